What follows belongs to an exercise in optimizing a design on an open flow for small area; a production flow would make more cautious choices.
Function was checked by simulation only, so behaviour that the tests miss may differ from the original.
Order is by start time. A run may have started before the one above it ended, and the first run may already hold edits.
The series may have gaps, and a smaller design here may also do less where the tests do not look.
The flow treats the clock pin as an ideal source, which a real chip does not have.
Power and IR drop assume default switching activity.

==> flow/design.v <==
module	LevelToPulse(
			 Clock,
			 Reset,
			 Level,
			 Pulse 
	);
	input					Clock;	 
	input					Reset;	 
	input					Level;
	output	 reg			Pulse;
	parameter INICIAL = 2'd00, INTERMEDIARIO = 2'd01, FINAL = 2'd11;
	reg [1:0] state , proxState;
	always @(posedge Clock or negedge  Reset) begin
		if(!Reset) begin
			state <= INICIAL;
		end
		else state <= proxState;
	end
	always @(*) begin
		case(state)
		INICIAL:begin
			Pulse <= 0;
			if(Level == 0)begin
				proxState <= INTERMEDIARIO ;
			end
			else proxState <= INICIAL;
		end
		INTERMEDIARIO:begin
				Pulse <= 1;
				proxState <= FINAL;
		end
		FINAL:begin
			Pulse <= 1;
			if(Level == 1)begin
				proxState <= INICIAL ;
			end
			else proxState <= FINAL ;
		end
		default:begin
			Pulse <= 0;
			proxState <= INICIAL;
		end
		endcase
	end
endmodule  
module fsm_genius(		 
  input reset,				 
  input clock, 				 
  input btn0,
  input btn1,
  input btn2,
  input btn3,
  input timerPronto,
  input colorPronto,
  input [3:0] colorSeq,
  input [3:0]key,  
  output [3:0] disp7,
  output [6:0] disp7Scr,
  output [5:0] disp7Aux,
  output [3:0]color_out,
  output exibeCor,
  output pulseSeq,
  output setTimerOn,
  output [1:0] velocity
);
  reg [3:0]color;
  reg [3:0]code;
  reg [6:0]codeScr;
  reg [5:0]codeAux;
  reg [5:0] state;							 
  reg [5:0] next_state;			 
  reg [1:0] dificuldade;
  reg [1:0] velocidade;
  reg [1:0] modo;
  reg [5:0] qtd_cores;			 
  reg [5:0] indSeq ;
  reg [1:0] cor;				     
  reg [5:0] max_cor;				 
  reg [4:0] cor_atual;			 
  reg [3:0] seq[31:0];	     
  reg pulse;					       
  reg next_player;
  reg p1;	 
  reg stateTimer;
  reg stateColor;
  reg geraSeq;
  reg setColor;
  reg startTimer;
  reg btn0on;
  reg btn1on;
  reg btn2on;
  reg btn3on;
	parameter off=                  1,
				 menu=                 2,
	 			 dif1=                 3,
				 dif2=                 4,
				 dif3=                 5,
				 vel1=                 6,
				 vel2=                 7,
				 mode1=                8,
				 mode2=                9,
 				 gen_sequence=         10,
				 exibe_sequencia=      11,
				 errou=             	  12,
 				 acertou=              13,
 				 player_gera=          14,
 				 continuar=				  15,
				 player_responde=      16,
				 ganhou=					  17;	
  always @(posedge clock) begin
		if(!reset) begin
			state <= off;
		end
		else state <= next_state;
	end
  always @(posedge clock) begin
  if(!reset) begin
	color = 4'b0000;
	code <= 4'b0000;
	codeScr = 7'b0000000;
	codeAux <= 6'b000000;
	p1 = 1;
	stateTimer = 0;
	stateColor = 0;
	geraSeq <= 0;
	setColor = 0;
	startTimer <= 0;
	btn0on = 0;
	btn1on = 0;
	btn2on = 0;
	btn3on = 0;
	velocidade <= 0;
	qtd_cores = 0;
	indSeq = 0;
	next_state <= off;
  end else begin
	  case(state)
    	off:	begin 
			setColor = 1;
			color = 4'b0101;
			dificuldade=0;
			velocidade <= 0;
			modo =0;
			qtd_cores = 0;
			code <= 0;
			codeAux <= 0;
			codeScr = 0;
			indSeq = 0;
			next_state <= off;
			if(btn0) begin  
				next_state <= menu;
			end
		end
		menu:	begin
				next_state <= dif1;
				btn0on = 1;
		end
      dif1: begin 
			max_cor = 8;
			dificuldade = 1;
			code <= 1;	
			if(btn0 && !btn0on) begin 	
				btn0on = 1; next_state <= dif2;
			end
			if(!btn0) begin btn0on = 0; end
			if(btn1 && !btn1on) begin 
				btn1on = 1; next_state <= vel1;
			end
			if(!btn1) begin btn1on = 0; end
      end
		dif2:begin
			max_cor = 16;
			dificuldade = 2;
			code <= 2;
			if(btn0 && !btn0on) begin 	
				btn0on = 1; next_state <= dif3;
			end
			if(!btn0) begin btn0on = 0; end
			if(btn1 && !btn1on) begin 
				btn1on = 1; next_state <= vel1;
			end
			if(!btn1) begin btn1on = 0; end
		end
      dif3:begin
			max_cor = 32;
			dificuldade = 3;
			code <= 3;
			if(btn0 && !btn0on) begin  
				btn0on = 1; next_state <= dif1;
			end
			if(!btn0) begin btn0on = 0; end
			if(btn1 && !btn1on) begin 
				btn1on = 1; next_state <= vel1;
			end
			if(!btn1) begin btn1on = 0; end
		end
		vel1:begin
			velocidade <= 1;
			code <= 4;
			if(btn0 && !btn0on) begin  
				btn0on = 1; next_state <= vel2;
			end
			if(!btn0) begin btn0on = 0; end
			if(btn1 && !btn1on) begin 
				btn1on = 1; next_state <= mode1;
			end
			if(!btn1) begin btn1on = 0; end
		end
		vel2:begin
			velocidade <= 2;
			code <= 5;
			if(btn0 && !btn0on) begin  
				btn0on = 1; next_state <= vel1;
			end
			if(!btn0) begin btn0on = 0; end
			if(btn1 && !btn1on) begin 
				btn1on = 1; next_state <= mode1;
			end
			if(!btn1) begin btn1on = 0; end
		end
		mode1: begin
			modo = 1;
			code <= 6;
			if(btn0 && !btn0on) begin  
				btn0on = 1; next_state <= mode2;
			end
			if(!btn0) begin btn0on = 0; end
			if(btn1 && !btn1on) begin 
				btn1on = 1; next_state <= gen_sequence;
			end
			if(!btn1) begin btn1on = 0; end
		end
		mode2: begin 
			modo = 2;
			code <= 7;
			if(btn0 && !btn0on) begin  
				btn0on = 1; next_state <= mode1;
			end
			if(!btn0) begin btn0on = 0; end
			if(btn1 && !btn1on) begin 
				btn1on = 1; next_state <= player_gera;
			end
			if(!btn1) begin btn1on = 0; end
		end
		gen_sequence: begin
			if(colorPronto) begin 
				stateColor = 1;
				seq[qtd_cores] = colorSeq;
				geraSeq <= 0;
				next_state <= gen_sequence;
			end  
			else begin 
				if(!colorPronto && stateColor)begin 
					geraSeq <= 0; 
					stateColor = 0; 
					if(max_cor > qtd_cores)begin 
						qtd_cores = qtd_cores + 1;
						next_state <= exibe_sequencia;
					end else begin 
						if(qtd_cores == max_cor) begin 
							qtd_cores = 0;
							next_state <= ganhou;
						end
					end 
				end
				else begin geraSeq <= 1; end
			end
				codeScr = (qtd_cores * 2)-2;
				if(velocidade == 2) begin 
					codeScr = qtd_cores;	
				end
			end
	  exibe_sequencia: begin
		code <= 12;
	  if(timerPronto)begin 
		color = seq[indSeq];
		stateTimer = 1;
		code <= 13;
	  end else begin 
		  if(!timerPronto && stateTimer)begin 
				stateTimer = 0;
				indSeq = indSeq + 1;
				startTimer <= 0;
				if(qtd_cores > indSeq) begin 
					next_state <= exibe_sequencia; 	
				end else begin 
					if(indSeq == qtd_cores) begin 
					indSeq = 0;
					color = 4'b0110;  
					next_state <= player_responde;
					end
				end 
		  end else 	begin 
				startTimer <= 1;
				color = 4'b1111; 
			end
	  end
		end
		 continuar: begin 
			 if(btn0 && !btn0on) begin  
					btn0on = 1; 
					next_state <= gen_sequence; 
			 end
			 if(!btn0) begin btn0on = 0; end
      end
		player_responde: begin 
			code <= 11;
			if(btn0 && !btn0on) begin color = 4'b0011; end  
			if(btn1 && !btn1on) begin color = 4'b0100; end  
			if(btn2 && !btn2on) begin color = 4'b0010; end  
			if(btn3 && !btn3on) begin color = 4'b0001; end  
			if(!btn0) begin btn0on = 0; end
			if(!btn1) begin btn1on = 0; end
			if(!btn2) begin btn2on = 0; end
			if(!btn3) begin btn3on = 0; end
			if( (btn0 && !btn0on)||(btn1 && !btn1on)||(btn2 && !btn2on)||(btn3 && !btn3on) ) begin 
				btn0on = 1 ;
				btn1on = 1 ;
				btn2on = 1 ;
				btn3on = 1 ;
				if(seq [indSeq] == color)begin 
					indSeq = indSeq +1;
					if(indSeq < qtd_cores)begin
						next_state <= player_responde;
					end else begin  
						if(indSeq == qtd_cores)begin
							indSeq = 0;
							color = 4'b1111;
							next_state <= acertou;
						end
					end	
				end else if(seq [indSeq] != color)begin 
					next_state <= errou;
				end
			end
				codeAux <= indSeq;
		end
		acertou: begin 
			startTimer <= 1;
			if(timerPronto) begin
				startTimer <= 0;
				code <= 9;  
				if(modo == 1) begin next_state <= gen_sequence;end
				if(modo == 2) begin next_state <= player_gera; end	
			end 
		end
		errou: begin 
			codeAux <= 33;
			code <= 14;
			if(btn0 && !btn0on) begin  
				qtd_cores = 0;
				indSeq = 0;
				btn0on = 1; 
				next_state <= gen_sequence;
			end
			if(!btn0) begin btn0on = 0; end
			if(btn1 && !btn1on) begin 
				qtd_cores = 0;
				btn1on = 1; next_state <= off;
			end
			if(!btn1) begin btn1on = 0; end
		end
		ganhou:begin 
			codeAux <= 34;
			code <= 14;  
			if(btn0 && !btn0on) begin  
				qtd_cores = 0;
				btn0on = 1; 
				if(modo == 1) begin 
					next_state <= gen_sequence;
				end
				if(modo == 2) begin 
					next_state <= player_gera;
				end
			end
			if(!btn0) begin btn0on = 0; end
			if(btn1 && !btn1on) begin 
				qtd_cores = 0;
				btn1on = 1; next_state <= off;
			end
			if(!btn1) begin btn1on = 0; end
		end
		player_gera: begin 
			p1 = ~p1;
			code <= 10;
			if(btn0 && !btn0on) begin color = 4'b0011; end  
			if(btn1 && !btn1on) begin color = 4'b0100; end  
			if(btn2 && !btn2on) begin color = 4'b0010; end  
			if(btn3 && !btn3on) begin color = 4'b0001; end  
			if(!btn0) begin btn0on = 0; end
			if(!btn1) begin btn1on = 0; end
			if(!btn2) begin btn2on = 0; end
			if(!btn3) begin btn3on = 0; end
			if( (btn0 && !btn0on)||(btn1 && !btn1on)||(btn2 && !btn2on)||(btn3 && !btn3on) ) begin 
				btn0on = 1 ;
				btn1on = 1 ;
				btn2on = 1 ;
				btn3on = 1 ;
				seq[qtd_cores] = color;
				if(max_cor > qtd_cores)begin 
					qtd_cores = qtd_cores + 1;
					next_state <= exibe_sequencia;
				end else begin 
					if(qtd_cores == max_cor) begin 
						qtd_cores = 0;
						next_state <= ganhou;
					end
				end 
			end
				codeScr = (qtd_cores * 2)-2;
				if(velocidade == 2) begin 
					codeScr = qtd_cores;	
				end
		end
		default: next_state <= off;
	  endcase
	  end
	  end
	  assign color_out[3:0]   = color;
	  assign disp7[3:0]   = code;
	  assign disp7Scr[6:0]   = codeScr;
	  assign disp7Aux[5:0]   = codeAux;
	  assign pulseSeq = geraSeq;
	  assign setTimerOn = startTimer;
	  assign velocity = velocidade;
	  assign exibeCor = setColor;
	  endmodule
module RandColor(
  input  clk,
  input  reset,
  input  enable,
  output reg [5:0] data,
  output reg [3:0] signal,
  output reg colorPronto
);
reg [5:0] data_next;
reg [1:0] rnd;
always @(*) begin
  data_next[4] = data[4]^data[1];
  data_next[3] = data[3]^data[0];
  data_next[2] = data[2]^data_next[4];
  data_next[1] = data[1]^data_next[3];
  data_next[0] = data[0]^data_next[2];
  data_next[5] = data[5];
  rnd[0] = data_next[1];
  rnd[1] = data_next[3];
end
always @(posedge clk) begin
  if (~reset) begin
    data <= 6'd0;
    signal <= 4'b0000;
    colorPronto <= 0;
  end
  else if (~enable) begin
    data <= data + signal + 4'hc;
	 colorPronto <= 0;
	 end
  else begin
		  case(rnd) 
			 2'b00: begin
				signal <= 4'b0001; 
			 end
			 2'b01: begin
				signal <= 4'b0010; 
			 end
			 2'b10: begin
				signal <= 4'b0100;
			 end
			 2'b11: begin
				signal <= 4'b0011;
			 end
		  endcase
		  colorPronto <= 1;
		  data <= data_next;
	end
end
endmodule
`timescale 1ns / 1ps
module counter1second #(
	parameter BIT_VEL1 = 4,
	parameter BIT_VEL2 = 5
) (
	input clock,     
	input reset,
	input [1:0] velocidade,
	input enable,
	output [3:0] y
);
	reg [31:0] value;
	reg saida;
always @(posedge clock) begin
	if (!reset) begin
		value <= 32'd0;
		saida <= 1'b0;
	end else begin
	value <= enable ? (value + 1'b1) : 4'b0000 ;
	if(velocidade == 1) begin 	saida <= value [BIT_VEL1];  end 
	if(velocidade == 2) begin 	saida <= value [BIT_VEL2];  end 
	end
end
	assign y = saida;
endmodule
`timescale 1ns / 1ps
module dec7seg(
   input  [3:0] X,
   output [6:0] segment0,
   output [6:0] segment1,
   output [6:0] segment2,
   output [6:0] segment3
);
	reg [6:0] seg0,seg1,seg2,seg3;
	always@ (*) begin
		case(X)
		0:begin  
		seg0 = ~(7'b0000000);
		seg1 = ~(7'b1110001);
		seg2 = ~(7'b1110001);
		seg3 = ~(7'b0111111);
		end
		1:begin  
		seg0 = ~(7'b0000110);
		seg1 = ~(7'b1110001);
		seg2 = ~(7'b0000110);
		seg3 = ~(7'b1011110);
		end
		2:begin  
		seg0 = ~(7'b1011011);
		seg1 = ~(7'b1110001);
		seg2 = ~(7'b0000110);
		seg3 = ~(7'b1011110);
		end
		3:begin  
		seg0 = ~(7'b1001111);
		seg1 = ~(7'b1110001);
		seg2 = ~(7'b0000110);
		seg3 = ~(7'b1011110);
		end
		4:begin  
		seg0 = ~(7'b0000110);
		seg1 = ~(7'b0111000);
		seg2 = ~(7'b1111001);
		seg3 = ~(7'b0111110);
		end
		5:begin  
		seg0 = ~(7'b1011011);
		seg1 = ~(7'b0111000);
		seg2 = ~(7'b1111001);
		seg3 = ~(7'b0111110);
		end
		6:begin  
		seg0 = ~(7'b0000000);
		seg1 = ~(7'b0000000);
		seg2 = ~(7'b0111001);
		seg3 = ~(7'b1110011);
		end
		7:begin	 
		seg0 = ~(7'b0000000);
		seg1 = ~(7'b1110011);
		seg2 = ~(7'b0111110);
		seg3 = ~(7'b1110011);
		end
		8:begin	 
		seg0 = ~(7'b1011100);
		seg1 = ~(7'b1010000);
		seg2 = ~(7'b1010000);
		seg3 = ~(7'b1111001);
		end
		9:begin	 
		seg0 = ~(7'b1101101);
		seg1 = ~(7'b1101101);
		seg2 = ~(7'b0111110);
		seg3 = ~(7'b1101101);
		end
		10:begin  
		seg0 = ~(7'b0000110);
		seg1 = ~(7'b1111101);
		seg2 = ~(7'b0000110);
		seg3 = ~(7'b1011110);
		end
		11:begin	 
		seg0 = ~(7'b1110011);
		seg1 = ~(7'b1101101);
		seg2 = ~(7'b1111001);
		seg3 = ~(7'b1010000);
		end
		12:begin  
		seg0 = ~(7'b1111111);
		seg1 = ~(7'b1111111);
		seg2 = ~(7'b1111111);
		seg3 = ~(7'b1111111);
		end
		13:begin  
		seg0 = ~(7'b0000000);
		seg1 = ~(7'b0000000);
		seg2 = ~(7'b0000000);
		seg3 = ~(7'b0000000);
		end
		14:begin  
		seg0 = ~(7'b0110001);
		seg1 = ~(7'b1010100);
		seg2 = ~(7'b1011100);
		seg3 = ~(7'b0111001);
		end
				default:begin
			seg0 = 7'b1111111;
			seg1 = 7'b1111111;
			seg2 = 7'b1111111;
			seg3 = 7'b1111111;
		end
		endcase
	end
	assign segment0 = seg0;
	assign segment1 = seg1;
	assign segment2 = seg2;
	assign segment3 = seg3;
endmodule
`timescale 1ns / 1ps
module dec7segScr(
   input  [6:0] X,
   output [6:0] segment5,
   output [6:0] segment4
);
	reg [6:0] seg5,seg4;
	always@ (*) begin
		case(X)
			6'd0:begin 
				seg5 = ~(7'b0111111);
				seg4 = ~(7'b0111111);
			end
			6'd1:begin 
				seg5 = ~(7'b0111111);
				seg4 = ~(7'b0000110);
			end
			6'd2:begin 
				seg5 = ~(7'b0111111);
				seg4 = ~(7'b1011011);
			end
			6'd3:begin 
				seg5 = ~(7'b0111111);
				seg4 = ~(7'b1001111);
			end
			6'd4:begin 
				seg5 = ~(7'b0111111);
				seg4 = ~(7'b1100110);
			end
			6'd5:begin 
				seg5 = ~(7'b0111111);
				seg4 = ~(7'b1101101);
			end
			6'd6:begin 
				seg5 = ~(7'b0111111);
				seg4 = ~(7'b1111101);
			end
			6'd7:begin 
				seg5 = ~(7'b0111111);
				seg4 = ~(7'b0000111);
			end
			6'd8:begin 
				seg5 = ~(7'b0111111);
				seg4 = ~(7'b1111111);
			end
			6'd9:begin 
				seg5 = ~(7'b0111111);
				seg4 = ~(7'b1101111);
			end
			6'd10:begin 
				seg5 = ~(7'b0111111);
				seg4 = ~(7'b0111111);
			end
			6'd11:begin 
				seg5 = ~(7'b0000110);
				seg4 = ~(7'b0000110);
			end
			6'd12:begin 
				seg5 = ~(7'b0000110);
				seg4 = ~(7'b1011011);
			end
			6'd13:begin 
				seg5 = ~(7'b0000110);
				seg4 = ~(7'b1001111);
			end
			6'd14:begin 
				seg5 = ~(7'b0000110);
				seg4 = ~(7'b1100110);
			end
			6'd15:begin 
				seg5 = ~(7'b0000110);
				seg4 = ~(7'b1101101);
			end
			6'd16:begin 
				seg5 = ~(7'b0000110);
				seg4 = ~(7'b1111101);
			end
			6'd17:begin 
				seg5 = ~(7'b0000110);
				seg4 = ~(7'b0000111);
			end
			6'd18:begin 
				seg5 = ~(7'b0000110);
				seg4 = ~(7'b1111111);
			end
			6'd19:begin 
				seg5 = ~(7'b0000110);
				seg4 = ~(7'b1101111);
			end
			6'd20:begin 
				seg5 = ~(7'b1011011);
				seg4 = ~(7'b0111111);
			end
			6'd21:begin 
				seg5 = ~(7'b1011011);
				seg4 = ~(7'b0000110);
			end
			6'd22:begin 
				seg5 = ~(7'b1011011);
				seg4 = ~(7'b1011011);
			end
			6'd23:begin 
				seg5 = ~(7'b1011011);
				seg4 = ~(7'b1001111);
			end
			6'd24:begin 
				seg5 = ~(7'b1011011);
				seg4 = ~(7'b1100110);
			end
			6'd25:begin 
				seg5 = ~(7'b1011011);
				seg4 = ~(7'b1101101);
			end
			6'd26:begin 
				seg5 = ~(7'b1011011);
				seg4 = ~(7'b1111101);
			end
			6'd27:begin 
				seg5 = ~(7'b1011011);
				seg4 = ~(7'b0000111);
			end
			6'd28:begin 
				seg5 = ~(7'b1011011);
				seg4 = ~(7'b1111111);
			end
			6'd29:begin 
				seg5 = ~(7'b1011011);
				seg4 = ~(7'b1101111);
			end
			6'd30:begin 
				seg5 = ~(7'b1001111);
				seg4 = ~(7'b0111111);
			end
			6'd31:begin 
				seg5 = ~(7'b1001111);
				seg4 = ~(7'b0000110);
			end
			6'd32:begin 
				seg5 = ~(7'b1001111);
				seg4 = ~(7'b1011011);
			end
			6'd33:begin 
				seg5 = ~(7'b1001111);
				seg4 = ~(7'b1001111);
			end
			6'd34:begin 
				seg5 = ~(7'b1001111);
				seg4 = ~(7'b1100110);
			end
			6'd35:begin 
				seg5 = ~(7'b1001111);
				seg4 = ~(7'b1101101);
			end
			6'd36:begin 
				seg5 = ~(7'b1001111);
				seg4 = ~(7'b1111101);
			end
			6'd37:begin 
				seg5 = ~(7'b1001111);
				seg4 = ~(7'b0000111);
			end
			6'd38:begin 
				seg5 = ~(7'b1001111);
				seg4 = ~(7'b1111111);
			end
			6'd39:begin 
				seg5 = ~(7'b1001111);
				seg4 = ~(7'b1101111);
			end
			6'd40:begin 
				seg5 = ~(7'b1100110);
				seg4 = ~(7'b0111111);
			end
			6'd41:begin 
				seg5 = ~(7'b1100110);
				seg4 = ~(7'b0000110);
			end
			6'd42:begin 
				seg5 = ~(7'b1100110);
				seg4 = ~(7'b1011011);
			end
			6'd43:begin 
				seg5 = ~(7'b1100110);
				seg4 = ~(7'b0000110);
			end
			6'd44:begin 
				seg5 = ~(7'b1100110);
				seg4 = ~(7'b1100110);
			end
			6'd45:begin 
				seg5 = ~(7'b1100110);
				seg4 = ~(7'b1101101);
			end
			6'd46:begin 
				seg5 = ~(7'b1100110);
				seg4 = ~(7'b1111101);
			end
			6'd47:begin 
				seg5 = ~(7'b1100110);
				seg4 = ~(7'b0000111);
			end
			6'd48:begin 
				seg5 = ~(7'b1100110);
				seg4 = ~(7'b1111111);
			end
			6'd49:begin 
				seg5 = ~(7'b1100110);
				seg4 = ~(7'b1101111);
			end
			6'd50:begin 
				seg5 = ~(7'b1101101);
				seg4 = ~(7'b0111111);
			end
			6'd51:begin 
				seg5 = ~(7'b1101101);
				seg4 = ~(7'b0000110);
			end
			6'd52:begin 
				seg5 = ~(7'b1101101);
				seg4 = ~(7'b1011011);
			end
			6'd53:begin 
				seg5 = ~(7'b1101101);
				seg4 = ~(7'b0000110);
			end
			6'd54:begin 
				seg5 = ~(7'b1101101);
				seg4 = ~(7'b1100110);
			end
			6'd55:begin 
				seg5 = ~(7'b1101101);
				seg4 = ~(7'b0000110);
			end
			6'd56:begin 
				seg5 = ~(7'b1101101);
				seg4 = ~(7'b1111101);
			end
			6'd57:begin 
				seg5 = ~(7'b1101101);
				seg4 = ~(7'b0000111);
			end
			6'd58:begin 
				seg5 = ~(7'b1101101);
				seg4 = ~(7'b1111111);
			end
			6'd59:begin 
				seg5 = ~(7'b1101101);
				seg4 = ~(7'b1101111);
			end
			6'd60:begin 
				seg5 = ~(7'b1111101);
				seg4 = ~(7'b0111111);
			end
			6'd61:begin 
				seg5 = ~(7'b1111101);
				seg4 = ~(7'b0000110);
			end
			6'd62:begin 
				seg5 = ~(7'b1111101);
				seg4 = ~(7'b1011011);
			end
			6'd63:begin 
				seg5 = ~(7'b1111101);
				seg4 = ~(7'b0000110);
			end
			6'd64:begin 
				seg5 = ~(7'b1111101);
				seg4 = ~(7'b1100110);
			end
				default:begin
			seg5 = 7'b1111111;
			seg4 = 7'b1111111;
		end
		endcase
	end
	assign segment5 = seg5;
	assign segment4 = seg4;
endmodule
`timescale 1ns / 1ps
module dec7segAux(
   input  [5:0] X,
   output [6:0] segment7,
   output [6:0] segment6
   );
	reg [6:0] seg7,seg6;
	always@ (*) begin
		case(X)
			0:begin 
				seg7 = ~(7'b0111111);
				seg6 = ~(7'b0111111);
			end
			1:begin 
				seg7 = ~(7'b0111111);
				seg6 = ~(7'b0000110);
			end
			2:begin 
				seg7 = ~(7'b0111111);
				seg6 = ~(7'b1011011);
			end
			3:begin 
				seg7 = ~(7'b0111111);
				seg6 = ~(7'b1001111);
			end
			4:begin 
				seg7 = ~(7'b0111111);
				seg6 = ~(7'b1100110);
			end
			5:begin 
				seg7 = ~(7'b0111111);
				seg6 = ~(7'b1101101);
			end
			6:begin 
				seg7 = ~(7'b0111111);
				seg6 = ~(7'b1111101);
			end
			7:begin 
				seg7 = ~(7'b0111111);
				seg6 = ~(7'b0000111);
			end
			8:begin 
				seg7 = ~(7'b0111111);
				seg6 = ~(7'b1111111);
			end
			9:begin 
				seg7 = ~(7'b0111111);
				seg6 = ~(7'b1101111);
			end
			10:begin 
				seg7 = ~(7'b0111111);
				seg6 = ~(7'b0111111);
			end
			11:begin 
				seg7 = ~(7'b0000110);
				seg6 = ~(7'b0000110);
			end
			12:begin 
				seg7 = ~(7'b0000110);
				seg6 = ~(7'b1011011);
			end
			13:begin 
				seg7 = ~(7'b0000110);
				seg6 = ~(7'b1001111);
			end
			14:begin 
				seg7 = ~(7'b0000110);
				seg6 = ~(7'b1100110);
			end
			15:begin 
				seg7 = ~(7'b0000110);
				seg6 = ~(7'b1101101);
			end
			16:begin 
				seg7 = ~(7'b0000110);
				seg6 = ~(7'b1111101);
			end
			17:begin 
				seg7 = ~(7'b0000110);
				seg6 = ~(7'b0000111);
			end
			18:begin 
				seg7 = ~(7'b0000110);
				seg6 = ~(7'b1111111);
			end
			19:begin 
				seg7 = ~(7'b0000110);
				seg6 = ~(7'b1101111);
			end
			20:begin 
				seg7 = ~(7'b1011011);
				seg6 = ~(7'b0111111);
			end
			21:begin 
				seg7 = ~(7'b1011011);
				seg6 = ~(7'b0000110);
			end
			22:begin 
				seg7 = ~(7'b1011011);
				seg6 = ~(7'b1011011);
			end
			23:begin 
				seg7 = ~(7'b1011011);
				seg6 = ~(7'b1001111);
			end
			24:begin 
				seg7 = ~(7'b1011011);
				seg6 = ~(7'b1100110);
			end
			25:begin 
				seg7 = ~(7'b1011011);
				seg6 = ~(7'b1101101);
			end
			26:begin 
				seg7 = ~(7'b1011011);
				seg6 = ~(7'b1111101);
			end
			27:begin 
				seg7 = ~(7'b1011011);
				seg6 = ~(7'b0000111);
			end
			28:begin 
				seg7 = ~(7'b1011011);
				seg6 = ~(7'b1111111);
			end
			29:begin 
				seg7 = ~(7'b1011011);
				seg6 = ~(7'b1101111);
			end
			30:begin 
				seg7 = ~(7'b1001111);
				seg6 = ~(7'b0111111);
			end
			31:begin 
				seg7 = ~(7'b1001111);
				seg6 = ~(7'b0000110);
			end
			32:begin
				seg7 = ~(7'b1001111);
				seg6 = ~(7'b1011011);
			end
			33:begin 
				seg7 = ~(7'b1111001);
				seg6 = ~(7'b1010000);
			end
			34:begin 
				seg7 = ~(7'b1101101);
				seg6 = ~(7'b1101101);
			end
				default:begin
			seg7 = 7'b1111111;
			seg6 = 7'b1111111;
		end
		endcase
	end
	assign segment7 = seg7;
	assign segment6 = seg6;
endmodule
module genius_top
	(
		input CLOCK_50,
		input RESET_N,
		input [3:0] KEY,
		output [7:0] LEDG,
		output [3:0] COLOR,
		output [6:0] HEX0,
		output [6:0] HEX1,
		output [6:0] HEX2,
		output [6:0] HEX3,
		output [6:0] HEX4,
		output [6:0] HEX5,
		output [6:0] HEX6,
		output [6:0] HEX7
	);
	wire LockReset = RESET_N;
	wire timerPronto;
	wire colorPronto;
	wire setTimerOn;
	wire pulseSeq;
	wire setColor;
	wire btn0;
	wire btn1;
	wire btn2;
	wire btn3;
	wire [1:0] velSelecionada;
	wire [3:0] signalRand;
	wire [3:0] color_fsm;
	wire [3:0] code;
	wire [6:0] codeScr;
	wire [5:0] codeAux;
	wire [5:0] auxData;
	wire [3:0] timerOut;
	LevelToPulse	LockEnterPulse0	(
						.Clock(				CLOCK_50),
						.Reset(				LockReset),
						.Level(				KEY[0]),
						.Pulse(				btn0));
	LevelToPulse	LockEnterPulse1	(
						.Clock(				CLOCK_50),
						.Reset(				LockReset),
						.Level(				KEY[1]),
						.Pulse(				btn1));
	LevelToPulse	LockEnterPulse2	(
						.Clock(				CLOCK_50),
						.Reset(				LockReset),
						.Level(				KEY[2]),
						.Pulse(				btn2));
	LevelToPulse	LockEnterPulse3	(
						.Clock(				CLOCK_50),
						.Reset(				LockReset),
						.Level(				KEY[3]),
						.Pulse(				btn3));
	fsm_genius FSM(.clock(CLOCK_50),
		.reset(LockReset),
		.key(KEY),
		.btn0(btn0),
		.btn1(btn1),
		.btn2(btn2),
		.btn3(btn3),
		.timerPronto(timerPronto),
		.colorPronto(colorPronto),
		.colorSeq(signalRand),
		.color_out(color_fsm),
		.disp7(code),
		.disp7Scr(codeScr),
		.disp7Aux(codeAux),
		.pulseSeq(pulseSeq),
		.exibeCor(setColor),
		.setTimerOn(setTimerOn),
		.velocity(velSelecionada)
		);
	assign LEDG[1:0] = {btn0,btn0};
	assign LEDG[3:2] = {btn1,btn1};
	assign LEDG[5:4] = {btn2,btn2};
	assign LEDG[7:6] = {btn3,btn3};
	assign COLOR = color_fsm;
	RandColor rand_gen(.clk(CLOCK_50), .reset(LockReset), .enable(pulseSeq), .data(auxData), .signal(signalRand), .colorPronto(colorPronto));
	counter1second contador (.clock(CLOCK_50), .reset(LockReset), .velocidade(velSelecionada), .enable(setTimerOn), .y(timerOut));
	assign timerPronto = timerOut[0];
	dec7seg dec7segDisplay (.X(code), .segment0(HEX0), .segment1(HEX1), .segment2(HEX2), .segment3(HEX3));
	dec7segScr dec7segScrDisplay (.X(codeScr), .segment5(HEX5), .segment4(HEX4));
	dec7segAux dec7segScrDisplayAux (.X(codeAux), .segment7(HEX7), .segment6(HEX6));
endmodule
==> flow/run.sh <==
#!/bin/bash
# synth_recipe.tcl (not shown) runs the flow's synth.tcl, then flattens the netlist and writes it again
# the make line also repeats each setting of config.mk as NAME=value (left out here)
make -C /OpenROAD-flow-scripts/flow DESIGN_CONFIG=/design/flow/config.mk WORK_HOME=/design/flow/orfs CLKGATE_MAP_FILE= SYNTH_SCRIPT=/design/flow/synth_recipe.tcl finish
==> flow/config.mk <==
export PLATFORM = sky130hd
export DESIGN_NAME = genius_top
export DESIGN_NICKNAME = genius_top
export VERILOG_FILES = /design/flow/design.v
export SDC_FILE = /design/flow/constraint.sdc
export NUM_CORES = 4
export LEC_CHECK = 0
export CAP_MARGIN = 20
export CORE_MARGIN = 2
export CORE_UTILIZATION = 40
export SLEW_MARGIN = 20
==> flow/constraint.sdc <==
create_clock -name core_clock -period 10.0 [get_ports {CLOCK_50}]
set_input_delay 2.0000 -clock core_clock [delete_from_list [all_inputs] [get_ports {CLOCK_50}]]
set_output_delay 2.0000 -clock core_clock [all_outputs]
set_load 0.01 [all_outputs]
==> results.json, run 1 <==
{
  "status": "timing/DRC/antenna clean",
  "slew_headroom": 0.2246,
  "grt_use_met1": 0.3540,
  "slew_viol_final": 0,
  "cpPeakStageDelay_ns": 0.64,
  "fin_setup_tns_ns": 0,
  "row_count": 70,
  "final_cell_mix": "157 x nor2_1, 149 x nand2_1, 133 x edfxtp_1",
  "crit_type": "reg2reg",
  "globalplace.congestion": 0.9595,
  "antenna_cells": 0,
  "dr.pass1.iters": 6,
  "postCtsHoldBufs": 0,
  "drt_iter0_markers": 1647,
  "crit_arrival_ns": 6.29,
  "finClkSkew_ns": 0.01447,
  "timing.final.ws_setup_ns": 4.213,
  "crit_path_frequent_cell": "ha_1",
  "start_util": 0.4057,
  "cp_max_fo": 20,
  "cts_made_buffers": 30,
  "leakage_nw": 6.266,
  "ir_drop_mv": 0.1308,
  "netlist.area_leader.share": 0.2689,
  "grt_use_met3": 0.03901,
  "dieWidth_um": 196.7,
  "critPathBufInv": 2,
  "postCtsSetupRepairBufs": 0,
  "fp.dieArea_sq_um": 38690,
  "antenna_found_initial": 0,
  "clk_pin_slew_ns": 0.06,
  "seqCellArea_sq_um": 6698,
  "synth_edf_count": 133,
  "wl_per_cell_um": 21.41,
  "post-route-period-util": 0.5787,
  "grt_overflow": 0,
  "post_cts_resized": 0,
  "drc": 0,
  "grt_pass1_vias": 11770,
  "syn_avg_cell_area_sq_um": 9.225,
  "async_reset_ff_frac": 0.03008,
  "grt_pass1_wl_um": 70220,
  "hpwl_um": 31710,
  "fillCellCount": 3446,
  "fin_crit_ns": 5.787,
  "powerDensity_nw_per_um2": 174.1,
  "synth.ff_latch_count": 266,
  "grt_use_met2": 0.3370,
  "fmax_mhz": 172.8,
  "start_kind": "flip-flop",
  "setup_viol": 0,
  "final_common_cell": "nor2_1",
  "grt_max_degree": 54,
  "cts-htree-levels": 1,
  "grtUsageTotal": 0.2311,
  "numClockSinks": 266,
  "ys_seq_area_frac": 0.4509,
  "synth_top_flop_cell": "edfxtp_1",
  "drive_gt1_frac": 0.07365,
  "endpoint_kind": "flip-flop",
  "num-nets-final": 1685,
  "die_h_um": 196.7,
  "cts_tree": "built",
  "syn_to_final_growth_pct": 13.34,
  "pre_cts_slack_ns": 4.309,
  "ys_top_cells_by_area": "edfxtp_1 27%, dfxtp_1 17%, ha_1 4.7%",
  "synthDistinctLibCells": 95,
  "synthCells": 1610,
  "rsz0062_at_grt": "false",
  "io-pin-count": 74,
  "syn-cell-area_sq_um": 14850,
  "crit_chain": "ha_1, and3_1, ha_1, a22oi_1, o21ai_1, a2111oi_0, nand4b_1, mux2i_2, and3_1, nand2_1, mux2i_1, o22ai_1, nand2_1, inv_1, ha_1, inv_1, or4b_4, a31oi_2, a211oi_1, o211ai_2",
  "critPathTopFamily": "simple AND/OR/NAND/NOR gates",
  "synth_warnings": 10,
  "worstHoldPathType": "reg2reg",
  "hold_viol": 0,
  "synthesis.nets": 1673,
  "clockBufferDepth": 3,
  "drt-total-wl_um": 45200,
  "worst_pin_slew_ns": 1.163,
  "routed_via_density": 6.101,
  "drv_cap": 0,
  "drtAntennaViolNets": 0,
  "portBuffers": 73,
  "yosys.area.top_type": "edfxtp_1",
  "vias": 12880,
  "worst_skew_pair.late_latency_ns": 0.58,
  "cts-root-buf": "clkbuf_16",
  "grt.busiest_layer": "met1",
  "multiInputGateArea_sq_um": 7431,
  "core_sq_um": 36610,
  "crit_required_ns": 10.50,
  "slowest_stage": "a2111oi_0"
}
-- where the power goes --
group | switching, W | internal [W] | leakage [nW]
clock network | 0.000455 | 0.000689 | 0.499
registers | 0.0000472 | 0.00119 | 2.41
logic | 0.000338 | 0.000211 | 3.36
-- area by class of cell --
type,count,share of cell area
sequential,266,0.3979
tap,468,0.03479
inverter,63,0.01405
multi-input combinational,1170,0.4414
clock buffer,34,0.04668
timing repair buffer,91,0.05114
clock inverter,19,0.01405
-- registers in the layout, summed over array words and instances (netlist names), 3 cells and up, named ones only --
name             cells
FSM.seq            128
FSM.codeScr          7
HEX0                 7
HEX1                 7
HEX2                 7
HEX3                 7
HEX6                 7
FSM.codeAux          6
FSM.indSeq           6
FSM.next_state       6
FSM.qtd_cores        6
FSM.state            6
HEX7                 6
contador.value       6
rand_gen.data        5
FSM.code             4
FSM.color            4
FSM.max_cor          3
rand_gen.signal      3
-- layer usage --
metal / vias up / share of wire
met2: 638 / 0.42
met5: - / 0
met4: 0 / 0.024
met3: 75 / 0.093
met1: 6188 / 0.46
li1: 5979 / -
-- logic make-up (layout without fill, tap and decap cells) --
family,Yosys count,count (layout),synth area share
AND/OR/NAND/NOR,566,566,0.1883
AO/OA/AOI/OAI,485,485,0.2186
flip-flops,266,266,0.4509
buffers and inverters,174,207,0.05097
adder cells (fa/ha/maj),58,58,0.04920
multiplexers,33,33,0.02367
XOR/XNOR,28,28,0.01837
-- through the flow --
stage | total power (W) | hold WS [ns] | utilization | area [sq um] | cells
finish | 0.002931 | 0.4476 | 0.4598 | 16830 | 2111
global route | 0.003049 | 0.4662 | 0.4598 | 16830 | 2111
CTS | 0.002942 | 0.4499 | 0.4598 | 16830 | 2111
detailed placement | 0.001794 | 0.4387 | 0.4319 | 15810 | 2058
global placement | 0.001797 | 0.4253 | 0.4319 | 15810 | 2058
floorplan | 0.001617 | 0.4132 | - | 14850 | 1610
-- Yosys cell counts, types with 7 or more instances --
| cell type | number |
|---|---|
| nor3_1 | 27 |
| nand3b_1 | 16 |
| and2_1 | 23 |
| dfxtp_1 | 125 |
| mux2i_1 | 24 |
| edfxtp_1 | 133 |
| nand4_1 | 8 |
| o21a_1 | 10 |
| a211oi_1 | 18 |
| a22oi_1 | 26 |
| buf_2 | 14 |
| a221o_1 | 8 |
| or3_1 | 15 |
| o211ai_1 | 11 |
| o21ai_0 | 94 |
| nor2_1 | 157 |
| a31oi_1 | 35 |
| buf_1 | 10 |
| o22ai_1 | 23 |
| a21oi_1 | 125 |
| buf_4 | 13 |
| clkbuf_1 | 69 |
| ha_1 | 56 |
| a21o_1 | 15 |
| xor2_1 | 7 |
| nor2b_1 | 18 |
| a32oi_1 | 11 |
| nand2_1 | 149 |
| a22o_1 | 15 |
| nor4_1 | 16 |
| or2_2 | 20 |
| a221oi_1 | 10 |
| nand2b_1 | 27 |
| xnor2_1 | 19 |
| and3_1 | 15 |
| nand3_1 | 45 |
| inv_1 | 56 |
| dfrtp_1 | 8 |
-- worst reg2reg max path: cells and delay by family, from the launching register on --
kind,cells,cell delay (ns)
adders and majority gates,3,1.11
AOI/OAI and AO/OA,7,1.59
buffers and inverters,2,0.36
DFF,1,0.38
muxes,2,0.49
and+or+nand+nor,6,1.78
-- final timing paths --
kind / startpoint / end / slack (ns) / cells past startpoint
max in group asynchronous: RESET_N / LockEnterPulse1.state[0] / 7.95 / 2
hold / removal: contador.value[0] / contador.value[0] / 0.45 / 1
min in group asynchronous: RESET_N / LockEnterPulse3.state[1] / 1.67 / 2
setup reg to reg: FSM.indSeq[0] / HEX6[6] / 4.21 / 20
hold reg to reg: contador.value[0] / contador.value[0] / 0.45 / 1
setup / recovery: FSM.indSeq[0] / HEX6[6] / 4.21 / 20
==> inputs of run 2 (changes only) <==
==> flow/design.v (replaced) <==
module	LevelToPulse(
			 Clock,
			 Reset,
			 Level,
			 Pulse 
	);
	input					Clock;	 
	input					Reset;	 
	input					Level;
	output	 reg			Pulse;
	parameter INICIAL = 2'd00, INTERMEDIARIO = 2'd01, FINAL = 2'd11;
	reg [1:0] state , proxState;
	always @(posedge Clock or negedge  Reset) begin
		if(!Reset) begin
			state <= INICIAL;
		end
		else state <= proxState;
	end
	always @(*) begin
		case(state)
		INICIAL:begin
			Pulse <= 0;
			if(Level == 0)begin
				proxState <= INTERMEDIARIO ;
			end
			else proxState <= INICIAL;
		end
		INTERMEDIARIO:begin
				Pulse <= 1;
				proxState <= FINAL;
		end
		FINAL:begin
			Pulse <= 1;
			if(Level == 1)begin
				proxState <= INICIAL ;
			end
			else proxState <= FINAL ;
		end
		default:begin
			Pulse <= 0;
			proxState <= INICIAL;
		end
		endcase
	end
endmodule  
module fsm_genius(
  input reset,
  input clock,
  input btn0,
  input btn1,
  input btn2,
  input btn3,
  input timerPronto,
  input colorPronto,
  input [3:0] colorSeq,
  input [3:0] key,
  output [3:0] disp7,
  output [6:0] disp7Scr,
  output [5:0] disp7Aux,
  output [3:0] color_out,
  output pulseSeq,
  output setTimerOn,
  output [1:0] velocity
);
  reg [3:0] color;
  reg [3:0] code;
  reg [6:0] codeScr;
  reg [5:0] codeAux;
  reg [4:0] state;
  reg [4:0] next_state;
  reg [1:0] velocidade;
  reg [1:0] modo;
  reg [5:0] qtd_cores;
  reg [5:0] indSeq;
  reg [1:0] mcs;
  reg [1:0] seq [31:0];
  reg stateTimer;
  reg stateColor;
  reg geraSeq;
  reg startTimer;
  reg btn0on, btn1on, btn2on, btn3on;
  reg [1:0] k;
  reg [5:0] max_cor;
  reg newp;
  parameter off=1, menu=2, dif1=3, dif2=4, dif3=5, vel1=6, vel2=7, mode1=8, mode2=9,
            gen_sequence=10, exibe_sequencia=11, errou=12, acertou=13, player_gera=14,
            continuar=15, player_responde=16, ganhou=17;
  function [3:0] col;
    input [1:0] c;
    case (c)
      2'd0: col = 4'b0001;
      2'd1: col = 4'b0010;
      2'd2: col = 4'b0100;
      default: col = 4'b0011;
    endcase
  endfunction
  always @(posedge clock) begin
    if (!reset) state <= off;
    else state <= next_state;
  end
  always @(*) begin
    case (mcs)
      2'd0: max_cor = 6'd8;
      2'd1: max_cor = 6'd16;
      default: max_cor = 6'd32;
    endcase
  end
  always @(posedge clock) begin
  if (!reset) begin
    color = 4'b0000;
    code <= 4'b0000;
    codeScr = 7'b0000000;
    codeAux <= 6'b000000;
    stateTimer = 0;
    stateColor = 0;
    geraSeq <= 0;
    startTimer <= 0;
    btn0on = 0;
    btn1on = 0;
    btn2on = 0;
    btn3on = 0;
    velocidade <= 0;
    qtd_cores = 0;
    indSeq = 0;
    next_state <= off;
  end else begin
    case (state)
    off: begin
      color = 4'b0101;
      velocidade <= 0;
      modo = 0;
      qtd_cores = 0;
      code <= 0;
      codeAux <= 0;
      codeScr = 0;
      indSeq = 0;
      next_state <= off;
      if (btn0) next_state <= menu;
    end
    menu: begin
      next_state <= dif1;
      btn0on = 1;
    end
    dif1: begin
      mcs = 0;
      code <= 1;
      if (btn0 && !btn0on) begin btn0on = 1; next_state <= dif2; end
      if (!btn0) btn0on = 0;
      if (btn1 && !btn1on) begin btn1on = 1; next_state <= vel1; end
      if (!btn1) btn1on = 0;
    end
    dif2: begin
      mcs = 1;
      code <= 2;
      if (btn0 && !btn0on) begin btn0on = 1; next_state <= dif3; end
      if (!btn0) btn0on = 0;
      if (btn1 && !btn1on) begin btn1on = 1; next_state <= vel1; end
      if (!btn1) btn1on = 0;
    end
    dif3: begin
      mcs = 2;
      code <= 3;
      if (btn0 && !btn0on) begin btn0on = 1; next_state <= dif1; end
      if (!btn0) btn0on = 0;
      if (btn1 && !btn1on) begin btn1on = 1; next_state <= vel1; end
      if (!btn1) btn1on = 0;
    end
    vel1: begin
      velocidade <= 1;
      code <= 4;
      if (btn0 && !btn0on) begin btn0on = 1; next_state <= vel2; end
      if (!btn0) btn0on = 0;
      if (btn1 && !btn1on) begin btn1on = 1; next_state <= mode1; end
      if (!btn1) btn1on = 0;
    end
    vel2: begin
      velocidade <= 2;
      code <= 5;
      if (btn0 && !btn0on) begin btn0on = 1; next_state <= vel1; end
      if (!btn0) btn0on = 0;
      if (btn1 && !btn1on) begin btn1on = 1; next_state <= mode1; end
      if (!btn1) btn1on = 0;
    end
    mode1: begin
      modo = 1;
      code <= 6;
      if (btn0 && !btn0on) begin btn0on = 1; next_state <= mode2; end
      if (!btn0) btn0on = 0;
      if (btn1 && !btn1on) begin btn1on = 1; next_state <= gen_sequence; end
      if (!btn1) btn1on = 0;
    end
    mode2: begin
      modo = 2;
      code <= 7;
      if (btn0 && !btn0on) begin btn0on = 1; next_state <= mode1; end
      if (!btn0) btn0on = 0;
      if (btn1 && !btn1on) begin btn1on = 1; next_state <= player_gera; end
      if (!btn1) btn1on = 0;
    end
    gen_sequence: begin
      if (colorPronto) begin
        stateColor = 1;
        if (!qtd_cores[5])
          seq[qtd_cores[4:0]] = {colorSeq[2] | (colorSeq[1] & colorSeq[0]), colorSeq[1]};
        geraSeq <= 0;
        next_state <= gen_sequence;
      end else begin
        if (stateColor) begin
          geraSeq <= 0;
          stateColor = 0;
          if (max_cor > qtd_cores) begin
            qtd_cores = qtd_cores + 1;
            next_state <= exibe_sequencia;
          end else if (qtd_cores == max_cor) begin
            qtd_cores = 0;
            next_state <= ganhou;
          end
        end else geraSeq <= 1;
      end
      codeScr = (qtd_cores * 2) - 2;
      if (velocidade == 2) codeScr = qtd_cores;
    end
    exibe_sequencia: begin
      code <= 12;
      if (timerPronto) begin
        color = col(seq[indSeq[4:0]]);
        stateTimer = 1;
        code <= 13;
      end else begin
        if (stateTimer) begin
          stateTimer = 0;
          indSeq = indSeq + 1;
          startTimer <= 0;
          if (qtd_cores > indSeq) begin
            next_state <= exibe_sequencia;
          end else if (indSeq == qtd_cores) begin
            indSeq = 0;
            color = 4'b0110;
            next_state <= player_responde;
          end
        end else begin
          startTimer <= 1;
          color = 4'b1111;
        end
      end
    end
    continuar: begin
      if (btn0 && !btn0on) begin btn0on = 1; next_state <= gen_sequence; end
      if (!btn0) btn0on = 0;
    end
    player_responde: begin
      code <= 11;
      newp = (btn0 && !btn0on) || (btn1 && !btn1on) || (btn2 && !btn2on) || (btn3 && !btn3on);
      k = 2'd0;
      if (btn0 && !btn0on) begin color = 4'b0011; k = 2'd3; end
      if (btn1 && !btn1on) begin color = 4'b0100; k = 2'd2; end
      if (btn2 && !btn2on) begin color = 4'b0010; k = 2'd1; end
      if (btn3 && !btn3on) begin color = 4'b0001; k = 2'd0; end
      if (!btn0) btn0on = 0;
      if (!btn1) btn1on = 0;
      if (!btn2) btn2on = 0;
      if (!btn3) btn3on = 0;
      if (newp) begin
        btn0on = 1;
        btn1on = 1;
        btn2on = 1;
        btn3on = 1;
        if (seq[indSeq[4:0]] == k) begin
          indSeq = indSeq + 1;
          if (indSeq < qtd_cores) begin
            next_state <= player_responde;
          end else if (indSeq == qtd_cores) begin
            indSeq = 0;
            color = 4'b1111;
            next_state <= acertou;
          end
        end else begin
          next_state <= errou;
        end
      end
      codeAux <= indSeq;
    end
    acertou: begin
      startTimer <= 1;
      if (timerPronto) begin
        startTimer <= 0;
        code <= 9;
        if (modo == 1) next_state <= gen_sequence;
        if (modo == 2) next_state <= player_gera;
      end
    end
    errou: begin
      codeAux <= 33;
      code <= 14;
      if (btn0 && !btn0on) begin
        qtd_cores = 0;
        indSeq = 0;
        btn0on = 1;
        next_state <= gen_sequence;
      end
      if (!btn0) btn0on = 0;
      if (btn1 && !btn1on) begin
        qtd_cores = 0;
        btn1on = 1;
        next_state <= off;
      end
      if (!btn1) btn1on = 0;
    end
    ganhou: begin
      codeAux <= 34;
      code <= 14;
      if (btn0 && !btn0on) begin
        qtd_cores = 0;
        btn0on = 1;
        if (modo == 1) next_state <= gen_sequence;
        if (modo == 2) next_state <= player_gera;
      end
      if (!btn0) btn0on = 0;
      if (btn1 && !btn1on) begin
        qtd_cores = 0;
        btn1on = 1;
        next_state <= off;
      end
      if (!btn1) btn1on = 0;
    end
    player_gera: begin
      code <= 10;
      newp = (btn0 && !btn0on) || (btn1 && !btn1on) || (btn2 && !btn2on) || (btn3 && !btn3on);
      k = 2'd0;
      if (btn0 && !btn0on) begin color = 4'b0011; k = 2'd3; end
      if (btn1 && !btn1on) begin color = 4'b0100; k = 2'd2; end
      if (btn2 && !btn2on) begin color = 4'b0010; k = 2'd1; end
      if (btn3 && !btn3on) begin color = 4'b0001; k = 2'd0; end
      if (!btn0) btn0on = 0;
      if (!btn1) btn1on = 0;
      if (!btn2) btn2on = 0;
      if (!btn3) btn3on = 0;
      if (newp) begin
        btn0on = 1;
        btn1on = 1;
        btn2on = 1;
        btn3on = 1;
        if (!qtd_cores[5]) seq[qtd_cores[4:0]] = k;
        if (max_cor > qtd_cores) begin
          qtd_cores = qtd_cores + 1;
          next_state <= exibe_sequencia;
        end else if (qtd_cores == max_cor) begin
          qtd_cores = 0;
          next_state <= ganhou;
        end
      end
      codeScr = (qtd_cores * 2) - 2;
      if (velocidade == 2) codeScr = qtd_cores;
    end
    default: next_state <= off;
    endcase
  end
  end
  assign color_out = color;
  assign disp7 = code;
  assign disp7Scr = codeScr;
  assign disp7Aux = codeAux;
  assign pulseSeq = geraSeq;
  assign setTimerOn = startTimer;
  assign velocity = velocidade;
endmodule
module RandColor(
  input  clk,
  input  reset,
  input  enable,
  output [5:0] data,
  output [3:0] signal,
  output reg colorPronto
);
reg [4:0] d;
reg [2:0] s;
wire [4:0] dn;
assign dn[4] = d[4]^d[1];
assign dn[3] = d[3]^d[0];
assign dn[2] = d[2]^dn[4];
assign dn[1] = d[1]^dn[3];
assign dn[0] = d[0]^dn[2];
always @(posedge clk) begin
  if (~reset) begin
    d <= 5'd0;
    s <= 3'b000;
    colorPronto <= 0;
  end else if (~enable) begin
    d <= d + {2'b00, s} + 5'd12;
    colorPronto <= 0;
  end else begin
    case ({dn[3], dn[1]})
      2'b00: s <= 3'b001;
      2'b01: s <= 3'b010;
      2'b10: s <= 3'b100;
      2'b11: s <= 3'b011;
    endcase
    colorPronto <= 1;
    d <= dn;
  end
end
assign data = {1'b0, d};
assign signal = {1'b0, s};
endmodule
module counter1second (
	input clock,
	input reset,
	input [1:0] velocidade,
	input enable,
	output [3:0] y
);
	reg [5:0] value;
	reg saida;
	always @(posedge clock) begin
		if (!reset) begin
			value <= 6'd0;
			saida <= 1'b0;
		end else begin
			value <= enable ? (value + 1'b1) : 6'd0;
			if (velocidade == 1) saida <= value[4];
			if (velocidade == 2) saida <= value[5];
		end
	end
	assign y = {3'b000, saida};
endmodule
module dec7seg(input [3:0] X, output [6:0] segment0, output [6:0] segment1, output [6:0] segment2, output [6:0] segment3);
  assign segment0[0] = (~X[1] & ~X[2] & ~X[3]) | (~X[0] & ~X[2] & X[3]) | (X[0] & X[2] & X[3]) | (X[1] & X[2] & ~X[3]) | (~X[0] & ~X[1] & ~X[3]);
  assign segment0[1] = (~X[0] & ~X[1] & ~X[2]) | (X[1] & X[2]) | (X[0] & ~X[1] & X[3]);
  assign segment0[2] = (X[0] & X[2]) | (X[0] & X[1] & X[3]) | (X[1] & X[2]) | (~X[0] & ~X[2] & ~X[3]);
  assign segment0[3] = (~X[1] & ~X[2] & ~X[3]) | (X[1] & X[2]) | (X[1] & X[3]) | (X[0] & X[2] & X[3]) | (~X[0] & ~X[1] & ~X[3]);
  assign segment0[4] = (~X[0] & ~X[2] & X[3]) | (~X[1] & ~X[2]) | (X[0] & X[1] & ~X[3]) | (~X[0] & X[2] & ~X[3]) | (X[0] & X[2] & X[3]);
  assign segment0[5] = (~X[3]) | (~X[0] & ~X[2]) | (X[0] & X[2]);
  assign segment0[6] = (~X[1] & ~X[2] & ~X[3]) | (X[1] & X[2]) | (X[0] & X[2] & X[3]) | (~X[0] & ~X[1] & ~X[3]) | (~X[0] & X[1] & X[3]);
  assign segment1[0] = (~X[0] & X[2] & ~X[3]) | (X[0] & ~X[1] & X[2]) | (~X[0] & X[1] & X[2]);
  assign segment1[1] = (~X[2]) | (X[0] & ~X[1]) | (~X[0] & X[1]) | (~X[1] & ~X[3]);
  assign segment1[2] = (~X[3]) | (X[0] & X[2]);
  assign segment1[3] = (~X[2] & ~X[3]) | (X[1] & X[2]) | (X[0] & X[2] & X[3]);
  assign segment1[4] = (X[0] & X[3]) | (~X[0] & X[1] & X[2] & ~X[3]);
  assign segment1[5] = (X[0] & X[2] & X[3]) | (~X[0] & X[1] & X[2]);
  assign segment1[6] = (~X[0] & X[2] & ~X[3]) | (X[0] & ~X[1] & X[2]);
  assign segment2[0] = (X[0] & ~X[2] & ~X[3]) | (X[0] & ~X[1] & X[3]) | (~X[0] & X[1] & X[3]) | (X[1] & ~X[2] & ~X[3]) | (X[0] & X[1] & ~X[3]);
  assign segment2[1] = (X[0] & X[1] & X[3]) | (~X[0] & ~X[1] & ~X[3]) | (X[0] & ~X[1] & X[2]) | (~X[0] & X[1] & X[2]);
  assign segment2[2] = (~X[0] & X[2] & ~X[3]) | (X[0] & X[1] & X[3]) | (X[0] & ~X[1] & X[2]) | (~X[0] & ~X[1] & ~X[3]);
  assign segment2[3] = (~X[2] & ~X[3]) | (~X[0] & ~X[2]) | (X[0] & X[2] & X[3]);
  assign segment2[4] = (X[0] & ~X[2] & ~X[3]) | (X[0] & X[2] & X[3]) | (~X[0] & X[1] & ~X[2]);
  assign segment2[5] = (X[0] & ~X[2] & ~X[3]) | (X[0] & X[2] & X[3]) | (~X[0] & X[1] & ~X[2]) | (X[1] & X[2] & X[3]);
  assign segment2[6] = (X[1] & ~X[3]) | (X[0] & ~X[1] & ~X[2]) | (~X[0] & X[1] & ~X[2]) | (X[0] & X[2] & X[3]);
  assign segment3[0] = (X[1] & ~X[2]) | (~X[1] & X[2] & ~X[3]) | (X[0] & ~X[2] & ~X[3]) | (X[0] & ~X[1] & X[2]);
  assign segment3[1] = (X[0] & X[3]) | (X[1] & X[2] & X[3]);
  assign segment3[2] = (X[1] & X[2]) | (X[0] & X[1] & X[3]) | (X[0] & X[2] & X[3]);
  assign segment3[3] = (X[0] & X[1] & X[3]) | (X[0] & X[2] & X[3]) | (X[1] & X[2] & ~X[3]);
  assign segment3[4] = (X[0] & ~X[1] & X[3]);
  assign segment3[5] = (X[0] & ~X[2] & ~X[3]) | (X[1] & ~X[2]) | (X[0] & X[2] & X[3]);
  assign segment3[6] = (X[1] & X[2] & X[3]) | (~X[0] & ~X[1] & ~X[3]) | (X[0] & ~X[1] & X[2]);
endmodule
module dec7segScr(input [6:0] X, output [6:0] segment5, output [6:0] segment4);
  assign segment5[0] = (X[3] & ~X[4] & X[5]) | (X[0] & X[1] & X[3] & ~X[4]) | (X[2] & X[3] & ~X[4]) | (~X[2] & ~X[3] & X[4] & ~X[5]) | (~X[1] & ~X[2] & ~X[3] & X[4]) | (X[6]);
  assign segment5[1] = (X[1] & X[4] & X[5]) | (X[3] & X[4] & X[5]) | (X[2] & X[4] & X[5]);
  assign segment5[2] = (X[2] & ~X[3] & X[4] & ~X[5]) | (~X[2] & X[3] & X[4] & ~X[5]) | (X[6]) | (~X[1] & X[2] & X[4] & ~X[5]);
  assign segment5[3] = (X[3] & ~X[4] & X[5]) | (X[0] & X[1] & X[3] & ~X[4]) | (X[2] & X[3] & ~X[4]) | (~X[2] & ~X[3] & X[4] & ~X[5]) | (~X[1] & ~X[2] & ~X[3] & X[4]) | (X[6]);
  assign segment5[4] = (X[0] & X[1] & X[3] & ~X[4]) | (X[2] & X[3] & ~X[4]) | (~X[2] & ~X[3] & X[4]) | (X[6]) | (~X[3] & X[5]) | (~X[2] & X[5]) | (X[1] & X[2] & X[3] & ~X[5]);
  assign segment5[5] = (X[0] & X[1] & X[3]) | (X[2] & X[3] & ~X[5]) | (~X[3] & ~X[4] & X[5]) | (X[4] & ~X[5]) | (X[6]);
  assign segment5[6] = (~X[4] & ~X[5]) | (~X[2] & ~X[3] & ~X[5]) | (X[6]);
  assign segment4[0] = (X[0] & ~X[1] & ~X[2] & ~X[3] & ~X[4]) | (X[1] & ~X[2] & ~X[3] & ~X[4] & X[5]) | (~X[0] & ~X[1] & X[2] & ~X[3] & ~X[4] & ~X[5]) | (X[0] & X[1] & ~X[2] & X[3] & ~X[4]) | (~X[1] & X[2] & X[3] & ~X[4] & X[5]) | (~X[0] & X[1] & X[2] & X[3] & ~X[4] & ~X[5]) | (X[0] & ~X[1] & X[2] & ~X[3] & X[4]) | (~X[0] & ~X[1] & ~X[2] & X[3] & X[4] & ~X[5]) | (X[1] & X[2] & ~X[3] & X[4] & X[5]) | (X[6]) | (X[0] & X[1] & X[2] & X[3] & X[4]);
  assign segment4[1] = (~X[1] & X[2] & ~X[3] & ~X[4] & X[5]) | (X[0] & ~X[1] & X[2] & ~X[3] & ~X[4]) | (~X[0] & X[1] & X[2] & ~X[3] & ~X[4] & ~X[5]) | (X[1] & X[2] & X[3] & ~X[4] & X[5]) | (X[0] & X[1] & X[2] & X[3] & ~X[4]) | (~X[0] & ~X[1] & ~X[2] & ~X[3] & X[4] & ~X[5]) | (~X[1] & ~X[2] & X[3] & X[4] & X[5]) | (X[0] & ~X[1] & ~X[2] & X[3] & X[4]) | (~X[0] & X[1] & ~X[2] & X[3] & X[4] & ~X[5]) | (X[6]);
  assign segment4[2] = (~X[1] & ~X[2] & ~X[3] & ~X[4] & X[5]) | (~X[0] & X[1] & ~X[2] & ~X[3] & ~X[4] & ~X[5]) | (X[1] & ~X[2] & X[3] & ~X[4] & X[5]) | (~X[0] & ~X[1] & X[2] & X[3] & ~X[4] & ~X[5]) | (X[1] & X[2] & X[3] & X[4] & X[5]) | (~X[1] & X[2] & ~X[3] & X[4] & X[5]) | (~X[0] & X[1] & X[2] & ~X[3] & X[4] & ~X[5]);
  assign segment4[3] = (X[0] & ~X[1] & ~X[2] & ~X[3]) | (X[1] & ~X[2] & ~X[3] & ~X[4] & X[5]) | (~X[0] & ~X[1] & X[2] & ~X[3] & ~X[4] & ~X[5]) | (X[0] & X[1] & X[2] & ~X[3] & ~X[4]) | (X[0] & X[1] & ~X[2] & X[3]) | (~X[1] & X[2] & X[3] & ~X[4] & X[5]) | (~X[0] & X[1] & X[2] & X[3] & ~X[4] & ~X[5]) | (X[0] & ~X[1] & ~X[3] & X[4]) | (~X[0] & ~X[1] & ~X[2] & X[3] & X[4] & ~X[5]) | (X[1] & X[2] & ~X[3] & X[4] & X[5]) | (X[6]) | (X[0] & X[1] & X[3] & X[4]);
  assign segment4[4] = (X[0]) | (X[1] & ~X[2] & ~X[3] & ~X[4] & X[5]) | (~X[1] & X[2] & ~X[3] & ~X[4] & ~X[5]) | (~X[1] & X[2] & X[3] & ~X[4] & X[5]) | (X[1] & X[2] & ~X[3] & X[4] & X[5]) | (~X[1] & ~X[2] & X[3] & X[4] & ~X[5]) | (X[6]) | (X[1] & X[2] & X[3] & ~X[4] & ~X[5]);
  assign segment4[5] = (X[1] & ~X[2] & ~X[3] & ~X[4] & ~X[5]) | (~X[1] & ~X[2] & ~X[3] & ~X[4] & X[5]) | (X[1] & ~X[2] & X[3] & ~X[4] & X[5]) | (~X[1] & X[2] & X[3] & ~X[4] & ~X[5]) | (~X[1] & X[2] & ~X[3] & X[4] & X[5]) | (X[1] & X[2] & ~X[3] & X[4] & ~X[5]) | (X[1] & X[2] & X[3] & X[4] & X[5]) | (X[0] & X[1] & ~X[2] & X[3]) | (X[0] & ~X[1] & ~X[3] & X[4]) | (X[0] & ~X[2] & ~X[3] & ~X[4]) | (X[0] & X[1] & ~X[3] & ~X[4]) | (X[0] & X[1] & X[3] & X[4]);
  assign segment4[6] = (~X[1] & ~X[2] & ~X[3] & ~X[4] & ~X[5]) | (X[0] & X[1] & X[2] & ~X[3] & ~X[4]) | (~X[1] & ~X[2] & X[3] & ~X[4] & X[5]) | (X[1] & ~X[2] & X[3] & ~X[4] & ~X[5]) | (X[1] & ~X[2] & ~X[3] & X[4] & X[5]) | (~X[1] & X[2] & ~X[3] & X[4] & ~X[5]) | (X[1] & X[2] & X[3] & X[4] & ~X[5]) | (~X[1] & X[2] & X[3] & X[4] & X[5]) | (X[6]) | (X[0] & ~X[1] & ~X[3] & X[4]) | (X[0] & X[1] & ~X[2] & X[3]);
endmodule
module dec7segAux(input [5:0] X, output [6:0] segment7, output [6:0] segment6);
  assign segment7[0] = (X[0] & X[1] & X[3] & ~X[4]) | (X[2] & X[3] & ~X[4]) | (~X[2] & ~X[3] & X[4]);
  assign segment7[1] = (X[5]);
  assign segment7[2] = (X[2] & ~X[3] & X[4]) | (~X[2] & X[3] & X[4]) | (~X[1] & X[3] & X[4]) | (X[0] & X[5]);
  assign segment7[3] = (X[0] & X[1] & X[3] & ~X[4]) | (X[2] & X[3] & ~X[4]) | (~X[2] & ~X[3] & X[4]);
  assign segment7[4] = (X[0] & X[1] & X[3] & ~X[4]) | (X[2] & X[3] & ~X[4]) | (~X[2] & ~X[3] & X[4]) | (X[1] & X[2] & X[3]) | (~X[0] & X[5]);
  assign segment7[5] = (X[0] & X[1] & X[3]) | (X[2] & X[3]) | (X[4]);
  assign segment7[6] = (~X[4] & ~X[5]) | (~X[2] & ~X[3] & X[4]);
  assign segment6[0] = (X[0] & ~X[1] & ~X[2] & ~X[3] & ~X[4]) | (~X[0] & ~X[1] & X[2] & ~X[3] & ~X[4]) | (X[0] & X[1] & ~X[2] & X[3] & ~X[4]) | (~X[0] & ~X[1] & ~X[2] & X[3] & X[4]) | (X[0] & ~X[1] & X[2] & ~X[3] & X[4]) | (~X[0] & X[1] & X[2] & X[3] & ~X[4]) | (X[0] & X[1] & X[2] & X[3] & X[4]);
  assign segment6[1] = (X[5]) | (X[0] & ~X[1] & X[2] & ~X[3] & ~X[4]) | (~X[0] & X[1] & X[2] & ~X[3] & ~X[4]) | (~X[0] & ~X[1] & ~X[2] & ~X[3] & X[4]) | (X[0] & ~X[1] & ~X[2] & X[3] & X[4]) | (~X[0] & X[1] & ~X[2] & X[3] & X[4]) | (X[0] & X[1] & X[2] & X[3] & ~X[4]);
  assign segment6[2] = (~X[0] & X[1] & ~X[2] & ~X[3] & ~X[4] & ~X[5]) | (~X[0] & ~X[1] & X[2] & X[3] & ~X[4]) | (~X[0] & X[1] & X[2] & ~X[3] & X[4]) | (~X[1] & X[5]);
  assign segment6[3] = (X[0] & ~X[1] & ~X[2] & ~X[3]) | (~X[0] & ~X[1] & X[2] & ~X[3] & ~X[4]) | (X[0] & X[1] & X[2] & ~X[3] & ~X[4]) | (X[0] & X[1] & ~X[2] & X[3]) | (~X[0] & ~X[1] & ~X[2] & X[3] & X[4]) | (X[0] & ~X[1] & ~X[3] & X[4]) | (~X[0] & X[1] & X[2] & X[3] & ~X[4]) | (X[0] & X[1] & X[3] & X[4]);
  assign segment6[4] = (X[0] & ~X[5]) | (~X[1] & ~X[2] & X[3] & X[4]) | (~X[1] & X[2] & ~X[3] & ~X[4]) | (X[1] & X[2] & X[3] & ~X[4]) | (~X[0] & X[5]);
  assign segment6[5] = (X[1] & ~X[2] & ~X[3] & ~X[4] & ~X[5]) | (~X[1] & X[2] & X[3] & ~X[4]) | (X[1] & X[2] & ~X[3] & X[4]) | (X[0] & ~X[1] & ~X[2] & ~X[3]) | (X[0] & X[1] & ~X[2] & X[3]) | (X[0] & ~X[1] & ~X[3] & X[4]) | (X[0] & X[1] & ~X[3] & ~X[4]) | (X[0] & X[1] & X[3] & X[4]);
  assign segment6[6] = (X[0] & X[1] & X[2] & ~X[3] & ~X[4]) | (X[1] & ~X[2] & X[3] & ~X[4]) | (~X[1] & X[2] & ~X[3] & X[4]) | (X[1] & X[2] & X[3] & X[4]) | (~X[1] & ~X[2] & ~X[3] & ~X[4] & ~X[5]) | (X[0] & ~X[1] & ~X[3] & X[4]) | (X[0] & X[1] & ~X[2] & X[3]);
endmodule
module genius_top
	(
		input CLOCK_50,
		input RESET_N,
		input [3:0] KEY,
		output [7:0] LEDG,
		output [3:0] COLOR,
		output [6:0] HEX0,
		output [6:0] HEX1,
		output [6:0] HEX2,
		output [6:0] HEX3,
		output [6:0] HEX4,
		output [6:0] HEX5,
		output [6:0] HEX6,
		output [6:0] HEX7
	);
	wire LockReset = RESET_N;
	wire timerPronto;
	wire colorPronto;
	wire setTimerOn;
	wire pulseSeq;
	wire setColor;
	wire btn0;
	wire btn1;
	wire btn2;
	wire btn3;
	wire [1:0] velSelecionada;
	wire [3:0] signalRand;
	wire [3:0] color_fsm;
	wire [3:0] code;
	wire [6:0] codeScr;
	wire [5:0] codeAux;
	wire [5:0] auxData;
	wire [3:0] timerOut;
	LevelToPulse	LockEnterPulse0	(
						.Clock(				CLOCK_50),
						.Reset(				LockReset),
						.Level(				KEY[0]),
						.Pulse(				btn0));
	LevelToPulse	LockEnterPulse1	(
						.Clock(				CLOCK_50),
						.Reset(				LockReset),
						.Level(				KEY[1]),
						.Pulse(				btn1));
	LevelToPulse	LockEnterPulse2	(
						.Clock(				CLOCK_50),
						.Reset(				LockReset),
						.Level(				KEY[2]),
						.Pulse(				btn2));
	LevelToPulse	LockEnterPulse3	(
						.Clock(				CLOCK_50),
						.Reset(				LockReset),
						.Level(				KEY[3]),
						.Pulse(				btn3));
	fsm_genius FSM(.clock(CLOCK_50),
		.reset(LockReset),
		.key(KEY),
		.btn0(btn0),
		.btn1(btn1),
		.btn2(btn2),
		.btn3(btn3),
		.timerPronto(timerPronto),
		.colorPronto(colorPronto),
		.colorSeq(signalRand),
		.color_out(color_fsm),
		.disp7(code),
		.disp7Scr(codeScr),
		.disp7Aux(codeAux),
		.pulseSeq(pulseSeq),
		.setTimerOn(setTimerOn),
		.velocity(velSelecionada)
		);
	assign LEDG[1:0] = {btn0,btn0};
	assign LEDG[3:2] = {btn1,btn1};
	assign LEDG[5:4] = {btn2,btn2};
	assign LEDG[7:6] = {btn3,btn3};
	assign COLOR = color_fsm;
	RandColor rand_gen(.clk(CLOCK_50), .reset(LockReset), .enable(pulseSeq), .data(auxData), .signal(signalRand), .colorPronto(colorPronto));
	counter1second contador (.clock(CLOCK_50), .reset(LockReset), .velocidade(velSelecionada), .enable(setTimerOn), .y(timerOut));
	assign timerPronto = timerOut[0];
	dec7seg dec7segDisplay (.X(code), .segment0(HEX0), .segment1(HEX1), .segment2(HEX2), .segment3(HEX3));
	dec7segScr dec7segScrDisplay (.X(codeScr), .segment5(HEX5), .segment4(HEX4));
	dec7segAux dec7segScrDisplayAux (.X(codeAux), .segment7(HEX7), .segment6(HEX6));
endmodule
==> run 2 against run 1 <==
  * Register-to-register slack better by 1.7 ns
  * Sequential share of layout area down 8.8 points
  * Area after synthesis down 31%
  * Clock skew down 0.0034 ns
  * Clock power down 41%
  * Highest routed layer unchanged
  * Largest cell class unchanged
  * Power down 27%
  * Critical path type is now reg2out
  * Largest power group unchanged
  * Synthesized cell count down 21%
  * Design area down 31%
  * Sequential power down 41%
  * Via count down 24%
==> results.json, run 2 <==
{
  "grt_pass1_wl_um": 49060,
  "synth_top_flop_cell": "dfxtp_1",
  "io-pin-count": 74,
  "post-route-period-util": 0.4745,
  "comb_power_share": 0.342,
  "drv_cap": 0,
  "powerDensity_nw_per_um2": 182.6,
  "post_cts_resized": 0,
  "drtAntennaViolNets": 0,
  "synth_most_common_cell": "nor2_1",
  "synth_edf_count": 68,
  "cts_made_buffers": 17,
  "fp.dieArea_sq_um": 27000,
  "grt_use_met3": 0.03864,
  "num-nets-final": 1320,
  "multiInputGateArea_sq_um": 5991,
  "net-switching-power_w": 0.0007674,
  "die_h_um": 164.3,
  "synthesis.nets": 1316,
  "fin_crit_ns": 4.745,
  "crit_required_ns": 8.00,
  "syn_avg_cell_area_sq_um": 8.056,
  "syn-cell-area_sq_um": 10280,
  "seqCellArea_sq_um": 3623,
  "dieWidth_um": 164.3,
  "clk_pin_slew_ns": 0.06,
  "drt_iter0_markers": 1314,
  "cts-root-buf": "clkbuf_16",
  "cp_max_fo": 16,
  "hold_viol": 0,
  "routed_via_density": 6.046,
  "fin_area_sq_um": 11690,
  "portBuffers": 73,
  "endpoint_kind": "output port",
  "drive_gt1_frac": 0.05800,
  "setup_viol": 0,
  "slew_headroom": 0.3188,
  "crit_arrival_ns": 2.75,
  "grt_pass1_vias": 8867,
  "synthCells": 1276,
  "row_count": 58,
  "clockBufferDepth": 2,
  "status": "timing/DRC/antenna clean",
  "final_common_cell": "nor2_1",
  "clkPwrFrac": 0.316,
  "grt_overflow": 0,
  "largest_reg_flops": 64,
  "dr.pass1.iters": 6,
  "drt-total-wl_um": 30990,
  "postCtsSetupRepairBufs": 0,
  "p_int_w": 0.001367,
  "core_sq_um": 25180,
  "finClkSkew_ns": 0.01106,
  "vias": 9819,
  "start_util": 0.4082,
  "syn_to_final_growth_pct": 13.69,
  "worstHoldStart": "LockEnterPulse1.state[1]",
  "start_kind": "flip-flop",
  "worstHoldPathType": "reg2reg",
  "fmax_mhz": 210.7,
  "grt.busiest_layer": "met2",
  "fillCellCount": 2489,
  "rsz0062_at_grt": "false",
  "fin_setup_tns_ns": 0,
  "grt_use_met1": 0.3243,
  "ir_drop_mv": 0.1144,
  "synth.ff_latch_count": 145,
  "wl_per_cell_um": 19.08,
  "drc": 0,
  "grt_max_degree": 40,
  "numClockSinks": 145,
  "slew_viol_final": 0,
  "globalplace.congestion": 0.9542,
  "ys_seq_area_frac": 0.3525,
  "postCtsHoldBufs": 0,
  "grt_use_met2": 0.3606,
  "cts_tree": "built",
  "yosys.area.top_type": "edfxtp_1",
  "leakage_nw": 4.300,
  "crit_type": "reg2out",
  "worst_skew_pair.late_latency_ns": 0.44,
  "worst_pin_slew_ns": 1.019,
  "async_reset_ff_frac": 0.05517,
  "final_cell_mix": "140 x nor2_1, 128 x nand2_1, 125 x a21oi_1",
  "swShare": 0.3595,
  "antenna_found_initial": 1,
  "cts-htree-levels": 4,
  "seqPwrFrac": 0.343,
  "hpwl_um": 22340,
  "placed_area_sq_um": 11080,
  "netlist.area_leader.share": 0.1986,
  "grtUsageTotal": 0.2317,
  "ys_top_cells_by_area": "edfxtp_1 20%, dfxtp_1 13%, a21oi_1 6.1%",
  "r2r_start": "FSM.qtd_cores[0]",
  "synthDistinctLibCells": 94,
  "synth_warnings": 6,
  "cp-startpoint": "FSM.code[2]",
  "yosys-top-cells-count": "140 x nor2_1, 128 x nand2_1, 126 x a21oi_1, 76 x o21ai_0, 75 x clkbuf_1"
}
run 2: cell type report:
cell class | count | share of cell area
repair buffers | 91 | 0.07408
clock inverters | 15 | 0.01563
well taps | 330 | 0.03533
diodes | 1 | 0.0002141
multi-input cells | 976 | 0.5126
inverters | 49 | 0.01574
clock buffers | 17 | 0.03640
flip-flops and latches | 145 | 0.3100
run 2: metal layers:
| layer | vias to the layer above | share of wire |
|---|---|---|
| li1 | 4675 | - |
| met1 | 4641 | 0.45 |
| met2 | 434 | 0.45 |
| met3 | 69 | 0.075 |
| met4 | 0 | 0.031 |
| met5 | - | 0 |
run 2: worst max-delay path: stages (launching register included):
cell             delay [ns]
dfxtp_1                0.66
clkinv_1               0.39
nand2_1                0.28
inv_1                  0.11
a21oi_1                0.15
nor2_1                 0.06
a21oi_1                0.13
clkdlybuf4s50_1        0.54
run 2: cell families after synthesis:
| logic type | Yosys count | synth area share |
|---|---|---|
| AND/OR/NAND/NOR | 451 | 0.2078 |
| AO/OA/AOI/OAI | 429 | 0.2757 |
| buffers and inverters | 155 | 0.06548 |
| flip-flops | 145 | 0.3525 |
| XOR/XNOR | 38 | 0.03238 |
| adder cells (fa/ha/maj) | 35 | 0.04309 |
| multiplexers | 23 | 0.02312 |
run 2: path summary, 6_finish.rpt:
path | to | slack, ns | cells after the start
hold / removal | LockEnterPulse1.state[1] | 0.44 | 1
min in group asynchronous | LockEnterPulse3.state[0] | 1.99 | 2
max in group asynchronous | LockEnterPulse1.state[0] | 7.70 | 2
setup reg to reg | FSM.seq[3][1] | 5.87 | 11
setup / recovery | HEX0[4] | 5.25 | 7
hold reg to reg | LockEnterPulse1.state[1] | 0.44 | 1
run 2: power by group through the flow:
stage | Clock [W] | Sequential (W) | Combinational (W)
detailed placement | 0 | 0.000744 | 0.000721
global route | 0.000709 | 0.000744 | 0.000799
CTS | 0.000681 | 0.000732 | 0.000723
floorplan | 0 | 0.000701 | 0.000508
finish | 0.000674 | 0.000732 | 0.000729
global placement | 0 | 0.000743 | 0.000719
run 2: per-stage QoR:
stage	setup slack, ns	power (W)	utilization	hold slack (ns)	std cells
finish	5.255	0.002135	0.4641	0.4431	1624
global route	4.980	0.002252	0.4640	0.4710	1623
detailed placement	5.214	0.001466	0.4399	0.4398	1591
global placement	5.260	0.001462	0.4399	0.4310	1591
floorplan	6.433	0.001208	-	0.4176	1276
CTS	5.246	0.002136	0.4640	0.4480	1623
==> inputs of run 3 (changes only) <==
==> flow/design.v (replaced) <==
module	LevelToPulse(
			 Clock,
			 Reset,
			 Level,
			 Pulse 
	);
	input					Clock;	 
	input					Reset;	 
	input					Level;
	output	 reg			Pulse;
	parameter INICIAL = 2'd00, INTERMEDIARIO = 2'd01, FINAL = 2'd11;
	reg [1:0] state , proxState;
	always @(posedge Clock or negedge  Reset) begin
		if(!Reset) begin
			state <= INICIAL;
		end
		else state <= proxState;
	end
	always @(*) begin
		case(state)
		INICIAL:begin
			Pulse <= 0;
			if(Level == 0)begin
				proxState <= INTERMEDIARIO ;
			end
			else proxState <= INICIAL;
		end
		INTERMEDIARIO:begin
				Pulse <= 1;
				proxState <= FINAL;
		end
		FINAL:begin
			Pulse <= 1;
			if(Level == 1)begin
				proxState <= INICIAL ;
			end
			else proxState <= FINAL ;
		end
		default:begin
			Pulse <= 0;
			proxState <= INICIAL;
		end
		endcase
	end
endmodule  
module fsm_genius(
  input reset,
  input clock,
  input btn0,
  input btn1,
  input btn2,
  input btn3,
  input timerPronto,
  input colorPronto,
  input [1:0] colorSeq,
  output reg [3:0] code,
  output reg [6:0] codeScr,
  output reg [6:0] codeAux,
  output reg [3:0] color,
  output reg geraSeq,
  output reg startTimer,
  output reg velA,
  output reg velB
);
  localparam OFF=4'd0, MENU=4'd1, DIF1=4'd2, DIF2=4'd3, DIF3=4'd4, VEL1=4'd5,
             VEL2=4'd6, MODE1=4'd7, MODE2=4'd8, GEN=4'd9, EXIBE=4'd10,
             ERROU=4'd11, ACERTOU=4'd12, GERA=4'd13, RESP=4'd14, GANHOU=4'd15;
  reg [3:0] state, next_state;
  reg [5:0] qtd_cores;    
  reg [6:0] indSeq;       
  reg stateTimer, stateColor;
  reg btn0on, btn1on, btn2on, btn3on;
  reg modo1, modo2;
  reg m16, m32;
  wire n0 = btn0 & ~btn0on;
  wire n1 = btn1 & ~btn1on;
  wire n2 = btn2 & ~btn2on;
  wire n3 = btn3 & ~btn3on;
  wire newp = n0 | n1 | n2 | n3;
  wire [1:0] k = {~n3 & ~n2, ~n3 & (n2 | ~n1)};
  wire sOFF = state == OFF, sMENU = state == MENU;
  wire sDIF1 = state == DIF1, sDIF2 = state == DIF2, sDIF3 = state == DIF3;
  wire sVEL1 = state == VEL1, sVEL2 = state == VEL2;
  wire sMODE1 = state == MODE1, sMODE2 = state == MODE2;
  wire sGEN = state == GEN, sEXIBE = state == EXIBE, sERROU = state == ERROU;
  wire sACERTOU = state == ACERTOU, sGERA = state == GERA, sRESP = state == RESP;
  wire sGANHOU = state == GANHOU;
  wire sMenuSel = sDIF1 | sDIF2 | sDIF3 | sVEL1 | sVEL2 | sMODE1 | sMODE2;
  wire [1:0] qt = qtd_cores[5:4];
  wire [3:0] qo = qtd_cores[3:0];
  wire [2:0] it = indSeq[6:4];
  wire [3:0] io = indSeq[3:0];
  wire we = reset & ((sGEN & colorPronto) | (sGERA & newp));
  wire [1:0] wd = sGEN ? colorSeq : k;
  reg [1:0] seq [0:31];
  wire [1:0] grp [0:3];
  genvar g;
  generate
    for (g = 0; g < 32; g = g + 1) begin : entry
      localparam [1:0] T = g / 10;
      localparam [3:0] O = g % 10;
      wire hit = (qt == T) & ((O >= 8) ? (qo[3] & (qo[0] == O[0])) : (~qo[3] & (qo[2:0] == O[2:0])));
      always @(posedge clock) if (we & hit) seq[g] <= wd;
    end
    for (g = 0; g < 3; g = g + 1) begin : tens
      wire [1:0] lo = io[2] ? (io[1] ? (io[0] ? seq[g*10+7] : seq[g*10+6]) : (io[0] ? seq[g*10+5] : seq[g*10+4]))
                            : (io[1] ? (io[0] ? seq[g*10+3] : seq[g*10+2]) : (io[0] ? seq[g*10+1] : seq[g*10+0]));
      assign grp[g] = io[3] ? (io[0] ? seq[g*10+9] : seq[g*10+8]) : lo;
    end
  endgenerate
  assign grp[3] = io[0] ? seq[31] : seq[30];
  wire [1:0] rd = it[1] ? (it[0] ? grp[3] : grp[2]) : (it[0] ? grp[1] : grp[0]);
  wire match = (rd == k);
  wire [6:0] i1 = (it == 3'd6 && io == 4'd3) ? 7'd0 :
                  (io == 4'd9) ? {it + 3'd1, 4'd0} : {it, io + 4'd1};
  wire iwrap = (i1 == {1'b0, qtd_cores});
  wire iless = (i1 < {1'b0, qtd_cores});
  wire [5:0] q1 = (qo == 4'd9) ? {qt + 2'd1, 4'd0} : {qt, qo + 4'd1};
  wire [5:0] max_cor = m32 ? 6'h32 : (m16 ? 6'h16 : 6'h08);
  wire qless = (qtd_cores < max_cor);
  wire qfull = (qtd_cores == max_cor);
  wire gen_step = sGEN & ~colorPronto & stateColor;
  wire add_step = gen_step | (sGERA & newp);
  wire ex_step = sEXIBE & ~timerPronto & stateTimer;
  wire ok_step = sRESP & newp & match;
  wire [5:0] q_new = ~add_step ? qtd_cores : (qless ? q1 : (qfull ? 6'd0 : qtd_cores));
  wire [6:0] scr_new;
  scr_value scrv (.X({velB, q_new}), .Y(scr_new));
  always @(posedge clock) begin
    if (!reset) state <= OFF;
    else state <= next_state;
  end
  always @(posedge clock) begin
    if (!reset) begin
      next_state <= OFF;
      code <= 4'd0;
      codeScr <= 7'd0;
      codeAux <= 7'd0;
      color <= 4'b0000;
      stateTimer <= 1'b0;
      stateColor <= 1'b0;
      geraSeq <= 1'b0;
      startTimer <= 1'b0;
      btn0on <= 1'b0;
      btn1on <= 1'b0;
      btn2on <= 1'b0;
      btn3on <= 1'b0;
    end else begin
      case (state)
        OFF: next_state <= btn0 ? MENU : OFF;
        MENU: next_state <= DIF1;
        DIF1: if (n1) next_state <= VEL1; else if (n0) next_state <= DIF2;
        DIF2: if (n1) next_state <= VEL1; else if (n0) next_state <= DIF3;
        DIF3: if (n1) next_state <= VEL1; else if (n0) next_state <= DIF1;
        VEL1: if (n1) next_state <= MODE1; else if (n0) next_state <= VEL2;
        VEL2: if (n1) next_state <= MODE1; else if (n0) next_state <= VEL1;
        MODE1: if (n1) next_state <= GEN; else if (n0) next_state <= MODE2;
        MODE2: if (n1) next_state <= GERA; else if (n0) next_state <= MODE1;
        GEN: if (colorPronto) next_state <= GEN;
             else if (stateColor) begin
               if (qless) next_state <= EXIBE;
               else if (qfull) next_state <= GANHOU;
             end
        EXIBE: if (ex_step) begin
                 if (iless) next_state <= EXIBE;
                 else if (iwrap) next_state <= RESP;
               end
        RESP: if (newp) begin
                if (~match) next_state <= ERROU;
                else if (iless) next_state <= RESP;
                else if (iwrap) next_state <= ACERTOU;
              end
        ACERTOU: if (timerPronto) begin
                   if (modo1) next_state <= GEN;
                   if (modo2) next_state <= GERA;
                 end
        ERROU: if (n1) next_state <= OFF; else if (n0) next_state <= GEN;
        GANHOU: if (n1) next_state <= OFF;
                else if (n0) begin
                  if (modo1) next_state <= GEN;
                  if (modo2) next_state <= GERA;
                end
        GERA: if (newp) begin
                if (qless) next_state <= EXIBE;
                else if (qfull) next_state <= GANHOU;
              end
      endcase
      case (state)
        OFF: code <= 4'd0;
        DIF1: code <= 4'd1;
        DIF2: code <= 4'd2;
        DIF3: code <= 4'd3;
        VEL1: code <= 4'd4;
        VEL2: code <= 4'd5;
        MODE1: code <= 4'd6;
        MODE2: code <= 4'd7;
        EXIBE: code <= timerPronto ? 4'd13 : 4'd12;
        RESP: code <= 4'd11;
        ACERTOU: if (timerPronto) code <= 4'd9;
        ERROU, GANHOU: code <= 4'd14;
        GERA: code <= 4'd10;
        default: ;
      endcase
      if (sOFF) color <= 4'b0101;
      else if (sEXIBE) begin
        if (timerPronto) color <= {1'b0, rd == 2'd2, rd[0], rd[1] ~^ rd[0]};
        else if (stateTimer) begin
          if (iwrap) color <= 4'b0110;
        end else color <= 4'b1111;
      end else if ((sRESP | sGERA) & newp) begin
        if (ok_step & iwrap) color <= 4'b1111;
        else color <= {1'b0, k == 2'd2, k[0], k[1] ~^ k[0]};
      end
      if (sEXIBE) stateTimer <= timerPronto;
      if (sGEN) begin
        stateColor <= colorPronto;
        geraSeq <= ~colorPronto & ~stateColor;
      end
      if (sEXIBE & ~timerPronto) startTimer <= ~stateTimer;
      if (sACERTOU) startTimer <= ~timerPronto;
      if (sMENU) btn0on <= 1'b1;
      if (sMenuSel | sERROU | sGANHOU) begin
        btn0on <= btn0;
        btn1on <= btn1;
      end
      if (sRESP | sGERA) begin
        btn0on <= newp | (btn0 & btn0on);
        btn1on <= newp | (btn1 & btn1on);
        btn2on <= newp | (btn2 & btn2on);
        btn3on <= newp | (btn3 & btn3on);
      end
      if (sOFF) codeAux <= 7'd0;
      else if (sRESP) codeAux <= ok_step ? (iwrap ? 7'd0 : i1) : indSeq;
      else if (sERROU) codeAux <= 7'h33;
      else if (sGANHOU) codeAux <= 7'h34;
      if (sOFF) codeScr <= 7'd0;
      else if (sGEN | sGERA) codeScr <= scr_new;
    end
  end
  always @(posedge clock) begin
    if (sOFF | sVEL1 | sVEL2) begin
      velA <= sVEL1;
      velB <= sVEL2;
    end
    if (sOFF | sMODE1 | sMODE2) begin
      modo1 <= sMODE1;
      modo2 <= sMODE2;
    end
    if (sDIF1 | sDIF2 | sDIF3) begin
      m16 <= sDIF2;
      m32 <= sDIF3;
    end
    if (sOFF | ((sERROU | sGANHOU) & (n0 | n1)))
      qtd_cores <= 6'd0;
    else if (add_step)
      qtd_cores <= q_new;
    if (sOFF | (sERROU & n0)) indSeq <= 7'd0;
    else if (ex_step | ok_step) indSeq <= iwrap ? 7'd0 : i1;
  end
endmodule
module RandColor(
  input  clk,
  input  reset,
  input  enable,
  output [1:0] code,
  output reg colorPronto
);
reg [4:0] d;
reg [2:0] signal;
assign code = {signal[2] | (signal[1] & signal[0]), signal[1]};
wire [4:0] dn;
assign dn[4] = d[4]^d[1];
assign dn[3] = d[3]^d[0];
assign dn[2] = d[2]^dn[4];
assign dn[1] = d[1]^dn[3];
assign dn[0] = d[0]^dn[2];
always @(posedge clk) begin
  if (~reset) begin
    d <= 5'd0;
    signal <= 3'b000;
    colorPronto <= 0;
  end else if (~enable) begin
    d <= d + {2'b00, signal} + 5'd12;
    colorPronto <= 0;
  end else begin
    case ({dn[3], dn[1]})
      2'b00: signal <= 3'b001;
      2'b01: signal <= 3'b010;
      2'b10: signal <= 3'b100;
      2'b11: signal <= 3'b011;
    endcase
    colorPronto <= 1;
    d <= dn;
  end
end
endmodule
module counter1second (
	input clock,
	input reset,
	input velA,
	input velB,
	input enable,
	output reg saida
);
	reg [5:0] value;
	always @(posedge clock) begin
		if (!reset) begin
			value <= 6'd0;
			saida <= 1'b0;
		end else begin
			value <= enable ? (value + 1'b1) : 6'd0;
			if (velA) saida <= value[4];
			if (velB) saida <= value[5];
		end
	end
endmodule
module dec7seg(input [3:0] X, output [6:0] segment0, output [6:0] segment1, output [6:0] segment2, output [6:0] segment3);
  assign segment0[0] = (~X[1] & ~X[2] & ~X[3]) | (~X[0] & ~X[2] & X[3]) | (X[0] & X[2] & X[3]) | (X[1] & X[2] & ~X[3]) | (~X[0] & ~X[1] & ~X[3]);
  assign segment0[1] = (~X[0] & ~X[1] & ~X[2]) | (X[1] & X[2]) | (X[0] & ~X[1] & X[3]);
  assign segment0[2] = (X[0] & X[2]) | (X[0] & X[1] & X[3]) | (X[1] & X[2]) | (~X[0] & ~X[2] & ~X[3]);
  assign segment0[3] = (~X[1] & ~X[2] & ~X[3]) | (X[1] & X[2]) | (X[1] & X[3]) | (X[0] & X[2] & X[3]) | (~X[0] & ~X[1] & ~X[3]);
  assign segment0[4] = (~X[0] & ~X[2] & X[3]) | (~X[1] & ~X[2]) | (X[0] & X[1] & ~X[3]) | (~X[0] & X[2] & ~X[3]) | (X[0] & X[2] & X[3]);
  assign segment0[5] = (~X[3]) | (~X[0] & ~X[2]) | (X[0] & X[2]);
  assign segment0[6] = (~X[1] & ~X[2] & ~X[3]) | (X[1] & X[2]) | (X[0] & X[2] & X[3]) | (~X[0] & ~X[1] & ~X[3]) | (~X[0] & X[1] & X[3]);
  assign segment1[0] = (~X[0] & X[2] & ~X[3]) | (X[0] & ~X[1] & X[2]) | (~X[0] & X[1] & X[2]);
  assign segment1[1] = (~X[2]) | (X[0] & ~X[1]) | (~X[0] & X[1]) | (~X[1] & ~X[3]);
  assign segment1[2] = (~X[3]) | (X[0] & X[2]);
  assign segment1[3] = (~X[2] & ~X[3]) | (X[1] & X[2]) | (X[0] & X[2] & X[3]);
  assign segment1[4] = (X[0] & X[3]) | (~X[0] & X[1] & X[2] & ~X[3]);
  assign segment1[5] = (X[0] & X[2] & X[3]) | (~X[0] & X[1] & X[2]);
  assign segment1[6] = (~X[0] & X[2] & ~X[3]) | (X[0] & ~X[1] & X[2]);
  assign segment2[0] = (X[0] & ~X[2] & ~X[3]) | (X[0] & ~X[1] & X[3]) | (~X[0] & X[1] & X[3]) | (X[1] & ~X[2] & ~X[3]) | (X[0] & X[1] & ~X[3]);
  assign segment2[1] = (X[0] & X[1] & X[3]) | (~X[0] & ~X[1] & ~X[3]) | (X[0] & ~X[1] & X[2]) | (~X[0] & X[1] & X[2]);
  assign segment2[2] = (~X[0] & X[2] & ~X[3]) | (X[0] & X[1] & X[3]) | (X[0] & ~X[1] & X[2]) | (~X[0] & ~X[1] & ~X[3]);
  assign segment2[3] = (~X[2] & ~X[3]) | (~X[0] & ~X[2]) | (X[0] & X[2] & X[3]);
  assign segment2[4] = (X[0] & ~X[2] & ~X[3]) | (X[0] & X[2] & X[3]) | (~X[0] & X[1] & ~X[2]);
  assign segment2[5] = (X[0] & ~X[2] & ~X[3]) | (X[0] & X[2] & X[3]) | (~X[0] & X[1] & ~X[2]) | (X[1] & X[2] & X[3]);
  assign segment2[6] = (X[1] & ~X[3]) | (X[0] & ~X[1] & ~X[2]) | (~X[0] & X[1] & ~X[2]) | (X[0] & X[2] & X[3]);
  assign segment3[0] = (X[1] & ~X[2]) | (~X[1] & X[2] & ~X[3]) | (X[0] & ~X[2] & ~X[3]) | (X[0] & ~X[1] & X[2]);
  assign segment3[1] = (X[0] & X[3]) | (X[1] & X[2] & X[3]);
  assign segment3[2] = (X[1] & X[2]) | (X[0] & X[1] & X[3]) | (X[0] & X[2] & X[3]);
  assign segment3[3] = (X[0] & X[1] & X[3]) | (X[0] & X[2] & X[3]) | (X[1] & X[2] & ~X[3]);
  assign segment3[4] = (X[0] & ~X[1] & X[3]);
  assign segment3[5] = (X[0] & ~X[2] & ~X[3]) | (X[1] & ~X[2]) | (X[0] & X[2] & X[3]);
  assign segment3[6] = (X[1] & X[2] & X[3]) | (~X[0] & ~X[1] & ~X[3]) | (X[0] & ~X[1] & X[2]);
endmodule
module scr_value(input [6:0] X, output [6:0] Y);
  assign Y[0] = (X[0] & X[6]);
  assign Y[1] = (~X[0] & X[1] & ~X[2]) | (X[1] & X[6]) | (~X[0] & ~X[1] & X[2] & ~X[6]) | (X[0] & X[1] & X[2]) | (X[0] & X[3] & ~X[6]);
  assign Y[2] = (X[0] & X[1] & ~X[2] & ~X[6]) | (~X[0] & ~X[1] & X[2]) | (X[2] & X[6]) | (X[3] & ~X[6]);
  assign Y[3] = (~X[0] & ~X[1] & ~X[2] & ~X[3] & X[5] & ~X[6]) | (X[0] & ~X[1] & X[2] & ~X[6]) | (X[3] & X[6]) | (~X[0] & ~X[1] & ~X[2] & ~X[3] & X[4] & ~X[6]);
  assign Y[4] = (~X[0] & ~X[1] & ~X[2] & ~X[6]) | (X[1] & X[2] & ~X[6]) | (X[3] & ~X[6]) | (X[4] & X[6]);
  assign Y[5] = (~X[0] & ~X[1] & ~X[2] & ~X[3] & ~X[4] & ~X[6]) | (X[0] & X[4] & ~X[6]) | (X[5] & X[6]) | (X[1] & X[4] & ~X[6]) | (X[3] & X[4] & ~X[6]) | (X[2] & X[4] & ~X[6]);
  assign Y[6] = (~X[0] & ~X[1] & ~X[2] & ~X[3] & ~X[4] & ~X[5] & ~X[6]) | (X[0] & X[5] & ~X[6]) | (X[1] & X[5] & ~X[6]) | (X[3] & X[5] & ~X[6]) | (X[4] & X[5] & ~X[6]) | (X[2] & X[5] & ~X[6]);
endmodule
module dec7segScr(input [6:0] X, output [6:0] segment5, output [6:0] segment4);
  assign segment5[0] = (~X[4] & ~X[5] & X[6]) | (X[4] & X[5] & X[6]) | (X[0] & X[4] & ~X[5]) | (X[3] & X[4] & ~X[5] & ~X[6]) | (X[1] & X[4] & ~X[5] & ~X[6]) | (X[2] & X[4] & ~X[5] & ~X[6]);
  assign segment5[1] = (X[5] & X[6]) | (X[4] & X[6]);
  assign segment5[2] = (~X[4] & X[5] & ~X[6]) | (X[4] & X[5] & X[6]);
  assign segment5[3] = (~X[4] & ~X[5] & X[6]) | (X[4] & X[5] & X[6]) | (X[0] & X[4] & ~X[5]) | (X[3] & X[4] & ~X[5] & ~X[6]) | (X[1] & X[4] & ~X[5] & ~X[6]) | (X[2] & X[4] & ~X[5] & ~X[6]);
  assign segment5[4] = (~X[5] & X[6]) | (X[4] & X[5]) | (X[0] & X[4]) | (X[3] & X[4]) | (X[1] & X[4]) | (X[2] & X[4]);
  assign segment5[5] = (X[0] & X[4]) | (X[1] & X[4] & ~X[6]) | (X[5] & ~X[6]) | (X[4] & X[5]) | (X[3] & X[4] & ~X[6]) | (X[2] & X[4] & ~X[6]);
  assign segment5[6] = (~X[5] & ~X[6]) | (X[4] & X[5] & X[6]);
  assign segment4[0] = (X[0] & ~X[1] & ~X[2] & ~X[3]) | (~X[0] & ~X[1] & X[2]) | (X[4] & X[5] & X[6]);
  assign segment4[1] = (X[0] & ~X[1] & X[2]) | (~X[0] & X[1] & X[2]) | (X[4] & X[5] & X[6]);
  assign segment4[2] = (~X[0] & X[1] & ~X[2]) | (X[4] & X[5] & X[6]);
  assign segment4[3] = (X[0] & ~X[1] & ~X[2] & ~X[3]) | (~X[0] & ~X[1] & X[2]) | (X[4] & X[5] & X[6]) | (X[0] & X[1] & X[2]);
  assign segment4[4] = (X[0]) | (~X[1] & X[2]) | (X[4] & X[5] & X[6]);
  assign segment4[5] = (X[0] & ~X[2] & ~X[3]) | (X[1] & ~X[2]) | (X[4] & X[5] & X[6]) | (X[0] & X[1]);
  assign segment4[6] = (~X[1] & ~X[2] & ~X[3]) | (X[0] & X[1] & X[2]);
endmodule
module dec7segAux(input [6:0] X, output [6:0] segment7, output [6:0] segment6);
  assign segment7[0] = (X[0] & X[4] & ~X[5]) | (X[1] & X[4] & ~X[5]) | (X[2] & X[4] & ~X[5]) | (X[3] & X[4]) | (X[6]) | (X[0] & X[2] & X[4]) | (X[1] & X[2] & X[4]);
  assign segment7[1] = (X[6]) | (X[0] & X[1] & X[4] & X[5]) | (X[2] & X[4] & X[5]) | (X[3] & X[4] & X[5]);
  assign segment7[2] = (~X[4] & X[5]) | (X[0] & X[1] & X[5]) | (X[0] & X[2] & X[5]) | (X[1] & X[2] & X[5]) | (X[3] & X[5]) | (X[6]);
  assign segment7[3] = (X[0] & X[4] & ~X[5]) | (X[1] & X[4] & ~X[5]) | (X[2] & X[4] & ~X[5]) | (X[3] & X[4]) | (X[6]) | (X[0] & X[2] & X[4]) | (X[1] & X[2] & X[4]);
  assign segment7[4] = (X[2] & X[4]) | (X[3] & X[4]) | (X[6]) | (X[0] & X[4] & ~X[5]) | (~X[0] & X[4] & X[5]) | (X[1] & X[4] & ~X[5]) | (~X[1] & X[4] & X[5]);
  assign segment7[5] = (X[2] & X[4] & ~X[5]) | (X[3] & X[4]) | (~X[4] & X[5]) | (X[6]) | (~X[0] & X[1] & X[4]) | (X[0] & ~X[1] & X[4]) | (X[0] & X[4] & ~X[5]) | (X[0] & X[2] & X[5]) | (~X[0] & ~X[2] & X[5]);
  assign segment7[6] = (~X[5]) | (X[6]) | (X[0] & X[2] & X[4]) | (X[3] & X[4]) | (X[1] & X[2] & X[4]);
  assign segment6[0] = (X[0] & ~X[1] & ~X[2] & ~X[3]) | (~X[0] & ~X[1] & X[2] & ~X[5]) | (~X[0] & ~X[1] & X[2] & ~X[4]) | (X[0] & X[4] & X[5]) | (X[1] & X[2] & X[4] & X[5]) | (X[3] & X[4] & X[5]) | (X[6]);
  assign segment6[1] = (X[0] & ~X[1] & X[2]) | (~X[0] & X[1] & X[2]) | (X[0] & X[1] & X[4] & X[5]) | (X[2] & X[4] & X[5]) | (X[3] & X[4] & X[5]) | (X[6]);
  assign segment6[2] = (~X[0] & X[1] & ~X[2]) | (X[1] & X[4] & X[5]) | (X[0] & X[2] & X[4] & X[5]) | (X[3] & X[4] & X[5]) | (X[6]);
  assign segment6[3] = (X[0] & ~X[1] & ~X[2] & ~X[3]) | (X[0] & X[1] & X[2]) | (~X[0] & ~X[1] & X[2] & ~X[5]) | (~X[0] & ~X[1] & X[2] & ~X[4]) | (X[0] & X[4] & X[5]) | (X[1] & X[2] & X[4] & X[5]) | (X[6]) | (X[3] & X[4] & X[5]);
  assign segment6[4] = (~X[1] & X[2]) | (X[0] & ~X[5]) | (X[0] & ~X[4]) | (X[6]) | (X[0] & ~X[1]) | (X[3] & X[4] & X[5]) | (X[2] & X[4] & X[5]);
  assign segment6[5] = (X[0] & ~X[2] & ~X[3]) | (X[1] & ~X[2]) | (X[0] & X[1]) | (X[6]) | (X[3] & X[4] & X[5]) | (X[0] & X[4] & X[5]) | (X[1] & X[4] & X[5]);
  assign segment6[6] = (~X[1] & ~X[2] & ~X[3]) | (X[0] & X[1] & X[2]) | (X[1] & X[2] & X[4] & X[5]) | (X[6]) | (X[3] & X[4] & X[5]) | (X[0] & ~X[1] & X[4] & X[5]);
endmodule
module genius_top
	(
		input CLOCK_50,
		input RESET_N,
		input [3:0] KEY,
		output [7:0] LEDG,
		output [3:0] COLOR,
		output [6:0] HEX0,
		output [6:0] HEX1,
		output [6:0] HEX2,
		output [6:0] HEX3,
		output [6:0] HEX4,
		output [6:0] HEX5,
		output [6:0] HEX6,
		output [6:0] HEX7
	);
	wire btn0, btn1, btn2, btn3;
	wire timerPronto, colorPronto, pulseSeq, setTimerOn, velA, velB;
	wire [1:0] signalRand;
	wire [3:0] code;
	wire [6:0] codeScr;
	wire [6:0] codeAux;
	LevelToPulse LockEnterPulse0 (.Clock(CLOCK_50), .Reset(RESET_N), .Level(KEY[0]), .Pulse(btn0));
	LevelToPulse LockEnterPulse1 (.Clock(CLOCK_50), .Reset(RESET_N), .Level(KEY[1]), .Pulse(btn1));
	LevelToPulse LockEnterPulse2 (.Clock(CLOCK_50), .Reset(RESET_N), .Level(KEY[2]), .Pulse(btn2));
	LevelToPulse LockEnterPulse3 (.Clock(CLOCK_50), .Reset(RESET_N), .Level(KEY[3]), .Pulse(btn3));
	fsm_genius FSM (
		.reset(RESET_N), .clock(CLOCK_50),
		.btn0(btn0), .btn1(btn1), .btn2(btn2), .btn3(btn3),
		.timerPronto(timerPronto), .colorPronto(colorPronto), .colorSeq(signalRand),
		.code(code), .codeScr(codeScr), .codeAux(codeAux),
		.color(COLOR), .geraSeq(pulseSeq), .startTimer(setTimerOn), .velA(velA), .velB(velB));
	assign LEDG = {btn3, btn3, btn2, btn2, btn1, btn1, btn0, btn0};
	RandColor rand_gen (.clk(CLOCK_50), .reset(RESET_N), .enable(pulseSeq), .code(signalRand), .colorPronto(colorPronto));
	counter1second contador (.clock(CLOCK_50), .reset(RESET_N), .velA(velA), .velB(velB), .enable(setTimerOn), .saida(timerPronto));
	dec7seg dec7segDisplay (.X(code), .segment0(HEX0), .segment1(HEX1), .segment2(HEX2), .segment3(HEX3));
	dec7segScr dec7segScrDisplay (.X(codeScr), .segment5(HEX5), .segment4(HEX4));
	dec7segAux dec7segScrDisplayAux (.X(codeAux), .segment7(HEX7), .segment6(HEX6));
endmodule
--- a/flow/config.mk
+++ b/flow/config.mk
@@ -5,6 +5,7 @@
 export SDC_FILE = /design/flow/constraint.sdc
 export NUM_CORES = 4
 export LEC_CHECK = 0
+export ABC_AREA = 1
 export CAP_MARGIN = 20
 export CORE_MARGIN = 2
 export CORE_UTILIZATION = 40
==> run 3 against run 2 <==
  * Area after synthesis down 16%
  * Clock power down 7.3%
  * Synthesized cell count down 8.3%
  * Critical path type unchanged
  * Via count down 20%
  * Non-clock buffer count down 14
  * Design area down 14%
  * Die area down 15%
  * Register-to-register slack better by 0.69 ns
  * Sequential power down 1%
  * Clock skew down 0.0012 ns
  * Flip-flop and latch count unchanged
==> results.json, run 3 <==
{
  "status": "timing/DRC/antenna clean",
  "whs_ns": 0.4524,
  "num-nets-final": 1257,
  "dr.pass1.iters": 5,
  "m1WireLength_um": 10190,
  "start_kind": "flip-flop",
  "clk_pin_slew_ns": 0.06,
  "endpoint_kind": "output port",
  "grt_overflow": 0,
  "fp.dieArea_sq_um": 22870,
  "async_reset_ff_frac": 0.05517,
  "drive_gt1_frac": 0.06661,
  "wl_met3_um": 1284,
  "slew_headroom": 0.4905,
  "worstHoldPathType": "reg2reg",
  "row_count": 53,
  "post-route-period-util": 0.4448,
  "synthesis.nets": 1208,
  "post_cts_resized": 0,
  "vias": 7810,
  "wl_per_cell_um": 14.80,
  "grtUsageTotal": 0.1991,
  "postCtsSetupRepairBufs": 0,
  "synth_most_common_cell": "nand2_1",
  "drv_cap": 0,
  "cpPeakStageDelay_ns": 0.62,
  "dr_wl_met2_um": 10470,
  "routed_via_density": 5.186,
  "powerDensity_nw_per_um2": 162.3,
  "crit_type": "reg2out",
  "top_layer": "met4",
  "fin_crit_ns": 4.448,
  "grt_max_degree": 39,
  "final_common_cell": "nand2_1",
  "syn-cell-area_sq_um": 8671,
  "portBuffers": 73,
  "fmax_mhz": 224.8,
  "slowest_stage": "clkdlybuf4s50_1",
  "ys_seq_area_frac": 0.4202,
  "grt_pass1_wl_um": 35500,
  "start_util": 0.4099,
  "syn_to_final_growth_pct": 16.26,
  "synth_warnings": 6,
  "synthDistinctLibCells": 56,
  "die_h_um": 151.2,
  "grt_pass1_vias": 7121,
  "synth_top_flop_cell": "edfxtp_1",
  "cts-root-buf": "clkbuf_16",
  "drtAntennaViolNets": 0,
  "netlist.area_leader.share": 0.2424,
  "hold_viol": 0,
  "slew_viol_final": 0,
  "cp_max_fo": 11,
  "drt-total-wl_um": 22290,
  "power.total_w": 0.001636,
  "syn_avg_cell_area_sq_um": 7.411,
  "dieWidth_um": 151.2,
  "worst_pin_slew_ns": 0.7614,
  "yosys-top-cells-count": "307 x nand2_1, 138 x inv_1, 133 x nor2_1, 79 x a21oi_1, 73 x nand3_1",
  "numClockSinks": 145,
  "drt_iter0_markers": 537,
  "fin_setup_tns_ns": 0,
  "antenna_found_initial": 0,
  "crit_required_ns": 8.00,
  "final_cell_mix": "307 x nand2_1, 138 x inv_1, 133 x nor2_1",
  "leakage_nw": 4.440,
  "ys_top_cells_by_area": "edfxtp_1 24%, dfxtp_1 15%, nand2_1 13%",
  "largest_reg_flops": 64,
  "synth_edf_count": 70,
  "rsz0062_at_grt": "false",
  "synthCells": 1170,
  "yosys.area.top_type": "edfxtp_1",
  "cts-htree-levels": 4,
  "core_sq_um": 21150,
  "drc": 0,
  "hpwl_um": 16240,
  "utilization": 0.4765,
  "synth.ff_latch_count": 145,
  "clockBufferDepth": 2,
  "finClkSkew_ns": 0.009868,
  "crit_chain": "nand2_1, inv_1, nand2_1, o211ai_1, inv_1, o311ai_0, clkdlybuf4s50_1",
  "antenna_cells": 0,
  "globalplace.congestion": 0.8919,
  "crit_arrival_ns": 2.45,
  "cts_tree": "built",
  "postCtsHoldBufs": 0,
  "ir_drop_mv": 0.1286,
  "io-pin-count": 74,
  "cts_made_buffers": 17,
  "setup_viol": 0,
  "worst_skew_pair.late_latency_ns": 0.43
}
==> run 3: cell families (layout without fill, tap and decap cells) <==
family,after synthesis,after routing,synth area share
simple gates,576,576,0.2885
flops,145,145,0.4202
fa+ha+maj,32,32,0.04704
buf+inv,200,261,0.09841
compound gates,208,208,0.1368
xor+xnor,9,9,0.009090
==> run 3: stage by stage <==
step,cell area (sq um),setup WS (ns),instances
after detailed placement,9509,5.238,1475
after global routing,10080,5.355,1506
after global placement,9509,5.290,1475
after CTS,10080,5.576,1506
after floorplan,8671,6.610,1170
final,10080,5.552,1506
==> run 3: layout make-up <==
type	instances	area [sq um]
multi-input combinational	825	4182
fill	2073	11070
inverter	153	579.3
sequential	145	3643
clock buffer	17	425.4
timing repair buffer	77	760.7
clock inverter	14	146.4
tap	275	344.1
==> run 3: routing by layer <==
layer	vias to the layer above	GRT usage
li1	3947	-
met1	3595	0.2704
met2	237	0.3249
met3	31	0.03253
met4	0	0.06355
met5	-	0
==> run 3: report_power, final <==
part | internal [W] | switching, W | leakage [nW]
clock network | 0.000351 | 0.000274 | 0.277
logic | 0.000105 | 0.000184 | 2.88
registers | 0.000689 | 0.0000327 | 1.28
total | 0.00114 | 0.000491 | 4.44
==> run 3: critical path: cells and delay by family (launching register included) <==
family | cells | cell delay [ns]
flip-flops | 1 | 0.54
AND/OR/NAND/NOR | 2 | 0.39
buffers and inverters | 3 | 0.80
AO/OA/AOI/OAI | 2 | 0.28
==> run 3: final timing paths <==
path / startpoint / end / slack, ns / cells after the start
max in group asynchronous: RESET_N / LockEnterPulse1.state[0] / 7.87 / 2
max reg2reg: FSM.indSeq[1] / FSM.next_state[0] / 6.56 / 19
min in group asynchronous: RESET_N / LockEnterPulse2.state[0] / 1.91 / 2
max: FSM.code[3] / HEX0[6] / 5.55 / 7
min reg2reg: contador.value[0] / contador.value[0] / 0.45 / 1
min: contador.value[0] / contador.value[0] / 0.45 / 1
==> inputs of run 4 (changes only) <==
--- a/flow/config.mk
+++ b/flow/config.mk
@@ -9,4 +9,5 @@
 export CAP_MARGIN = 20
 export CORE_MARGIN = 2
 export CORE_UTILIZATION = 40
+export CTS_BUF_LIST = sky130_fd_sc_hd__clkbuf_8
 export SLEW_MARGIN = 20
==> run 4 against run 3 <==
  * Sequential power hardly changed
  * Clock skew is 0.0034 ns higher
  * Power is 10% lower
==> results.json, run 4 <==
{
  "post_cts_resized": 0,
  "core_sq_um": 21150,
  "powerDensity_nw_per_um2": 148.6,
  "synth_warnings": 6,
  "clkPwrFrac": 0.312,
  "ir_drop_mv": 0.1143,
  "synth_top_family_by_area": "simple AND/OR/NAND/NOR gates",
  "fmax_mhz": 222.7,
  "netlist.area_leader.share": 0.2424,
  "synth_edf_count": 70,
  "drt_iter0_markers": 560,
  "vias": 7801,
  "drc": 0,
  "postCtsSetupRepairBufs": 0,
  "grt_pass1_vias": 7105,
  "async_reset_ff_frac": 0.05517,
  "final_common_cell": "nand2_1",
  "cp_max_fo": 11,
  "numClockSinks": 145,
  "slew_viol_final": 0,
  "swShare": 0.3207,
  "synth_compound_gate_area_share": 0.1368,
  "wl_per_cell_um": 14.74,
  "synthCells": 1170,
  "r2r-end": "FSM.next_state[0]",
  "muxShareOfSynthArea": 0,
  "syn_avg_cell_area_sq_um": 7.411,
  "hold_viol": 0,
  "ys_top_cells_by_area": "edfxtp_1 24%, dfxtp_1 15%, nand2_1 13%",
  "critPathTopFamily": "buffers and inverters",
  "crit_type": "reg2out",
  "synth-xor-area-share": 0.009091,
  "hpwl_um": 16240,
  "fillCellCount": 2110,
  "cts-htree-levels": 4,
  "synth_top_flop_cell": "edfxtp_1",
  "syn-cell-area_sq_um": 8671,
  "comb_power_share": 0.197,
  "postCtsHoldBufs": 0,
  "start_util": 0.4099,
  "seqPwrFrac": 0.491,
  "r2r_cells": 19,
  "cts_tree": "built",
  "io-pin-count": 74,
  "p_int_w": 0.0009983,
  "drtAntennaViolNets": 0,
  "start_kind": "flip-flop",
  "synth_most_common_cell": "nand2_1",
  "cpPeakStageDelay_ns": 0.62,
  "synth-simple-area-share": 0.2885,
  "worst_pin_slew_ns": 0.7431,
  "post-route-period-util": 0.4491,
  "slowest_stage": "clkdlybuf4s50_1",
  "crit_arrival_ns": 2.49,
  "drt-total-wl_um": 22200,
  "synth.ff_latch_count": 145,
  "rsz0062_at_grt": "false",
  "worst_skew_pair.late_latency_ns": 0.47,
  "grt.busiest_layer": "met2",
  "clockBufferDepth": 2,
  "grt_max_degree": 39,
  "drv_cap": 0,
  "grt_overflow": 0,
  "cp.depth": 7,
  "critPathBufInv": 3,
  "fin_cells": 1506,
  "grt_use_met2": 0.3240,
  "grt_use_met1": 0.2679,
  "crit_chain": "nand2_1, inv_1, nand2_1, o211ai_1, inv_1, o311ai_0, clkdlybuf4s50_1",
  "clk_pin_slew_ns": 0.09,
  "seqCellArea_sq_um": 3643,
  "synthesis.nets": 1208,
  "dr.pass1.iters": 5,
  "fin_setup_tns_ns": 0,
  "r2r_setup_slack_ns": 6.60,
  "num-nets-final": 1257,
  "cts_made_buffers": 17,
  "final_cell_mix": "307 x nand2_1, 138 x inv_1, 133 x nor2_1",
  "grt_pass1_wl_um": 35360,
  "status": "timing/DRC/antenna clean",
  "cts-root-buf": "clkbuf_8",
  "endpoint_kind": "output port",
  "r2r_start": "FSM.indSeq[1]",
  "drive_gt1_frac": 0.06661,
  "row_count": 53,
  "yosys.area_share.adder": 0.04704,
  "routed_via_density": 5.180,
  "globalplace.congestion": 0.8919,
  "antenna_found_initial": 0,
  "largest_reg_flops": 64,
  "synthDistinctLibCells": 56,
  "dieWidth_um": 151.2,
  "setup_viol": 0,
  "slew_headroom": 0.5027,
  "grt_use_met3": 0.03434,
  "grtUsageTotal": 0.1984,
  "placed_cells": 1475,
  "net-switching-power_w": 0.0004714,
  "die_h_um": 151.2,
  "yosys-top-cells-count": "307 x nand2_1, 138 x inv_1, 133 x nor2_1, 79 x a21oi_1, 73 x nand3_1",
  "syn_to_final_growth_pct": 14.05,
  "crit_end": "HEX0[6]",
  "leakage_nw": 4.353,
  "yosys.area.top_type": "edfxtp_1",
  "multiInputGateArea_sq_um": 4182,
  "cp-startpoint": "FSM.code[3]",
  "antenna_cells": 0,
  "fin_crit_ns": 4.491,
  "worstHoldPathType": "reg2reg",
  "portBuffers": 73,
  "crit_required_ns": 8.00,
  "fp.dieArea_sq_um": 22870,
  "ys_seq_area_frac": 0.4202,
  "finClkSkew_ns": 0.01327
}
## run 4: cell counts after synthesis
Identical to the previous run, type by type.
## run 4: per-stage QoR
step	setup slack, ns	cell area, sq um	power [W]	util	hold slack (ns)
after floorplan	6.610	8671	0.0009197	-	0.4176
after CTS	5.526	9889	0.001480	0.4675	0.4574
after detailed placement	5.238	9509	0.001023	0.4495	0.4446
after global placement	5.290	9509	0.001022	0.4495	0.4384
after global routing	5.296	9889	0.001540	0.4675	0.4672
final	5.509	9889	0.001470	0.4675	0.4564
## run 4: cells by family after synthesis
family / count (synthesis)
DFF: 145
AOI/OAI and AO/OA: 208
and+or+nand+nor: 576
xor gates and xnor gates: 9
buffers and inverters: 200
adders and majority gates: 32
## run 4: power by group through the flow
stage               logic, W  registers [W]  clock network, W
global route        0.000319       0.000725          0.000495
floorplan           0.000199       0.000720                 0
finish              0.000289       0.000721          0.000459
detailed placement  0.000288       0.000735                 0
global placement    0.000287       0.000735                 0
CTS                 0.000290       0.000721          0.000469
## run 4: area by class of cell
| class | count | area share |
|---|---|---|
| clock buffers | 17 | 0.02366 |
| flip-flops and latches | 145 | 0.3684 |
| repair buffers | 77 | 0.07692 |
| inverters | 153 | 0.05858 |
| well taps | 275 | 0.03479 |
| clock inverters | 14 | 0.01480 |
| multi-input cells | 825 | 0.4228 |
## run 4: worst min path at each step
stage / start / endpoint / slack [ns] / cells past startpoint
global route: contador.value[0] / contador.value[0] / 0.47 / 1
global placement: contador.value[0] / contador.value[0] / 0.44 / 1
finish: LockEnterPulse0.state[1] / LockEnterPulse0.state[0] / 0.46 / 1
floorplan: contador.value[0] / contador.value[0] / 0.42 / 1
detailed placement: LockEnterPulse0.state[1] / LockEnterPulse0.state[0] / 0.44 / 1
CTS: LockEnterPulse0.state[1] / LockEnterPulse0.state[0] / 0.46 / 1
## run 4: worst reg2reg max path, delay by kind of cell, from the launching register on
kind / cells / cell delay, ns
AO/OA/AOI/OAI: 2 / 0.45
adder cells (fa/ha/maj): 2 / 0.46
buffers and inverters: 3 / 0.40
flip-flops: 1 / 0.79
AND/OR/NAND/NOR: 12 / 1.23
## run 4: routing by layer
layer,part of all wire,vias up
met5,0,-
met4,0.016,0
met3,0.056,30
met2,0.47,239
met1,0.46,3584
li1,-,3948
==> inputs of run 5 (changes only) <==
--- a/flow/design.v
+++ b/flow/design.v
@@ -1,48 +1,16 @@
-module	LevelToPulse(
-			 Clock,
-			 Reset,
-			 Level,
-			 Pulse 
-	);
-	input					Clock;	 
-	input					Reset;	 
-	input					Level;
-	output	 reg			Pulse;
-	parameter INICIAL = 2'd00, INTERMEDIARIO = 2'd01, FINAL = 2'd11;
-	reg [1:0] state , proxState;
-	always @(posedge Clock or negedge  Reset) begin
-		if(!Reset) begin
-			state <= INICIAL;
-		end
-		else state <= proxState;
-	end
-	always @(*) begin
-		case(state)
-		INICIAL:begin
-			Pulse <= 0;
-			if(Level == 0)begin
-				proxState <= INTERMEDIARIO ;
-			end
-			else proxState <= INICIAL;
-		end
-		INTERMEDIARIO:begin
-				Pulse <= 1;
-				proxState <= FINAL;
-		end
-		FINAL:begin
-			Pulse <= 1;
-			if(Level == 1)begin
-				proxState <= INICIAL ;
-			end
-			else proxState <= FINAL ;
-		end
-		default:begin
-			Pulse <= 0;
-			proxState <= INICIAL;
-		end
-		endcase
+module LevelToPulse(
+	input Clock,
+	input Reset,
+	input Level,
+	output Pulse
+);
+	reg [1:0] state;
+	assign Pulse = state[0];
+	always @(posedge Clock or negedge Reset) begin
+		if (!Reset) state <= 2'b00;
+		else state <= {state[0] & ~(state[1] & Level), ~Level | (state[0] & ~state[1])};
 	end
-endmodule  
+endmodule
 module fsm_genius(
   input reset,
   input clock,
@@ -262,33 +230,29 @@
   input  clk,
   input  reset,
   input  enable,
-  output [1:0] code,
+  output reg [1:0] code,
   output reg colorPronto
 );
 reg [4:0] d;
-reg [2:0] signal;
-assign code = {signal[2] | (signal[1] & signal[0]), signal[1]};
+reg v;
 wire [4:0] dn;
 assign dn[4] = d[4]^d[1];
 assign dn[3] = d[3]^d[0];
 assign dn[2] = d[2]^dn[4];
 assign dn[1] = d[1]^dn[3];
 assign dn[0] = d[0]^dn[2];
+wire [2:0] signal = {3{v}} & {code == 2'd2, code[0], code[1] ~^ code[0]};
 always @(posedge clk) begin
   if (~reset) begin
     d <= 5'd0;
-    signal <= 3'b000;
+    v <= 1'b0;
     colorPronto <= 0;
   end else if (~enable) begin
     d <= d + {2'b00, signal} + 5'd12;
     colorPronto <= 0;
   end else begin
-    case ({dn[3], dn[1]})
-      2'b00: signal <= 3'b001;
-      2'b01: signal <= 3'b010;
-      2'b10: signal <= 3'b100;
-      2'b11: signal <= 3'b011;
-    endcase
+    code <= {dn[3], dn[1]};
+    v <= 1'b1;
     colorPronto <= 1;
     d <= dn;
   end
==> flow/flow/run.sh (new file) <==
#!/bin/bash
# Own layout flow: the standard flow's synthesis with an area-oriented ABC script, then
# the standard layout (standard.sh) with 1x port buffers and a clock tree
# of smaller buffers without dummy loads.
# Logs: synth_make.log and standard.log here, each step's log in orfs/logs.
set -euo pipefail
W=$PWD
export MY_ABC_SCRIPT=$W/flow/abc_area.script
export FLOW_SYNTH_TCL=$W/synth_recipe.tcl
export BUFFER_PORTS_ARGS="-buffer_cell sky130_fd_sc_hd__buf_1"
export CTS_ARGS="-sink_clustering_enable -repair_clock_nets -dont_use_dummy_load -buf_list sky130_fd_sc_hd__clkbuf_8"
make -C "$FLOW_HOME" DESIGN_CONFIG=$W/config.mk WORK_HOME=$W/orfs CLKGATE_MAP_FILE= SYNTH_SCRIPT=$W/flow/synth.tcl synth > synth_make.log 2>&1
bash standard.sh > standard.log 2>&1
==> flow/flow/abc_area.script (new file) <==
strash
&get -n
&fraig -x
&put
scorr
dc2
balance
rewrite
refactor
balance
rewrite
rewrite -z
balance
refactor -z
rewrite -z
balance
strash
&get -n
&dch -f
&nf -R 1000 -p
&put
==> flow/flow/synth.tcl (new file) <==
proc abc {args} {
  set i [lsearch -exact $args -script]
  if { $i >= 0 } { lset args [expr {$i + 1}] $::env(MY_ABC_SCRIPT) }
  set j [lsearch -exact $args -D]
  if { $j >= 0 } { set args [lreplace $args $j [expr {$j + 1}]] }
  yosys abc {*}$args
}
source $::env(FLOW_SYNTH_TCL)
==> flow/standard.sh (new file) <==
#!/bin/bash
# synth_recipe.tcl (not shown) runs the flow's synth.tcl, then flattens the netlist and writes it again
# the make line also repeats each setting of config.mk as NAME=value (left out here)
make -C /OpenROAD-flow-scripts/flow DESIGN_CONFIG=/design/flow/config.mk WORK_HOME=/design/flow/orfs CLKGATE_MAP_FILE= SYNTH_SCRIPT=/design/flow/synth_recipe.tcl "${@:-finish}"
--- a/flow/config.mk
+++ b/flow/config.mk
@@ -5,9 +5,7 @@
 export SDC_FILE = /design/flow/constraint.sdc
 export NUM_CORES = 4
 export LEC_CHECK = 0
-export ABC_AREA = 1
 export CAP_MARGIN = 20
 export CORE_MARGIN = 2
 export CORE_UTILIZATION = 40
-export CTS_BUF_LIST = sky130_fd_sc_hd__clkbuf_8
 export SLEW_MARGIN = 20
removed: flow/run.sh
==> run 5 against run 4 <==
  * Sequential power decreased by 7.5%
  * Largest cell class unchanged
  * Critical path depth rose by 5
  * Still clean on timing, DRC and antenna
  * Critical path type is now reg2reg
  * Core utilization decreased by 1.4 points
  * Worst setup slack improved by 0.24 ns
  * Clock skew increased by 0.010 ns
  * Clock-buffer cell count unchanged
  * Register-to-register slack got worse by 0.85 ns
==> results.json, run 5 <==
{
  "fin_crit_ns": 4.248,
  "r2r_cells": 12,
  "clk_pin_slew_ns": 0.07,
  "hold_viol": 0,
  "slew_viol_final": 0,
  "synth.ff_latch_count": 145,
  "die_h_um": 143.1,
  "final_cell_mix": "112 x nor2_1, 102 x nand2_1, 77 x o21ai_0",
  "syn-cell-area_sq_um": 7741,
  "yosys-top-cells-count": "112 x nor2_1, 102 x nand2_1, 78 x o21ai_0, 72 x edfxtp_1, 65 x dfxtp_1",
  "dr.pass1.iters": 5,
  "grt_overflow": 0,
  "dieWidth_um": 143.1,
  "post_cts_resized": 0,
  "portBuffers": 73,
  "drv_cap": 0,
  "core_sq_um": 18830,
  "worstHoldPathType": "reg2reg",
  "start_kind": "flip-flop",
  "drc": 0,
  "synthDistinctLibCells": 54,
  "routed_via_density": 5.504,
  "post-route-period-util": 0.4248,
  "clockBufferDepth": 2,
  "endpoint_kind": "flip-flop",
  "synthesis.nets": 870,
  "vias": 6478,
  "hpwl_um": 14140,
  "rsz0062_at_grt": "false",
  "crit_type": "reg2reg",
  "async_reset_ff_frac": 0.05517,
  "r2r_start": "FSM.indSeq[0]",
  "postCtsHoldBufs": 0,
  "num-nets-final": 957,
  "whs_ns": 0.4370,
  "cts-root-buf": "clkbuf_8",
  "start_util": 0.4111,
  "syn_to_final_growth_pct": 10.33,
  "worstHoldPathCells": 1,
  "drtAntennaViolNets": 0,
  "synth_most_common_cell": "nor2_1",
  "antenna_cells": 0,
  "powerDensity_nw_per_um2": 131.2,
  "slew_headroom": 0.2422,
  "cp_max_fo": 22,
  "cts_made_buffers": 17,
  "hold_end": "LockEnterPulse0.state[1]",
  "ys_seq_area_frac": 0.4733,
  "cts-htree-levels": 4,
  "final_common_cell": "nor2_1",
  "syn_avg_cell_area_sq_um": 9.304,
  "setup_viol": 0,
  "worstHoldStart": "LockEnterPulse0.state[1]",
  "grt_pass1_wl_um": 30760,
  "netlist.area_leader.share": 0.2793,
  "antenna_found_initial": 0,
  "worst_skew_pair.late_latency_ns": 0.45,
  "status": "timing/DRC/antenna clean",
  "fin_area_sq_um": 8541,
  "synth_warnings": 5,
  "r2r-end": "FSM.color[0]",
  "finClkSkew_ns": 0.02346,
  "crit_arrival_ns": 4.58,
  "crit_required_ns": 10.33,
  "synth_edf_count": 72,
  "drive_gt1_frac": 0.03817,
  "drt-total-wl_um": 19050,
  "leakage_nw": 2.973,
  "placed_area_sq_um": 8307,
  "drt_iter0_markers": 626,
  "cts_tree": "built",
  "yosys.area.top_type": "edfxtp_1",
  "grt_pass1_vias": 6016,
  "synthCells": 832,
  "ir_drop_mv": 0.09471,
  "io-pin-count": 74,
  "fp.dieArea_sq_um": 20480,
  "wl_per_cell_um": 16.18,
  "grtUsageTotal": 0.1933,
  "r2r_setup_slack_ns": 5.75,
  "fmax_mhz": 235.4,
  "grt_max_degree": 33,
  "postCtsSetupRepairBufs": 0,
  "largest_reg_flops": 64,
  "synth_top_flop_cell": "edfxtp_1",
  "numClockSinks": 145,
  "worst_pin_slew_ns": 1.125,
  "fin_setup_tns_ns": 0,
  "globalplace.congestion": 0.8560,
  "ys_top_cells_by_area": "edfxtp_1 28%, dfxtp_1 17%, nor2_1 5.4%",
  "row_count": 50
}
run 5: changes by cell type after synthesis, sizes merged, moves of 21 or more:
cell,before,now
nand2,319,102
clkbuf,21,0
inv,151,0
clkinv,2,36
nand2b,0,24
nor2,144,112
nand3,77,18
run 5: worst max path at each step:
stage | startpoint | end | slack (ns)
after floorplan | FSM.indSeq[0] | FSM.indSeq[2] | 6.00
after global placement | RESET_N | FSM.seq[1][0] | 5.80
after detailed placement | RESET_N | FSM.seq[7][0] | 5.76
after CTS | FSM.indSeq[0] | FSM.color[0] | 5.74
after global routing | FSM.indSeq[0] | FSM.color[0] | 5.37
final | FSM.indSeq[0] | FSM.color[0] | 5.75
run 5: worst max-delay path, stage by stage, from the launching register on:
cell and delay [ns]:
dfxtp_1 0.50, buf_4 0.40, mux4_2 0.56, a221oi_1 0.31, a221oi_1 0.16, a21oi_1 0.35, xor2_1 0.12, or3_1 0.46
nor2_1 0.59, nand2_1 0.25, clkinv_1 0.10, o21ai_0 0.08, a311oi_1 0.26
run 5: routing by layer:
layer  vias up  share of wire  GRT usage
met4         0          0.011    0.05003
met5         -              0          0
met1      3064           0.47     0.2720
met2       177           0.46     0.3019
li1       3219              -          -
met3        18          0.056    0.04259
run 5: kinds of logic (layout without fill, tap and decap cells):
family                   after synthesis  in the layout  synth area share
flip-flops                           145            145            0.4732
XOR/XNOR                              15             15           0.01697
buffers and inverters                 46            131           0.02715
AND/OR/NAND/NOR                      350            350            0.2083
AO/OA/AOI/OAI                        223            223            0.1742
multiplexers                          21             21           0.04736
adder cells (fa/ha/maj)               32             32           0.05269
run 5: per-stage QoR:
| stage | worst slack (ns) | power [W] | cells | utilization |
|---|---|---|---|---|
| 6_report | 5.752 | 0.001121 | 1177 | 0.4536 |
| 5_1_grt | 5.369 | 0.001170 | 1177 | 0.4536 |
| 4_1_cts | 5.740 | 0.001131 | 1177 | 0.4536 |
| 3_5_place_dp | 5.756 | 0.0007969 | 1160 | 0.4411 |
| 3_3_place_gp | 5.798 | 0.0007967 | 1160 | 0.4411 |
| 2_1_floorplan | 6.000 | 0.0007586 | 832 | - |
run 5: report_power, final:
part           total, W  leakage (nW)  switching, W  internal (W)
logic          0.000118          1.57     0.0000774     0.0000407
registers      0.000667          1.28     0.0000210      0.000646
clock network  0.000335         0.122      0.000186      0.000150
run 5: cell type report:
type / instances / area, sq um
clock buffer: 17 / 234.0
fill: 1868 / 10290
inverter: 36 / 135.1
multi-input combinational: 641 / 3871
sequential: 145 / 3664
tap: 260 / 325.3
timing repair buffer: 78 / 311.5
==> inputs of run 6 (changes only) <==
==> flow/flow/run.sh (replaced) <==
#!/bin/bash
# Own layout flow: the standard flow's synthesis (synth_recipe.tcl) with adders left to ABC
# (no full/half-adder cells) and an area-oriented ABC script, then the standard flow's
# standard layout (standard.sh) with 1x port buffers and a clock tree of
# smaller buffers without dummy loads.
# Logs: synth_make.log and standard.log here, each step's log in orfs/logs.
set -euo pipefail
W=$PWD
export MY_ABC_SCRIPT=$W/flow/abc_area.script
export FLOW_SYNTH_TCL=$W/synth_recipe.tcl
export BUFFER_PORTS_ARGS="-buffer_cell sky130_fd_sc_hd__buf_1"
export CTS_ARGS="-sink_clustering_enable -repair_clock_nets -dont_use_dummy_load -buf_list {sky130_fd_sc_hd__clkbuf_4 sky130_fd_sc_hd__clkbuf_8}"
make -C "$FLOW_HOME" DESIGN_CONFIG=$W/config.mk WORK_HOME=$W/orfs CLKGATE_MAP_FILE= ADDER_MAP_FILE= SYNTH_SCRIPT=$W/flow/synth.tcl synth > synth_make.log 2>&1
bash standard.sh > standard.log 2>&1
==> run 6 against run 5 <==
  * Flip-flop and latch count unchanged
  * Clock-buffer cell count unchanged
  * First-iteration DRC count down 15%
  * Critical path depth is 6 lower
  * Sequential power is 2% lower
  * Hold slack about the same
  * Synthesized cell count increased by 1.3%
  * Global-route usage is 0.16 points higher
  * Area after synthesis is 2.5% lower
  * Largest cell class unchanged
  * Highest routed layer unchanged
==> results.json, run 6 <==
{
  "swShare": 0.2339,
  "muxShareOfSynthArea": 0.03831,
  "critPathBufInv": 1,
  "post-route-period-util": 0.4119,
  "fmax_mhz": 242.8,
  "setup_viol": 0,
  "comb_power_share": 0.068,
  "yosys.area_share.adder": 0,
  "placed_area_sq_um": 8083,
  "yosys-top-cells-count": "135 x nor2_1, 102 x nand2_1, 74 x o21ai_0, 72 x edfxtp_1, 71 x a21oi_1",
  "r2r_start": "FSM.state[1]",
  "crit_required_ns": 8.00,
  "power.total_w": 0.001059,
  "ys_top_cells_by_area": "edfxtp_1 29%, dfxtp_1 17%, nor2_1 6.7%",
  "vias": 6652,
  "syn-cell-area_sq_um": 7545,
  "clkPwrFrac": 0.317,
  "post_cts_resized": 0,
  "leakage_nw": 2.801,
  "grt_pass1_wl_um": 30600,
  "antenna_cells": 0,
  "netlist.area_leader.share": 0.2866,
  "start_util": 0.4061,
  "placed_cells": 1145,
  "synth_top_flop_cell": "edfxtp_1",
  "worst_pin_slew_ns": 0.9616,
  "grt_overflow": 0,
  "rsz0062_at_grt": "false",
  "ir_drop_mv": 0.08566,
  "seqPwrFrac": 0.615,
  "hold_viol": 0,
  "final_cell_mix": "135 x nor2_1, 102 x nand2_1, 72 x edfxtp_1, 72 x o21ai_0, 72 x buf_1",
  "endpoint_kind": "output port",
  "grt_use_met3": 0.03577,
  "slew_headroom": 0.3576,
  "async_reset_ff_frac": 0.05517,
  "die_h_um": 141.3,
  "syn_to_final_growth_pct": 10.23,
  "clk_pin_slew_ns": 0.06,
  "crit_chain": "nor2b_1, a21oi_1, a21oi_1, and2_0, o21ai_0, buf_1",
  "cpPeakStageDelay_ns": 0.60,
  "largest_reg_flops": 64,
  "synth-xor-area-share": 0.02206,
  "worstHoldPathCells": 1,
  "synth_most_common_cell": "nor2_1",
  "r2r-end": "FSM.codeScr[6]",
  "worstHoldPathType": "reg2reg",
  "postCtsHoldBufs": 0,
  "fin_setup_tns_ns": 0,
  "grt_pass1_vias": 5961,
  "powerDensity_nw_per_um2": 127.4,
  "routed_via_density": 5.725,
  "drt-total-wl_um": 19260,
  "fp.dieArea_sq_um": 19980,
  "fin_area_sq_um": 8317,
  "yosys.area.top_type": "edfxtp_1",
  "drtAntennaViolNets": 0,
  "cts-root-buf": "clkbuf_8",
  "fin_crit_ns": 4.119,
  "worst_skew_pair.late_latency_ns": 0.46,
  "hpwl_um": 13740,
  "grt.busiest_layer": "met2",
  "drv_cap": 0,
  "ys_seq_area_frac": 0.4856,
  "numClockSinks": 145,
  "start_kind": "flip-flop",
  "cts-htree-levels": 4,
  "crit_type": "reg2out",
  "cp-startpoint": "FSM.code[2]",
  "grt_use_met2": 0.3022,
  "slew_viol_final": 0,
  "grtUsageTotal": 0.1949,
  "synthesis.nets": 849,
  "critPathTopFamily": "flip-flops",
  "synth_compound_gate_area_share": 0.1987,
  "io-pin-count": 74,
  "synthDistinctLibCells": 56,
  "globalplace.congestion": 0.9173,
  "drc": 0,
  "synth_edf_count": 72,
  "cp_max_fo": 14,
  "num-nets-final": 936,
  "synth_top_family_by_area": "simple AND/OR/NAND/NOR gates",
  "hold_end": "LockEnterPulse1.state[1]",
  "crit_arrival_ns": 2.12,
  "portBuffers": 73,
  "synth-simple-area-share": 0.2335,
  "wl_per_cell_um": 16.58,
  "fin_cells": 1162,
  "grt_max_degree": 40,
  "status": "timing/DRC/antenna clean",
  "drive_gt1_frac": 0.03772,
  "r2r_cells": 14,
  "worstHoldStart": "LockEnterPulse1.state[1]",
  "synth.ff_latch_count": 145,
  "r2r_setup_slack_ns": 6.06,
  "drt_iter0_markers": 535,
  "dieWidth_um": 141.3,
  "finClkSkew_ns": 0.02752,
  "antenna_found_initial": 0,
  "crit_path_frequent_cell": "a21oi_1",
  "row_count": 50,
  "clockBufferDepth": 2,
  "cts_tree": "built",
  "postCtsSetupRepairBufs": 0,
  "core_sq_um": 18580,
  "dr.pass1.iters": 7,
  "synth_warnings": 5,
  "net-switching-power_w": 0.0002478,
  "p_int_w": 0.0008114,
  "final_common_cell": "nor2_1",
  "slowest_stage": "dfxtp_1",
  "synthCells": 843,
  "syn_avg_cell_area_sq_um": 8.950,
  "cts_made_buffers": 17,
  "grt_use_met1": 0.2775
}
## run 6: through the flow
step                      utilization  hold slack, ns  setup slack, ns
after global routing           0.4476          0.4572            5.661
after detailed placement       0.4350          0.4309            6.068
after global placement         0.4350          0.4254            6.110
final                          0.4476          0.4367            5.881
after floorplan                     -          0.4140            6.505
after CTS                      0.4476          0.4388            5.901
## run 6: area by class of cell
cell class	count	area, sq um
Multi-Input combinational cell	664	3724
Sequential cell	145	3664
Timing Repair Buffer	78	312.8
Inverter	24	90.09
Tap cell	234	292.8
Fill cell	1843	10260
Clock buffer	17	234.0
## run 6: kinds of logic (layout without fill, tap and decap cells)
kind of cell	Yosys count	after routing
simple gates	385	385
compound gates	244	244
buf+inv	34	119
mux	16	16
xor+xnor	19	19
flops	145	145
## run 6: worst reg2reg max path, delay by kind of cell (launching register included)
| family | cells | cell delay, ns |
|---|---|---|
| AOI/OAI and AO/OA | 6 | 1.17 |
| and+or+nand+nor | 8 | 2.16 |
| DFF | 1 | 0.48 |
## run 6: per-layer routing
| metal | vias up | wire length [um] |
|---|---|---|
| li1 | 3257 | - |
| met5 | - | 0 |
| met1 | 3140 | 8931 |
| met3 | 27 | 1170 |
| met4 | 0 | 290 |
| met2 | 228 | 8869 |
## run 6: power groups by stage
stage               clock [W]  sequential, W  combinational (W)
floorplan                   0       0.000661          0.0000512
global placement            0       0.000664          0.0000725
detailed placement          0       0.000664          0.0000724
CTS                  0.000344       0.000651          0.0000726
global route         0.000363       0.000653          0.0000812
finish               0.000335       0.000651          0.0000725
## run 6: worst max path at each step
stage	to	slack, ns	cells past startpoint
finish	HEX0[6]	5.88	6
floorplan	FSM.next_state[1]	6.51	12
CTS	HEX0[6]	5.90	6
detailed placement	FSM.seq[2][0]	6.07	5
global placement	FSM.seq[19][0]	6.11	5
global route	FSM.codeScr[6]	5.66	14
==> inputs of run 7 (changes only) <==
--- a/flow/flow/run.sh
+++ b/flow/flow/run.sh
@@ -9,6 +9,7 @@
 export MY_ABC_SCRIPT=$W/flow/abc_area.script
 export FLOW_SYNTH_TCL=$W/synth_recipe.tcl
 export BUFFER_PORTS_ARGS="-buffer_cell sky130_fd_sc_hd__buf_1"
-export CTS_ARGS="-sink_clustering_enable -repair_clock_nets -dont_use_dummy_load -buf_list {sky130_fd_sc_hd__clkbuf_4 sky130_fd_sc_hd__clkbuf_8}"
+export POST_CTS_TCL=$W/flow/post_cts.tcl
+export CTS_ARGS="-sink_clustering_enable -repair_clock_nets -dont_use_dummy_load -buf_list sky130_fd_sc_hd__clkbuf_4 -root_buf sky130_fd_sc_hd__clkbuf_8"
 make -C "$FLOW_HOME" DESIGN_CONFIG=$W/config.mk WORK_HOME=$W/orfs CLKGATE_MAP_FILE= ADDER_MAP_FILE= SYNTH_SCRIPT=$W/flow/synth.tcl synth > synth_make.log 2>&1
 bash standard.sh > standard.log 2>&1
==> flow/flow/post_cts.tcl (new file) <==
set block [ord::get_db_block]
set changed 0
foreach inst [$block getInsts] {
  if {[[$inst getMaster] getName] ne "sky130_fd_sc_hd__clkbuf_4"} { continue }
  set onet "NULL"
  foreach it [$inst getITerms] {
    if {[$it isOutputSignal]} { set onet [$it getNet] }
  }
  if {$onet eq "NULL" || $onet eq ""} { continue }
  set sinks 0
  foreach it [$onet getITerms] {
    if {[$it isInputSignal]} { incr sinks }
  }
  if {$sinks >= 11} {
    replace_cell [get_cells [$inst getName]] sky130_fd_sc_hd__clkbuf_8
    incr changed
  }
}
puts "post_cts: upsized $changed clock buffers"
if {$changed > 0} {
  detailed_placement
  check_placement -verbose
  estimate_parasitics -placement
}
==> run 7 against run 6 <==
  * Hold slack improved by 0.0033 ns
  * Non-clock buffer count did not move
  * Global-route usage fell by 0.065 points
  * Clock power fell by 18%
  * First-iteration DRC count rose by 11%
  * Cell count did not move
  * Worst setup slack improved by 0.023 ns
  * Clock-buffer cell count did not move
  * Combinational power barely moved
  * Largest power group unchanged
==> results.json, run 7 <==
{
  "p_int_w": 0.0007616,
  "slew_viol_final": 0,
  "async_reset_ff_frac": 0.05517,
  "hpwl_um": 13740,
  "worst_skew_pair.late_latency_ns": 0.43,
  "synthDistinctLibCells": 56,
  "setup_viol": 0,
  "synth_edf_count": 72,
  "numClockSinks": 145,
  "netlist.area_leader.share": 0.2866,
  "drt_iter0_markers": 595,
  "placed_area_sq_um": 8083,
  "finClkSkew_ns": 0.03176,
  "ys_top_cells_by_area": "edfxtp_1 29%, dfxtp_1 17%, nor2_1 6.7%",
  "syn_avg_cell_area_sq_um": 8.950,
  "crit_required_ns": 8.00,
  "swShare": 0.2380,
  "start_kind": "flip-flop",
  "fp.dieArea_sq_um": 19980,
  "grt_overflow": 0,
  "syn-cell-area_sq_um": 7545,
  "dieWidth_um": 141.3,
  "endpoint_kind": "output port",
  "drt-total-wl_um": 19210,
  "fin_area_sq_um": 8242,
  "die_h_um": 141.3,
  "dr.pass1.iters": 5,
  "crit_type": "reg2out",
  "final_cell_mix": "135 x nor2_1, 102 x nand2_1, 72 x edfxtp_1, 72 x o21ai_0, 72 x buf_1",
  "hold_viol": 0,
  "drtAntennaViolNets": 0,
  "yosys-top-cells-count": "135 x nor2_1, 102 x nand2_1, 74 x o21ai_0, 72 x edfxtp_1, 71 x a21oi_1",
  "clkPwrFrac": 0.276,
  "powerDensity_nw_per_um2": 121.3,
  "globalplace.congestion": 0.9173,
  "drive_gt1_frac": 0.03772,
  "status": "timing/DRC/antenna clean",
  "net-switching-power_w": 0.0002379,
  "synth_most_common_cell": "nor2_1",
  "num-nets-final": 936,
  "row_count": 50,
  "start_util": 0.4061,
  "grtUsageTotal": 0.1942,
  "synthCells": 843,
  "fmax_mhz": 244.1,
  "cp_max_fo": 14,
  "vias": 6634,
  "io-pin-count": 74,
  "largest_reg_flops": 64,
  "synth.ff_latch_count": 145,
  "worst_pin_slew_ns": 0.9630,
  "grt_pass1_wl_um": 30640,
  "leakage_nw": 2.770,
  "antenna_cells": 0,
  "post-route-period-util": 0.4097,
  "whs_ns": 0.4400,
  "ir_drop_mv": 0.07296,
  "yosys.area.top_type": "edfxtp_1",
  "fin_crit_ns": 4.097,
  "rsz0062_at_grt": "false",
  "worstHoldPathType": "reg2reg",
  "antenna_found_initial": 0,
  "power.total_w": 0.0009995,
  "grt_max_degree": 40,
  "grt_pass1_vias": 5965,
  "syn_to_final_growth_pct": 9.237,
  "utilization": 0.4436,
  "synthesis.nets": 849,
  "final_common_cell": "nor2_1",
  "crit_arrival_ns": 2.10,
  "fin_setup_tns_ns": 0,
  "drc": 0,
  "synth_warnings": 5,
  "synth_top_flop_cell": "edfxtp_1",
  "drv_cap": 0,
  "cts_tree": "built",
  "clk_pin_slew_ns": 0.08,
  "comb_power_share": 0.073,
  "portBuffers": 73,
  "wl_per_cell_um": 16.53,
  "seqPwrFrac": 0.651,
  "ys_seq_area_frac": 0.4856,
  "routed_via_density": 5.709,
  "core_sq_um": 18580,
  "slew_headroom": 0.3567
}
==> run 7: changes by cell type in the layout (fill, tap and decap cells not counted) <==
cell	previous run	this run
clkbuf_4	0	12
clkbuf_8	17	5
==> run 7: layer usage <==
layer	up-vias	share of wire	routed length, um	GRT usage
li1	3256	-	-	-
met1	3121	0.47	8942	0.2790
met2	229	0.46	8803	0.3015
met3	28	0.062	1196	0.03814
met4	0	0.014	266	0.05211
met5	-	0	0	0
==> run 7: worst max-delay path: stages, from the launching register on <==
cell and delay, ns:
dfxtp_1 0.59, nor2b_1 0.34, a21oi_1 0.10, a21oi_1 0.24, and2_0 0.17, o21ai_0 0.08
buf_1 0.15
==> run 7: area by class of cell <==
class,count,area [sq um]
inverters,24,90.09
well taps,234,292.8
clock buffers,17,158.9
repair buffers,78,312.8
multi-input cells,664,3724
flip-flops and latches,145,3664
fillers,1861,10340
==> run 7: metrics by stage <==
| step | setup WS (ns) | instances |
|---|---|---|
| finish | 5.903 | 1162 |
| global route | 5.629 | 1162 |
| detailed placement | 6.068 | 1145 |
| global placement | 6.110 | 1145 |
| floorplan | 6.505 | 843 |
==> run 7: kinds of logic (layout without fill, tap and decap cells) <==
| family | count (synthesis) | count (layout) | share of synthesized area |
|---|---|---|---|
| DFF | 145 | 145 | 0.4856 |
| AOI/OAI and AO/OA | 244 | 244 | 0.1987 |
| buffers and inverters | 34 | 119 | 0.02189 |
| and+or+nand+nor | 385 | 385 | 0.2335 |
| xor gates and xnor gates | 19 | 19 | 0.02206 |
| muxes | 16 | 16 | 0.03831 |
==> run 7: worst paths after layout <==
kind | from | end | slack [ns] | depth (start not counted)
min reg2reg | LockEnterPulse1.state[1] | LockEnterPulse1.state[1] | 0.44 | 1
max | FSM.code[2] | HEX0[6] | 5.90 | 6
min in group asynchronous | RESET_N | LockEnterPulse0.state[0] | 1.58 | 2
max in group asynchronous | RESET_N | LockEnterPulse3.state[0] | 8.13 | 2
min | LockEnterPulse1.state[1] | LockEnterPulse1.state[1] | 0.44 | 1
max reg2reg | FSM.state[1] | FSM.codeScr[3] | 6.02 | 12
==> run 7: power groups by stage <==
stage	registers [W]	clock network, W	logic [W]
after global routing	0.000652	0.000306	0.0000813
final	0.000651	0.000276	0.0000726
after detailed placement	0.000664	0	0.0000724
after floorplan	0.000661	0	0.0000512
after global placement	0.000664	0	0.0000725
==> inputs of run 8 (changes only) <==
--- a/flow/design.v
+++ b/flow/design.v
@@ -30,9 +30,9 @@
   output reg velA,
   output reg velB
 );
-  localparam OFF=4'd0, MENU=4'd1, DIF1=4'd2, DIF2=4'd3, DIF3=4'd4, VEL1=4'd5,
-             VEL2=4'd6, MODE1=4'd7, MODE2=4'd8, GEN=4'd9, EXIBE=4'd10,
-             ERROU=4'd11, ACERTOU=4'd12, GERA=4'd13, RESP=4'd14, GANHOU=4'd15;
+  localparam OFF=4'd0, MENU=4'd4, DIF1=4'd2, DIF2=4'd3, DIF3=4'd1, VEL1=4'd5,
+             VEL2=4'd6, MODE1=4'd7, MODE2=4'd8, GEN=4'd9, EXIBE=4'd11,
+             ERROU=4'd10, ACERTOU=4'd12, GERA=4'd13, RESP=4'd14, GANHOU=4'd15;
   reg [3:0] state, next_state;
   reg [5:0] qtd_cores;    
   reg [6:0] indSeq;       
--- a/flow/flow/run.sh
+++ b/flow/flow/run.sh
@@ -2,7 +2,8 @@
 # Own layout flow: the standard flow's synthesis (synth_recipe.tcl) with adders left to ABC
 # (no full/half-adder cells) and an area-oriented ABC script, then the standard flow's
 # standard layout (standard.sh) with 1x port buffers and a clock tree of
-# smaller buffers without dummy loads.
+# smaller buffers without dummy loads (leaf buffers with many flip-flops
+# upsized after CTS, flow/post_cts.tcl).
 # Logs: synth_make.log and standard.log here, each step's log in orfs/logs.
 set -euo pipefail
 W=$PWD
==> run 8 against run 7 <==
  * Still clean on timing, DRC and antenna
  * Hold slack worse by 0.0051 ns
  * Clock power up 3%
  * Clock skew up 0.0082 ns
  * Area after synthesis down 0.58%
  * Sequential power up 0.6%
  * Core utilization down 0.18 points
  * Cell count down 1.2%
  * Critical path type unchanged
  * Critical endpoint is now HEX2[2]
  * Highest routed layer unchanged
==> results.json, run 8 <==
{
  "synthDistinctLibCells": 55,
  "crit_path_frequent_cell": "nor2b_1",
  "seqCellArea_sq_um": 3664,
  "ys_seq_area_frac": 0.4884,
  "pre_cts_slack_ns": 6.000,
  "drive_gt1_frac": 0.03939,
  "rsz0062_at_grt": "false",
  "endpoint_kind": "output port",
  "num-nets-final": 922,
  "leakage_nw": 2.755,
  "largest_reg_flops": 64,
  "critPathTopFamily": "simple AND/OR/NAND/NOR gates",
  "drt_iter0_markers": 486,
  "synth.ff_latch_count": 145,
  "fp.dieArea_sq_um": 19860,
  "placed_area_sq_um": 8043,
  "wl_per_cell_um": 16.18,
  "antenna_cells": 0,
  "post-route-period-util": 0.4190,
  "start_util": 0.4037,
  "yosys-top-cells-count": "136 x nor2_1, 93 x o21ai_0, 89 x nand2_1, 72 x edfxtp_1, 69 x a21oi_1",
  "yosys.area.top_type": "edfxtp_1",
  "slew_viol_final": 0,
  "ys_top_cells_by_area": "edfxtp_1 29%, dfxtp_1 17%, nor2_1 6.8%",
  "grtUsageTotal": 0.1905,
  "fillCellCount": 1830,
  "synthesis.nets": 836,
  "row_count": 50,
  "m1WireLength_um": 8948,
  "synth_top_flop_cell": "edfxtp_1",
  "vias": 6511,
  "final_common_cell": "nor2_1",
  "final_cell_mix": "136 x nor2_1, 92 x o21ai_0, 89 x nand2_1",
  "worstHoldPathType": "reg2reg",
  "fin_area_sq_um": 8208,
  "start_kind": "flip-flop",
  "core_sq_um": 18580,
  "hpwl_um": 13080,
  "synth_edf_count": 72,
  "critPathBufInv": 1,
  "drc": 0,
  "grt_max_degree": 44,
  "numClockSinks": 145,
  "grt_pass1_vias": 5745,
  "ir_drop_mv": 0.06599,
  "yosys.area_share.adder": 0,
  "slowest_stage": "dfxtp_1",
  "multiInputGateArea_sq_um": 3699,
  "cts_tree": "built",
  "globalplace.congestion": 0.8856,
  "wl_met3_um": 1057,
  "grt_overflow": 0,
  "timing.final.ws_setup_ns": 5.810,
  "drtAntennaViolNets": 0,
  "grt_pass1_wl_um": 30020,
  "utilization": 0.4418,
  "drv_cap": 0,
  "portBuffers": 73,
  "synth_most_common_cell": "nor2_1",
  "crit_type": "reg2out",
  "dr_wl_met2_um": 8226,
  "worst_pin_slew_ns": 0.9551,
  "powerDensity_nw_per_um2": 123.8,
  "crit_required_ns": 8.00,
  "die_h_um": 140.9,
  "placed_cells": 1131,
  "slew_headroom": 0.3633,
  "fin_crit_ns": 4.190,
  "synth_top_family_by_area": "simple AND/OR/NAND/NOR gates",
  "worst_skew_pair.late_latency_ns": 0.45,
  "top_layer": "met4",
  "hold_viol": 0,
  "cpPeakStageDelay_ns": 0.66,
  "crit_arrival_ns": 2.19,
  "cp_max_fo": 17,
  "clk_pin_slew_ns": 0.11,
  "status": "timing/DRC/antenna clean",
  "async_reset_ff_frac": 0.05517,
  "crit_chain": "nor2b_1, nor2b_1, o21bai_1, or3b_1, buf_1",
  "dr.pass1.iters": 5,
  "fin_cells": 1148,
  "fin_setup_tns_ns": 0,
  "synth-xor-area-share": 0.02219,
  "drt-total-wl_um": 18580,
  "finClkSkew_ns": 0.04001,
  "dieWidth_um": 140.9,
  "syn_avg_cell_area_sq_um": 9.037,
  "fmax_mhz": 238.7,
  "io-pin-count": 74,
  "setup_viol": 0,
  "syn-cell-area_sq_um": 7501,
  "synth_warnings": 5,
  "synth_compound_gate_area_share": 0.1942,
  "antenna_found_initial": 0,
  "synthCells": 830,
  "syn_to_final_growth_pct": 9.424,
  "muxShareOfSynthArea": 0.04704,
  "netlist.area_leader.share": 0.2882,
  "synth-simple-area-share": 0.2272,
  "routed_via_density": 5.672
}
## run 8: metal layers
metal  vias up  GRT usage
li1       3215          -
met1      3052     0.2719
met2       216     0.2914
met3        28    0.03974
met4         0    0.06105
met5         -          0
## run 8: worst register-to-register path: cells and delay by family (launching register included)
family	cells	cell delay [ns]
flops	1	0.59
simple gates	9	2.62
compound gates	4	0.68
## run 8: metrics by stage
stage | hold WS [ns] | power, W
final | 0.4349 | 0.001016
after global routing | 0.4562 | 0.001059
after detailed placement | 0.4288 | 0.0007444
after global placement | 0.4216 | 0.0007452
after floorplan | 0.4131 | 0.0007180
## run 8: kinds of logic after synthesis
family / Yosys count
multiplexers: 20
flip-flops: 145
AND/OR/NAND/NOR: 369
AO/OA/AOI/OAI: 245
XOR/XNOR: 19
buffers and inverters: 32
## run 8: layout make-up
type | count | share of cell area
multi-input combinational | 653 | 0.4506
sequential | 145 | 0.4463
timing repair buffer | 77 | 0.03720
tap | 234 | 0.03567
clock buffer | 17 | 0.02012
inverter | 22 | 0.01006
## run 8: path summary, 6_finish.rpt
path | startpoint | to | slack [ns] | cells after the start
max | FSM.code[3] | HEX2[2] | 5.81 | 5
min | LockEnterPulse2.state[1] | LockEnterPulse2.state[1] | 0.43 | 1
max reg2reg | FSM.indSeq[1] | FSM.color[0] | 6.00 | 13
min reg2reg | LockEnterPulse2.state[1] | LockEnterPulse2.state[1] | 0.43 | 1
max in group asynchronous | RESET_N | LockEnterPulse2.state[0] | 8.09 | 2
min in group asynchronous | RESET_N | LockEnterPulse0.state[0] | 1.59 | 2
## run 8: power by group
| group | leakage, nW | switching (W) | internal [W] |
|---|---|---|---|
| clock | 0.0937 | 0.000180 | 0.000104 |
| combinational | 1.38 | 0.0000513 | 0.0000257 |
| sequential | 1.28 | 0.0000158 | 0.000639 |
==> inputs of run 9 (changes only) <==
--- a/flow/design.v
+++ b/flow/design.v
@@ -24,16 +24,19 @@
   output reg [3:0] code,
   output reg [6:0] codeScr,
   output reg [6:0] codeAux,
-  output reg [3:0] color,
+  output [3:0] color,
   output reg geraSeq,
   output reg startTimer,
   output reg velA,
   output reg velB
 );
-  localparam OFF=4'd0, MENU=4'd4, DIF1=4'd2, DIF2=4'd3, DIF3=4'd1, VEL1=4'd5,
-             VEL2=4'd6, MODE1=4'd7, MODE2=4'd8, GEN=4'd9, EXIBE=4'd11,
-             ERROU=4'd10, ACERTOU=4'd12, GERA=4'd13, RESP=4'd14, GANHOU=4'd15;
+  localparam OFF=4'd0, MENU=4'd8, DIF1=4'd2, DIF2=4'd3, DIF3=4'd1, VEL1=4'd5,
+             VEL2=4'd6, MODE1=4'd7, MODE2=4'd4, GEN=4'd9, EXIBE=4'd11,
+             ERROU=4'd12, ACERTOU=4'd10, GERA=4'd13, RESP=4'd14, GANHOU=4'd15;
   reg [3:0] state, next_state;
+  reg [2:0] colr;
+  assign color = colr[2] ? {colr[1] & ~colr[0], colr[1] | colr[0], colr[1], colr[1] ^ colr[0]}
+                         : {1'b0, colr[1] & ~colr[0], colr[0], colr[1] ~^ colr[0]};
   reg [5:0] qtd_cores;    
   reg [6:0] indSeq;       
   reg stateTimer, stateColor;
@@ -104,7 +107,7 @@
       code <= 4'd0;
       codeScr <= 7'd0;
       codeAux <= 7'd0;
-      color <= 4'b0000;
+      colr <= 3'b100;
       stateTimer <= 1'b0;
       stateColor <= 1'b0;
       geraSeq <= 1'b0;
@@ -169,15 +172,15 @@
         GERA: code <= 4'd10;
         default: ;
       endcase
-      if (sOFF) color <= 4'b0101;
+      if (sOFF) colr <= 3'b101;
       else if (sEXIBE) begin
-        if (timerPronto) color <= {1'b0, rd == 2'd2, rd[0], rd[1] ~^ rd[0]};
+        if (timerPronto) colr <= {1'b0, rd};
         else if (stateTimer) begin
-          if (iwrap) color <= 4'b0110;
-        end else color <= 4'b1111;
+          if (iwrap) colr <= 3'b111;
+        end else colr <= 3'b110;
       end else if ((sRESP | sGERA) & newp) begin
-        if (ok_step & iwrap) color <= 4'b1111;
-        else color <= {1'b0, k == 2'd2, k[0], k[1] ~^ k[0]};
+        if (ok_step & iwrap) colr <= 3'b110;
+        else colr <= {1'b0, k};
       end
       if (sEXIBE) stateTimer <= timerPronto;
       if (sGEN) begin
==> flow/flow/abc_area.script (replaced) <==
strash
&get -n
&fraig -x
&put
scorr
dc2
balance
rewrite
refactor
balance
rewrite
rewrite -z
balance
refactor -z
rewrite -z
balance
strash
dch -f
amap -m
topo
==> run 9 against run 8 <==
  * Design area is 1.7% lower
  * Wire length up 11%
  * Power rose by 3.8%
  * Global-route usage rose by 2.3 points
  * Cell count increased by 4.7%
  * Clock power fell by 4%
  * Clock skew fell by 0.0031 ns
  * Core utilization up 0.58 points
  * Clock-buffer cell count did not move
  * Via count increased by 6.0%
  * Largest power group unchanged
==> results.json, run 9 <==
{
  "status": "timing/DRC/antenna clean",
  "start_util": 0.4096,
  "synth_most_common_cell": "nor2_1",
  "hold_viol": 0,
  "globalplace.congestion": 0.9544,
  "powerDensity_nw_per_um2": 130.7,
  "start_kind": "flip-flop",
  "synth_warnings": 5,
  "antenna_found_initial": 0,
  "fp.dieArea_sq_um": 19560,
  "clk_pin_slew_ns": 0.09,
  "worstHoldPathCells": 1,
  "routed_via_density": 5.740,
  "synthDistinctLibCells": 48,
  "synthCells": 889,
  "async_reset_ff_frac": 0.05556,
  "drtAntennaViolNets": 0,
  "grt_pass1_vias": 6507,
  "drive_gt1_frac": 0.02467,
  "row_count": 49,
  "syn_avg_cell_area_sq_um": 8.305,
  "crit_arrival_ns": 6.05,
  "drv_cap": 0,
  "dieWidth_um": 139.9,
  "slew_viol_final": 0,
  "numClockSinks": 144,
  "io-pin-count": 74,
  "synth_top_flop_cell": "edfxtp_1",
  "finClkSkew_ns": 0.03692,
  "wl_per_cell_um": 17.09,
  "antenna_cells": 0,
  "fin_crit_ns": 5.733,
  "synthesis.nets": 895,
  "post-route-period-util": 0.5733,
  "slowest_stage": "dfxtp_1",
  "cts_tree": "built",
  "slew_headroom": 0.3557,
  "ir_drop_mv": 0.1132,
  "crit_required_ns": 10.31,
  "core_sq_um": 18020,
  "largest_reg_flops": 64,
  "netlist.area_leader.share": 0.2928,
  "ys_top_cells_by_area": "edfxtp_1 29%, dfxtp_1 17%, nor2_1 11%",
  "crit_chain": "clkinv_1, nor2_1, a221oi_1, o2111ai_1, a311o_1, nor2_1, a21oi_1, o211ai_1, nor3_1, clkinv_1, nor2_1, clkinv_1, a31oi_1, o221a_1, nor2_1",
  "final_cell_mix": "222 x nor2_1, 109 x clkinv_1, 78 x nand2_1",
  "drt-total-wl_um": 20540,
  "num-nets-final": 981,
  "r2r_setup_slack_ns": 4.27,
  "final_common_cell": "nor2_1",
  "worstHoldPathType": "reg2reg",
  "rsz0062_at_grt": "false",
  "grt_overflow": 0,
  "synth_edf_count": 72,
  "portBuffers": 73,
  "syn_to_final_growth_pct": 9.253,
  "r2r_cells": 15,
  "cpPeakStageDelay_ns": 0.90,
  "cp_max_fo": 25,
  "synth.ff_latch_count": 144,
  "crit_path_frequent_cell": "nor2_1",
  "grt_max_degree": 33,
  "placed_area_sq_um": 7914,
  "endpoint_kind": "flip-flop",
  "hpwl_um": 15190,
  "crit_type": "reg2reg",
  "critPathBufInv": 3,
  "ys_seq_area_frac": 0.4935,
  "dr.pass1.iters": 5,
  "setup_viol": 0,
  "fillCellCount": 1848,
  "cp.depth": 15,
  "grt_pass1_wl_um": 33490,
  "worst_pin_slew_ns": 0.9629,
  "fin_area_sq_um": 8066,
  "fmax_mhz": 174.4,
  "yosys-top-cells-count": "222 x nor2_1, 109 x clkinv_1, 78 x nand2_1, 72 x edfxtp_1, 66 x o21ai_0",
  "yosys.area.top_type": "edfxtp_1",
  "grtUsageTotal": 0.2133,
  "leakage_nw": 2.574,
  "fin_setup_tns_ns": 0,
  "drt_iter0_markers": 551,
  "vias": 6900,
  "critPathTopFamily": "simple AND/OR/NAND/NOR gates",
  "drc": 0,
  "worst_skew_pair.late_latency_ns": 0.44,
  "die_h_um": 139.9,
  "syn-cell-area_sq_um": 7383
}
## run 9: changes by cell type after synthesis, moves of 19 or more
cell / delta
a21oi_1: -26
clkinv_1: +87
nand2b_1: -20
nand3_1: -20
nor2_1: +86
nor2b_1: -19
o21ai_0: -27
o22ai_1: +19
## run 9: worst register-to-register path: cells and delay by family (launching register included)
family,cells,cell delay [ns]
AO/OA/AOI/OAI,7,1.41
buffers and inverters,3,1.36
flip-flops,1,0.90
AND/OR/NAND/NOR,5,1.97
## run 9: through the flow
stage | hold slack, ns | util | std cells | total power, W | setup WS, ns
after global placement | 0.4248 | 0.4391 | 1185 | 0.0007942 | 4.544
after detailed placement | 0.4299 | 0.4391 | 1185 | 0.0007935 | 4.406
after floorplan | 0.4139 | - | 889 | 0.0007533 | 4.836
final | 0.4404 | 0.4475 | 1202 | 0.001055 | 4.267
after global routing | 0.4592 | 0.4475 | 1202 | 0.001099 | 3.584
## run 9: final timing paths
check                                         startpoint                        to
worst max-delay path                       FSM.indSeq[0]               FSM.colr[0]
worst min-delay path            LockEnterPulse2.state[1]  LockEnterPulse2.state[1]
worst max register to register             FSM.indSeq[0]               FSM.colr[0]
worst min register to register  LockEnterPulse2.state[1]  LockEnterPulse2.state[1]
max in group asynchronous                        RESET_N  LockEnterPulse2.state[0]
min in group asynchronous                        RESET_N  LockEnterPulse0.state[0]
## run 9: layout make-up
class	count	area (sq um)	share of cell area
flip-flops and latches	144	3643	0.4517
multi-input cells	625	3263	0.4045
inverters	109	409.1	0.05072
repair buffers	78	311.5	0.03862
well taps	229	286.5	0.03552
clock buffers	17	152.6	0.01892
## run 9: kinds of logic (layout without fill, tap and decap cells)
logic type             count (synthesis)  in the layout  share of synthesized area
AOI/OAI and AO/OA                    259            259                     0.2371
buffers and inverters                120            204                    0.06609
DFF                                  144            144                     0.4935
and+or+nand+nor                      366            366                     0.2034
## run 9: routing by layer
metal	GRT usage	up-vias	share of wire
li1	-	3385	-
met1	0.2888	3236	0.46
met2	0.3392	244	0.46
met3	0.05231	35	0.059
met4	0.06526	0	0.020
met5	0	-	0
## run 9: power by group
part           internal, W  leakage, nW  switching (W)  total [W]
Sequential        0.000641         1.28      0.0000168   0.000658
Clock            0.0000959       0.0886       0.000177   0.000273
Combinational    0.0000382         1.21      0.0000859   0.000124
==> inputs of run 10 (changes only) <==
--- a/flow/flow/run.sh
+++ b/flow/flow/run.sh
@@ -2,8 +2,8 @@
 # Own layout flow: the standard flow's synthesis (synth_recipe.tcl) with adders left to ABC
 # (no full/half-adder cells) and an area-oriented ABC script, then the standard flow's
 # standard layout (standard.sh) with 1x port buffers and a clock tree of
-# smaller buffers without dummy loads (leaf buffers with many flip-flops
-# upsized after CTS, flow/post_cts.tcl).
+# smaller buffers without dummy loads (leaf buffers resized to their
+# flip-flop count after CTS, flow/post_cts.tcl).
 # Logs: synth_make.log and standard.log here, each step's log in orfs/logs.
 set -euo pipefail
 W=$PWD
==> flow/flow/post_cts.tcl (replaced) <==
set block [ord::get_db_block]
set up 0
set down 0
foreach inst [$block getInsts] {
  if {[[$inst getMaster] getName] ne "sky130_fd_sc_hd__clkbuf_4"} { continue }
  set onet "NULL"
  foreach it [$inst getITerms] {
    if {[$it isOutputSignal]} { set onet [$it getNet] }
  }
  if {$onet eq "NULL" || $onet eq ""} { continue }
  set sinks 0
  set bufs 0
  foreach it [$onet getITerms] {
    if {[$it isInputSignal]} {
      incr sinks
      if {[string match "sky130_fd_sc_hd__clkbuf_*" [[[$it getInst] getMaster] getName]]} { incr bufs }
    }
  }
  if {$bufs > 0} { continue }
  if {$sinks >= 11} {
    replace_cell [get_cells [$inst getName]] sky130_fd_sc_hd__clkbuf_8
    incr up
  } elseif {$sinks <= 6} {
    replace_cell [get_cells [$inst getName]] sky130_fd_sc_hd__clkbuf_2
    incr down
  }
}
puts "post_cts: upsized $up and downsized $down clock buffers"
if {$up + $down > 0} {
  detailed_placement
  check_placement -verbose
  estimate_parasitics -placement
}
==> run 10 against run 9 <==
  * Register-to-register slack barely moved
  * Clock-buffer cell count did not move
  * Worst setup slack got worse by 0.0041 ns
  * Via count rose by 0.23%
  * Largest cell class unchanged
  * Combinational power barely moved
  * Synthesized cell count did not move
  * Still clean
  * Area after synthesis did not move
  * Sequential share of layout area barely moved
  * Largest power group unchanged
==> results.json, run 10 <==
{
  "grt_use_met2": 0.3392,
  "start_kind": "flip-flop",
  "synth_edf_count": 72,
  "syn_avg_cell_area_sq_um": 8.305,
  "endpoint_kind": "flip-flop",
  "antenna_found_initial": 0,
  "yosys.area.top_type": "edfxtp_1",
  "drive_gt1_frac": 0.02467,
  "clk_pin_slew_ns": 0.08,
  "crit_type": "reg2reg",
  "cts_tree": "built",
  "seqCellArea_sq_um": 3643,
  "fp.dieArea_sq_um": 19560,
  "final_cell_mix": "222 x nor2_1, 109 x clkinv_1, 78 x nand2_1",
  "synthesis.nets": 895,
  "largest_reg_flops": 64,
  "wl_per_cell_um": 17.10,
  "drt_iter0_markers": 551,
  "hpwl_um": 15190,
  "ys_seq_area_frac": 0.4935,
  "globalplace.congestion": 0.9544,
  "io-pin-count": 74,
  "portBuffers": 73,
  "synth_most_common_cell": "nor2_1",
  "grt_pass1_vias": 6507,
  "rsz0062_at_grt": "false",
  "worstHoldPathType": "reg2reg",
  "leakage_nw": 2.574,
  "grtUsageTotal": 0.2133,
  "grt_max_degree": 33,
  "crit_required_ns": 10.32,
  "netlist.area_leader.share": 0.2928,
  "power.total_w": 0.001053,
  "drt-total-wl_um": 20560,
  "die_h_um": 139.9,
  "placed_cells": 1185,
  "worst_pin_slew_ns": 0.9629,
  "drtAntennaViolNets": 0,
  "multiInputGateArea_sq_um": 3263,
  "synth.ff_latch_count": 144,
  "fmax_mhz": 174.3,
  "yosys-top-cells-count": "222 x nor2_1, 109 x clkinv_1, 78 x nand2_1, 72 x edfxtp_1, 66 x o21ai_0",
  "antenna_cells": 0,
  "grt_overflow": 0,
  "syn_to_final_growth_pct": 9.219,
  "grt_pass1_wl_um": 33490,
  "fillCellCount": 1849,
  "synthCells": 889,
  "drc": 0,
  "vias": 6916,
  "utilization": 0.4474,
  "routed_via_density": 5.754,
  "fin_setup_tns_ns": 0,
  "fin_cells": 1202,
  "slew_viol_final": 0,
  "ys_top_cells_by_area": "edfxtp_1 29%, dfxtp_1 17%, nor2_1 11%",
  "post-route-period-util": 0.5737,
  "crit_arrival_ns": 6.05,
  "num-nets-final": 981,
  "synth_top_flop_cell": "edfxtp_1",
  "dr.pass1.iters": 5,
  "slew_headroom": 0.3557,
  "row_count": 49,
  "setup_viol": 0,
  "grt_use_met1": 0.2888,
  "status": "timing/DRC/antenna clean",
  "start_util": 0.4096,
  "worst_skew_pair.late_latency_ns": 0.45,
  "powerDensity_nw_per_um2": 130.6,
  "ir_drop_mv": 0.1133,
  "fin_crit_ns": 5.737,
  "grt.busiest_layer": "met2",
  "final_common_cell": "nor2_1",
  "drv_cap": 0,
  "dieWidth_um": 139.9,
  "numClockSinks": 144,
  "core_sq_um": 18020,
  "hold_viol": 0,
  "finClkSkew_ns": 0.04543,
  "cp_max_fo": 25,
  "synthDistinctLibCells": 48,
  "syn-cell-area_sq_um": 7383,
  "grt_use_met3": 0.05231,
  "async_reset_ff_frac": 0.05556,
  "synth_warnings": 5
}
==> run 10: kinds of logic after synthesis <==
group                  after synthesis  share of synthesized area
DFF                                144                     0.4935
AOI/OAI and AO/OA                  259                     0.2371
buffers and inverters              120                    0.06609
and+or+nand+nor                    366                     0.2034
==> run 10: per-layer routing <==
layer	routed length (um)	part of all wire
met5	0	0
met4	443	0.022
met3	1254	0.061
met2	9539	0.46
met1	9317	0.45
==> run 10: cell type report <==
| class | instances | share of cell area |
|---|---|---|
| flip-flops and latches | 144 | 0.4518 |
| repair buffers | 78 | 0.03863 |
| clock buffers | 17 | 0.01862 |
| inverters | 109 | 0.05074 |
| well taps | 229 | 0.03553 |
| multi-input cells | 625 | 0.4047 |
==> run 10: where the power goes <==
part	total, W	switching [W]	internal [W]
clock network	0.000272	0.000178	0.0000939
logic	0.000124	0.0000858	0.0000382
registers	0.000658	0.0000168	0.000641
total	0.00105	0.000281	0.000773
==> run 10: critical path: stages, from the launching register on <==
cell	delay (ns)
dfxtp_1	0.90
clkinv_1	0.86
nor2_1	0.91
a221oi_1	0.17
o2111ai_1	0.27
a311o_1	0.27
nor2_1	0.06
a21oi_1	0.14
o211ai_1	0.16
nor3_1	0.71
clkinv_1	0.40
nor2_1	0.25
clkinv_1	0.11
a31oi_1	0.19
o221a_1	0.20
nor2_1	0.04
==> run 10: worst paths after layout <==
kind / start / end / slack [ns] / cells after the start
setup / recovery: FSM.indSeq[0] / FSM.colr[0] / 4.26 / 15
hold / removal: LockEnterPulse2.state[1] / LockEnterPulse2.state[1] / 0.44 / 1
setup reg to reg: FSM.indSeq[0] / FSM.colr[0] / 4.26 / 15
hold reg to reg: LockEnterPulse2.state[1] / LockEnterPulse2.state[1] / 0.44 / 1
max in group asynchronous: RESET_N / LockEnterPulse2.state[0] / 8.32 / 2
min in group asynchronous: RESET_N / LockEnterPulse0.state[0] / 1.49 / 2
==> run 10: metrics by stage <==
step	cell area [sq um]	hold slack (ns)	setup slack, ns
2_1_floorplan	7383	0.4139	4.836
6_report	8064	0.4404	4.263
3_3_place_gp	7914	0.4248	4.544
5_1_grt	8064	0.4592	3.584
3_5_place_dp	7914	0.4299	4.406
==> inputs of run 11 (changes only) <==
--- a/flow/design.v
+++ b/flow/design.v
@@ -23,16 +23,18 @@
   input [1:0] colorSeq,
   output reg [3:0] code,
   output reg [6:0] codeScr,
-  output reg [6:0] codeAux,
+  output reg [5:0] codeAux,
   output [3:0] color,
   output reg geraSeq,
   output reg startTimer,
   output reg velA,
   output reg velB
 );
-  localparam OFF=4'd0, MENU=4'd8, DIF1=4'd2, DIF2=4'd3, DIF3=4'd1, VEL1=4'd5,
-             VEL2=4'd6, MODE1=4'd7, MODE2=4'd4, GEN=4'd9, EXIBE=4'd11,
-             ERROU=4'd12, ACERTOU=4'd10, GERA=4'd13, RESP=4'd14, GANHOU=4'd15;
+  localparam [3:0] C_OFF=4'd0, C_DIF1=4'd1, C_DIF2=4'd2, C_DIF3=4'd3, C_VEL1=4'd14, C_VEL2=4'd5,
+    C_PC=4'd6, C_PVP=4'd8, C_SUSS=4'd9, C_DIGI=4'd10, C_RESP=4'd11, C_DARK=4'd12, C_LIT=4'd13, C_CONT=4'd4;
+  localparam OFF=4'd0, MENU=4'd8, DIF1=4'd2, DIF2=4'd3, DIF3=4'd10, VEL1=4'd5,
+             VEL2=4'd6, MODE1=4'd7, MODE2=4'd4, GEN=4'd14, EXIBE=4'd11,
+             ERROU=4'd12, ACERTOU=4'd1, GERA=4'd13, RESP=4'd9, GANHOU=4'd15;
   reg [3:0] state, next_state;
   reg [2:0] colr;
   assign color = colr[2] ? {colr[1] & ~colr[0], colr[1] | colr[0], colr[1], colr[1] ^ colr[0]}
@@ -90,6 +92,10 @@
   wire [5:0] max_cor = m32 ? 6'h32 : (m16 ? 6'h16 : 6'h08);
   wire qless = (qtd_cores < max_cor);
   wire qfull = (qtd_cores == max_cor);
+  function [5:0] aux_value;
+    input [6:0] v;
+    aux_value = (v[6] | ((v[5:4] == 2'd3) & (v[3] | (v[2] & (v[1] | v[0]))))) ? 6'h3F : v[5:0];
+  endfunction
   wire gen_step = sGEN & ~colorPronto & stateColor;
   wire add_step = gen_step | (sGERA & newp);
   wire ex_step = sEXIBE & ~timerPronto & stateTimer;
@@ -104,9 +110,9 @@
   always @(posedge clock) begin
     if (!reset) begin
       next_state <= OFF;
-      code <= 4'd0;
+      code <= C_OFF;
       codeScr <= 7'd0;
-      codeAux <= 7'd0;
+      codeAux <= 6'd0;
       colr <= 3'b100;
       stateTimer <= 1'b0;
       stateColor <= 1'b0;
@@ -157,19 +163,19 @@
               end
       endcase
       case (state)
-        OFF: code <= 4'd0;
-        DIF1: code <= 4'd1;
-        DIF2: code <= 4'd2;
-        DIF3: code <= 4'd3;
-        VEL1: code <= 4'd4;
-        VEL2: code <= 4'd5;
-        MODE1: code <= 4'd6;
-        MODE2: code <= 4'd7;
-        EXIBE: code <= timerPronto ? 4'd13 : 4'd12;
-        RESP: code <= 4'd11;
-        ACERTOU: if (timerPronto) code <= 4'd9;
-        ERROU, GANHOU: code <= 4'd14;
-        GERA: code <= 4'd10;
+        OFF: code <= C_OFF;
+        DIF1: code <= C_DIF1;
+        DIF2: code <= C_DIF2;
+        DIF3: code <= C_DIF3;
+        VEL1: code <= C_VEL1;
+        VEL2: code <= C_VEL2;
+        MODE1: code <= C_PC;
+        MODE2: code <= C_PVP;
+        EXIBE: code <= timerPronto ? C_LIT : C_DARK;
+        RESP: code <= C_RESP;
+        ACERTOU: if (timerPronto) code <= C_SUSS;
+        ERROU, GANHOU: code <= C_CONT;
+        GERA: code <= C_DIGI;
         default: ;
       endcase
       if (sOFF) colr <= 3'b101;
@@ -200,10 +206,10 @@
         btn2on <= newp | (btn2 & btn2on);
         btn3on <= newp | (btn3 & btn3on);
       end
-      if (sOFF) codeAux <= 7'd0;
-      else if (sRESP) codeAux <= ok_step ? (iwrap ? 7'd0 : i1) : indSeq;
-      else if (sERROU) codeAux <= 7'h33;
-      else if (sGANHOU) codeAux <= 7'h34;
+      if (sOFF) codeAux <= 6'd0;
+      else if (sRESP) codeAux <= aux_value(ok_step ? (iwrap ? 7'd0 : i1) : indSeq);
+      else if (sERROU) codeAux <= 6'h33;
+      else if (sGANHOU) codeAux <= 6'h34;
       if (sOFF) codeScr <= 7'd0;
       else if (sGEN | sGERA) codeScr <= scr_new;
     end
@@ -282,34 +288,34 @@
 	end
 endmodule
 module dec7seg(input [3:0] X, output [6:0] segment0, output [6:0] segment1, output [6:0] segment2, output [6:0] segment3);
-  assign segment0[0] = (~X[1] & ~X[2] & ~X[3]) | (~X[0] & ~X[2] & X[3]) | (X[0] & X[2] & X[3]) | (X[1] & X[2] & ~X[3]) | (~X[0] & ~X[1] & ~X[3]);
-  assign segment0[1] = (~X[0] & ~X[1] & ~X[2]) | (X[1] & X[2]) | (X[0] & ~X[1] & X[3]);
-  assign segment0[2] = (X[0] & X[2]) | (X[0] & X[1] & X[3]) | (X[1] & X[2]) | (~X[0] & ~X[2] & ~X[3]);
-  assign segment0[3] = (~X[1] & ~X[2] & ~X[3]) | (X[1] & X[2]) | (X[1] & X[3]) | (X[0] & X[2] & X[3]) | (~X[0] & ~X[1] & ~X[3]);
-  assign segment0[4] = (~X[0] & ~X[2] & X[3]) | (~X[1] & ~X[2]) | (X[0] & X[1] & ~X[3]) | (~X[0] & X[2] & ~X[3]) | (X[0] & X[2] & X[3]);
-  assign segment0[5] = (~X[3]) | (~X[0] & ~X[2]) | (X[0] & X[2]);
-  assign segment0[6] = (~X[1] & ~X[2] & ~X[3]) | (X[1] & X[2]) | (X[0] & X[2] & X[3]) | (~X[0] & ~X[1] & ~X[3]) | (~X[0] & X[1] & X[3]);
-  assign segment1[0] = (~X[0] & X[2] & ~X[3]) | (X[0] & ~X[1] & X[2]) | (~X[0] & X[1] & X[2]);
-  assign segment1[1] = (~X[2]) | (X[0] & ~X[1]) | (~X[0] & X[1]) | (~X[1] & ~X[3]);
-  assign segment1[2] = (~X[3]) | (X[0] & X[2]);
-  assign segment1[3] = (~X[2] & ~X[3]) | (X[1] & X[2]) | (X[0] & X[2] & X[3]);
-  assign segment1[4] = (X[0] & X[3]) | (~X[0] & X[1] & X[2] & ~X[3]);
-  assign segment1[5] = (X[0] & X[2] & X[3]) | (~X[0] & X[1] & X[2]);
-  assign segment1[6] = (~X[0] & X[2] & ~X[3]) | (X[0] & ~X[1] & X[2]);
-  assign segment2[0] = (X[0] & ~X[2] & ~X[3]) | (X[0] & ~X[1] & X[3]) | (~X[0] & X[1] & X[3]) | (X[1] & ~X[2] & ~X[3]) | (X[0] & X[1] & ~X[3]);
-  assign segment2[1] = (X[0] & X[1] & X[3]) | (~X[0] & ~X[1] & ~X[3]) | (X[0] & ~X[1] & X[2]) | (~X[0] & X[1] & X[2]);
-  assign segment2[2] = (~X[0] & X[2] & ~X[3]) | (X[0] & X[1] & X[3]) | (X[0] & ~X[1] & X[2]) | (~X[0] & ~X[1] & ~X[3]);
-  assign segment2[3] = (~X[2] & ~X[3]) | (~X[0] & ~X[2]) | (X[0] & X[2] & X[3]);
-  assign segment2[4] = (X[0] & ~X[2] & ~X[3]) | (X[0] & X[2] & X[3]) | (~X[0] & X[1] & ~X[2]);
-  assign segment2[5] = (X[0] & ~X[2] & ~X[3]) | (X[0] & X[2] & X[3]) | (~X[0] & X[1] & ~X[2]) | (X[1] & X[2] & X[3]);
-  assign segment2[6] = (X[1] & ~X[3]) | (X[0] & ~X[1] & ~X[2]) | (~X[0] & X[1] & ~X[2]) | (X[0] & X[2] & X[3]);
-  assign segment3[0] = (X[1] & ~X[2]) | (~X[1] & X[2] & ~X[3]) | (X[0] & ~X[2] & ~X[3]) | (X[0] & ~X[1] & X[2]);
-  assign segment3[1] = (X[0] & X[3]) | (X[1] & X[2] & X[3]);
-  assign segment3[2] = (X[1] & X[2]) | (X[0] & X[1] & X[3]) | (X[0] & X[2] & X[3]);
-  assign segment3[3] = (X[0] & X[1] & X[3]) | (X[0] & X[2] & X[3]) | (X[1] & X[2] & ~X[3]);
+  assign segment0[0] = (~X[1] & ~X[2] & ~X[3]) | (X[1] & X[2]) | (X[0] & X[2] & X[3]) | (~X[0] & ~X[2] & X[3]);
+  assign segment0[1] = (~X[0] & ~X[1] & ~X[3]) | (~X[1] & ~X[2] & X[3]) | (X[1] & X[2] & ~X[3]) | (X[0] & X[2] & X[3]);
+  assign segment0[2] = (~X[0] & ~X[3]) | (~X[0] & ~X[1] & ~X[2]) | (X[0] & X[1] & X[3]) | (X[0] & X[2]);
+  assign segment0[3] = (~X[1] & ~X[2] & ~X[3]) | (X[1] & X[3]) | (X[0] & X[2] & X[3]) | (~X[0] & X[2] & ~X[3]) | (~X[0] & ~X[2] & X[3]);
+  assign segment0[4] = (~X[1] & ~X[2]) | (X[1] & X[2]) | (X[0] & ~X[1] & X[3]) | (X[0] & ~X[2] & ~X[3]) | (~X[0] & X[1] & X[3]);
+  assign segment0[5] = (~X[0] & ~X[2]) | (X[0] & X[2]) | (X[1] & ~X[3]) | (~X[0] & X[1]) | (X[0] & ~X[3]);
+  assign segment0[6] = (~X[1] & ~X[2] & ~X[3]) | (X[0] & X[2] & X[3]) | (X[1] & X[2]) | (~X[0] & ~X[2] & X[3]) | (~X[0] & ~X[1] & ~X[3]);
+  assign segment1[0] = (X[2] & ~X[3]) | (X[0] & X[2]) | (X[1] & X[2]);
+  assign segment1[1] = (~X[3]) | (X[0]) | (X[1]);
+  assign segment1[2] = (~X[0] & ~X[1] & ~X[2]) | (X[0] & X[2]) | (X[1] & X[2]) | (~X[2] & ~X[3]);
+  assign segment1[3] = (~X[2] & ~X[3]) | (~X[0] & ~X[1] & ~X[2]) | (~X[0] & ~X[3]) | (X[0] & X[2] & X[3]);
+  assign segment1[4] = (X[0] & X[3]) | (X[1] & X[2] & ~X[3]);
+  assign segment1[5] = (~X[0] & X[2] & ~X[3]) | (X[0] & X[2] & X[3]);
+  assign segment1[6] = (X[0] & X[2]) | (X[1] & X[2]);
+  assign segment2[0] = (~X[0] & ~X[1] & X[2] & ~X[3]) | (X[0] & ~X[2] & ~X[3]) | (~X[1] & ~X[2] & X[3]) | (~X[0] & X[1] & ~X[2]) | (X[0] & X[2] & X[3]);
+  assign segment2[1] = (~X[0] & ~X[1] & ~X[3]) | (X[0] & X[1] & X[3]) | (X[0] & X[2]) | (X[1] & X[2]);
+  assign segment2[2] = (~X[0] & ~X[1] & ~X[2] & ~X[3]) | (X[0] & X[2]) | (X[0] & X[1] & X[3]) | (X[1] & X[2]);
+  assign segment2[3] = (~X[2] & ~X[3]) | (~X[0] & X[1] & ~X[2]) | (X[0] & X[2] & X[3]);
+  assign segment2[4] = (X[0] & ~X[2] & ~X[3]) | (~X[0] & X[1] & ~X[2]) | (X[0] & X[2] & X[3]);
+  assign segment2[5] = (X[0] & ~X[2] & ~X[3]) | (~X[0] & X[1] & ~X[2]) | (~X[0] & ~X[1] & X[2] & ~X[3]) | (X[0] & X[2] & X[3]);
+  assign segment2[6] = (X[1] & ~X[3]) | (~X[1] & ~X[2] & X[3]) | (X[0] & ~X[2] & ~X[3]) | (~X[0] & X[1] & ~X[2]) | (X[0] & X[2] & X[3]);
+  assign segment3[0] = (X[0] & ~X[3]) | (X[1] & ~X[2]) | (X[0] & X[2]) | (X[1] & X[3]);
+  assign segment3[1] = (X[0] & X[3]) | (~X[0] & ~X[1] & X[2] & ~X[3]);
+  assign segment3[2] = (~X[0] & X[2] & ~X[3]) | (~X[0] & ~X[1] & ~X[2] & X[3]) | (X[0] & X[1] & X[3]) | (X[0] & X[2] & X[3]);
+  assign segment3[3] = (~X[0] & ~X[1] & ~X[2] & X[3]) | (X[0] & X[1] & X[3]) | (X[0] & X[2] & X[3]) | (X[1] & X[2] & ~X[3]);
   assign segment3[4] = (X[0] & ~X[1] & X[3]);
   assign segment3[5] = (X[0] & ~X[2] & ~X[3]) | (X[1] & ~X[2]) | (X[0] & X[2] & X[3]);
-  assign segment3[6] = (X[1] & X[2] & X[3]) | (~X[0] & ~X[1] & ~X[3]) | (X[0] & ~X[1] & X[2]);
+  assign segment3[6] = (~X[0] & ~X[1] & ~X[3]) | (X[0] & X[2]) | (X[1] & X[2] & X[3]);
 endmodule
 module scr_value(input [6:0] X, output [6:0] Y);
   assign Y[0] = (X[0] & X[6]);
@@ -336,21 +342,21 @@
   assign segment4[5] = (X[0] & ~X[2] & ~X[3]) | (X[1] & ~X[2]) | (X[4] & X[5] & X[6]) | (X[0] & X[1]);
   assign segment4[6] = (~X[1] & ~X[2] & ~X[3]) | (X[0] & X[1] & X[2]);
 endmodule
-module dec7segAux(input [6:0] X, output [6:0] segment7, output [6:0] segment6);
-  assign segment7[0] = (X[0] & X[4] & ~X[5]) | (X[1] & X[4] & ~X[5]) | (X[2] & X[4] & ~X[5]) | (X[3] & X[4]) | (X[6]) | (X[0] & X[2] & X[4]) | (X[1] & X[2] & X[4]);
-  assign segment7[1] = (X[6]) | (X[0] & X[1] & X[4] & X[5]) | (X[2] & X[4] & X[5]) | (X[3] & X[4] & X[5]);
-  assign segment7[2] = (~X[4] & X[5]) | (X[0] & X[1] & X[5]) | (X[0] & X[2] & X[5]) | (X[1] & X[2] & X[5]) | (X[3] & X[5]) | (X[6]);
-  assign segment7[3] = (X[0] & X[4] & ~X[5]) | (X[1] & X[4] & ~X[5]) | (X[2] & X[4] & ~X[5]) | (X[3] & X[4]) | (X[6]) | (X[0] & X[2] & X[4]) | (X[1] & X[2] & X[4]);
-  assign segment7[4] = (X[2] & X[4]) | (X[3] & X[4]) | (X[6]) | (X[0] & X[4] & ~X[5]) | (~X[0] & X[4] & X[5]) | (X[1] & X[4] & ~X[5]) | (~X[1] & X[4] & X[5]);
-  assign segment7[5] = (X[2] & X[4] & ~X[5]) | (X[3] & X[4]) | (~X[4] & X[5]) | (X[6]) | (~X[0] & X[1] & X[4]) | (X[0] & ~X[1] & X[4]) | (X[0] & X[4] & ~X[5]) | (X[0] & X[2] & X[5]) | (~X[0] & ~X[2] & X[5]);
-  assign segment7[6] = (~X[5]) | (X[6]) | (X[0] & X[2] & X[4]) | (X[3] & X[4]) | (X[1] & X[2] & X[4]);
-  assign segment6[0] = (X[0] & ~X[1] & ~X[2] & ~X[3]) | (~X[0] & ~X[1] & X[2] & ~X[5]) | (~X[0] & ~X[1] & X[2] & ~X[4]) | (X[0] & X[4] & X[5]) | (X[1] & X[2] & X[4] & X[5]) | (X[3] & X[4] & X[5]) | (X[6]);
-  assign segment6[1] = (X[0] & ~X[1] & X[2]) | (~X[0] & X[1] & X[2]) | (X[0] & X[1] & X[4] & X[5]) | (X[2] & X[4] & X[5]) | (X[3] & X[4] & X[5]) | (X[6]);
-  assign segment6[2] = (~X[0] & X[1] & ~X[2]) | (X[1] & X[4] & X[5]) | (X[0] & X[2] & X[4] & X[5]) | (X[3] & X[4] & X[5]) | (X[6]);
-  assign segment6[3] = (X[0] & ~X[1] & ~X[2] & ~X[3]) | (X[0] & X[1] & X[2]) | (~X[0] & ~X[1] & X[2] & ~X[5]) | (~X[0] & ~X[1] & X[2] & ~X[4]) | (X[0] & X[4] & X[5]) | (X[1] & X[2] & X[4] & X[5]) | (X[6]) | (X[3] & X[4] & X[5]);
-  assign segment6[4] = (~X[1] & X[2]) | (X[0] & ~X[5]) | (X[0] & ~X[4]) | (X[6]) | (X[0] & ~X[1]) | (X[3] & X[4] & X[5]) | (X[2] & X[4] & X[5]);
-  assign segment6[5] = (X[0] & ~X[2] & ~X[3]) | (X[1] & ~X[2]) | (X[0] & X[1]) | (X[6]) | (X[3] & X[4] & X[5]) | (X[0] & X[4] & X[5]) | (X[1] & X[4] & X[5]);
-  assign segment6[6] = (~X[1] & ~X[2] & ~X[3]) | (X[0] & X[1] & X[2]) | (X[1] & X[2] & X[4] & X[5]) | (X[6]) | (X[3] & X[4] & X[5]) | (X[0] & ~X[1] & X[4] & X[5]);
+module dec7segAux(input [5:0] X, output [6:0] segment7, output [6:0] segment6);
+  assign segment7[0] = (X[0] & X[4] & ~X[5]) | (X[1] & X[4] & ~X[5]) | (X[3] & X[4]) | (X[2] & X[4] & ~X[5]);
+  assign segment7[1] = (X[0] & X[1] & X[4] & X[5]) | (X[2] & X[4] & X[5]);
+  assign segment7[2] = (~X[4] & X[5]) | (X[0] & X[1] & X[5]);
+  assign segment7[3] = (X[0] & X[4] & ~X[5]) | (X[1] & X[4] & ~X[5]) | (X[3] & X[4]) | (X[2] & X[4] & ~X[5]);
+  assign segment7[4] = (X[2] & X[4]) | (X[3] & X[4]) | (~X[0] & X[4] & X[5]) | (X[1] & X[4] & ~X[5]) | (X[0] & ~X[1] & X[4]);
+  assign segment7[5] = (X[2] & X[4] & ~X[5]) | (X[3] & X[4]) | (~X[4] & X[5]) | (X[1] & X[4] & ~X[5]) | (~X[0] & ~X[2] & X[5]) | (X[0] & ~X[1] & X[4]);
+  assign segment7[6] = (~X[5]) | (X[2] & X[3]);
+  assign segment6[0] = (X[0] & ~X[1] & ~X[2] & ~X[3]) | (~X[0] & ~X[1] & X[2] & ~X[4]) | (X[0] & X[4] & X[5]) | (~X[0] & ~X[1] & X[2] & ~X[5]);
+  assign segment6[1] = (X[0] & ~X[1] & X[2]) | (~X[0] & X[1] & X[2]) | (X[0] & X[1] & X[4] & X[5]) | (X[2] & X[4] & X[5]);
+  assign segment6[2] = (~X[0] & X[1] & ~X[2]) | (X[1] & X[4] & X[5]);
+  assign segment6[3] = (X[0] & ~X[1] & ~X[2] & ~X[3]) | (~X[0] & ~X[1] & X[2] & ~X[4]) | (X[0] & X[1] & X[2]) | (X[0] & X[4] & X[5]) | (~X[0] & ~X[1] & X[2] & ~X[5]);
+  assign segment6[4] = (~X[1] & X[2]) | (X[0] & ~X[4]) | (X[0] & ~X[1]) | (X[0] & ~X[5]) | (X[1] & X[3]);
+  assign segment6[5] = (X[0] & ~X[2] & ~X[3]) | (X[1] & ~X[2]) | (X[0] & X[1]);
+  assign segment6[6] = (~X[1] & ~X[2] & ~X[3]) | (X[0] & X[1] & X[2]);
 endmodule
 module genius_top
 	(
@@ -373,7 +379,7 @@
 	wire [1:0] signalRand;
 	wire [3:0] code;
 	wire [6:0] codeScr;
-	wire [6:0] codeAux;
+	wire [5:0] codeAux;
 	LevelToPulse LockEnterPulse0 (.Clock(CLOCK_50), .Reset(RESET_N), .Level(KEY[0]), .Pulse(btn0));
 	LevelToPulse LockEnterPulse1 (.Clock(CLOCK_50), .Reset(RESET_N), .Level(KEY[1]), .Pulse(btn1));
 	LevelToPulse LockEnterPulse2 (.Clock(CLOCK_50), .Reset(RESET_N), .Level(KEY[2]), .Pulse(btn2));
--- a/flow/flow/run.sh
+++ b/flow/flow/run.sh
@@ -2,8 +2,8 @@
 # Own layout flow: the standard flow's synthesis (synth_recipe.tcl) with adders left to ABC
 # (no full/half-adder cells) and an area-oriented ABC script, then the standard flow's
 # standard layout (standard.sh) with 1x port buffers and a clock tree of
-# smaller buffers without dummy loads (leaf buffers resized to their
-# flip-flop count after CTS, flow/post_cts.tcl).
+# smaller buffers without dummy loads (leaf buffers with many flip-flops
+# upsized after CTS, flow/post_cts.tcl).
 # Logs: synth_make.log and standard.log here, each step's log in orfs/logs.
 set -euo pipefail
 W=$PWD
==> flow/flow/post_cts.tcl (replaced) <==
set block [ord::get_db_block]
set changed 0
foreach inst [$block getInsts] {
  if {[[$inst getMaster] getName] ne "sky130_fd_sc_hd__clkbuf_4"} { continue }
  set onet "NULL"
  foreach it [$inst getITerms] {
    if {[$it isOutputSignal]} { set onet [$it getNet] }
  }
  if {$onet eq "NULL" || $onet eq ""} { continue }
  set sinks 0
  foreach it [$onet getITerms] {
    if {[$it isInputSignal]} { incr sinks }
  }
  if {$sinks >= 11} {
    replace_cell [get_cells [$inst getName]] sky130_fd_sc_hd__clkbuf_8
    incr changed
  }
}
puts "post_cts: upsized $changed clock buffers"
if {$changed > 0} {
  detailed_placement
  check_placement -verbose
  estimate_parasitics -placement
}
==> run 11 against run 10 <==
  * Hold slack barely moved
  * Register-to-register slack improved by 0.43 ns
  * Sequential share of layout area rose by 0.12 points
  * Wire length fell by 3.5%
  * Sequential power rose by 2%
  * Combinational power rose by 45%
  * Clock skew fell by 0.013 ns
  * Flip-flop and latch count fell by 1
  * Synthesized cell count fell by 2.1%
  * Critical path type unchanged
  * Highest routed layer unchanged
==> results.json, run 11 <==
{
  "r2r_start": "FSM.indSeq[1]",
  "async_reset_ff_frac": 0.05594,
  "fin_area_sq_um": 7999,
  "synth.ff_latch_count": 143,
  "numClockSinks": 143,
  "grt_pass1_wl_um": 32180,
  "crit_required_ns": 10.31,
  "die_h_um": 139.1,
  "synthesis.nets": 876,
  "ys_top_cells_by_area": "edfxtp_1 30%, dfxtp_1 17%, nor2_1 11%",
  "vias": 6718,
  "worst_pin_slew_ns": 0.8601,
  "crit_end": "FSM.codeAux[5]",
  "status": "timing/DRC/antenna clean",
  "grt_overflow": 0,
  "synth_most_common_cell": "nor2_1",
  "fin_crit_ns": 5.307,
  "num-nets-final": 963,
  "antenna_found_initial": 0,
  "start_kind": "flip-flop",
  "dieWidth_um": 139.1,
  "r2r-end": "FSM.codeAux[5]",
  "yosys.area.top_type": "edfxtp_1",
  "ys_seq_area_frac": 0.4960,
  "drt-total-wl_um": 19830,
  "drive_gt1_frac": 0.02618,
  "critPathBufInv": 2,
  "cpPeakStageDelay_ns": 0.66,
  "utilization": 0.4453,
  "r2r_setup_slack_ns": 4.69,
  "worst_skew_pair.late_latency_ns": 0.44,
  "slew_headroom": 0.4245,
  "syn_avg_cell_area_sq_um": 8.397,
  "ir_drop_mv": 0.1005,
  "endpoint_kind": "flip-flop",
  "pre_cts_slack_ns": 4.802,
  "cp-startpoint": "FSM.indSeq[1]",
  "globalplace.congestion": 0.9746,
  "slowest_stage": "dfxtp_1",
  "wl_per_cell_um": 16.75,
  "grt_max_degree": 33,
  "clk_pin_slew_ns": 0.09,
  "core_sq_um": 17960,
  "routed_via_density": 5.674,
  "r2r_cells": 18,
  "post-route-period-util": 0.5307,
  "timing.final.ws_setup_ns": 4.693,
  "syn-cell-area_sq_um": 7306,
  "crit_arrival_ns": 5.62,
  "drt_iter0_markers": 684,
  "netlist.area_leader.share": 0.2959,
  "drv_cap": 0,
  "leakage_nw": 2.603,
  "portBuffers": 73,
  "fp.dieArea_sq_um": 19360,
  "cp_max_fo": 15,
  "crit_type": "reg2reg",
  "synthDistinctLibCells": 45,
  "rsz0062_at_grt": "false",
  "synth_top_flop_cell": "edfxtp_1",
  "synthCells": 870,
  "placed_area_sq_um": 7846,
  "powerDensity_nw_per_um2": 140.6,
  "grtUsageTotal": 0.2056,
  "hpwl_um": 14760,
  "crit_path_frequent_cell": "nor2_1",
  "antenna_cells": 0,
  "finClkSkew_ns": 0.03252,
  "final_common_cell": "nor2_1",
  "cp.depth": 18,
  "largest_reg_flops": 64,
  "synth_edf_count": 72,
  "final_cell_mix": "211 x nor2_1, 104 x clkinv_1, 79 x o21ai_0",
  "cts_tree": "built",
  "yosys-top-cells-count": "211 x nor2_1, 104 x clkinv_1, 79 x o21ai_0, 72 x edfxtp_1, 63 x dfxtp_1",
  "critPathTopFamily": "compound AO/OA/AOI/OAI gates",
  "drc": 0,
  "hold_viol": 0,
  "row_count": 49,
  "worstHoldPathType": "reg2reg",
  "syn_to_final_growth_pct": 9.488,
  "dr.pass1.iters": 5,
  "start_util": 0.4067,
  "grt_pass1_vias": 6251,
  "fmax_mhz": 188.4,
  "io-pin-count": 74,
  "slew_viol_final": 0,
  "synth_warnings": 5,
  "crit_chain": "clkinv_1, and3_1, a2111oi_0, nor3_1, or3_1, a31oi_1, nor2_1, a211oi_1, nand2_1, nor2_1, clkinv_1, nor2_1, a21oi_1, o21a_1, o211ai_1, o21ai_0, or3_1, o221a_1",
  "drtAntennaViolNets": 0,
  "setup_viol": 0,
  "fin_setup_tns_ns": 0
}
## run 11: cell types whose count changed in the layout (fill, tap and decap cells not counted), sizes merged, moves of 4 or more
cell     change
nand2       -28
o21ai       +13
a21oi       +11
nor2        -11
or3         +10
o221ai       -8
o22ai        -8
and3         +7
a2111oi      +6
a211oi       +5
a22oi        +5
clkinv       -5
o211ai       -4
or4          -4
## run 11: logic make-up after synthesis
kind of cell,share of synthesized area
AO/OA/AOI/OAI,0.2387
XOR/XNOR,0.001199
buffers and inverters,0.06422
flip-flops,0.4960
AND/OR/NAND/NOR,0.1999
## run 11: stage by stage
stage / hold WS [ns] / power [W] / cells
finish: 0.4405 / 0.001125 / 1184
global route: 0.4518 / 0.001178 / 1184
detailed placement: 0.4320 / 0.0008602 / 1167
global placement: 0.4248 / 0.0008607 / 1167
floorplan: 0.4139 / 0.0008034 / 870
## run 11: worst register-to-register path, stage by stage, from the launching register on
cell and delay (ns):
dfxtp_1 0.66, clkinv_1 0.45, and3_1 0.30, a2111oi_0 0.37, nor3_1 0.10, or3_1 0.40
a31oi_1 0.34, nor2_1 0.07, a211oi_1 0.34, nand2_1 0.14, nor2_1 0.24, clkinv_1 0.34
nor2_1 0.19, a21oi_1 0.07, o21a_1 0.20, o211ai_1 0.16, o21ai_0 0.18, or3_1 0.39
o221a_1 0.26
## run 11: where the power goes
part           internal (W)  leakage [nW]  total (W)  switching (W)
combinational     0.0000576          1.25   0.000180       0.000123
sequential         0.000644          1.27   0.000671      0.0000262
clock             0.0000960        0.0886   0.000274       0.000178
total              0.000798          2.60    0.00112       0.000327
## run 11: worst min path at each step
stage / startpoint / endpoint / depth (start not counted) / slack (ns)
finish: LockEnterPulse3.state[1] / LockEnterPulse3.state[1] / 1 / 0.44
detailed placement: LockEnterPulse3.state[1] / LockEnterPulse3.state[1] / 1 / 0.43
floorplan: LockEnterPulse0.state[1] / LockEnterPulse0.state[1] / 1 / 0.41
global placement: LockEnterPulse3.state[1] / LockEnterPulse3.state[1] / 1 / 0.42
global route: LockEnterPulse2.state[1] / LockEnterPulse2.state[1] / 1 / 0.45
## run 11: routing by layer
layer	part of all wire	GRT usage	up-vias
met5	0	0	-
met4	0.0080	0.04732	0
met3	0.066	0.05180	14
met2	0.46	0.3205	234
met1	0.46	0.2898	3131
li1	-	-	3339
## run 11: area by class of cell
type                       count  area, sq um
multi-input combinational    612         3227
tap                          229        286.5
clock buffer                  17        152.6
inverter                     104        390.4
fill                        1808         9965
timing repair buffer          79        319.1
sequential                   143         3623

==> static timing again, ports no longer ideal <==
Ports are ideal in the flow. The routed layouts listed here were re-timed in OpenROAD.
Step 1 sets driving cells, clkbuf_16 on the clock port and buf_2 on the other inputs (assumed; they add their load-dependent delay and slew).
Step 2 times the ports against the registers' clock, not the clock port: input delays grow and output delays shrink by t, the midpoint of the rising clock arrivals with the driver on.
Slacks: ideal ports / drivers / drivers and shift; pairs: ideal ports / drivers.
| run | t, ns | slack for setup (ns) | worst setup path after step 2 | worst data-port slew with drivers (ns) | cell pins on the clock port's net |
|---|---|---|---|---|---|
| run 1 | 0.623 | 4.213 / 4.213 / 4.213 | register to register | 0.04 | 1 |
| run 2 | 0.475 | 5.255 / 5.210 / 5.156 | input to register | 0.03 | 1 |
| run 3 | 0.475 | 5.552 / 5.504 / 5.264 | input to register | 0.04 | 1 |
| run 4 | 0.511 | 5.509 / 5.464 / 5.263 | input to register | 0.04 | 1 |
| run 5 | 0.472 | 5.752 / 5.752 / 5.698 | input to register | 0.03 | 1 |
| run 6 | 0.489 | 5.881 / 5.841 / 6.059 | register to register | 0.03 | 1 |
| run 7 | 0.452 | 5.903 / 5.863 / 6.017 | register to register | 0.03 | 1 |
| run 8 | 0.468 | 5.810 / 5.771 / 6.003 | register to register | 0.03 | 1 |
| run 9 | 0.466 | 4.267 / 4.267 / 4.267 | register to register | 0.03 | 1 |
| run 10 | 0.465 | 4.263 / 4.263 / 4.263 | register to register | 0.03 | 1 |
| run 11 | 0.461 | 4.693 / 4.693 / 4.693 | register to register | 0.03 | 1 |
After both steps every run listed still meets setup and hold. The setup slack of run 3, which loses most, moves by -0.048 ns with the drivers and by -0.288 ns with both steps.
